From an optimization exercise on the open Yosys and OpenROAD flow, aimed at small area, a short achievable clock period and few clock cycles per item; shortcuts taken in it are not production practice.
Where RTL was checked, it was by simulation tests only, not by an equivalence proof against the original.
Runs are listed by start time; runs that overlapped did not see each other's results, and the first one shown may already differ from the original design.
Not every run is shown, and edits may drop behaviour that the tests do not exercise.
Function not checked in runs 1, 9, 10, 12 and 13: the RTL went through the layout flow alone.
Power is estimated from default activity; no workload was simulated.

[flow/config.mk]
export PLATFORM = sky130hd
export DESIGN_NAME = md5
export DESIGN_NICKNAME = md5
export VERILOG_FILES = /design/flow/design.v
export SDC_FILE = /design/flow/constraint.sdc
export NUM_CORES = 4
export LEC_CHECK = 0
export CAP_MARGIN = 20
export CORE_MARGIN = 2
export CORE_UTILIZATION = 40
export PLACE_DENSITY = 0.6
export SLEW_MARGIN = 20
[flow/constraint.sdc]
create_clock -name core_clock -period 10.0 [get_ports {clk}]
set_input_delay 2.0000 -clock core_clock [delete_from_list [all_inputs] [get_ports {clk}]]
set_output_delay 2.0000 -clock core_clock [all_outputs]
set_load 0.01 [all_outputs]
[flow/design.v]
`timescale 1ns / 1ps
module md5(
    input clk,
    input reset,
    input [0:8*8-1] input_num,
    input input_valid,
    output  [0:128-1] output_hash,
    output  output_valid
);
localparam [2:0] S_WAIT = 3'b000, S_CAL_F = 3'b001, S_ROTATE = 3'b010,S_ADD = 3'b011, S_DONE = 3'b100;   
localparam [0:32*64 -1] r ={
    32'd7, 32'd12, 32'd17, 32'd22, 32'd7, 32'd12, 32'd17, 32'd22, 32'd7, 32'd12, 32'd17, 32'd22, 32'd7, 32'd12, 32'd17, 32'd22,
    32'd5, 32'd9  , 32'd14, 32'd20, 32'd5,  32'd9 , 32'd14, 32'd20, 32'd5, 32'd9  , 32'd14, 32'd20, 32'd5,  32'd9 , 32'd14, 32'd20,
    32'd4, 32'd11, 32'd16, 32'd23, 32'd4, 32'd11, 32'd16, 32'd23, 32'd4, 32'd11, 32'd16, 32'd23, 32'd4, 32'd11, 32'd16, 32'd23,
    32'd6, 32'd10, 32'd15, 32'd21, 32'd6, 32'd10, 32'd15, 32'd21, 32'd6, 32'd10, 32'd15, 32'd21, 32'd6, 32'd10, 32'd15, 32'd21
};
localparam [0:32*64-1]k = {
    32'hd76aa478, 32'he8c7b756, 32'h242070db, 32'hc1bdceee,
    32'hf57c0faf, 32'h4787c62a, 32'ha8304613, 32'hfd469501,
    32'h698098d8, 32'h8b44f7af, 32'hffff5bb1, 32'h895cd7be,
    32'h6b901122, 32'hfd987193, 32'ha679438e, 32'h49b40821,
    32'hf61e2562, 32'hc040b340, 32'h265e5a51, 32'he9b6c7aa,
    32'hd62f105d, 32'h02441453, 32'hd8a1e681, 32'he7d3fbc8,
    32'h21e1cde6, 32'hc33707d6, 32'hf4d50d87, 32'h455a14ed,
    32'ha9e3e905, 32'hfcefa3f8, 32'h676f02d9, 32'h8d2a4c8a,
    32'hfffa3942, 32'h8771f681, 32'h6d9d6122, 32'hfde5380c,
    32'ha4beea44, 32'h4bdecfa9, 32'hf6bb4b60, 32'hbebfbc70,
    32'h289b7ec6, 32'heaa127fa, 32'hd4ef3085, 32'h04881d05,
    32'hd9d4d039, 32'he6db99e5, 32'h1fa27cf8, 32'hc4ac5665,
    32'hf4292244, 32'h432aff97, 32'hab9423a7, 32'hfc93a039,
    32'h655b59c3, 32'h8f0ccc92, 32'hffeff47d, 32'h85845dd1,
    32'h6fa87e4f, 32'hfe2ce6e0, 32'ha3014314, 32'h4e0811a1,
    32'hf7537e82, 32'hbd3af235, 32'h2ad7d2bb, 32'heb86d391
};
localparam [31:0] h0 = 32'h67452301;
localparam [31:0] h1 = 32'hefcdab89;
localparam [31:0] h2 = 32'h98badcfe;
localparam [31:0] h3 = 32'h10325476;
reg [31:0] a, b, c, d, f, g, temp, temp2,temp3;
reg cal_done, cal_start;
reg [0:512-1] msg;
integer shift_amt, idx;
reg [2:0] P, P_next;
wire finished;
reg [0:128-1]  output_temp;
assign output_valid = cal_done;
assign output_hash = {output_temp[24+:8], output_temp[16+:8], output_temp[8+:8], output_temp[0+:8],
                                      output_temp[56+:8], output_temp[48+:8], output_temp[40+:8], output_temp[32+:8],
                                      output_temp[88+:8], output_temp[80+:8], output_temp[72+:8], output_temp[64+:8],
                                      output_temp[120+:8], output_temp[112+:8], output_temp[104+:8], output_temp[96+:8]};
assign finished = (idx >= 64);
always @(posedge clk) begin
  if (reset) output_temp <=0;  
  else output_temp <= {h0+a, h1+b, h2+c, h3+d};
end
always @(posedge clk) begin
    if (reset)begin
        cal_start <= 0;
        msg <= 0;
    end 
    else if (input_valid == 1)begin
        msg[0:(8*8)-1] <= {input_num[8*3+:8],input_num[8*2+:8],input_num[8*1+:8],input_num[8*0+:8], 
                                        input_num[8*7+:8],input_num[8*6+:8],input_num[8*5+:8],input_num[8*4+:8]};
        msg[(32*2)+:32] <= 32'd128;
        msg[(32*14)+:32] <= 32'd64;  
        cal_start <=1;
    end
    else if (P == S_DONE)begin
        cal_start <=0;
    end
end
always @(posedge clk) begin
    if (reset)begin
        f <=0;
        g<=0;
    end
    else if(P == S_CAL_F && !finished) begin
        shift_amt <= r[(idx*32)+:32];
        if(idx<16)begin
            f  <= (b & c) | ((~b) & d);  
            g <= idx;
        end
        else if (idx<32)begin
            f <= (d & b) | ((~d) & c);
            g <= (5*idx + 1) % 16;
        end
        else if (idx<48)begin
            f <= b ^ c ^ d;
            g <= (3*idx + 5) % 16;  
        end
        else if (idx<64)begin
            f <= c ^ (b | (~d));
            g <= (7*idx) % 16;
        end
    end
end
reg [63:0] sum;
always @(posedge clk) begin
    if (reset)begin
        temp <= 0;
    end
    else if(P == S_ROTATE && !finished)begin
        temp <=  a+ f+  k[(idx*32)+:32]+ msg[(g*32)+:32];
    end
end
reg [31:0] d_temp;
always @(posedge clk) begin
    if (reset)begin
        idx <= 0;
        a <= h0;
        b <= h1;
        c <= h2;
        d <= h3;
    end
    else if(P == S_ADD&& !finished) begin
        d<=c;
        c<=b;
        b<= b + (   (temp<<shift_amt) | (temp>>(32-shift_amt) )  );  
        a<= d;
        idx <=idx +1;
    end
end
always @(posedge clk) begin
    if (reset) cal_done <= 0;
    else if(idx >= 64) cal_done <= 1;
end
always @(posedge clk) begin
  if (reset) P <= S_WAIT;  
  else P <= P_next;
end
always @(*) begin  
    case (P)
        S_WAIT:  
            if(cal_start) P_next = S_CAL_F;
            else P_next = S_WAIT;
        S_CAL_F:
            P_next = S_ROTATE;
        S_ROTATE:
            P_next = S_ADD;
        S_ADD:
            if (idx <= 64) P_next = S_CAL_F;
            else P_next = S_DONE;
        S_DONE:
            P_next = S_WAIT;
        default:
            P_next = S_WAIT;
    endcase
end
endmodule
[flow/run.sh]
#!/bin/bash
# synth_recipe.tcl (not shown) runs the flow's synth.tcl, then flattens the netlist and writes it again
# the make line also repeats each setting of config.mk as NAME=value (left out here)
make -C /OpenROAD-flow-scripts/flow DESIGN_CONFIG=/design/flow/config.mk WORK_HOME=/design/flow/orfs CLKGATE_MAP_FILE= SYNTH_SCRIPT=/design/flow/synth_recipe.tcl finish
==> qor.txt, run 1 <==
Placed cell count: 5,424
Top cell type's share of synthesized area: 25.0%
RSZ-0062 raised after global routing: false
Final period utilization: 70.5%
Clock Tree Buf Depth: 3
Drt wl/cell: 21.9 um
Startpoint Class: register
Clock power frac: 32.9%
Core area: 85,000 sq um
Mean area per synthesized cell: 7.87 sq um
DRC marker count from the first detailed-route iteration: 3,191
Type of the worst setup path: register to register
Die H: 297 um
Maximum VDD drop: 140 uV
Worst Path Arrival: 7.55 ns
Final Hold Viols: 0
Via count: 32.1k
Fillers: 8,528
Achievable clock frequency: 142 MHz
Synth area leaders: dfxtp_1 (25%), ha_1 (10%), a21oi_1 (6.7%), nand2_1 (6.2%), fa_1 (5.3%)
Cells after synthesis: 4,359
Critical path fanouts, max: 30
Cell Rows: 107
Initial antenna violation count: 2
Root Buffer: clkbuf_16
CTS tree: built
Setup bufs post-CTS: 0
Avg Vias per Cell: 5.81
TritonCTS sink count: 433
H-tree depth: 2
Top-count cell post-synth: nand2_1
Worst-skew pair later-pin latency: 0.64 ns
PortBufs: 195
Final WL: 121,000 um
Detailed Routing Iterations Pass 1: 6
Post-synth EDFFs: 5
Detail Route Antenna Nets: 0
Final setup viols: 0
P_int: 4000 uW
Total track usage: 26.4%
Hold path cells: 2
Synth Flop Type: dfxtp_1
Total chip power: 6320 uW
Ports: 196
Final Slew Violations: 0
Non-Filler Instances: 5,524
Layout area overhead: 13.0%
LEAKAGE: 0.0162 uW
Sw frac: 36.7%
Clk pin slew, worst setup/hold paths: 0.06 ns
WP data required: 10.49 ns
Comb pwr share: 33.8%
Post-route DRC: 0
Die area: 88,100 sq um
PwrDens: 163 nW/um^2
Synthesized area: 34,300 sq um
Yosys top cell by area: dfxtp_1
P_sw: 2320 uW
Fin nets: 4,770
Skew final: 0.0220 ns
Status: no timing/DRC/antenna violations
Worst reg-to-reg path cell count: 21
Top post-synthesis cells by count: nand2_1 (562), a21oi_1 (461), nor2_1 (456)
Post_cts resized: 0
Die Wd: 297 um
Worst Hold Class: register to register
Relative slew margins: 29.2%
YS warnings: 1
Setup TNS: 0 ns
Final GP Congestion: 0.995
Hold-fix buffers, CTS: 0
First-pass GRT wire length: 183,000 um
Total congestion overflow: 0
Final HPWL DP: 88,600 um
Post-synthesis sequential area ratio: 25.4%
Initial Utilization: 40.3%
Share of post-route cells with drive strength above 1: 7.04%
Num CTS Buffers: 52
Fin crit period: 7.05 ns
Max cap viols: 0
Flop pwr share: 33.3%
Async SR Flop Fraction: 0%
Worst slew pin tran: 1.06 ns
Synthesis-stage register bit count: 433
Post-synthesis net count: 4,795
Largest net degree at the start of global routing: 185
Synth unique cells: 93
Crit path capture type: register
Vias in the first global route: 30.3k
[flip-flops by register name (all words and copies together), names as in the netlist]
signal       flops
cal_done         1
g                6
a               32
idx             32
temp            32
c               32
P                3
msg             65
b               32
d               32
shift_amt        5
f               32
cal_start        1
output_temp    128
[cell families (layout without fill, tap and decap cells)]
kind of cell	count (synthesis)	count (layout)	share of synthesized area (%)
AND/OR/NAND/NOR	1360	1360	17.2
AO/OA/AOI/OAI	1170	1170	21.1
other	0	2	0
multiplexers	228	228	8.49
buffers and inverters	570	589	6.44
flip-flops	433	433	25.4
adder cells (fa/ha/maj)	387	387	16.0
XOR/XNOR	211	211	5.43
[final cells by class]
cell class	instances	area [sq um]	share of cell area, %
clock buffer	63	1420	3.67
tap	1144	1430	3.70
sequential	433	8730	22.5
clock inverter	35	444	1.15
antenna	2	5.00	0.0129
multi-input combinational	3356	23400	60.5
inverter	246	923	2.38
timing repair buffer	245	2350	6.06
[metrics by stage]
step           setup slack [ns]  utilization, %  instance area, sq um  hold slack (ns)
2_1_floorplan              4.20               -                 34300            0.436
3_3_place_gp               3.09            43.3                 36800            0.444
3_5_place_dp               3.08            43.3                 36900            0.457
4_1_cts                    3.07            45.5                 38700            0.465
5_1_grt                    2.39            45.6                 38700            0.479
6_report                   2.95            45.6                 38700            0.460
[path summary, 6_finish.rpt]
| path | startpoint | endpoint | slack (ns) |
|---|---|---|---|
| hold reg to reg | a[11] | a[11] | 0.46 |
| hold / removal | a[11] | a[11] | 0.46 |
| setup / recovery | shift_amt[0] | b[30] | 2.95 |
| setup reg to reg | shift_amt[0] | b[30] | 2.95 |
[power groups by stage]
stage	combinational (uW)	sequential, uW	clock, uW
floorplan	1570	2020	0
global placement	2110	2130	0
detailed placement	2110	2130	0
CTS	2120	2100	2120
global route	2350	2120	2180
finish	2140	2100	2080
[cells in the final DEF, fill, tap and decap left out, types with 21 or more instances in the layout]
cell type / Yosys / final
a211oi_1: 56 / 56
a21o_1: 38 / 38
a21oi_1: 461 / 461
a31oi_1: 26 / 26
buf_4: 5 / 49
clkbuf_16: 0 / 52
clkdlybuf4s50_1: 0 / 193
dfxtp_1: 428 / 422
fa_1: 91 / 91
ha_1: 278 / 278
inv_1: 239 / 238
mux2_2: 49 / 49
mux2i_1: 133 / 133
mux4_2: 45 / 45
nand2_1: 562 / 561
nand2b_1: 31 / 30
nand3_1: 95 / 95
nand4_1: 31 / 31
nor2_1: 456 / 456
nor2b_1: 26 / 26
nor3_1: 62 / 61
o211ai_1: 69 / 69
o21a_1: 21 / 21
o21ai_0: 225 / 225
o221ai_1: 34 / 34
o22ai_1: 44 / 44
o31ai_1: 32 / 32
or3_1: 21 / 21
xnor2_1: 163 / 159
xor2_1: 46 / 45
[worst max-delay path, stage by stage, from the launching register on]
cell	delay (ns)
edfxtp_1	0.33
buf_4	0.41
clkinv_1	0.62
ha_1	1.03
buf_4	0.38
mux4_2	0.36
a21oi_1	0.36
a21oi_1	0.14
a21oi_1	0.16
o22ai_1	0.14
ha_1	0.30
fa_1	0.43
a211oi_1	0.30
o21ai_0	0.23
a41o_1	0.33
a32o_1	0.30
o32ai_2	0.37
o21bai_1	0.10
a21oi_1	0.24
a22oi_1	0.14
xnor2_1	0.16
o21ai_1	0.07
[layer usage]
metal	global-route usage [%]	wire [um]	vias up
met5	0	12	-
met3	3.66	8130	240
met2	42.8	55200	1247
met4	13.3	6520	2
li1	-	-	15200
met1	34.3	50900	15400
==> run 2, diff against run 1 <==
==> flow/design.v (replaced) <==
module md5(
    input clk,
    input reset,
    input [0:8*8-1] input_num,
    input input_valid,
    output [0:128-1] output_hash,
    output output_valid
);
localparam [31:0] H0 = 32'h67452301;
localparam [31:0] H1 = 32'hefcdab89;
localparam [31:0] H2 = 32'h98badcfe;
localparam [31:0] H3 = 32'h10325476;
reg idle;        
reg run;         
reg done;        
reg [5:0] i;     
reg [31:0] b, c, d, x;
reg [31:0] w0, w1;   
wire [31:0] in_w0 = {input_num[24:31], input_num[16:23], input_num[8:15], input_num[0:7]};
wire [31:0] in_w1 = {input_num[56:63], input_num[48:55], input_num[40:47], input_num[32:39]};
wire last = (i == 6'd63);
always @(posedge clk) begin
    if (reset) begin
        idle <= 1'b1;
        run <= 1'b0;
        done <= 1'b0;
    end else begin
        if (idle && input_valid) begin
            idle <= 1'b0;
            run <= 1'b1;
        end
        if (run && last) begin
            run <= 1'b0;
            done <= 1'b1;
        end
    end
end
reg [31:0] knext;
always @(*) begin
    case (i)
      6'd0: knext = 32'he8c7b756;
      6'd1: knext = 32'h2420715b;
      6'd2: knext = 32'hc1bdceee;
      6'd3: knext = 32'hf57c0faf;
      6'd4: knext = 32'h4787c62a;
      6'd5: knext = 32'ha8304613;
      6'd6: knext = 32'hfd469501;
      6'd7: knext = 32'h698098d8;
      6'd8: knext = 32'h8b44f7af;
      6'd9: knext = 32'hffff5bb1;
      6'd10: knext = 32'h895cd7be;
      6'd11: knext = 32'h6b901122;
      6'd12: knext = 32'hfd987193;
      6'd13: knext = 32'ha67943ce;
      6'd14: knext = 32'h49b40821;
      6'd15: knext = 32'hf61e2562;
      6'd16: knext = 32'hc040b340;
      6'd17: knext = 32'h265e5a51;
      6'd18: knext = 32'he9b6c7aa;
      6'd19: knext = 32'hd62f105d;
      6'd20: knext = 32'h02441453;
      6'd21: knext = 32'hd8a1e681;
      6'd22: knext = 32'he7d3fbc8;
      6'd23: knext = 32'h21e1cde6;
      6'd24: knext = 32'hc3370816;
      6'd25: knext = 32'hf4d50d87;
      6'd26: knext = 32'h455a14ed;
      6'd27: knext = 32'ha9e3e905;
      6'd28: knext = 32'hfcefa478;
      6'd29: knext = 32'h676f02d9;
      6'd30: knext = 32'h8d2a4c8a;
      6'd31: knext = 32'hfffa3942;
      6'd32: knext = 32'h8771f681;
      6'd33: knext = 32'h6d9d6122;
      6'd34: knext = 32'hfde5384c;
      6'd35: knext = 32'ha4beea44;
      6'd36: knext = 32'h4bdecfa9;
      6'd37: knext = 32'hf6bb4b60;
      6'd38: knext = 32'hbebfbc70;
      6'd39: knext = 32'h289b7ec6;
      6'd40: knext = 32'heaa127fa;
      6'd41: knext = 32'hd4ef3085;
      6'd42: knext = 32'h04881d05;
      6'd43: knext = 32'hd9d4d039;
      6'd44: knext = 32'he6db99e5;
      6'd45: knext = 32'h1fa27cf8;
      6'd46: knext = 32'hc4ac56e5;
      6'd47: knext = 32'hf4292244;
      6'd48: knext = 32'h432aff97;
      6'd49: knext = 32'hab9423e7;
      6'd50: knext = 32'hfc93a039;
      6'd51: knext = 32'h655b59c3;
      6'd52: knext = 32'h8f0ccc92;
      6'd53: knext = 32'hffeff47d;
      6'd54: knext = 32'h85845dd1;
      6'd55: knext = 32'h6fa87e4f;
      6'd56: knext = 32'hfe2ce6e0;
      6'd57: knext = 32'ha3014314;
      6'd58: knext = 32'h4e0811a1;
      6'd59: knext = 32'hf7537e82;
      6'd60: knext = 32'hbd3af235;
      6'd61: knext = 32'h2ad7d33b;
      6'd62: knext = 32'heb86d391;
      6'd63: knext = 32'h67452301;
      default: knext = 32'h0;
    endcase
end
wire sel_w0 = i == 6'd18 || i == 6'd40 || i == 6'd47;
wire sel_w1 = i == 6'd0 || i == 6'd15 || i == 6'd35 || i == 6'd54;
wire [31:0] wnext = ({32{sel_w0}} & w0) | ({32{sel_w1}} & w1);
wire [31:0] x_a = idle ? H0 : d;
wire [31:0] x_k = idle ? 32'hd76aa478 : knext;
wire [31:0] x_m = idle ? in_w0 : wnext;
wire [31:0] x_next = x_a + x_k + x_m;
wire [1:0] grp = i[5:4];
reg [31:0] f;
always @(*) begin
    case (grp)
        2'd0: f = (b & c) | (~b & d);
        2'd1: f = (d & b) | (~d & c);
        2'd2: f = b ^ c ^ d;
        default: f = c ^ (b | ~d);
    endcase
end
wire [31:0] t = f + x;
reg [31:0] t1;
always @(*) begin
    case (i[1:0])
        2'd0: t1 = {t[27:0], t[31:28]};    
        2'd1: t1 = {t[22:0], t[31:23]};    
        2'd2: t1 = {t[17:0], t[31:18]};    
        default: t1 = {t[11:0], t[31:12]};  
    endcase
end
reg [1:0] fine;
always @(*) begin
    case ({grp, i[1:0]})
        4'd0, 4'd1, 4'd2: fine = 2'd3;
        4'd3: fine = 2'd2;
        4'd4: fine = 2'd1;
        4'd5, 4'd6, 4'd7: fine = 2'd0;
        4'd8: fine = 2'd0;
        4'd9, 4'd10: fine = 2'd2;
        4'd11: fine = 2'd3;
        4'd12: fine = 2'd2;
        default: fine = 2'd1;
    endcase
end
reg [31:0] t2;
always @(*) begin
    case (fine)
        2'd0: t2 = t1;
        2'd1: t2 = {t1[30:0], t1[31]};
        2'd2: t2 = {t1[29:0], t1[31:30]};
        default: t2 = {t1[28:0], t1[31:29]};
    endcase
end
wire [31:0] b_next = b + t2;
always @(posedge clk) begin
    if (idle) begin
        b <= H1;
        c <= H2;
        d <= H3;
        x <= x_next;
        w0 <= in_w0;
        w1 <= in_w1;
        i <= 6'd0;
    end else if (run) begin
        b <= b_next;
        c <= b;
        d <= c;
        x <= x_next;
        i <= i + 6'd1;
    end
end
wire [31:0] o0 = x;
wire [31:0] o1 = H1 + b;
wire [31:0] o2 = H2 + c;
wire [31:0] o3 = H3 + d;
assign output_valid = done;
assign output_hash = {o0[7:0], o0[15:8], o0[23:16], o0[31:24],
                      o1[7:0], o1[15:8], o1[23:16], o1[31:24],
                      o2[7:0], o2[15:8], o2[23:16], o2[31:24],
                      o3[7:0], o3[15:8], o3[23:16], o3[31:24]};
endmodule
==> run 2 against run 1 <==
  * Still clean
  * Power up 24%
  * First-iteration DRC count down 20%
  * Sequential cell count down 198
  * Clock-buffer cell count down 20
  * Register-to-register slack worse by 1.5 ns
  * Clock skew up 0.0097 ns
  * Routed wire length down 23%
  * Via count down 28%
  * Cell area down 33%
  * Highest routed layer is now met4
==> qor.txt, run 2 <==
Fin nets: 3,171
Layout area overhead: 13.9%
Avg Vias per Cell: 6.21
Initial Utilization: 40.3%
Post-synthesis compound-gate area fraction: 28.3%
Final Slew Violations: 0
Xor/xnor share of the synthesized area: 7.58%
Synth Area in Adders: 9.86%
Synth unique cells: 92
Post-route DRC: 0
Critical Path Start: i[4]
H-tree depth: 1
Initial antenna violation count: 0
Maximum VDD drop: 189 uV
Share of post-route cells with drive strength above 1: 5.25%
Post-synth EDFFs: 96
Detail Route Antenna Nets: 0
Worst Path Arrival: 9.13 ns
Synth area leaders: edfxtp_1 (13%), dfxtp_1 (12%), ha_1 (6.9%), a21oi_1 (6.0%), nand2_1 (5.7%)
Async SR Flop Fraction: 0%
YS warnings: 1
Critical path fanouts, max: 87
Top-count cell post-synth: nand2_1
Total track usage: 30.6%
Hold-fix buffers, CTS: 0
Total chip power: 7840 uW
Final period utilization: 86.0%
Relative slew margins: 27.7%
Cell Rows: 87
Final GP Congestion: 0.952
Setup bufs post-CTS: 0
Non-Filler Instances: 3,726
Final HPWL DP: 70,100 um
Crit path capture type: register
Worst-skew pair later-pin latency: 0.59 ns
Ports: 196
Post-synthesis net count: 3,174
PwrDens: 304 nW/um^2
Post-synthesis sequential area ratio: 25.0%
Max cap viols: 0
Yosys top cell by area: edfxtp_1
CP max stage delay: 1.01 ns
Placed cell count: 3,671
Largest family of logic cells by synthesized area: compound AO/OA/AOI/OAI gates
Leading cell type in the layout, fill and taps excluded: nand2_1
LEAKAGE: 0.00961 uW
Final setup viols: 0
Fillers: 5,657
Num CTS Buffers: 29
Via count: 23.1k
Synthesis-stage register bit count: 235
Skew final: 0.0317 ns
Achievable clock frequency: 116 MHz
Worst slew pin tran: 1.08 ns
Die area: 58,500 sq um
Die Wd: 242 um
Setup TNS: 0 ns
First-pass GRT wire length: 138,000 um
Hold Path Origin: done
Worst Hold Class: register to register
Top post-synthesis cells by count: nand2_1 (346), nor2_1 (272), a21oi_1 (271)
Synth Flop Type: dfxtp_1
PortBufs: 195
Post-Synth Simple-Gate Area: 18.4%
RSZ-0062 raised after global routing: false
Fin crit period: 8.60 ns
Top cell type's share of synthesized area: 12.7%
CTS tree: built
Clock Tree Buf Depth: 3
Total congestion overflow: 0
Die H: 242 um
Clk pin slew, worst setup/hold paths: 0.08 ns
Final WL: 92,800 um
Most frequent cells in the layout: nand2_1 (346), nor2_1 (272), a21oi_1 (271), o21ai_0 (200), clkdlybuf4s50_1 (195)
Largest net degree at the start of global routing: 88
WP data required: 10.53 ns
DRC marker count from the first detailed-route iteration: 2,562
Mean area per synthesized cell: 7.67 sq um
Synthesized area: 22,600 sq um
Final Hold Viols: 0
Worst r2r src: i[4]
Startpoint Class: register
Core area: 56,200 sq um
TritonCTS sink count: 235
Status: no timing/DRC/antenna violations
Vias in the first global route: 21.6k
Drt wl/cell: 24.9 um
Post_cts resized: 0
Cells after synthesis: 2,949
CP max-delay cell: dfxtp_4
Type of the worst setup path: register to register
Detailed Routing Iterations Pass 1: 6
Root Buffer: clkbuf_16
Post-synthesis mux area share: 4.86%
[run 2: critical path: cells and delay by family, from the launching register on]
family | cells | cell delay, ns
AOI/OAI and AO/OA | 15 | 4.01
buffers and inverters | 1 | 0.52
adders and majority gates | 2 | 0.83
and+or+nand+nor | 7 | 1.62
DFF | 1 | 1.01
muxes | 3 | 0.53
[run 2: report_power, final]
group	internal (uW)	leakage, uW	switching [uW]	total [uW]
logic	2170	0.00705	3100	5270
registers	1180	0.00211	320	1500
clock network	625	0.000455	444	1070
total	3970	0.00961	3870	7840
[run 2: cell type report]
class / instances / area, sq um / area share (%)
Inverter: 77 / 289 / 1.12
Sequential cell: 235 / 5680 / 22.0
Antenna cell: 1 / 2.50 / 0.00970
Tap cell: 756 / 946 / 3.67
Multi-Input combinational cell: 2365 / 15600 / 60.7
Timing Repair Buffer: 238 / 2270 / 8.82
Clock inverter: 11 / 124 / 0.480
Clock buffer: 43 / 828 / 3.21
[run 2: final timing paths]
path / end / slack (ns) / cells past startpoint
worst min-delay path: done / 0.48 / 2
worst max-delay path: b[31] / 1.40 / 28
worst min register to register: done / 0.48 / 2
worst max register to register: b[31] / 1.40 / 28
[run 2: kinds of logic after synthesis]
group / count (synthesis)
AO/OA/AOI/OAI: 983
buffers and inverters: 349
XOR/XNOR: 196
adder cells (fa/ha/maj): 158
AND/OR/NAND/NOR: 923
multiplexers: 105
flip-flops: 235
[run 2: through the flow]
| step | instance area, sq um | hold slack, ns | util [%] | setup slack [ns] |
|---|---|---|---|---|
| finish | 25800 | 0.476 | 45.9 | 1.40 |
| global route | 25800 | 0.516 | 45.9 | 0.893 |
| CTS | 25800 | 0.479 | 45.9 | 1.57 |
| detailed placement | 24800 | 0.465 | 44.2 | 1.56 |
| global placement | 24800 | 0.459 | 44.2 | 1.75 |
| floorplan | 22600 | 0.503 | - | 2.96 |
[run 2: routing by layer]
| layer | track usage (%) | vias up | part of all wire, % |
|---|---|---|---|
| met1 | 40.4 | 11200 | 41 |
| met3 | 3.74 | 218 | 7.1 |
| li1 | - | 10700 | - |
| met4 | 17.4 | 0 | 6.7 |
| met2 | 48.2 | 1085 | 45 |
| met5 | 0 | - | 0 |
Testbench counts for the RTL of run 2, summed over its fixed seeds: cycles 25,720, hashes 384.
==> run 3, diff against run 2 <==
==> flow/design.v (replaced) <==
module md5(
    input clk,
    input reset,
    input [0:8*8-1] input_num,
    input input_valid,
    output [0:128-1] output_hash,
    output output_valid
);
localparam [31:0] H0 = 32'h67452301;
localparam [31:0] H1 = 32'hefcdab89;
localparam [31:0] H2 = 32'h98badcfe;
localparam [31:0] H3 = 32'h10325476;
reg idle;        
reg rnd;         
reg fin;         
reg done;        
reg [6:0] i;     
reg [31:0] b, c, d, x;
reg [31:0] w0, w1;   
wire [31:0] in_w0 = {input_num[24:31], input_num[16:23], input_num[8:15], input_num[0:7]};
wire [31:0] in_w1 = {input_num[56:63], input_num[48:55], input_num[40:47], input_num[32:39]};
always @(posedge clk) begin
    if (reset) begin
        idle <= 1'b1;
        rnd <= 1'b0;
        fin <= 1'b0;
        done <= 1'b0;
    end else begin
        if (idle && input_valid) begin
            idle <= 1'b0;
            rnd <= 1'b1;
        end
        if (rnd && i[5:0] == 6'd63) begin
            rnd <= 1'b0;
            fin <= 1'b1;
        end
        if (fin && i[1:0] == 2'd2) begin
            fin <= 1'b0;
            done <= 1'b1;
        end
    end
end
wire step = rnd || fin;
wire [6:0] i_next = idle ? 7'd0 : i + 7'd1;
always @(posedge clk) begin
    if (idle || step)
        i <= i_next;
end
reg [3:0] fs, rc, rf;
reg [3:0] fs_n, rc_n, rf_n;
always @(*) begin
    fs_n = 4'd0;
    fs_n[i_next[5:4]] = 1'b1;
    rc_n = 4'd0;
    rc_n[i_next[1:0]] = 1'b1;
    rf_n = 4'd0;
    case ({i_next[5:4], i_next[1:0]})
        4'd0, 4'd1, 4'd2: rf_n[3] = 1'b1;
        4'd3: rf_n[2] = 1'b1;
        4'd4: rf_n[1] = 1'b1;
        4'd5, 4'd6, 4'd7: rf_n[0] = 1'b1;
        4'd8: rf_n[0] = 1'b1;
        4'd9, 4'd10: rf_n[2] = 1'b1;
        4'd11: rf_n[3] = 1'b1;
        4'd12: rf_n[2] = 1'b1;
        default: rf_n[1] = 1'b1;
    endcase
end
always @(posedge clk) begin
    if (idle || step) begin
        fs <= fs_n;
        rc <= rc_n;
        rf <= rf_n;
    end
end
reg [31:0] knext;
always @(*) begin
    case (i)
        7'd0: knext = 32'he8c7b756;
        7'd1: knext = 32'h2420715b;
        7'd2: knext = 32'hc1bdceee;
        7'd3: knext = 32'hf57c0faf;
        7'd4: knext = 32'h4787c62a;
        7'd5: knext = 32'ha8304613;
        7'd6: knext = 32'hfd469501;
        7'd7: knext = 32'h698098d8;
        7'd8: knext = 32'h8b44f7af;
        7'd9: knext = 32'hffff5bb1;
        7'd10: knext = 32'h895cd7be;
        7'd11: knext = 32'h6b901122;
        7'd12: knext = 32'hfd987193;
        7'd13: knext = 32'ha67943ce;
        7'd14: knext = 32'h49b40821;
        7'd15: knext = 32'hf61e2562;
        7'd16: knext = 32'hc040b340;
        7'd17: knext = 32'h265e5a51;
        7'd18: knext = 32'he9b6c7aa;
        7'd19: knext = 32'hd62f105d;
        7'd20: knext = 32'h02441453;
        7'd21: knext = 32'hd8a1e681;
        7'd22: knext = 32'he7d3fbc8;
        7'd23: knext = 32'h21e1cde6;
        7'd24: knext = 32'hc3370816;
        7'd25: knext = 32'hf4d50d87;
        7'd26: knext = 32'h455a14ed;
        7'd27: knext = 32'ha9e3e905;
        7'd28: knext = 32'hfcefa478;
        7'd29: knext = 32'h676f02d9;
        7'd30: knext = 32'h8d2a4c8a;
        7'd31: knext = 32'hfffa3942;
        7'd32: knext = 32'h8771f681;
        7'd33: knext = 32'h6d9d6122;
        7'd34: knext = 32'hfde5384c;
        7'd35: knext = 32'ha4beea44;
        7'd36: knext = 32'h4bdecfa9;
        7'd37: knext = 32'hf6bb4b60;
        7'd38: knext = 32'hbebfbc70;
        7'd39: knext = 32'h289b7ec6;
        7'd40: knext = 32'heaa127fa;
        7'd41: knext = 32'hd4ef3085;
        7'd42: knext = 32'h04881d05;
        7'd43: knext = 32'hd9d4d039;
        7'd44: knext = 32'he6db99e5;
        7'd45: knext = 32'h1fa27cf8;
        7'd46: knext = 32'hc4ac56e5;
        7'd47: knext = 32'hf4292244;
        7'd48: knext = 32'h432aff97;
        7'd49: knext = 32'hab9423e7;
        7'd50: knext = 32'hfc93a039;
        7'd51: knext = 32'h655b59c3;
        7'd52: knext = 32'h8f0ccc92;
        7'd53: knext = 32'hffeff47d;
        7'd54: knext = 32'h85845dd1;
        7'd55: knext = 32'h6fa87e4f;
        7'd56: knext = 32'hfe2ce6e0;
        7'd57: knext = 32'ha3014314;
        7'd58: knext = 32'h4e0811a1;
        7'd59: knext = 32'hf7537e82;
        7'd60: knext = 32'hbd3af235;
        7'd61: knext = 32'h2ad7d33b;
        7'd62: knext = 32'heb86d391;
        7'd63: knext = 32'h67452301;
        7'd64: knext = 32'h10325476;
        7'd65: knext = 32'h98badcfe;
        7'd66: knext = 32'hefcdab89;
        default: knext = 32'h0;
    endcase
end
wire sel_w0 = i == 7'd18 || i == 7'd40 || i == 7'd47;
wire sel_w1 = i == 7'd0 || i == 7'd15 || i == 7'd35 || i == 7'd54;
wire [31:0] wnext = ({32{sel_w0}} & w0) | ({32{sel_w1}} & w1);
wire [31:0] x_a = idle ? H0 : d;
wire [31:0] x_k = idle ? 32'hd76aa478 : knext;
wire [31:0] x_m = idle ? in_w0 : wnext;
wire [31:0] x_next = x_a + x_k + x_m;
wire [31:0] f = ({32{fs[0]}} & ((b & c) | (~b & d)))
              | ({32{fs[1]}} & ((d & b) | (~d & c)))
              | ({32{fs[2]}} & (b ^ c ^ d))
              | ({32{fs[3]}} & (c ^ (b | ~d)));
wire [31:0] t = f + x;
wire [31:0] t1 = ({32{rc[0]}} & {t[27:0], t[31:28]})
               | ({32{rc[1]}} & {t[22:0], t[31:23]})
               | ({32{rc[2]}} & {t[17:0], t[31:18]})
               | ({32{rc[3]}} & {t[11:0], t[31:12]});
wire [31:0] t2 = ({32{rf[0]}} & t1)
               | ({32{rf[1]}} & {t1[30:0], t1[31]})
               | ({32{rf[2]}} & {t1[29:0], t1[31:30]})
               | ({32{rf[3]}} & {t1[28:0], t1[31:29]});
wire [31:0] b_next = b + t2;
always @(posedge clk) begin
    if (rnd)
        b <= b_next;
    else if (fin)
        b <= x;
    else if (idle)
        b <= H1;
end
always @(posedge clk) begin
    if (idle) begin
        c <= H2;
        d <= H3;
        w0 <= in_w0;
        w1 <= in_w1;
    end else if (step) begin
        c <= b;
        d <= c;
    end
end
always @(posedge clk) begin
    if (idle || step)
        x <= x_next;
end
assign output_valid = done;
assign output_hash = {d[7:0], d[15:8], d[23:16], d[31:24],
                      x[7:0], x[15:8], x[23:16], x[31:24],
                      b[7:0], b[15:8], b[23:16], b[31:24],
                      c[7:0], c[15:8], c[23:16], c[31:24]};
endmodule
==> run 3 against run 2 <==
  * Critical endpoint is now b[26]
  * Sequential share of layout area up 2.1 points
  * Largest cell class unchanged
  * Die area decreased by 9.1%
  * Combinational power up 9.3%
==> qor.txt, run 3 <==
Synthesis-stage register bit count: 215
Initial antenna violation count: 0
Post-Place Worst Slack: 1.43 ns
DRC marker count from the first detailed-route iteration: 2,708
Leading cell type in the layout, fill and taps excluded: nand2_1
Post-route DRC: 0
Final HPWL DP: 67,000 um
Final WL: 89,500 um
Critical path fanouts, max: 33
Final Slew Violations: 0
Post-synthesis net count: 2,818
Total congestion overflow: 0
CTS tree: built
Cells after synthesis: 2,587
Type of the worst setup path: register to register
Detail Route Antenna Nets: 0
PwrDens: 345 nW/um^2
Synth area leaders: edfxtp_1 (22%), ha_1 (7.9%), a21oi_1 (7.2%), nand2_1 (7.0%), dfxtp_1 (6.6%)
Clock Tree Buf Depth: 3
Final Hold Viols: 0
Most frequent cells in the layout: nand2_1 (384), a21oi_1 (296), clkdlybuf4s50_1 (195), o21ai_0 (180), nor2_1 (162)
Vias in the first global route: 20.1k
Hold WS: 0.493 ns
H-tree depth: 1
CP max-delay cell: nor2_2
Root Buffer: clkbuf_16
Critical Path Start: fs[0]
Layout area overhead: 16.5%
Hold-fix buffers, CTS: 0
Mean area per synthesized cell: 7.94 sq um
Ports: 196
Num CTS Buffers: 25
YS warnings: 1
LEAKAGE: 0.00917 uW
Worst Path Arrival: 8.99 ns
Startpoint Class: register
Total chip power: 8240 uW
Clk pin slew, worst setup/hold paths: 0.06 ns
TritonCTS sink count: 215
Worst-skew pair later-pin latency: 0.57 ns
Post-DP Area: 23,100 sq um
Final GP Congestion: 1.00
Initial Utilization: 40.3%
Post-synthesis sequential area ratio: 28.1%
Reg2reg setup slack: 1.30 ns
Async SR Flop Fraction: 0%
Skew final: 0.0227 ns
Top-count cell post-synth: nand2_1
M1 GR Usage: 41.1%
Top post-synthesis cells by count: nand2_1 (384), a21oi_1 (296), o21ai_0 (180)
Core area: 51,000 sq um
Post_cts resized: 0
Met2 usage: 56.2%
Setup TNS: 0 ns
WP data required: 10.29 ns
Grt peak-use layer: met2
Share of post-route cells with drive strength above 1: 4.66%
Top cell type's share of synthesized area: 21.5%
Status: no timing/DRC/antenna violations
Worst r2r src: fs[0]
Critical R2R Capture: b[26]
Cell area after layout: 23,900 sq um
CP most frequent cell: o21ai_0
Synthesized area: 20,500 sq um
Final setup viols: 0
PnR worst setup slack: 1.30 ns
Die H: 231 um
Largest net degree at the start of global routing: 154
PortBufs: 195
Cell Rows: 83
Worst slew pin tran: 1.08 ns
Die Wd: 231 um
First-pass GRT wire length: 131,000 um
Crit path capture type: register
Avg Vias per Cell: 6.25
Synth unique cells: 81
Fin nets: 2,916
Maximum VDD drop: 128 uV
Relative slew margins: 27.4%
Fin crit period: 8.70 ns
RSZ-0062 raised after global routing: false
Final period utilization: 87.0%
Yosys top cell by area: edfxtp_1
Achievable clock frequency: 115 MHz
Post-synth EDFFs: 147
Setup bufs post-CTS: 0
Synth Flop Type: edfxtp_1
Detailed Routing Iterations Pass 1: 7
Worst setup path endpoint: b[26]
Die area: 53,100 sq um
Worst reg-to-reg path cell count: 30
CP max stage delay: 0.82 ns
Via count: 21.2k
Total track usage: 32.6%
Max cap viols: 0
Worst Hold Class: register to register
Drt wl/cell: 26.4 um
Met3 Track Usage GR: 3.38%
==> run 3: cell families after synthesis <==
logic type | Yosys count | synth area share [%]
buffers and inverters | 272 | 4.98
muxes | 13 | 0.774
AOI/OAI and AO/OA | 914 | 29.0
DFF | 215 | 28.1
and+or+nand+nor | 860 | 19.5
adders and majority gates | 164 | 11.2
xor gates and xnor gates | 149 | 6.36
==> run 3: through the flow <==
stage	utilization [%]	cells
2_1_floorplan	-	2587
3_3_place_gp	45.3	3338
3_5_place_dp	45.3	3338
4_1_cts	46.9	3384
5_1_grt	46.9	3384
6_report	46.9	3385
==> run 3: how the worst min path moves through the flow <==
| stage | to | slack [ns] | startpoint | cells past startpoint |
|---|---|---|---|---|
| floorplan | done | 0.50 | done | 2 |
| global placement | done | 0.46 | done | 2 |
| detailed placement | done | 0.48 | done | 2 |
| CTS | done | 0.50 | done | 2 |
| global route | done | 0.53 | done | 2 |
| finish | done | 0.49 | done | 2 |
==> run 3: power by group <==
group | internal [uW] | switching, uW | leakage (uW)
logic | 2280 | 3480 | 0.00675
registers | 1180 | 359 | 0.00202
clock network | 537 | 402 | 0.000397
==> run 3: cell type report <==
cell class	count	area (sq um)
sequential	215	5780
multi-input combinational	2100	13800
timing repair buffer	241	2320
tap	680	851
clock inverter	9	95.1
antenna	1	2.50
fill	5053	27100
inverter	102	383
clock buffer	37	732
==> run 3: critical path, delay by kind of cell, from the launching register on <==
kind                       cells  cell delay [ns]
AOI/OAI and AO/OA             19             4.80
xor gates and xnor gates       1             0.18
muxes                          1             0.19
adders and majority gates      2             0.73
buffers and inverters          2             0.65
and+or+nand+nor                5             1.49
DFF                            1             0.35
==> run 3: layer usage <==
metal,up-vias,share of wire (%)
met2,942,48
met3,210,6.3
met4,0,5.0
met1,10300,41
met5,-,0
li1,9701,-
Testbench counts for the RTL of run 3, summed over its fixed seeds: cycles 26,872, hashes 384.
==> run 4, diff against run 3 <==
--- a/flow/config.mk
+++ b/flow/config.mk
@@ -9,4 +9,5 @@
 export CORE_MARGIN = 2
 export CORE_UTILIZATION = 40
 export PLACE_DENSITY = 0.6
+export SETUP_SLACK_MARGIN = 4
 export SLEW_MARGIN = 20
==> run 4 against run 3 <==
  * Critical path type unchanged
  * Still clean
  * Synthesized cell count stayed put
  * Worst hold slack worse by 0.0056 ns
  * Fmax is 26% higher
  * Worst setup slack better by 1.8 ns
==> qor.txt, run 4 <==
Status: no timing/DRC/antenna violations
Leading cell type in the layout, fill and taps excluded: nand2_1
PwrDens: 369 nW/um^2
Final HPWL DP: 66,800 um
RSZ-0062 raised after global routing: true
Total congestion overflow: 0
CTS tree: built
TritonCTS sink count: 215
Detail Route Antenna Nets: 0
Total track usage: 33.6%
Type of the worst setup path: register to register
Final WL: 92,800 um
Avg Vias per Cell: 6.24
Synth Flop Type: edfxtp_1
Top post-synthesis cells by count: nand2_1 (384), a21oi_1 (296), o21ai_0 (180)
Total chip power: 9750 uW
Cells after synthesis: 2,587
Top-count cell post-synth: nand2_1
Die area: 53,100 sq um
Final GP Congestion: 1.04
Most frequent cells in the layout: nand2_1 (378), a21oi_1 (268), clkdlybuf4s50_1 (195), nor2_1 (158), edfxtp_1 (147)
Initial antenna violation count: 1
Cell area after layout: 26,400 sq um
Comb pwr share: 73.7%
Num CTS Buffers: 27
Yosys top cell by area: edfxtp_1
Async SR Flop Fraction: 0%
Final Hold Viols: 0
Post-synthesis sequential area ratio: 28.1%
Ports: 196
Clk pin slew, worst setup/hold paths: 0.07 ns
Fin crit period: 6.92 ns
P_sw: 4790 uW
Post-synth EDFFs: 147
Mean area per synthesized cell: 7.94 sq um
Post-DP Area: 23,400 sq um
H-tree depth: 1
CP max-delay cell: edfxtp_1
Achievable clock frequency: 144 MHz
Startpoint Class: register
Fillers: 4,842
Worst Hold Class: register to register
Via count: 21.9k
Setup TNS: 0 ns
LEAKAGE: 0.0100 uW
Die Wd: 231 um
Post-route DRC: 0
Max cap viols: 0
CP most frequent cell: a21o_1
Skew final: 0.0133 ns
Synth area leaders: edfxtp_1 (22%), ha_1 (7.9%), a21oi_1 (7.2%), nand2_1 (7.0%), dfxtp_1 (6.6%)
Post-synthesis net count: 2,818
Layout area overhead: 28.5%
Share of post-route cells with drive strength above 1: 15.3%
Initial Utilization: 40.3%
Critical path fanouts, max: 13
Detailed Routing Iterations Pass 1: 11
P_int: 4960 uW
WP data required: 10.32 ns
Vias in the first global route: 20.7k
Maximum VDD drop: 187 uV
First-pass GRT wire length: 135,000 um
Final period utilization: 69.2%
Cell Rows: 83
Clock power frac: 10.1%
Worst-skew pair later-pin latency: 0.59 ns
Sw frac: 49.1%
Fin nets: 3,039
Root Buffer: clkbuf_16
Core area: 51,000 sq um
Relative slew margins: 14.4%
CP max stage delay: 0.43 ns
Drt wl/cell: 26.5 um
Top cell type's share of synthesized area: 21.5%
Worst Path Arrival: 7.24 ns
Flop pwr share: 16.2%
Synthesized area: 20,500 sq um
Final setup viols: 0
Worst slew pin tran: 1.27 ns
Clock Tree Buf Depth: 3
YS warnings: 1
Largest net degree at the start of global routing: 203
Synth unique cells: 81
Inserted Diodes: 0
PortBufs: 195
DRC marker count from the first detailed-route iteration: 2,579
Util after Layout: 51.7%
Synthesis-stage register bit count: 215
Die H: 231 um
Crit path capture type: register
Final Slew Violations: 0
run 4: routing by layer:
metal	up-vias	wire length (um)	share of wire, %	global-route usage (%)
met5	-	11	0.012	0
met3	249	6040	6.5	4.08
li1	9950	-	-	-
met1	10700	37600	40	42.7
met4	2	6050	6.5	19.5
met2	1033	43100	46	55.2
run 4: path summary, 6_finish.rpt:
| kind | cells past startpoint | slack [ns] | endpoint | startpoint |
|---|---|---|---|---|
| min reg2reg | 2 | 0.49 | done | done |
| max | 32 | 3.08 | b[30] | fs[1] |
| min | 2 | 0.49 | done | done |
| max reg2reg | 32 | 3.08 | b[30] | fs[1] |
run 4: final cells by class:
class,count,area [sq um],share of cell area [%]
Multi-Input combinational cell,2100,15000,56.9
Sequential cell,215,5780,21.9
Timing Repair Buffer,362,3460,13.1
Tap cell,680,851,3.22
Clock buffer,30,708,2.68
Inverter,102,402,1.52
Clock inverter,18,159,0.602
run 4: what timing repair did:
| item | 4_1_cts | 5_1_grt |
|---|---|---|
| hold endpoints to repair | 0 | 0 |
| buffers inserted | 73 | 43 |
| endpoints found under the setup margin | 44 | 38 |
| gates resized for setup | 160 | 92 |
| gates cloned | 5 | 0 |
| pin swaps | 124 | 74 |
| hold buffers | 0 | 0 |
run 4: power groups by stage:
stage | registers (uW) | clock network [uW] | logic, uW
2_1_floorplan | 1420 | 0 | 4110
3_3_place_gp | 1560 | 0 | 5730
4_1_cts | 1560 | 999 | 6620
6_report | 1580 | 985 | 7180
5_1_grt | 1590 | 1040 | 7680
3_5_place_dp | 1570 | 0 | 5770
run 4: per-stage QoR:
step                      hold slack [ns]  setup WS [ns]  cells
final                               0.487           3.08   3507
after global routing                0.545           2.81   3507
after CTS                           0.505           3.22   3463
after detailed placement            0.477           2.45   3337
after global placement              0.468           2.57   3337
after floorplan                     0.505           3.79   2587
run 4: kinds of logic (layout without fill, tap and decap cells):
| logic type | Yosys count | count (layout) | synth area share (%) |
|---|---|---|---|
| xor+xnor | 149 | 149 | 6.36 |
| flops | 215 | 215 | 28.1 |
| compound gates | 914 | 914 | 29.0 |
| mux | 13 | 13 | 0.774 |
| buf+inv | 272 | 512 | 4.98 |
| simple gates | 860 | 860 | 19.5 |
| fa+ha+maj | 164 | 164 | 11.2 |
run 4: worst max-delay path, delay by kind of cell (launching register included):
family / cells / cell delay [ns]
xor+xnor: 2 / 0.27
fa+ha+maj: 2 / 0.63
flops: 1 / 0.43
buf+inv: 4 / 0.57
simple gates: 4 / 0.63
compound gates: 20 / 4.10
==> run 5, diff against run 4 <==
--- a/flow/config.mk
+++ b/flow/config.mk
@@ -5,9 +5,11 @@
 export SDC_FILE = /design/flow/constraint.sdc
 export NUM_CORES = 4
 export LEC_CHECK = 0
+export ABC_AREA = 1
 export CAP_MARGIN = 20
+export CELL_PAD_IN_SITES_DETAIL_PLACEMENT = 1
 export CORE_MARGIN = 2
 export CORE_UTILIZATION = 40
 export PLACE_DENSITY = 0.6
-export SETUP_SLACK_MARGIN = 4
+export SETUP_SLACK_MARGIN = 4.5
 export SLEW_MARGIN = 20
==> run 5 against run 4 <==
  * Sequential cell count is the same
  * First-iteration DRC count fell by 0.97%
  * Critical path depth is 2 higher
  * Die area rose by 2.7%
  * Power grew 17%
  * Still clean
  * Cell count is 17% higher
  * Worst hold slack better by 0.018 ns
  * Clock-buffer cell count grew 5
  * Fmax grew 5.1%
  * Combinational power up 22%
  * Via count up 20%
==> qor.txt, run 5 <==
Top-count cell post-synth: nand2_1
Yosys top cell by area: edfxtp_1
Final WL: 122,000 um
Critical path fanouts, max: 5
Worst path bufs/invs: 3
Die Wd: 234 um
Worst path top cell family by delay: simple AND/OR/NAND/NOR gates
Total chip power: 11,400 uW
Post-synthesis sequential area ratio: 27.4%
DRC marker count from the first detailed-route iteration: 2,554
Status: no timing/DRC/antenna violations
Critical R2R Capture: b[21]
Most frequent cells in the layout: nand2_1 (730), inv_1 (369), o21ai_0 (219), nor2_1 (211), a21oi_1 (202)
Vias in the first global route: 25.8k
Post-DP Area: 23,800 sq um
Skew final: 0.0630 ns
Drt wl/cell: 29.6 um
Via count: 26.2k
First-pass GRT wire length: 163,000 um
Leading cell type in the layout, fill and taps excluded: nand2_1
Non-Filler Instances: 4,119
Fin crit period: 6.58 ns
Synthesized area: 21,100 sq um
RSZ-0062 raised after global routing: true
Setup TNS: 0 ns
Num CTS Buffers: 28
Avg Vias per Cell: 6.37
Detail Route Antenna Nets: 0
Relative slew margins: 9.67%
TritonCTS sink count: 215
Worst slew pin tran: 1.35 ns
Top cell type's share of synthesized area: 20.9%
Hold Path Origin: done
Hold-fix buffers, CTS: 0
Worst Path Arrival: 6.93 ns
Reg2reg setup slack: 3.42 ns
Clock Tree Buf Depth: 3
Worst reg-to-reg path cell count: 34
Final Slew Violations: 0
Crit path capture type: register
Root Buffer: clkbuf_16
CP most frequent cell: nand2_1
Clk pin slew, worst setup/hold paths: 0.08 ns
Post-synthesis net count: 3,350
CP max stage delay: 0.70 ns
YS warnings: 1
Largest net degree at the start of global routing: 71
Ports: 196
Core area: 52,300 sq um
Worst r2r src: b[5]
Cells after synthesis: 3,119
Initial Utilization: 40.3%
Final GP Congestion: 1.05
Synthesis-stage register bit count: 215
Synth area leaders: edfxtp_1 (21%), nand2_1 (14%), ha_1 (7.7%), inv_1 (6.9%), o21ai_0 (6.5%)
Final setup viols: 0
Cell area after layout: 28,000 sq um
Layout area overhead: 32.9%
WP data required: 10.34 ns
Type of the worst setup path: register to register
Mean area per synthesized cell: 6.76 sq um
WHS Endpoint: done
Max cap viols: 0
LEAKAGE: 0.0120 uW
CTS tree: built
Final Hold Viols: 0
Worst Hold Class: register to register
Top post-synthesis cells by count: nand2_1 (801), inv_1 (386), o21ai_0 (274)
Fin nets: 3,637
Post-synth EDFFs: 147
Die H: 234 um
Cell Rows: 84
Achievable clock frequency: 152 MHz
Hold path cells: 2
H-tree depth: 1
CP max-delay cell: o21ai_0
Final period utilization: 65.8%
Die area: 54,600 sq um
Share of post-route cells with drive strength above 1: 19.1%
PwrDens: 407 nW/um^2
Final HPWL DP: 85,500 um
Maximum VDD drop: 195 uV
Async SR Flop Fraction: 0%
Total track usage: 40.1%
Initial antenna violation count: 4
Synth unique cells: 64
Worst-skew pair later-pin latency: 0.61 ns
Startpoint Class: register
Synth Flop Type: edfxtp_1
Total congestion overflow: 0
Post-route DRC: 0
Placed cell count: 3,920
Detailed Routing Iterations Pass 1: 5
PortBufs: 195
-- run 5: layout make-up --
cell class,instances,area [sq um]
Fill cell,6427,24300
Multi-Input combinational cell,2375,15400
Sequential cell,215,5820
Timing Repair Buffer,372,3410
Inverter,413,1570
Tap cell,688,861
Clock buffer,35,779
Clock inverter,17,204
Antenna cell,3,7.51
Timing Repair inverter,1,5.00
-- run 5: kinds of logic after synthesis --
kind of cell    count (synthesis)  synth area share, %
flops                         215                 27.4
buf+inv                       529                 9.46
simple gates                 1359                 26.9
compound gates                782                 22.4
fa+ha+maj                     164                 10.9
xor+xnor                       70                 2.98
-- run 5: stage by stage --
stage	hold slack [ns]	utilization [%]	setup WS, ns
floorplan	0.503	-	4.61
global placement	0.456	45.3	3.74
detailed placement	0.486	45.4	3.55
CTS	0.503	48.8	4.41
global route	0.522	53.5	3.32
finish	0.505	53.5	3.42
-- run 5: worst max path at each step --
stage	end	cells past startpoint	from	slack [ns]
2_1_floorplan	x[29]	18	idle	4.61
3_3_place_gp	b[22]	30	fs[3]	3.74
3_5_place_dp	b[22]	33	d[1]	3.55
4_1_cts	b[22]	33	b[1]	4.41
5_1_grt	b[21]	34	b[5]	3.32
6_report	b[21]	34	b[5]	3.42
-- run 5: what timing repair did --
item,in CTS,in global routing
buffers inserted,48,94
cloned,0,1
gates resized for setup,124,425
pin swaps,20,160
endpoints found under the setup margin,38,35
-- run 5: per-layer routing --
metal	global-route usage [%]	wire [um]	up-vias
met5	0	27	-
met3	8.51	12300	546
met1	49.1	45700	12900
met4	24.7	9120	4
li1	-	-	11200
met2	64.4	54800	1673
-- run 5: where the power goes --
group,total (uW),leakage [uW],switching [uW],internal (uW)
clock network,1110,0.000480,452,658
registers,1560,0.00204,380,1180
logic,8750,0.00952,5560,3190
total,11400,0.0120,6390,5020
-- run 5: worst reg2reg max path: cells and delay by family, from the launching register on --
family | cells | cell delay, ns
simple gates | 20 | 2.50
flops | 1 | 0.58
compound gates | 9 | 2.06
buf+inv | 3 | 0.40
fa+ha+maj | 2 | 0.77
==> run 6, diff against run 5 <==
--- a/flow/config.mk
+++ b/flow/config.mk
@@ -7,7 +7,6 @@
 export LEC_CHECK = 0
 export ABC_AREA = 1
 export CAP_MARGIN = 20
-export CELL_PAD_IN_SITES_DETAIL_PLACEMENT = 1
 export CORE_MARGIN = 2
 export CORE_UTILIZATION = 40
 export PLACE_DENSITY = 0.6
==> run 6 against run 5 <==
  * Still clean
  * Power decreased by 11%
  * Clock-buffer cell count decreased by 6
  * Cell area decreased by 3.9%
  * First-iteration DRC count increased by 0.67%
  * Fmax increased by 22%
  * Routed wire length decreased by 15%
  * Combinational power decreased by 15%
  * Sequential share of layout area increased by 0.84 points
  * Cell count decreased by 0.97%
  * Clock power about the same
  * Worst setup slack improved by 1.2 ns
  * Register-to-register slack improved by 1.2 ns
  * Critical endpoint is now x[30]
  * Largest cell class unchanged
==> qor.txt, run 6 <==
Status: no timing/DRC/antenna violations
Yosys top cell by area: edfxtp_1
CP most frequent cell: inv_1
Share of post-route cells with drive strength above 1: 14.9%
Comb pwr share: 73.9%
Detailed Routing Iterations Pass 1: 7
Detail Route Antenna Nets: 0
Cell area after layout: 26,900 sq um
Final Slew Violations: 0
P_sw: 5500 uW
Die H: 234 um
Root Buffer: clkbuf_16
Top cell type's share of synthesized area: 20.9%
Achievable clock frequency: 186 MHz
Mean area per synthesized cell: 6.76 sq um
Ports: 196
Final HPWL DP: 79,200 um
Post-synth EDFFs: 147
Post-Place Worst Slack: 3.64 ns
Worst slew pin tran: 1.08 ns
Async SR Flop Fraction: 0%
CP max stage delay: 0.59 ns
First-pass GRT wire length: 147,000 um
Final WL: 104,000 um
Synth area leaders: edfxtp_1 (21%), nand2_1 (14%), ha_1 (7.7%), inv_1 (6.9%), o21ai_0 (6.5%)
Synth unique cells: 64
Final setup viols: 0
CTS tree: built
Worst-skew pair later-pin latency: 0.60 ns
Clock Tree Buf Depth: 3
Largest net degree at the start of global routing: 71
Cell chain of the critical path: inv_1 > ha_2 > inv_1 > ha_1 > nor2_1 > a21oi_1 > o211ai_1 > nand2_1 > nand2_1 > fa_1 > inv_1 > ha_1 > inv_1 > nor3_1 > nor3b_1 > nand3_1 > o21ai_0 > xor2_1
Crit path capture type: register
Avg Vias per Cell: 5.95
Type of the worst setup path: register to register
Final GP Congestion: 1.05
Die Wd: 234 um
Worst Hold Class: register to register
Initial Utilization: 40.3%
Inserted Diodes: 0
Synth Flop Type: edfxtp_1
LEAKAGE: 0.0116 uW
Num CTS Buffers: 28
Fillers: 5,117
Synthesized area: 21,100 sq um
PnR worst setup slack: 4.62 ns
Die area: 54,600 sq um
CP max-delay cell: nor2_1
Post-DP Area: 23,800 sq um
Vias in the first global route: 23.1k
Post-synthesis net count: 3,350
Top-count cell post-synth: nand2_1
Maximum VDD drop: 164 uV
Register area: 5820 sq um
Max cap viols: 0
Final Hold Viols: 0
Total track usage: 36.6%
PortBufs: 195
Setup TNS: 0 ns
YS warnings: 1
Multi-input gate area: 14,600 sq um
PwrDens: 375 nW/um^2
Synthesis-stage register bit count: 215
Relative slew margins: 27.6%
Drt wl/cell: 25.5 um
Leading cell type in the layout, fill and taps excluded: nand2_1
WP data required: 10.34 ns
Post-synthesis sequential area ratio: 27.4%
Layout area overhead: 27.7%
Clk pin slew, worst setup/hold paths: 0.06 ns
Flop pwr share: 15.2%
Reg2reg setup slack: 4.62 ns
Fin crit period: 5.38 ns
DRC marker count from the first detailed-route iteration: 2,571
Top post-synthesis cells by count: nand2_1 (801), inv_1 (386), o21ai_0 (274)
Final period utilization: 53.8%
H-tree depth: 1
Fin nets: 3,600
Total congestion overflow: 0
Worst Path Arrival: 5.71 ns
Cells after synthesis: 3,119
Critical path fanouts, max: 9
Initial antenna violation count: 2
Hold WS: 0.507 ns
Via count: 24.3k
Startpoint Class: register
P_int: 4610 uW
Sw frac: 54.4%
Skew final: 0.0186 ns
Cell Rows: 84
Most frequent cells in the layout: nand2_1 (762), inv_1 (380), o21ai_0 (242), nor2_1 (233), a21oi_1 (204)
Core area: 52,300 sq um
TritonCTS sink count: 215
Total chip power: 10,100 uW
Clock power frac: 10.9%
Post-route DRC: 0
RSZ-0062 raised after global routing: true
Hold-fix buffers, CTS: 0
==> run 6: cell counts after synthesis <==
No cell type changed its count.
==> run 6: area by class of cell <==
cell class / count / share of cell area [%]
timing repair buffer: 335 / 11.4
clock inverter: 23 / 1.05
timing repair inverter: 1 / 0.0186
multi-input combinational: 2375 / 54.3
tap: 688 / 3.20
sequential: 215 / 21.6
clock buffer: 29 / 2.61
inverter: 413 / 5.84
==> run 6: kinds of logic after synthesis <==
group,Yosys count,share of synthesized area (%)
xor+xnor,70,2.98
flops,215,27.4
compound gates,782,22.4
buf+inv,529,9.46
fa+ha+maj,164,10.9
simple gates,1359,26.9
==> run 6: timing repair <==
item	4_1_cts	5_1_grt
buffers inserted	31	74
pin swaps	11	95
endpoints found under the setup margin	34	36
gates resized for setup	84	265
gates cloned	0	1
==> run 6: path summary, 6_finish.rpt <==
path | start | end | cells after the start
setup / recovery | i[1] | x[30] | 18
hold / removal | done | done | 2
setup reg to reg | i[1] | x[30] | 18
hold reg to reg | done | done | 2
==> run 6: power by group through the flow <==
| stage | clock (uW) | sequential (uW) | combinational (uW) |
|---|---|---|---|
| 2_1_floorplan | 0 | 1390 | 3880 |
| 3_3_place_gp | 0 | 1540 | 5860 |
| 3_5_place_dp | 0 | 1540 | 5900 |
| 4_1_cts | 1110 | 1510 | 6260 |
| 5_1_grt | 1140 | 1530 | 8050 |
| 6_report | 1100 | 1530 | 7470 |
==> run 6: per-stage QoR <==
| step | std cells | utilization (%) |
|---|---|---|
| final | 4079 | 51.5 |
| after global routing | 4079 | 51.5 |
| after CTS | 4003 | 48.4 |
| after detailed placement | 3920 | 45.4 |
| after global placement | 3919 | 45.3 |
| after floorplan | 3119 | - |
==> run 6: per-layer routing <==
layer	GRT usage (%)	vias up	routed length, um
li1	-	11100	-
met1	45.8	11600	41500
met2	58.2	1245	46800
met3	7.92	323	9240
met4	20.7	0	6570
met5	0	-	0
==> run 6: critical path, delay by kind of cell (launching register included) <==
family	cells	cell delay, ns
AND/OR/NAND/NOR	6	1.69
adder cells (fa/ha/maj)	4	1.25
AO/OA/AOI/OAI	3	0.99
buffers and inverters	4	0.61
flip-flops	1	0.48
XOR/XNOR	1	0.10
==> run 7, diff against run 6 <==
==> flow/flow/run.sh (new file) <==
#!/bin/bash
set -euo pipefail
export BUFFER_PORTS_ARGS="-buffer_cell sky130_fd_sc_hd__buf_1"
bash standard.sh > standard.log 2>&1
==> flow/standard.sh (new file) <==
#!/bin/bash
# synth_recipe.tcl (not shown) runs the flow's synth.tcl, then flattens the netlist and writes it again
# the make line also repeats each setting of config.mk as NAME=value (left out here)
make -C /OpenROAD-flow-scripts/flow DESIGN_CONFIG=/design/flow/config.mk WORK_HOME=/design/flow/orfs CLKGATE_MAP_FILE= SYNTH_SCRIPT=/design/flow/synth_recipe.tcl "${@:-finish}"
--- a/flow/config.mk
+++ b/flow/config.mk
@@ -10,5 +10,5 @@
 export CORE_MARGIN = 2
 export CORE_UTILIZATION = 40
 export PLACE_DENSITY = 0.6
-export SETUP_SLACK_MARGIN = 4.5
+export SETUP_SLACK_MARGIN = 5
 export SLEW_MARGIN = 20
removed: flow/run.sh
==> run 7 against run 6 <==
  * Worst hold slack got worse by 0.027 ns
  * Core utilization increased by 1.8 points
  * Worst setup slack improved by 0.044 ns
  * Via count increased by 1.8%
  * Combinational power increased by 15%
  * Clock skew increased by 0.030 ns
  * Global-route usage about the same
  * Die area unchanged
  * Area after synthesis unchanged
  * Cell count increased by 2.5%
==> qor.txt, run 7 <==
Worst Path Arrival: 5.69 ns
Achievable clock frequency: 188 MHz
First-pass GRT wire length: 147,000 um
Final setup viols: 0
Worst r2r src: b[7]
PortBufs: 195
TritonCTS sink count: 215
YS warnings: 1
Clock power frac: 9.2%
Mean area per synthesized cell: 6.76 sq um
CTS tree: built
Initial Utilization: 40.3%
Hold path cells: 2
Die area: 54,600 sq um
Yosys top cell by area: edfxtp_1
Leading cell type in the layout, fill and taps excluded: nand2_1
Initial antenna violation count: 2
Largest net degree at the start of global routing: 76
Cell area after layout: 27,900 sq um
Max cap viols: 0
Final Hold Viols: 0
Final WL: 106,000 um
Crit path capture type: register
Num CTS Buffers: 28
Final GP Congestion: 1.07
Root Buffer: clkbuf_16
Final HPWL DP: 77,800 um
Reg2reg setup slack: 4.67 ns
Avg Vias per Cell: 5.91
WHS Endpoint: done
CP max-delay cell: edfxtp_1
Detailed Routing Iterations Pass 1: 6
Total congestion overflow: 0
Post-synthesis net count: 3,350
Multi-input gate area: 15,900 sq um
Maximum VDD drop: 196 uV
Critical path fanouts, max: 4
Cell Rows: 84
Total chip power: 11,200 uW
Top-count cell post-synth: nand2_1
Hold WS: 0.480 ns
Hold Path Origin: done
DRC marker count from the first detailed-route iteration: 2,506
Via count: 24.7k
WP data required: 10.36 ns
Flop pwr share: 13.9%
Core area: 52,300 sq um
Async SR Flop Fraction: 0%
Worst slew pin tran: 1.11 ns
Final period utilization: 53.3%
Synthesis-stage register bit count: 215
Post-synth EDFFs: 147
Drt wl/cell: 25.2 um
Clk pin slew, worst setup/hold paths: 0.07 ns
Worst Hold Class: register to register
Worst reg-to-reg path cell count: 34
Total track usage: 36.6%
Final Slew Violations: 0
Clock Tree Buf Depth: 3
Ports: 196
Critical R2R Capture: b[18]
Fin crit period: 5.33 ns
Sw frac: 54.0%
P_sw: 6050 uW
Comb pwr share: 76.9%
Worst-skew pair later-pin latency: 0.61 ns
Inserted Diodes: 0
P_int: 5140 uW
Vias in the first global route: 23.1k
Synth area leaders: edfxtp_1 (21%), nand2_1 (14%), ha_1 (7.7%), inv_1 (6.9%), o21ai_0 (6.5%)
Fillers: 5,066
Setup TNS: 0 ns
Post-route DRC: 0
Startpoint Class: register
Synth Flop Type: edfxtp_1
CP max stage delay: 0.52 ns
Post-DP Area: 22,500 sq um
Skew final: 0.0489 ns
Synth unique cells: 64
LEAKAGE: 0.0118 uW
Top cell type's share of synthesized area: 20.9%
Detail Route Antenna Nets: 0
Fin nets: 3,704
Util after Layout: 53.2%
Relative slew margins: 25.7%
PwrDens: 402 nW/um^2
H-tree depth: 1
Most frequent cells in the layout: nand2_1 (713), inv_1 (352), o21ai_0 (220), buf_4 (211), nor2_1 (205)
Post-synthesis sequential area ratio: 27.4%
RSZ-0062 raised after global routing: true
Die Wd: 234 um
Synthesized area: 21,100 sq um
Register area: 5830 sq um
Worst path bufs/invs: 5
Hold-fix buffers, CTS: 0
Share of post-route cells with drive strength above 1: 23.7%
Layout area overhead: 32.1%
Status: no timing/DRC/antenna violations
Die H: 234 um
Type of the worst setup path: register to register
Worst path top cell family by delay: simple AND/OR/NAND/NOR gates
Top post-synthesis cells by count: nand2_1 (801), inv_1 (386), o21ai_0 (274)
Cells after synthesis: 3,119
[run 7: what timing repair did]
action | in CTS | in global routing
setup endpoints to repair | 47 | 46
gates cloned | 1 | 2
gates resized for setup | 335 | 363
buffers inserted | 119 | 89
pin swaps | 107 | 163
[run 7: power groups by stage]
stage	logic [uW]	registers (uW)	clock network, uW
after detailed placement	5700	1560	0
after floorplan	3880	1390	0
after global placement	5680	1550	0
final	8610	1560	1020
after CTS	7090	1520	1030
after global routing	9200	1550	1060
[run 7: cell type report]
| type | count | share of cell area (%) |
|---|---|---|
| multi-input cells | 2375 | 57.2 |
| flip-flops and latches | 215 | 20.9 |
| repair buffers | 437 | 9.78 |
| inverters | 413 | 5.77 |
| well taps | 688 | 3.09 |
| clock buffers | 32 | 2.64 |
| clock inverters | 19 | 0.521 |
| repair inverters | 3 | 0.0629 |
[run 7: worst min-delay path, stage by stage (launching register included)]
cell and delay [ns]:
dfxtp_1 0.33, nor2_1 0.05, nor2_1 0.07
[run 7: metrics by stage]
| step | setup WS (ns) | instances |
|---|---|---|
| 3_3_place_gp | 3.77 | 3920 |
| 5_1_grt | 4.43 | 4182 |
| 3_5_place_dp | 3.64 | 3920 |
| 6_report | 4.67 | 4182 |
| 2_1_floorplan | 5.06 | 3119 |
| 4_1_cts | 4.78 | 4091 |
[run 7: how the worst max path moves through the flow]
stage                     startpoint  endpoint  slack [ns]  cells past startpoint
after floorplan                 b[1]     b[22]        5.06                     32
after global placement         fs[3]     b[22]        3.77                     28
after detailed placement       fs[3]     b[22]        3.64                     28
after CTS                       b[5]     b[18]        4.78                     33
after global routing           b[15]     b[22]        4.43                     36
final                           b[7]     b[18]        4.67                     34
[run 7: cell families after synthesis]
family	synth area share, %
and+or+nand+nor	26.9
AOI/OAI and AO/OA	22.4
buffers and inverters	9.46
DFF	27.4
adders and majority gates	10.9
xor gates and xnor gates	2.98
[run 7: per-layer routing]
layer	vias to the layer above	share of wire, %	global-route usage, %
li1	11300	-	-
met1	11800	41	47.2
met2	1281	45	58.4
met3	315	8.5	7.01
met4	2	6.0	18.2
met5	-	0.017	0
==> run 8, diff against run 7 <==
--- a/flow/config.mk
+++ b/flow/config.mk
@@ -10,5 +10,5 @@
 export CORE_MARGIN = 2
 export CORE_UTILIZATION = 40
 export PLACE_DENSITY = 0.6
-export SETUP_SLACK_MARGIN = 5
+export SETUP_SLACK_MARGIN = 4.5
 export SLEW_MARGIN = 20
==> run 8 against run 7 <==
  * Core utilization down 4.2 points
  * Combinational power down 17%
  * Largest power group unchanged
  * Clock skew down 0.024 ns
  * Area after synthesis unchanged
  * First-iteration DRC count up 1.6%
==> qor.txt, run 8 <==
Status: no timing/DRC/antenna violations
Drt wl/cell: 25.1 um
Final period utilization: 53.9%
Relative slew margins: 26.9%
Hold path cells: 2
Final WL: 102,000 um
Final Hold Viols: 0
Synth Flop Type: edfxtp_1
Synthesis-stage register bit count: 215
DRC marker count from the first detailed-route iteration: 2,545
Die Wd: 234 um
Root Buffer: clkbuf_16
Final HPWL DP: 78,600 um
Cell Rows: 84
Maximum VDD drop: 201 uV
Share of post-route cells with drive strength above 1: 15.1%
Yosys top cell by area: edfxtp_1
Hold-fix buffers, CTS: 0
Largest net degree at the start of global routing: 81
PwrDens: 381 nW/um^2
Detail Route Antenna Nets: 0
Skew final: 0.0245 ns
Crit path capture type: register
Startpoint Class: register
Achievable clock frequency: 185 MHz
Total congestion overflow: 0
Clock Tree Buf Depth: 3
Multi-input gate area: 14,600 sq um
Worst-skew pair later-pin latency: 0.59 ns
Sw frac: 55.2%
Post-synthesis net count: 3,350
Final GP Congestion: 1.03
Reg2reg setup slack: 4.61 ns
Placed cell count: 3,921
PortBufs: 195
P_int: 4390 uW
Most frequent cells in the layout: nand2_1 (759), inv_1 (379), o21ai_0 (236), nor2_1 (228), a21oi_1 (203)
TritonCTS sink count: 215
Ports: 196
Hold Path Origin: done
Top cell type's share of synthesized area: 20.9%
Async SR Flop Fraction: 0%
Synthesized area: 21,100 sq um
P_sw: 5400 uW
Max cap viols: 0
First-pass GRT wire length: 144,000 um
Vias in the first global route: 22.6k
Core area: 52,300 sq um
CTS tree: built
Synth unique cells: 64
Post-synthesis sequential area ratio: 27.4%
Leading cell type in the layout, fill and taps excluded: nand2_1
LEAKAGE: 0.0111 uW
Initial antenna violation count: 3
Total track usage: 35.9%
YS warnings: 1
Clock power frac: 10.9%
Post-route DRC: 0
WP data required: 10.32 ns
Detailed Routing Iterations Pass 1: 6
Initial Utilization: 40.3%
Mean area per synthesized cell: 6.76 sq um
Via count: 24.0k
Post-synth EDFFs: 147
Die H: 234 um
Fillers: 5,297
H-tree depth: 1
Type of the worst setup path: register to register
Final setup viols: 0
Die area: 54,600 sq um
Register area: 5820 sq um
Worst r2r src: i[1]
RSZ-0062 raised after global routing: true
Worst slew pin tran: 1.10 ns
Avg Vias per Cell: 5.89
Critical path fanouts, max: 10
Synth area leaders: edfxtp_1 (21%), nand2_1 (14%), ha_1 (7.7%), inv_1 (6.9%), o21ai_0 (6.5%)
Fin crit period: 5.39 ns
Critical R2R Capture: x[29]
Flop pwr share: 15.7%
Final Slew Violations: 0
Top-count cell post-synth: nand2_1
Clk pin slew, worst setup/hold paths: 0.07 ns
WHS Endpoint: done
Setup TNS: 0 ns
Worst reg-to-reg path cell count: 24
Worst Hold Class: register to register
Top post-synthesis cells by count: nand2_1 (801), inv_1 (386), o21ai_0 (274)
Comb pwr share: 73.4%
Fin nets: 3,602
Worst Path Arrival: 5.71 ns
Non-Filler Instances: 4,082
Layout area overhead: 21.7%
Num CTS Buffers: 28
Cells after synthesis: 3,119
## run 8: worst max-delay path by stage
stage | depth (start not counted) | endpoint | slack [ns] | start
3_3_place_gp | 28 | b[22] | 3.86 | fs[3]
2_1_floorplan | 18 | x[29] | 4.61 | idle
5_1_grt | 29 | b[22] | 4.39 | b[7]
4_1_cts | 31 | b[22] | 4.37 | d[12]
3_5_place_dp | 28 | b[22] | 3.76 | fs[3]
6_report | 24 | x[29] | 4.61 | i[1]
## run 8: layer usage
layer  share of wire [%]  track usage [%]  up-vias
li1                    -                -    11100
met1                  40             45.7    11500
met2                  45             57.3     1235
met3                 8.4             7.47      258
met4                 5.6             18.4        2
met5               0.011                0        -
## run 8: worst max-delay path: stages (launching register included)
cell and delay, ns:
edfxtp_1 0.32, buf_4 0.20, clkinvlp_4 0.22, buf_4 0.19, ha_1 0.25, nor2_1 0.43, nor2_1 0.19, inv_1 0.18
o21ai_0 0.09, nand2_1 0.12, o2111ai_2 0.21, nand2_1 0.17, nand2_1 0.09, fa_1 0.52, inv_1 0.05, ha_1 0.37
nand2_1 0.09, nor4_1 0.35, a21oi_2 0.13, o21bai_1 0.28, a21oi_2 0.13, o21bai_2 0.18, a21boi_2 0.10, o211ai_1 0.17
nand2_1 0.08
## run 8: cell families (layout without fill, tap and decap cells)
kind of cell    count (synthesis)  count (layout)  synth area share, %
simple gates                 1359            1359                 26.9
compound gates                782             782                 22.4
buf+inv                       529             803                 9.46
flops                         215             215                 27.4
fa+ha+maj                     164             164                 10.9
xor+xnor                       70              70                 2.98
other cells                     0               1                    0
## run 8: layout make-up
type / instances / share of cell area [%]
Tap cell: 688 / 3.35
Multi-Input combinational cell: 2375 / 56.9
Antenna cell: 1 / 0.00975
Clock buffer: 37 / 2.98
Sequential cell: 215 / 22.7
Timing Repair Buffer: 338 / 7.26
Clock inverter: 15 / 0.707
Inverter: 413 / 6.11
## run 8: power groups by stage
stage / logic, uW / registers [uW] / clock network, uW
final: 7180 / 1540 / 1070
after global routing: 7760 / 1540 / 1110
after CTS: 6000 / 1520 / 1080
after detailed placement: 5720 / 1550 / 0
after global placement: 5720 / 1540 / 0
after floorplan: 3880 / 1390 / 0
## run 8: stage by stage
stage	area (sq um)	worst slack, ns	hold slack, ns	utilization (%)	total power [uW]
after floorplan	21100	4.61	0.503	-	5270
after global placement	22500	3.86	0.460	43.0	7260
after detailed placement	22500	3.76	0.488	43.0	7270
after CTS	23900	4.37	0.501	45.6	8600
after global routing	25700	4.39	0.516	49.0	10400
final	25700	4.61	0.500	49.0	9790
## run 8: repair_timing
action,in CTS,in global routing
gates resized for setup,60,303
buffers inserted,27,81
pin swaps,11,86
endpoints found under the setup margin,31,35
==> run 9, diff against run 8 <==
==> flow/design.v (replaced) <==
module md5(
    input clk,
    input reset,
    input [0:8*8-1] input_num,
    input input_valid,
    output [0:128-1] output_hash,
    output output_valid
);
localparam [31:0] H0 = 32'h67452301;
localparam [31:0] H1 = 32'hefcdab89;
localparam [31:0] H2 = 32'h98badcfe;
localparam [31:0] H3 = 32'h10325476;
reg idle;        
reg rnd;         
reg fin;         
reg done;        
reg [6:0] i;     
reg [31:0] b, c, d, x;
reg [31:0] w0, w1;   
wire [31:0] in_w0 = {input_num[24:31], input_num[16:23], input_num[8:15], input_num[0:7]};
wire [31:0] in_w1 = {input_num[56:63], input_num[48:55], input_num[40:47], input_num[32:39]};
always @(posedge clk) begin
    if (reset) begin
        idle <= 1'b1;
        rnd <= 1'b0;
        fin <= 1'b0;
        done <= 1'b0;
    end else begin
        if (idle && input_valid) begin
            idle <= 1'b0;
            rnd <= 1'b1;
        end
        if (rnd && i[5:0] == 6'd63) begin
            rnd <= 1'b0;
            fin <= 1'b1;
        end
        if (fin && i[1:0] == 2'd2) begin
            fin <= 1'b0;
            done <= 1'b1;
        end
    end
end
wire step = rnd || fin;
wire [6:0] i_next = idle ? 7'd0 : i + 7'd1;
always @(posedge clk)
    i <= i_next;
reg [3:0] fs, rc, rf;
reg [3:0] fs_n, rc_n, rf_n;
always @(*) begin
    fs_n = 4'd0;
    fs_n[i_next[5:4]] = 1'b1;
    rc_n = 4'd0;
    rc_n[i_next[1:0]] = 1'b1;
    rf_n = 4'd0;
    case ({i_next[5:4], i_next[1:0]})
        4'd0, 4'd1, 4'd2: rf_n[3] = 1'b1;
        4'd3: rf_n[2] = 1'b1;
        4'd4: rf_n[1] = 1'b1;
        4'd5, 4'd6, 4'd7: rf_n[0] = 1'b1;
        4'd8: rf_n[0] = 1'b1;
        4'd9, 4'd10: rf_n[2] = 1'b1;
        4'd11: rf_n[3] = 1'b1;
        4'd12: rf_n[2] = 1'b1;
        default: rf_n[1] = 1'b1;
    endcase
end
always @(posedge clk) begin
    fs <= fs_n;
    rc <= rc_n;
    rf <= rf_n;
end
reg [31:0] knext;
reg sel_w0, sel_w1;
always @(posedge clk) begin
    case (i_next)
        7'd0: knext <= 32'he8c7b756;
        7'd1: knext <= 32'h2420715b;
        7'd2: knext <= 32'hc1bdceee;
        7'd3: knext <= 32'hf57c0faf;
        7'd4: knext <= 32'h4787c62a;
        7'd5: knext <= 32'ha8304613;
        7'd6: knext <= 32'hfd469501;
        7'd7: knext <= 32'h698098d8;
        7'd8: knext <= 32'h8b44f7af;
        7'd9: knext <= 32'hffff5bb1;
        7'd10: knext <= 32'h895cd7be;
        7'd11: knext <= 32'h6b901122;
        7'd12: knext <= 32'hfd987193;
        7'd13: knext <= 32'ha67943ce;
        7'd14: knext <= 32'h49b40821;
        7'd15: knext <= 32'hf61e2562;
        7'd16: knext <= 32'hc040b340;
        7'd17: knext <= 32'h265e5a51;
        7'd18: knext <= 32'he9b6c7aa;
        7'd19: knext <= 32'hd62f105d;
        7'd20: knext <= 32'h02441453;
        7'd21: knext <= 32'hd8a1e681;
        7'd22: knext <= 32'he7d3fbc8;
        7'd23: knext <= 32'h21e1cde6;
        7'd24: knext <= 32'hc3370816;
        7'd25: knext <= 32'hf4d50d87;
        7'd26: knext <= 32'h455a14ed;
        7'd27: knext <= 32'ha9e3e905;
        7'd28: knext <= 32'hfcefa478;
        7'd29: knext <= 32'h676f02d9;
        7'd30: knext <= 32'h8d2a4c8a;
        7'd31: knext <= 32'hfffa3942;
        7'd32: knext <= 32'h8771f681;
        7'd33: knext <= 32'h6d9d6122;
        7'd34: knext <= 32'hfde5384c;
        7'd35: knext <= 32'ha4beea44;
        7'd36: knext <= 32'h4bdecfa9;
        7'd37: knext <= 32'hf6bb4b60;
        7'd38: knext <= 32'hbebfbc70;
        7'd39: knext <= 32'h289b7ec6;
        7'd40: knext <= 32'heaa127fa;
        7'd41: knext <= 32'hd4ef3085;
        7'd42: knext <= 32'h04881d05;
        7'd43: knext <= 32'hd9d4d039;
        7'd44: knext <= 32'he6db99e5;
        7'd45: knext <= 32'h1fa27cf8;
        7'd46: knext <= 32'hc4ac56e5;
        7'd47: knext <= 32'hf4292244;
        7'd48: knext <= 32'h432aff97;
        7'd49: knext <= 32'hab9423e7;
        7'd50: knext <= 32'hfc93a039;
        7'd51: knext <= 32'h655b59c3;
        7'd52: knext <= 32'h8f0ccc92;
        7'd53: knext <= 32'hffeff47d;
        7'd54: knext <= 32'h85845dd1;
        7'd55: knext <= 32'h6fa87e4f;
        7'd56: knext <= 32'hfe2ce6e0;
        7'd57: knext <= 32'ha3014314;
        7'd58: knext <= 32'h4e0811a1;
        7'd59: knext <= 32'hf7537e82;
        7'd60: knext <= 32'hbd3af235;
        7'd61: knext <= 32'h2ad7d33b;
        7'd62: knext <= 32'heb86d391;
        7'd63: knext <= 32'h67452301;
        7'd64: knext <= 32'h10325476;
        7'd65: knext <= 32'h98badcfe;
        7'd66: knext <= 32'hefcdab89;
        default: knext <= 32'h0;
    endcase
    sel_w0 <= i_next == 7'd18 || i_next == 7'd40 || i_next == 7'd47;
    sel_w1 <= i_next == 7'd0 || i_next == 7'd15 || i_next == 7'd35 || i_next == 7'd54;
end
wire [31:0] wnext = ({32{sel_w0}} & w0) | ({32{sel_w1}} & w1);
wire [31:0] x_a = idle ? H0 : d;
wire [31:0] x_k = idle ? 32'hd76aa478 : knext;
wire [31:0] x_m = idle ? in_w0 : wnext;
wire [31:0] x_next = x_a + x_k + x_m;
wire [31:0] f = ({32{fs[0]}} & ((b & c) | (~b & d)))
              | ({32{fs[1]}} & ((d & b) | (~d & c)))
              | ({32{fs[2]}} & (b ^ c ^ d))
              | ({32{fs[3]}} & (c ^ (b | ~d)));
wire [31:0] t = f + x;
wire [31:0] t1 = ({32{rc[0]}} & {t[27:0], t[31:28]})
               | ({32{rc[1]}} & {t[22:0], t[31:23]})
               | ({32{rc[2]}} & {t[17:0], t[31:18]})
               | ({32{rc[3]}} & {t[11:0], t[31:12]});
wire [31:0] t2 = ({32{rf[0]}} & t1)
               | ({32{rf[1]}} & {t1[30:0], t1[31]})
               | ({32{rf[2]}} & {t1[29:0], t1[31:30]})
               | ({32{rf[3]}} & {t1[28:0], t1[31:29]});
wire [31:0] b_next = b + t2;
always @(posedge clk) begin
    if (rnd)
        b <= b_next;
    else if (fin)
        b <= x;
    else if (idle)
        b <= H1;
end
always @(posedge clk) begin
    if (idle) begin
        c <= H2;
        d <= H3;
        w0 <= in_w0;
        w1 <= in_w1;
    end else if (step) begin
        c <= b;
        d <= c;
    end
end
always @(posedge clk) begin
    if (idle || step)
        x <= x_next;
end
assign output_valid = done;
assign output_hash = {d[7:0], d[15:8], d[23:16], d[31:24],
                      x[7:0], x[15:8], x[23:16], x[31:24],
                      b[7:0], b[15:8], b[23:16], b[31:24],
                      c[7:0], c[15:8], c[23:16], c[31:24]};
endmodule
==> run 9 against run 8 <==
  * Still clean on timing, DRC and antenna
  * Register-to-register slack better by 0.04 ns
  * Routed wire length down 6.2%
  * Global-route usage down 3.2 points
  * Clock power up 4%
  * Clock-buffer cell count down 2
  * Sequential power up 9.7%
  * Via count about the same
  * Non-clock buffer count down 15
  * Critical path depth up 4
  * Critical endpoint is now b[25]
  * Largest cell class unchanged
  * Highest routed layer unchanged
==> qor.txt, run 9 <==
Status: no timing/DRC/antenna violations
Vias in the first global route: 21.3k
DRC marker count from the first detailed-route iteration: 2,540
Share of post-route cells with drive strength above 1: 11.8%
CP max-delay cell: edfxtp_1
Final HPWL DP: 72,600 um
Fin crit period: 5.36 ns
Post-synthesis mux area share: 0%
Hold WS: 0.503 ns
Layout area overhead: 19.2%
Detail Route Antenna Nets: 0
Worst Path Arrival: 5.71 ns
Xor/xnor share of the synthesized area: 2.54%
Total chip power: 8390 uW
Worst path bufs/invs: 5
Root Buffer: clkbuf_16
Synthesis-stage register bit count: 249
H-tree depth: 1
Core area: 52,800 sq um
Synth unique cells: 54
Final WL: 95,900 um
Max cap viols: 0
Drt wl/cell: 23.4 um
Type of the worst setup path: register to register
Top post-synthesis cells by count: nand2_1 (756), inv_1 (401), o21ai_0 (332)
Cell area after layout: 25,500 sq um
Post-synthesis compound-gate area fraction: 22.1%
Cells after synthesis: 3,152
Post-Synth Simple-Gate Area: 26.7%
Mean area per synthesized cell: 6.79 sq um
Crit path capture type: register
Placed cell count: 3,954
Synthesized area: 21,400 sq um
PortBufs: 195
Final GP Congestion: 1.05
Final setup viols: 0
Die area: 55,300 sq um
Final Slew Violations: 0
Clock Tree Buf Depth: 3
LEAKAGE: 0.0110 uW
Num CTS Buffers: 30
Yosys top cell by area: edfxtp_1
Largest family of logic cells by synthesized area: simple AND/OR/NAND/NOR gates
WP data required: 10.35 ns
Avg Vias per Cell: 5.85
CP max stage delay: 0.52 ns
Total congestion overflow: 0
CTS tree: built
TritonCTS sink count: 249
Clk pin slew, worst setup/hold paths: 0.06 ns
Non-Filler Instances: 4,106
Worst path top cell family by delay: compound AO/OA/AOI/OAI gates
Ports: 196
Post-DP Area: 22,800 sq um
Total track usage: 32.7%
Worst-skew pair later-pin latency: 0.62 ns
First-pass GRT wire length: 137,000 um
Synth Flop Type: edfxtp_1
Setup TNS: 0 ns
YS warnings: 1
Startpoint Class: register
Worst Hold Class: register to register
Post-synth EDFFs: 128
CP most frequent cell: nand2_1
Post-synthesis net count: 3,369
Final Hold Viols: 0
Largest net degree at the start of global routing: 81
Top-count cell post-synth: nand2_1
Most frequent cells in the layout: nand2_1 (733), inv_1 (381), o21ai_0 (311), nor2_1 (292), buf_1 (195)
Top cell type's share of synthesized area: 18.0%
Post-route DRC: 0
Achievable clock frequency: 187 MHz
Worst slew pin tran: 1.13 ns
Die H: 235 um
Die Wd: 235 um
Initial antenna violation count: 5
RSZ-0062 raised after global routing: true
Final period utilization: 53.6%
Critical path fanouts, max: 6
Async SR Flop Fraction: 0%
Fin nets: 3,609
Synth area leaders: edfxtp_1 (18%), nand2_1 (13%), dfxtp_1 (11%), o21ai_0 (7.8%), inv_1 (7.0%)
Maximum VDD drop: 166 uV
Cell Rows: 84
Relative slew margins: 24.8%
Synth Area in Adders: 9.97%
Detailed Routing Iterations Pass 1: 6
PwrDens: 329 nW/um^2
Post-synthesis sequential area ratio: 29.3%
Via count: 24.0k
Fillers: 5,496
Initial Utilization: 40.5%
Skew final: 0.0155 ns
Leading cell type in the layout, fill and taps excluded: nand2_1
-- run 9: cell types whose count changed in the layout (fill, tap and decap cells not counted), moves of 24 or more --
cell / before / now
a21oi_1: 203 / 157
nor2_1: 228 / 292
nand2_1: 759 / 733
o21ai_0: 236 / 311
o2bb2ai_1: 24 / 0
nand2_2: 45 / 19
a221o_1: 1 / 34
dfxtp_1: 46 / 110
-- run 9: logic make-up (layout without fill, tap and decap cells) --
logic type                 Yosys count  count (layout)
and+or+nand+nor                   1380            1380
AOI/OAI and AO/OA                  786             786
buffers and inverters              525             789
DFF                                249             249
adders and majority gates          150             150
xor gates and xnor gates            62              62
other                                0               2
-- run 9: final timing paths --
path	from	end	slack, ns	cells past startpoint
worst max-delay path	b[18]	b[25]	4.64	28
worst min-delay path	done	done	0.50	2
worst max register to register	b[18]	b[25]	4.64	28
worst min register to register	done	done	0.50	2
-- run 9: timing repair --
item,in CTS,in global routing
pin swaps,13,73
setup buffers,31,63
setup endpoints to repair,23,25
resized for setup,41,214
hold buffers,0,0
-- run 9: report_power, final --
part           internal (uW)  total, uW  switching (uW)  leakage, uW
sequential              1300       1690             394      0.00228
clock                    628       1110             477     0.000469
combinational           1970       5600            3620      0.00827
-- run 9: through the flow --
| step | worst slack, ns | utilization [%] |
|---|---|---|
| after floorplan | 4.92 | - |
| after global placement | 3.62 | 43.2 |
| after detailed placement | 3.56 | 43.2 |
| after CTS | 4.50 | 45.8 |
| after global routing | 4.34 | 48.3 |
| final | 4.64 | 48.3 |
-- run 9: cell type report --
cell class                      count  area, sq um  area share, %
Multi-Input combinational cell   2378        14100           55.3
Sequential cell                   249         6290           24.7
Timing Repair Buffer              323         1710           6.69
Inverter                          410         1550           6.07
Tap cell                          688          861           3.38
Clock buffer                       35          769           3.02
Clock inverter                     21          206          0.810
Antenna cell                        2         5.00         0.0196
-- run 9: tightest hold or removal path, cell delays in order (launching register included) --
cell and delay [ns]:
dfxtp_1 0.34, nor2_1 0.05, nor2_1 0.08
-- run 9: metal layers --
metal	part of all wire, %	wire, um	vias to the layer above	global-route usage, %
met2	43	41600	1265	50.6
li1	-	-	11200	-
met5	0.016	15	-	0
met4	6.5	6230	2	17.2
met1	41	39600	11300	44.3
met3	8.9	8510	289	4.89
==> run 10, diff against run 9 <==
--- a/flow/design.v
+++ b/flow/design.v
@@ -11,6 +11,7 @@
 localparam [31:0] H2 = 32'h98badcfe;
 localparam [31:0] H3 = 32'h10325476;
 reg idle;        
+reg prep;        
 reg rnd;         
 reg fin;         
 reg done;        
@@ -22,12 +23,17 @@
 always @(posedge clk) begin
     if (reset) begin
         idle <= 1'b1;
+        prep <= 1'b0;
         rnd <= 1'b0;
         fin <= 1'b0;
         done <= 1'b0;
     end else begin
         if (idle && input_valid) begin
             idle <= 1'b0;
+            prep <= 1'b1;
+        end
+        if (prep) begin
+            prep <= 1'b0;
             rnd <= 1'b1;
         end
         if (rnd && i[5:0] == 6'd63) begin
@@ -41,7 +47,7 @@
     end
 end
 wire step = rnd || fin;
-wire [6:0] i_next = idle ? 7'd0 : i + 7'd1;
+wire [6:0] i_next = idle ? 7'd127 : i + 7'd1;
 always @(posedge clk)
     i <= i_next;
 reg [3:0] fs, rc, rf;
@@ -140,16 +146,74 @@
         7'd64: knext <= 32'h10325476;
         7'd65: knext <= 32'h98badcfe;
         7'd66: knext <= 32'hefcdab89;
+        7'd67: knext <= 32'h00000000;
+        7'd68: knext <= 32'h00000000;
+        7'd69: knext <= 32'h00000000;
+        7'd70: knext <= 32'h00000000;
+        7'd71: knext <= 32'h00000000;
+        7'd72: knext <= 32'h00000000;
+        7'd73: knext <= 32'h00000000;
+        7'd74: knext <= 32'h00000000;
+        7'd75: knext <= 32'h00000000;
+        7'd76: knext <= 32'h00000000;
+        7'd77: knext <= 32'h00000000;
+        7'd78: knext <= 32'h00000000;
+        7'd79: knext <= 32'h00000000;
+        7'd80: knext <= 32'h00000000;
+        7'd81: knext <= 32'h00000000;
+        7'd82: knext <= 32'h00000000;
+        7'd83: knext <= 32'h00000000;
+        7'd84: knext <= 32'h00000000;
+        7'd85: knext <= 32'h00000000;
+        7'd86: knext <= 32'h00000000;
+        7'd87: knext <= 32'h00000000;
+        7'd88: knext <= 32'h00000000;
+        7'd89: knext <= 32'h00000000;
+        7'd90: knext <= 32'h00000000;
+        7'd91: knext <= 32'h00000000;
+        7'd92: knext <= 32'h00000000;
+        7'd93: knext <= 32'h00000000;
+        7'd94: knext <= 32'h00000000;
+        7'd95: knext <= 32'h00000000;
+        7'd96: knext <= 32'h00000000;
+        7'd97: knext <= 32'h00000000;
+        7'd98: knext <= 32'h00000000;
+        7'd99: knext <= 32'h00000000;
+        7'd100: knext <= 32'h00000000;
+        7'd101: knext <= 32'h00000000;
+        7'd102: knext <= 32'h00000000;
+        7'd103: knext <= 32'h00000000;
+        7'd104: knext <= 32'h00000000;
+        7'd105: knext <= 32'h00000000;
+        7'd106: knext <= 32'h00000000;
+        7'd107: knext <= 32'h00000000;
+        7'd108: knext <= 32'h00000000;
+        7'd109: knext <= 32'h00000000;
+        7'd110: knext <= 32'h00000000;
+        7'd111: knext <= 32'h00000000;
+        7'd112: knext <= 32'h00000000;
+        7'd113: knext <= 32'h00000000;
+        7'd114: knext <= 32'h00000000;
+        7'd115: knext <= 32'h00000000;
+        7'd116: knext <= 32'h00000000;
+        7'd117: knext <= 32'h00000000;
+        7'd118: knext <= 32'h00000000;
+        7'd119: knext <= 32'h00000000;
+        7'd120: knext <= 32'h00000000;
+        7'd121: knext <= 32'h00000000;
+        7'd122: knext <= 32'h00000000;
+        7'd123: knext <= 32'h00000000;
+        7'd124: knext <= 32'h00000000;
+        7'd125: knext <= 32'h00000000;
+        7'd126: knext <= 32'h00000000;
+        7'd127: knext <= 32'hd76aa478;
         default: knext <= 32'h0;
     endcase
-    sel_w0 <= i_next == 7'd18 || i_next == 7'd40 || i_next == 7'd47;
+    sel_w0 <= i_next == 7'd127 || i_next == 7'd18 || i_next == 7'd40 || i_next == 7'd47;
     sel_w1 <= i_next == 7'd0 || i_next == 7'd15 || i_next == 7'd35 || i_next == 7'd54;
 end
 wire [31:0] wnext = ({32{sel_w0}} & w0) | ({32{sel_w1}} & w1);
-wire [31:0] x_a = idle ? H0 : d;
-wire [31:0] x_k = idle ? 32'hd76aa478 : knext;
-wire [31:0] x_m = idle ? in_w0 : wnext;
-wire [31:0] x_next = x_a + x_k + x_m;
+wire [31:0] x_next = d + knext + wnext;
 wire [31:0] f = ({32{fs[0]}} & ((b & c) | (~b & d)))
               | ({32{fs[1]}} & ((d & b) | (~d & c)))
               | ({32{fs[2]}} & (b ^ c ^ d))
@@ -169,22 +233,24 @@
         b <= b_next;
     else if (fin)
         b <= x;
+    else if (prep)
+        b <= H1;
     else if (idle)
-        b <= H1;
+        b <= H2;
 end
 always @(posedge clk) begin
     if (idle) begin
-        c <= H2;
-        d <= H3;
+        c <= H3;
+        d <= H0;
         w0 <= in_w0;
         w1 <= in_w1;
-    end else if (step) begin
+    end else if (prep || step) begin
         c <= b;
         d <= c;
     end
 end
 always @(posedge clk) begin
-    if (idle || step)
+    if (prep || step)
         x <= x_next;
 end
 assign output_valid = done;
==> run 10 against run 9 <==
  * Cell area down 0.19%
  * First-iteration DRC count is 3.1% lower
  * Combinational power up 12%
  * Non-clock buffer count up 8
  * Area after synthesis is 1.7% lower
  * Global-route usage is 3.1 points higher
  * Clock skew rose by 0.030 ns
  * Clock-buffer cell count grew 2
  * Synthesized cell count shrank 3.6%
  * Critical path depth grew 6
  * Sequential cell count is 1 higher
  * Largest cell class unchanged
  * Highest routed layer is now met4
==> qor.txt, run 10 <==
Status: no timing/DRC/antenna violations
Max cap viols: 0
WP data required: 10.38 ns
Root Buffer: clkbuf_16
Post-synth EDFFs: 128
Worst Hold Class: register to register
Achievable clock frequency: 182 MHz
Num CTS Buffers: 31
Core area: 52,200 sq um
PnR worst setup slack: 4.52 ns
Relative slew margins: 23.3%
Total track usage: 35.8%
Mean area per synthesized cell: 6.92 sq um
Synth Flop Type: edfxtp_1
DRC marker count from the first detailed-route iteration: 2,462
Initial antenna violation count: 2
Die H: 233 um
Fin nets: 3,516
Final GP Congestion: 1.01
Sw frac: 52.8%
Synth unique cells: 61
Top post-synthesis cells by count: nand2_1 (740), inv_1 (434), o21ai_0 (306)
Clock Tree Buf Depth: 3
Largest net degree at the start of global routing: 76
Final Slew Violations: 0
Share of post-route cells with drive strength above 1: 13.3%
Final Hold Viols: 0
PwrDens: 358 nW/um^2
Clk pin slew, worst setup/hold paths: 0.06 ns
Die Wd: 233 um
YS warnings: 1
Worst r2r src: b[23]
Type of the worst setup path: register to register
Via count: 23.6k
Die area: 54,400 sq um
Drt wl/cell: 25.1 um
Worst Path Arrival: 5.86 ns
Post-synthesis net count: 3,256
RSZ-0062 raised after global routing: true
Post-Place Worst Slack: 3.51 ns
Layout area overhead: 21.1%
Cell Rows: 84
Async SR Flop Fraction: 0%
Worst slew pin tran: 1.15 ns
Synth area leaders: edfxtp_1 (18%), nand2_1 (13%), dfxtp_1 (12%), inv_1 (7.8%), o21ai_0 (7.3%)
CP most frequent cell: nand2_1
Most frequent cells in the layout: nand2_1 (703), inv_1 (411), o21ai_0 (280), nor2_1 (240), buf_1 (195)
Critical Path Start: b[23]
TritonCTS sink count: 250
Startpoint Class: register
Final period utilization: 54.8%
Synthesized area: 21,000 sq um
Initial Utilization: 40.2%
First-pass GRT wire length: 144,000 um
Synthesis-stage register bit count: 250
Fin crit period: 5.48 ns
Register area: 6300 sq um
Vias in the first global route: 22.5k
CP max stage delay: 0.50 ns
Hold-fix buffers, CTS: 0
Skew final: 0.0452 ns
Maximum VDD drop: 203 uV
Top cell type's share of synthesized area: 18.3%
Total congestion overflow: 0
Post-route DRC: 0
Worst-skew pair later-pin latency: 0.63 ns
Crit path capture type: register
Avg Vias per Cell: 5.87
Clock power frac: 13.7%
Final WL: 101,000 um
Flop pwr share: 17.6%
Cells after synthesis: 3,039
CTS tree: built
Multi-input gate area: 13,700 sq um
CP max-delay cell: edfxtp_1
Yosys top cell by area: edfxtp_1
PortBufs: 195
Leading cell type in the layout, fill and taps excluded: nand2_1
Hold Path Origin: prep
Fillers: 5,286
Final HPWL DP: 75,900 um
Comb pwr share: 68.7%
Detail Route Antenna Nets: 0
LEAKAGE: 0.0112 uW
Post-synthesis sequential area ratio: 29.9%
Ports: 196
P_sw: 4810 uW
Final setup viols: 0
Critical path fanouts, max: 4
Detailed Routing Iterations Pass 1: 6
Setup TNS: 0 ns
P_int: 4300 uW
Top-count cell post-synth: nand2_1
H-tree depth: 1
## run 10: cell types whose count changed in the layout (fill, tap and decap cells not counted), moves of 11 or more
cell	delta
a21oi_1	-13
nand2_2	+12
a221o_1	-34
nand4_1	-17
o21ai_1	-20
nand2_1	-30
o21ai_0	-31
nor2_1	-52
and2_1	-11
a22o_1	+28
inv_1	+30
## run 10: metal layers
metal / share of wire, % / global-route usage, %
met5: 0 / 0
met4: 7.0 / 21.7
met3: 7.8 / 5.83
met2: 46 / 58.5
met1: 39 / 44.2
## run 10: metrics by stage
stage / utilization [%] / total power (uW) / hold WS (ns) / cells / instance area, sq um
floorplan: - / 4860 / 0.397 / 3039 / 21000
global placement: 42.9 / 6560 / 0.408 / 3850 / 22400
detailed placement: 42.9 / 6570 / 0.417 / 3850 / 22400
CTS: 46.3 / 8170 / 0.425 / 3955 / 24200
global route: 48.7 / 9630 / 0.464 / 4012 / 25400
finish: 48.7 / 9110 / 0.418 / 4017 / 25400
## run 10: power groups by stage
stage                     clock, uW  sequential (uW)  combinational, uW
after floorplan                   0             1500               3360
after global placement            0             1600               4960
after detailed placement          0             1600               4970
after CTS                      1260             1580               5330
after global routing           1300             1610               6720
final                          1250             1600               6260
## run 10: cells by family (layout without fill, tap and decap cells)
group | Yosys count | count (layout) | synth area share [%]
AOI/OAI and AO/OA | 749 | 749 | 21.7
other | 0 | 5 | 0
buffers and inverters | 547 | 832 | 10.1
DFF | 250 | 250 | 29.9
xor gates and xnor gates | 74 | 74 | 3.12
and+or+nand+nor | 1269 | 1269 | 25.1
adders and majority gates | 150 | 150 | 10.1
## run 10: critical path, delay by kind of cell, from the launching register on
family                     cells  cell delay [ns]
AOI/OAI and AO/OA             10             1.72
adders and majority gates      2             0.60
buffers and inverters          4             0.52
DFF                            1             0.50
and+or+nand+nor               18             1.88
## run 10: layout make-up
| cell class | count | area share [%] |
|---|---|---|
| Antenna cell | 5 | 0.0492 |
| Clock buffer | 37 | 3.18 |
| Clock inverter | 21 | 1.18 |
| Inverter | 443 | 6.55 |
| Multi-Input combinational cell | 2242 | 53.9 |
| Sequential cell | 250 | 24.8 |
| Tap cell | 688 | 3.38 |
| Timing Repair Buffer | 331 | 7.01 |
## run 10: final timing paths
| kind | endpoint | cells past startpoint | slack (ns) |
|---|---|---|---|
| worst max-delay path | b[26] | 34 | 4.52 |
| worst min-delay path | prep | 1 | 0.42 |
| worst max register to register | b[26] | 34 | 4.52 |
| worst min register to register | prep | 1 | 0.42 |
## run 10: repair_timing
item / CTS / global route
pin swaps: 27 / 70
setup buffers: 47 / 57
resized for setup: 82 / 211
gates cloned: 0 / 0
setup endpoints to repair: 23 / 24
==> run 11, diff against run 10 <==
==> flow/design.v (replaced) <==
module md5(
    input clk,
    input reset,
    input [0:8*8-1] input_num,
    input input_valid,
    output [0:128-1] output_hash,
    output output_valid
);
localparam [31:0] H0 = 32'h67452301;
localparam [31:0] H1 = 32'hefcdab89;
localparam [31:0] H2 = 32'h98badcfe;
localparam [31:0] H3 = 32'h10325476;
reg idle;        
reg rnd;         
reg fin;         
reg done;        
reg [6:0] i;     
reg [31:0] b, c, d, x;
reg [31:0] w0, w1;   
wire [31:0] in_w0 = {input_num[24:31], input_num[16:23], input_num[8:15], input_num[0:7]};
wire [31:0] in_w1 = {input_num[56:63], input_num[48:55], input_num[40:47], input_num[32:39]};
wire last_rnd = i[5:0] == 6'd63;
wire last_fin = i[1:0] == 2'd2;
wire idle_n = reset || (idle && !input_valid);
wire rnd_n = !reset && ((idle && input_valid) || (rnd && !last_rnd));
wire fin_n = !reset && ((rnd && last_rnd) || (fin && !last_fin));
wire done_n = !reset && (done || (fin && last_fin));
always @(posedge clk) begin
    idle <= idle_n;
    rnd <= rnd_n;
    fin <= fin_n;
    done <= done_n;
end
wire step = rnd || fin;
wire [6:0] i_next = idle ? 7'd0 : i + 7'd1;
always @(posedge clk)
    i <= i_next;
reg [3:0] fs, rc, rf;
reg [3:0] fs_n, rc_n, rf_n;
always @(*) begin
    fs_n = 4'd0;
    rc_n = 4'd0;
    rf_n = 4'd0;
    if (rnd_n) begin
        fs_n[i_next[5:4]] = 1'b1;
        rc_n[i_next[1:0]] = 1'b1;
        case ({i_next[5:4], i_next[1:0]})
            4'd0, 4'd1, 4'd2: rf_n[3] = 1'b1;
            4'd3: rf_n[2] = 1'b1;
            4'd4: rf_n[1] = 1'b1;
            4'd5, 4'd6, 4'd7: rf_n[0] = 1'b1;
            4'd8: rf_n[0] = 1'b1;
            4'd9, 4'd10: rf_n[2] = 1'b1;
            4'd11: rf_n[3] = 1'b1;
            4'd12: rf_n[2] = 1'b1;
            default: rf_n[1] = 1'b1;
        endcase
    end else if (fin_n) begin
        rc_n[0] = 1'b1;
        rf_n[0] = 1'b1;
    end
end
always @(posedge clk) begin
    fs <= fs_n;
    rc <= rc_n;
    rf <= rf_n;
end
reg [31:0] knext;
reg sel_w0, sel_w1;
always @(posedge clk) begin
    case (i_next)
        7'd0: knext <= 32'he8c7b756;
        7'd1: knext <= 32'h2420715b;
        7'd2: knext <= 32'hc1bdceee;
        7'd3: knext <= 32'hf57c0faf;
        7'd4: knext <= 32'h4787c62a;
        7'd5: knext <= 32'ha8304613;
        7'd6: knext <= 32'hfd469501;
        7'd7: knext <= 32'h698098d8;
        7'd8: knext <= 32'h8b44f7af;
        7'd9: knext <= 32'hffff5bb1;
        7'd10: knext <= 32'h895cd7be;
        7'd11: knext <= 32'h6b901122;
        7'd12: knext <= 32'hfd987193;
        7'd13: knext <= 32'ha67943ce;
        7'd14: knext <= 32'h49b40821;
        7'd15: knext <= 32'hf61e2562;
        7'd16: knext <= 32'hc040b340;
        7'd17: knext <= 32'h265e5a51;
        7'd18: knext <= 32'he9b6c7aa;
        7'd19: knext <= 32'hd62f105d;
        7'd20: knext <= 32'h02441453;
        7'd21: knext <= 32'hd8a1e681;
        7'd22: knext <= 32'he7d3fbc8;
        7'd23: knext <= 32'h21e1cde6;
        7'd24: knext <= 32'hc3370816;
        7'd25: knext <= 32'hf4d50d87;
        7'd26: knext <= 32'h455a14ed;
        7'd27: knext <= 32'ha9e3e905;
        7'd28: knext <= 32'hfcefa478;
        7'd29: knext <= 32'h676f02d9;
        7'd30: knext <= 32'h8d2a4c8a;
        7'd31: knext <= 32'hfffa3942;
        7'd32: knext <= 32'h8771f681;
        7'd33: knext <= 32'h6d9d6122;
        7'd34: knext <= 32'hfde5384c;
        7'd35: knext <= 32'ha4beea44;
        7'd36: knext <= 32'h4bdecfa9;
        7'd37: knext <= 32'hf6bb4b60;
        7'd38: knext <= 32'hbebfbc70;
        7'd39: knext <= 32'h289b7ec6;
        7'd40: knext <= 32'heaa127fa;
        7'd41: knext <= 32'hd4ef3085;
        7'd42: knext <= 32'h04881d05;
        7'd43: knext <= 32'hd9d4d039;
        7'd44: knext <= 32'he6db99e5;
        7'd45: knext <= 32'h1fa27cf8;
        7'd46: knext <= 32'hc4ac56e5;
        7'd47: knext <= 32'hf4292244;
        7'd48: knext <= 32'h432aff97;
        7'd49: knext <= 32'hab9423e7;
        7'd50: knext <= 32'hfc93a039;
        7'd51: knext <= 32'h655b59c3;
        7'd52: knext <= 32'h8f0ccc92;
        7'd53: knext <= 32'hffeff47d;
        7'd54: knext <= 32'h85845dd1;
        7'd55: knext <= 32'h6fa87e4f;
        7'd56: knext <= 32'hfe2ce6e0;
        7'd57: knext <= 32'ha3014314;
        7'd58: knext <= 32'h4e0811a1;
        7'd59: knext <= 32'hf7537e82;
        7'd60: knext <= 32'hbd3af235;
        7'd61: knext <= 32'h2ad7d33b;
        7'd62: knext <= 32'heb86d391;
        7'd63: knext <= 32'h67452301;
        7'd64: knext <= 32'h10325476;
        7'd65: knext <= 32'h98badcfe;
        7'd66: knext <= 32'hefcdab89;
        default: knext <= 32'h0;
    endcase
    sel_w0 <= i_next == 7'd18 || i_next == 7'd40 || i_next == 7'd47;
    sel_w1 <= i_next == 7'd0 || i_next == 7'd15 || i_next == 7'd35 || i_next == 7'd54;
end
wire [31:0] wnext = ({32{sel_w0}} & w0) | ({32{sel_w1}} & w1);
wire [31:0] x_a = idle ? H0 : d;
wire [31:0] x_k = idle ? 32'hd76aa478 : knext;
wire [31:0] x_m = idle ? in_w0 : wnext;
wire [31:0] x_next = x_a + x_k + x_m;
wire [31:0] f = ({32{fs[0]}} & ((b & c) | (~b & d)))
              | ({32{fs[1]}} & ((d & b) | (~d & c)))
              | ({32{fs[2]}} & (b ^ c ^ d))
              | ({32{fs[3]}} & (c ^ (b | ~d)));
wire [31:0] t = f + x;
wire [31:0] t1 = ({32{rc[0]}} & {t[27:0], t[31:28]})
               | ({32{rc[1]}} & {t[22:0], t[31:23]})
               | ({32{rc[2]}} & {t[17:0], t[31:18]})
               | ({32{rc[3]}} & {t[11:0], t[31:12]});
wire [31:0] t2 = ({32{rf[0]}} & t1)
               | ({32{rf[1]}} & {t1[30:0], t1[31]})
               | ({32{rf[2]}} & {t1[29:0], t1[31:30]})
               | ({32{rf[3]}} & {t1[28:0], t1[31:29]});
wire [31:0] bop = idle ? H1 : fin ? 32'd0 : b;
always @(posedge clk)
    b <= bop + t2;
always @(posedge clk) begin
    if (idle) begin
        c <= H2;
        d <= H3;
        w0 <= in_w0;
        w1 <= in_w1;
    end else if (step) begin
        c <= b;
        d <= c;
    end
end
always @(posedge clk) begin
    if (idle || step)
        x <= x_next;
end
wire [31:0] o0 = {d[3:0], d[31:4]};
wire [31:0] o2 = {b[3:0], b[31:4]};
wire [31:0] o3 = {c[3:0], c[31:4]};
assign output_valid = done;
assign output_hash = {o0[7:0], o0[15:8], o0[23:16], o0[31:24],
                      x[7:0], x[15:8], x[23:16], x[31:24],
                      o2[7:0], o2[15:8], o2[23:16], o2[31:24],
                      o3[7:0], o3[15:8], o3[23:16], o3[31:24]};
endmodule
==> run 11 against run 10 <==
  * Global-route usage shrank 4.1 points
  * Fmax rose by 5.2%
  * Critical endpoint is now b[30]
  * Still clean on timing, DRC and antenna
  * Clock skew fell by 0.0061 ns
  * Sequential cell count down 1
  * Area after synthesis rose by 0.46%
  * Worst hold slack improved by 0.068 ns
  * Cell area shrank 5.9%
  * First-iteration DRC count grew 21%
==> qor.txt, run 11 <==
Fin crit period: 5.21 ns
Synth Area in Adders: 10.2%
Share of post-route cells with drive strength above 1: 7.01%
Worst Path Arrival: 5.74 ns
Synth unique cells: 56
Top cell type's share of synthesized area: 14.5%
Worst Hold Class: register to register
Ports: 196
Total chip power: 4780 uW
Met3 Wirelength: 8880 um
CP max stage delay: 0.46 ns
Final HPWL DP: 69,700 um
Type of the worst setup path: register to register
Reg2reg setup slack: 4.79 ns
Die H: 234 um
WP data required: 10.53 ns
Die Wd: 234 um
Worst slew pin tran: 0.871 ns
Core area: 52,300 sq um
Synthesized area: 21,100 sq um
Total congestion overflow: 0
Critical Path Start: b[4]
Achievable clock frequency: 192 MHz
Relative slew margins: 41.5%
WL met1: 38,100 um
Async SR Flop Fraction: 0%
Mean area per synthesized cell: 6.75 sq um
Avg Vias per Cell: 5.70
Synth area leaders: dfxtp_1 (15%), edfxtp_1 (14%), nand2_1 (13%), o21ai_0 (7.2%), ha_1 (6.9%)
LEAKAGE: 0.0108 uW
Status: no timing/DRC/antenna violations
Yosys top cell by area: dfxtp_1
Hold Path Origin: done
CP max-delay cell: ha_1
Xor/xnor share of the synthesized area: 3.61%
Post-Place Worst Slack: 3.65 ns
Largest net degree at the start of global routing: 78
RSZ-0062 raised after global routing: true
Total track usage: 31.7%
Post-route DRC: 0
Most frequent cells in the layout: nand2_1 (745), inv_1 (387), o21ai_0 (298), nor2_1 (283), buf_1 (195)
Final WL: 89,200 um
Initial antenna violation count: 2
First-pass GRT wire length: 132,000 um
Die area: 54,600 sq um
Post-synthesis net count: 3,346
Worst reg-to-reg path cell count: 29
TritonCTS sink count: 249
Maximum VDD drop: 130 uV
Clk pin slew, worst setup/hold paths: 0.06 ns
Largest family of logic cells by synthesized area: simple AND/OR/NAND/NOR gates
Post-synthesis sequential area ratio: 28.2%
CP most frequent cell: nand2_1
Root Buffer: clkbuf_16
Final Hold Viols: 0
Setup TNS: 0 ns
Worst r2r src: b[4]
Synth Flop Type: dfxtp_1
Cell Rows: 84
Num CTS Buffers: 30
Clock Tree Buf Depth: 3
Worst setup path endpoint: b[30]
Layout area overhead: 13.4%
Final period utilization: 52.1%
CTS tree: built
Worst-skew pair later-pin latency: 0.60 ns
Vias in the first global route: 20.8k
Placed cell count: 3,925
Post-Synth Simple-Gate Area: 27.5%
Synthesis-stage register bit count: 249
DRC marker count from the first detailed-route iteration: 2,972
Leading cell type in the layout, fill and taps excluded: nand2_1
Met2 routed WL: 38,700 um
Top-count cell post-synth: nand2_1
Initial Utilization: 40.3%
Cells after synthesis: 3,128
YS warnings: 1
Non-Filler Instances: 4,001
Post-synth EDFFs: 96
Final GP Congestion: 1.03
H-tree depth: 1
Crit path capture type: register
Via count: 22.8k
PortBufs: 195
Drt wl/cell: 22.3 um
Startpoint Class: register
Final Slew Violations: 0
Detail Route Antenna Nets: 0
Max cap viols: 0
Detailed Routing Iterations Pass 1: 7
Post-synthesis mux area share: 0%
PwrDens: 200 nW/um^2
Top post-synthesis cells by count: nand2_1 (752), inv_1 (387), o21ai_0 (302)
PnR worst setup slack: 4.79 ns
Highest routed layer: met4
Fin nets: 3,504
Final setup viols: 0
Post-synthesis compound-gate area fraction: 21.1%
Critical R2R Capture: b[30]
Critical path fanouts, max: 6
Skew final: 0.0392 ns
[run 11: cell count changes after synthesis, sizes merged, moves of 19 or more]
cell and change:
a21oi +19, a221o +34, a22o -29, inv -39
nor2 +21, nand2 +20, o21ai +24, dfxtp +31
nand3 +31, edfxtp -32
[run 11: logic make-up (layout without fill, tap and decap cells)]
| logic type | after synthesis | count (layout) |
|---|---|---|
| AND/OR/NAND/NOR | 1377 | 1377 |
| AO/OA/AOI/OAI | 744 | 744 |
| buffers and inverters | 520 | 702 |
| flip-flops | 249 | 249 |
| adder cells (fa/ha/maj) | 151 | 151 |
| XOR/XNOR | 87 | 87 |
| other | 0 | 3 |
[run 11: how the worst min path moves through the flow]
stage | slack, ns | cells after the start | end
after detailed placement | 0.46 | 2 | done
after CTS | 0.49 | 2 | done
after global placement | 0.47 | 2 | done
after global routing | 0.50 | 2 | done
final | 0.49 | 2 | done
after floorplan | 0.46 | 2 | fin
[run 11: stage by stage]
step,utilization [%],cell area [sq um],hold WS (ns)
2_1_floorplan,-,21100,0.459
3_3_place_gp,42.9,22500,0.467
3_5_place_dp,42.9,22500,0.460
5_1_grt,45.7,23900,0.497
4_1_cts,44.9,23500,0.487
6_report,45.8,23900,0.486
[run 11: layer usage]
layer,global-route usage (%),vias to the layer above
met4,10.7,0
met1,43.7,10600
li1,-,10900
met2,49.3,1141
met3,6.49,192
met5,0,-
[run 11: report_power, final]
part           total, uW  leakage, uW  switching [uW]  internal (uW)
clock               1100     0.000482             464            639
combinational       2150      0.00808            1470            687
sequential          1520      0.00223             273           1250
total               4780       0.0108            2200           2570
[run 11: repair_timing]
item | 4_1_cts | 5_1_grt
pin swaps | 2 | 18
gates resized for setup | 10 | 75
setup endpoints to repair | 25 | 20
setup buffers | 1 | 16
hold buffers | 0 | 0
[run 11: layout make-up]
class                   instances  area, sq um
fillers                      5563        28400
multi-input cells            2359        13500
flip-flops and latches        249         5960
inverters                     402         1520
repair buffers                244         1100
well taps                     688          861
clock buffers                  36          825
clock inverters                20          169
diodes                          3         7.51
[run 11: critical path: cells and delay by family (launching register included)]
family	cells	cell delay (ns)
AOI/OAI and AO/OA	7	1.05
and+or+nand+nor	15	1.83
DFF	1	0.44
adders and majority gates	3	1.05
buffers and inverters	2	0.17
xor gates and xnor gates	2	0.60
Testbench counts for the RTL of run 11, summed over its fixed seeds: cycles 26,872, hashes 384.
==> run 12, diff against run 11 <==
--- a/flow/design.v
+++ b/flow/design.v
@@ -35,14 +35,19 @@
 wire [6:0] i_next = idle ? 7'd0 : i + 7'd1;
 always @(posedge clk)
     i <= i_next;
-reg [3:0] fs, rc, rf;
-reg [3:0] fs_n, rc_n, rf_n;
+reg [4:0] fs;
+reg [3:0] rc, rf;
+reg [4:0] fs_n;
+reg [3:0] rc_n, rf_n;
 always @(*) begin
-    fs_n = 4'd0;
+    fs_n = 5'd0;
     rc_n = 4'd0;
     rf_n = 4'd0;
     if (rnd_n) begin
-        fs_n[i_next[5:4]] = 1'b1;
+        if (i_next[5:0] == 6'd0)
+            fs_n[4] = 1'b1;
+        else
+            fs_n[i_next[5:4]] = 1'b1;
         rc_n[i_next[1:0]] = 1'b1;
         case ({i_next[5:4], i_next[1:0]})
             4'd0, 4'd1, 4'd2: rf_n[3] = 1'b1;
@@ -142,14 +147,15 @@
     sel_w1 <= i_next == 7'd0 || i_next == 7'd15 || i_next == 7'd35 || i_next == 7'd54;
 end
 wire [31:0] wnext = ({32{sel_w0}} & w0) | ({32{sel_w1}} & w1);
-wire [31:0] x_a = idle ? H0 : d;
-wire [31:0] x_k = idle ? 32'hd76aa478 : knext;
-wire [31:0] x_m = idle ? in_w0 : wnext;
+wire [31:0] x_a = idle ? 32'd0 : d;
+wire [31:0] x_k = idle ? 32'hd76aa477 : knext;
+wire [31:0] x_m = idle ? 32'd0 : wnext;
 wire [31:0] x_next = x_a + x_k + x_m;
 wire [31:0] f = ({32{fs[0]}} & ((b & c) | (~b & d)))
               | ({32{fs[1]}} & ((d & b) | (~d & c)))
               | ({32{fs[2]}} & (b ^ c ^ d))
-              | ({32{fs[3]}} & (c ^ (b | ~d)));
+              | ({32{fs[3]}} & (c ^ (b | ~d)))
+              | ({32{fs[4]}} & w0);
 wire [31:0] t = f + x;
 wire [31:0] t1 = ({32{rc[0]}} & {t[27:0], t[31:28]})
                | ({32{rc[1]}} & {t[22:0], t[31:23]})
--- a/flow/config.mk
+++ b/flow/config.mk
@@ -10,5 +10,5 @@
 export CORE_MARGIN = 2
 export CORE_UTILIZATION = 40
 export PLACE_DENSITY = 0.6
-export SETUP_SLACK_MARGIN = 4.5
+export SETUP_SLACK_MARGIN = 5
 export SLEW_MARGIN = 20
==> run 12 against run 11 <==
  * Still clean
  * Global-route usage increased by 0.85 points
  * Sequential power down 3%
  * Via count is 4.7% higher
  * Clock-buffer cell count is the same
  * Critical path type unchanged
  * Highest routed layer unchanged
==> qor.txt, run 12 <==
Worst Hold Class: register to register
Type of the worst setup path: register to register
Core area: 52,700 sq um
Die Wd: 235 um
Ports: 196
TritonCTS sink count: 250
CP max stage delay: 0.38 ns
Critical Path Start: fs[0]
Leading cell type in the layout, fill and taps excluded: nand2_1
Inserted Diodes: 0
Num CTS Buffers: 30
Skew final: 0.0438 ns
Initial antenna violation count: 0
Worst-skew pair later-pin latency: 0.61 ns
Detailed Routing Iterations Pass 1: 6
Crit path capture type: register
Final GP Congestion: 1.05
Most frequent cells in the layout: nand2_1 (836), inv_1 (366), o21ai_0 (237), nor2_1 (236), buf_1 (195)
Initial Utilization: 40.6%
Clock Tree Buf Depth: 3
Critical path fanouts, max: 32
Clk pin slew, worst setup/hold paths: 0.06 ns
Worst Path Arrival: 5.43 ns
Relative slew margins: 33.1%
Final period utilization: 49.6%
Startpoint Class: register
CP max-delay cell: ha_1
Worst slew pin tran: 1.00 ns
Cell Rows: 84
Largest family of logic cells by synthesized area: simple AND/OR/NAND/NOR gates
Worst setup path endpoint: b[31]
Cells after synthesis: 3,220
Xor/xnor share of the synthesized area: 4.13%
M1 GR Usage: 46.0%
Post-synthesis sequential area ratio: 27.9%
Post-route DRC: 0
Async SR Flop Fraction: 0%
Synthesis-stage register bit count: 250
Reg2reg setup slack: 5.04 ns
Met2 usage: 49.5%
Post-synthesis mux area share: 0%
Total congestion overflow: 0
Worst r2r src: fs[0]
Die area: 55,300 sq um
Hold-fix buffers, CTS: 0
Final setup viols: 0
Synth area leaders: nand2_1 (16%), dfxtp_1 (14%), edfxtp_1 (13%), ha_1 (7.3%), inv_1 (6.8%)
Post-synthesis net count: 3,445
Fin crit period: 4.96 ns
Final Slew Violations: 0
WP data required: 10.47 ns
PwrDens: 181 nW/um^2
Post-synthesis compound-gate area fraction: 19.7%
Root Buffer: clkbuf_16
Synthesized area: 21,400 sq um
Detail Route Antenna Nets: 0
Final HPWL DP: 73,000 um
Final WL: 94,700 um
CTS tree: built
Post-Synth Simple-Gate Area: 28.5%
Achievable clock frequency: 202 MHz
Register area: 6140 sq um
Worst reg-to-reg path cell count: 29
Util after Layout: 48.8%
Hold WS: 0.508 ns
Via count: 23.9k
LEAKAGE: 0.0116 uW
YS warnings: 1
Top-count cell post-synth: nand2_1
Synth unique cells: 61
Share of post-route cells with drive strength above 1: 15.1%
PortBufs: 195
Post-synth EDFFs: 96
First-pass GRT wire length: 138,000 um
Synth Area in Adders: 10.4%
CP most frequent cell: nand2_1
Multi-input gate area: 14,500 sq um
Fin nets: 3,664
Top post-synthesis cells by count: nand2_1 (897), inv_1 (387), nor2_1 (282)
Layout area overhead: 20.2%
RSZ-0062 raised after global routing: true
Final Hold Viols: 0
Status: no timing/DRC/antenna violations
Maximum VDD drop: 169 uV
Avg Vias per Cell: 5.75
Total track usage: 32.6%
Synth Flop Type: dfxtp_1
Mean area per synthesized cell: 6.64 sq um
Largest net degree at the start of global routing: 78
Yosys top cell by area: nand2_1
Setup TNS: 0 ns
Fillers: 5,487
Max cap viols: 0
Grt peak-use layer: met2
Top cell type's share of synthesized area: 15.8%
Met3 Track Usage GR: 4.27%
Die H: 235 um
Vias in the first global route: 21.7k
DRC marker count from the first detailed-route iteration: 2,499
Drt wl/cell: 22.8 um
Critical R2R Capture: b[31]
H-tree depth: 1
-- run 12: changes by cell type after synthesis, sizes merged, moves of 16 or more --
cell	delta
nand2	+145
a31oi	+38
o2111ai	-38
a221o	-34
a22o	+22
o21ai	-21
nand3	-17
xor2	+16
-- run 12: worst min-delay path by stage --
stage,depth (start not counted),to,start
2_1_floorplan,2,done,done
3_3_place_gp,2,done,done
3_5_place_dp,2,done,done
4_1_cts,2,c[0],b[0]
5_1_grt,2,d[13],d[13]
6_report,2,d[19],d[19]
-- run 12: cell families after synthesis --
| logic type | Yosys count |
|---|---|
| simple gates | 1473 |
| compound gates | 722 |
| buf+inv | 517 |
| flops | 250 |
| fa+ha+maj | 158 |
| xor+xnor | 100 |
-- run 12: stage by stage --
| stage | cells | setup slack (ns) | cell area (sq um) | power, uW |
|---|---|---|---|---|
| 6_report | 4151 | 5.04 | 25700 | 4660 |
| 4_1_cts | 4098 | 4.96 | 24200 | 4340 |
| 3_5_place_dp | 4015 | 4.37 | 22700 | 3070 |
| 3_3_place_gp | 4015 | 4.39 | 22700 | 3090 |
| 5_1_grt | 4151 | 4.86 | 25700 | 4880 |
| 2_1_floorplan | 3220 | 5.36 | 21400 | 2420 |
-- run 12: final cells by class --
cell class	count	area share, %
repair buffers	306	6.42
flip-flops and latches	250	23.9
well taps	688	3.35
multi-input cells	2453	56.5
inverters	398	5.84
clock buffers	36	3.13
clock inverters	20	0.892
-- run 12: critical path, delay by kind of cell (launching register included) --
kind                     cells  cell delay [ns]
XOR/XNOR                     1             0.19
adder cells (fa/ha/maj)      2             0.74
buffers and inverters        3             0.43
AND/OR/NAND/NOR             18             2.31
AO/OA/AOI/OAI                5             0.83
flip-flops                   1             0.31
-- run 12: power by group --
group	internal (uW)	switching [uW]
combinational	709	1300
clock	698	470
sequential	1230	255
total	2640	2020
-- run 12: timing repair --
item,4_1_cts,5_1_grt
gates cloned,0,0
gates resized for setup,116,337
setup buffers,27,52
pin swaps,34,156
endpoints found under the setup margin,20,37
-- run 12: routing by layer --
metal,up-vias,part of all wire [%],wire length (um)
li1,11200,-,-
met1,11200,43,40700
met2,1259,43,40600
met3,216,8.9,8450
met4,0,5.2,4950
met5,-,0,0
==> run 13, diff against run 12 <==
--- a/flow/config.mk
+++ b/flow/config.mk
@@ -10,5 +10,5 @@
 export CORE_MARGIN = 2
 export CORE_UTILIZATION = 40
 export PLACE_DENSITY = 0.6
-export SETUP_SLACK_MARGIN = 5
+export SETUP_SLACK_MARGIN = 4.75
 export SLEW_MARGIN = 20
==> run 13 against run 12 <==
  * Sequential power barely moved
  * Cell count fell by 0.82%
  * Clock power barely moved
  * Largest cell class unchanged
  * Die area did not move
  * Via count fell by 1.3%
  * Synthesized cell count did not move
  * Still clean
  * Sequential share of layout area rose by 0.59 points
  * Non-clock buffer count fell by 34
  * Fmax fell by 3.0%
  * Worst hold slack improved by 0.014 ns
==> qor.txt, run 13 <==
Total congestion overflow: 0
Final GP Congestion: 1.05
Final period utilization: 51.1%
Critical path fanouts, max: 6
Synth Flop Type: dfxtp_1
Total track usage: 32.5%
Synthesized area: 21,400 sq um
CP max stage delay: 0.40 ns
RSZ-0062 raised after global routing: true
Relative slew margins: 33.5%
Vias in the first global route: 21.6k
First-pass GRT wire length: 138,000 um
CP most frequent cell: nand2_1
Final WL: 93,900 um
Yosys top cell by area: nand2_1
Clock Tree Buf Depth: 3
Worst-skew pair later-pin latency: 0.61 ns
Hold-fix buffers, CTS: 0
Synthesis-stage register bit count: 250
Mean area per synthesized cell: 6.64 sq um
Flop pwr share: 33.0%
Status: no timing/DRC/antenna violations
P_sw: 1940 uW
Async SR Flop Fraction: 0%
Die H: 235 um
Fin crit period: 5.11 ns
Fin nets: 3,630
Post-synthesis sequential area ratio: 27.9%
PwrDens: 180 nW/um^2
Initial Utilization: 40.6%
Worst Hold Class: register to register
Final HPWL DP: 73,000 um
Root Buffer: clkbuf_16
Register area: 6090 sq um
Placed cell count: 4,015
Num CTS Buffers: 30
PortBufs: 195
Crit path capture type: register
Detailed Routing Iterations Pass 1: 6
P_int: 2540 uW
Layout area overhead: 16.2%
Post-route DRC: 0
TritonCTS sink count: 250
Max cap viols: 0
Leading cell type in the layout, fill and taps excluded: nand2_1
CTS tree: built
Top post-synthesis cells by count: nand2_1 (897), inv_1 (387), nor2_1 (282)
H-tree depth: 1
Synth area leaders: nand2_1 (16%), dfxtp_1 (14%), edfxtp_1 (13%), ha_1 (7.3%), inv_1 (6.8%)
Final setup viols: 0
Comb pwr share: 41.1%
Achievable clock frequency: 196 MHz
DRC marker count from the first detailed-route iteration: 2,584
Worst Path Arrival: 5.59 ns
Initial antenna violation count: 1
YS warnings: 1
Post-synth EDFFs: 96
Inserted Diodes: 0
Skew final: 0.0458 ns
Multi-input gate area: 14,000 sq um
Worst path top cell family by delay: simple AND/OR/NAND/NOR gates
Sw frac: 43.3%
Startpoint Class: register
Cells after synthesis: 3,220
Die area: 55,300 sq um
Ports: 196
Core area: 52,700 sq um
Worst slew pin tran: 0.996 ns
Final Hold Viols: 0
Most frequent cells in the layout: nand2_1 (877), inv_1 (384), o21ai_0 (268), nor2_1 (257), buf_1 (195)
Critical Path Start: b[18]
Via count: 23.6k
Type of the worst setup path: register to register
Non-Filler Instances: 4,117
WP data required: 10.47 ns
Avg Vias per Cell: 5.72
Clock power frac: 26.0%
Top cell type's share of synthesized area: 15.8%
Synth unique cells: 61
CP max-delay cell: ha_1
Setup TNS: 0 ns
Worst r2r src: b[18]
Clk pin slew, worst setup/hold paths: 0.06 ns
Top-count cell post-synth: nand2_1
Drt wl/cell: 22.8 um
Cell Rows: 84
Maximum VDD drop: 168 uV
Share of post-route cells with drive strength above 1: 10.4%
Hold Path Origin: done
Final Slew Violations: 0
Largest net degree at the start of global routing: 78
Worst path bufs/invs: 5
Die Wd: 235 um
Fillers: 5,543
Detail Route Antenna Nets: 0
Post-synthesis net count: 3,445
LEAKAGE: 0.0113 uW
[run 13: final cells by class]
cell class / instances / area share [%]
clock buffers: 36 / 3.24
clock inverters: 20 / 0.922
inverters: 398 / 6.03
multi-input cells: 2453 / 56.4
flip-flops and latches: 250 / 24.5
well taps: 688 / 3.46
repair buffers: 272 / 5.45
[run 13: through the flow]
stage / setup slack, ns / hold WS (ns) / util (%) / total power [uW] / instance area, sq um
2_1_floorplan: 5.36 / 0.503 / - / 2420 / 21400
3_3_place_gp: 4.39 / 0.510 / 43.1 / 3090 / 22700
3_5_place_dp: 4.37 / 0.517 / 43.1 / 3070 / 22700
4_1_cts: 4.79 / 0.508 / 45.7 / 4310 / 24100
5_1_grt: 4.65 / 0.553 / 47.2 / 4700 / 24800
6_report: 4.89 / 0.523 / 47.2 / 4480 / 24800
[run 13: timing repair]
item | in CTS | in global routing
pin swaps | 26 | 56
buffers inserted | 21 | 24
setup endpoints to repair | 14 | 19
resized for setup | 87 | 151
[run 13: cells by family after synthesis]
group / count (synthesis) / synth area share (%)
AND/OR/NAND/NOR: 1473 / 28.5
flip-flops: 250 / 27.9
adder cells (fa/ha/maj): 158 / 10.4
buffers and inverters: 517 / 9.31
XOR/XNOR: 100 / 4.13
AO/OA/AOI/OAI: 722 / 19.7
[run 13: metal layers]
metal	vias to the layer above	share of wire (%)	track usage (%)
met1	11100	43	45.9
li1	11100	-	-
met4	2	5.1	13.9
met5	-	0.014	0
met3	208	8.8	4.35
met2	1162	43	49.6
[run 13: worst paths after layout]
kind / end / slack (ns) / cells past startpoint
worst min register to register: done / 0.52 / 2
worst min-delay path: done / 0.52 / 2
worst max register to register: b[31] / 4.89 / 31
worst max-delay path: b[31] / 4.89 / 31
[run 13: power by group through the flow]
| stage | registers, uW | logic [uW] | clock network, uW |
|---|---|---|---|
| global placement | 1480 | 1610 | 0 |
| finish | 1480 | 1840 | 1160 |
| detailed placement | 1470 | 1600 | 0 |
| CTS | 1460 | 1670 | 1180 |
| global route | 1480 | 2000 | 1220 |
| floorplan | 1380 | 1040 | 0 |
[run 13: worst min-delay path, cell delays in order, from the launching register on]
cell and delay (ns):
dfxtp_1 0.36, a21oi_1 0.05, nor2_1 0.07
==> run 14, diff against run 13 <==
--- a/flow/design.v
+++ b/flow/design.v
@@ -35,19 +35,14 @@
 wire [6:0] i_next = idle ? 7'd0 : i + 7'd1;
 always @(posedge clk)
     i <= i_next;
-reg [4:0] fs;
-reg [3:0] rc, rf;
-reg [4:0] fs_n;
-reg [3:0] rc_n, rf_n;
+reg [3:0] fs, rc, rf;
+reg [3:0] fs_n, rc_n, rf_n;
 always @(*) begin
-    fs_n = 5'd0;
+    fs_n = 4'd0;
     rc_n = 4'd0;
     rf_n = 4'd0;
     if (rnd_n) begin
-        if (i_next[5:0] == 6'd0)
-            fs_n[4] = 1'b1;
-        else
-            fs_n[i_next[5:4]] = 1'b1;
+        fs_n[i_next[5:4]] = 1'b1;
         rc_n[i_next[1:0]] = 1'b1;
         case ({i_next[5:4], i_next[1:0]})
             4'd0, 4'd1, 4'd2: rf_n[3] = 1'b1;
@@ -147,15 +142,14 @@
     sel_w1 <= i_next == 7'd0 || i_next == 7'd15 || i_next == 7'd35 || i_next == 7'd54;
 end
 wire [31:0] wnext = ({32{sel_w0}} & w0) | ({32{sel_w1}} & w1);
-wire [31:0] x_a = idle ? 32'd0 : d;
-wire [31:0] x_k = idle ? 32'hd76aa477 : knext;
-wire [31:0] x_m = idle ? 32'd0 : wnext;
+wire [31:0] x_a = idle ? H0 : d;
+wire [31:0] x_k = idle ? 32'hd76aa478 : knext;
+wire [31:0] x_m = idle ? in_w0 : wnext;
 wire [31:0] x_next = x_a + x_k + x_m;
 wire [31:0] f = ({32{fs[0]}} & ((b & c) | (~b & d)))
               | ({32{fs[1]}} & ((d & b) | (~d & c)))
               | ({32{fs[2]}} & (b ^ c ^ d))
-              | ({32{fs[3]}} & (c ^ (b | ~d)))
-              | ({32{fs[4]}} & w0);
+              | ({32{fs[3]}} & (c ^ (b | ~d)));
 wire [31:0] t = f + x;
 wire [31:0] t1 = ({32{rc[0]}} & {t[27:0], t[31:28]})
                | ({32{rc[1]}} & {t[22:0], t[31:23]})
--- a/flow/config.mk
+++ b/flow/config.mk
@@ -9,6 +9,8 @@
 export CAP_MARGIN = 20
 export CORE_MARGIN = 2
 export CORE_UTILIZATION = 40
+export CTS_CLUSTER_DIAMETER = 80
+export CTS_CLUSTER_SIZE = 25
 export PLACE_DENSITY = 0.6
-export SETUP_SLACK_MARGIN = 4.75
+export SETUP_SLACK_MARGIN = 5
 export SLEW_MARGIN = 20
==> run 14 against run 13 <==
  * Sequential cell count fell by 1
  * Clock skew fell by 0.018 ns
  * Largest power group unchanged
  * Critical endpoint is now b[28]
  * Via count fell by 1.7%
  * Synthesized cell count fell by 2.9%
  * Area after synthesis fell by 1.2%
  * Largest cell class unchanged
==> qor.txt, run 14 <==
Core area: 52,300 sq um
P_sw: 2380 uW
CP most frequent cell: nand2_1
RSZ-0062 raised after global routing: true
PwrDens: 196 nW/um^2
Via count: 23.2k
Worst Path Arrival: 5.39 ns
Post-synthesis sequential area ratio: 28.2%
Flop pwr share: 31.3%
Hold-fix buffers, CTS: 0
Clock power frac: 19.3%
M1 GR Usage: 43.3%
Clock Tree Buf Depth: 3
Setup TNS: 0 ns
Share of post-route cells with drive strength above 1: 14.2%
Avg Vias per Cell: 5.76
Met3 Track Usage GR: 6.98%
Cells after synthesis: 3,128
Initial Utilization: 40.3%
Synthesized area: 21,100 sq um
YS warnings: 1
Comb pwr share: 49.4%
WP data required: 10.49 ns
Relative slew margins: 42.9%
Crit path capture type: register
LEAKAGE: 0.0110 uW
Worst-skew pair later-pin latency: 0.57 ns
Type of the worst setup path: register to register
Die area: 54,600 sq um
Inserted Diodes: 0
Total track usage: 31.9%
Util after Layout: 48.0%
Die Wd: 234 um
Root Buffer: clkbuf_16
TritonCTS sink count: 249
Async SR Flop Fraction: 0%
Startpoint Class: register
Synthesis-stage register bit count: 249
Final HPWL DP: 69,200 um
Post-route DRC: 0
Yosys top cell by area: dfxtp_1
Sw frac: 48.5%
Mean area per synthesized cell: 6.75 sq um
Fillers: 5,412
Grt peak-use layer: met2
H-tree depth: 1
Num CTS Buffers: 21
Final setup viols: 0
Worst Hold Class: register to register
Status: no timing/DRC/antenna violations
Total chip power: 4910 uW
Final Hold Viols: 0
Met2 usage: 50.1%
Initial antenna violation count: 1
Final WL: 90,500 um
Max cap viols: 0
Total congestion overflow: 0
Leading cell type in the layout, fill and taps excluded: nand2_1
CTS tree: built
Vias in the first global route: 20.9k
P_int: 2530 uW
Top-count cell post-synth: nand2_1
Top post-synthesis cells by count: nand2_1 (752), inv_1 (387), o21ai_0 (302)
Worst slew pin tran: 0.854 ns
Synth unique cells: 56
Drt wl/cell: 22.5 um
Post-synth EDFFs: 96
Detail Route Antenna Nets: 0
Detailed Routing Iterations Pass 1: 6
Largest net degree at the start of global routing: 79
DRC marker count from the first detailed-route iteration: 3,032
Die H: 234 um
Most frequent cells in the layout: nand2_1 (716), inv_1 (377), o21ai_0 (286), nor2_1 (245), buf_1 (195)
Clk pin slew, worst setup/hold paths: 0.09 ns
CP max-delay cell: dfxtp_1
Final Slew Violations: 0
Synth Flop Type: dfxtp_1
Critical path fanouts, max: 5
Skew final: 0.0277 ns
Synth area leaders: dfxtp_1 (15%), edfxtp_1 (14%), nand2_1 (13%), o21ai_0 (7.2%), ha_1 (6.9%)
First-pass GRT wire length: 132,000 um
Final GP Congestion: 1.06
Final period utilization: 48.9%
Layout area overhead: 18.9%
Maximum VDD drop: 105 uV
Fin crit period: 4.89 ns
CP max stage delay: 0.52 ns
PortBufs: 195
Post-synthesis net count: 3,346
Achievable clock frequency: 204 MHz
Ports: 196
Cell Rows: 84
Fin nets: 3,537
Top cell type's share of synthesized area: 14.5%
run 14: power by group through the flow:
stage	Combinational, uW	Clock (uW)	Sequential (uW)
floorplan	1320	0	1430
global placement	2020	0	1540
detailed placement	2010	0	1540
CTS	2100	959	1510
global route	2640	993	1540
finish	2430	947	1540
run 14: cell type report:
| class | instances | area [sq um] | share of cell area, % |
|---|---|---|---|
| clock buffers | 23 | 533 | 2.12 |
| clock inverters | 15 | 245 | 0.977 |
| inverters | 402 | 1520 | 6.04 |
| multi-input cells | 2359 | 14500 | 57.6 |
| flip-flops and latches | 249 | 6050 | 24.1 |
| well taps | 688 | 861 | 3.43 |
| repair buffers | 286 | 1440 | 5.74 |
run 14: stage by stage:
| step | hold WS [ns] | instances | setup WS (ns) | cell area [sq um] |
|---|---|---|---|---|
| 2_1_floorplan | 0.459 | 3128 | 5.46 | 21100 |
| 3_3_place_gp | 0.458 | 3924 | 3.67 | 22500 |
| 5_1_grt | 0.545 | 4022 | 4.83 | 25100 |
| 4_1_cts | 0.486 | 3980 | 5.00 | 23700 |
| 6_report | 0.483 | 4022 | 5.11 | 25100 |
| 3_5_place_dp | 0.466 | 3924 | 3.58 | 22500 |
run 14: layer usage:
metal,vias up,share of wire [%]
li1,10900,-
met1,10900,43
met3,203,9.4
met2,1150,44
met5,-,0
met4,0,4.1
run 14: worst paths after layout:
path / start / cells after the start / slack, ns / to
worst max-delay path: b[15] / 31 / 5.11 / b[28]
worst min-delay path: done / 2 / 0.48 / done
worst max register to register: b[15] / 31 / 5.11 / b[28]
worst min register to register: done / 2 / 0.48 / done
run 14: what timing repair did:
item                       in CTS  in global routing
resized for setup              82                281
pin swaps                      18                 79
buffers inserted               18                 42
setup endpoints to repair      31                 34
run 14: worst max-delay path: cells and delay by family (launching register included):
kind | cells | cell delay, ns
flip-flops | 1 | 0.52
AND/OR/NAND/NOR | 17 | 1.54
XOR/XNOR | 2 | 0.44
AO/OA/AOI/OAI | 6 | 1.17
buffers and inverters | 3 | 0.30
adder cells (fa/ha/maj) | 3 | 0.84
run 14: cell families (layout without fill, tap and decap cells):
| family | after synthesis | count (layout) | synth area share [%] |
|---|---|---|---|
| AND/OR/NAND/NOR | 1377 | 1377 | 27.5 |
| AO/OA/AOI/OAI | 744 | 744 | 21.1 |
| buffers and inverters | 520 | 726 | 9.51 |
| flip-flops | 249 | 249 | 28.2 |
| adder cells (fa/ha/maj) | 151 | 151 | 10.2 |
| XOR/XNOR | 87 | 87 | 3.61 |
Testbench counts for the RTL of run 14, summed over its fixed seeds: cycles 26,872, hashes 384.
==> run 15, diff against run 14 <==
--- a/flow/config.mk
+++ b/flow/config.mk
@@ -12,5 +12,5 @@
 export CTS_CLUSTER_DIAMETER = 80
 export CTS_CLUSTER_SIZE = 25
 export PLACE_DENSITY = 0.6
-export SETUP_SLACK_MARGIN = 5
+export SETUP_SLACK_MARGIN = 4.75
 export SLEW_MARGIN = 20
==> run 15 against run 14 <==
  * Global-route usage shrank 0.11 points
  * Area after synthesis is the same
  * Worst hold slack gained 0.016 ns
  * Highest routed layer unchanged
==> qor.txt, run 15 <==
Synth area leaders: dfxtp_1 (15%), edfxtp_1 (14%), nand2_1 (13%), o21ai_0 (7.2%), ha_1 (6.9%)
Cell Rows: 84
Placed cell count: 3,925
Worst r2r src: fs[0]
Largest family of logic cells by synthesized area: simple AND/OR/NAND/NOR gates
Fin crit period: 5.01 ns
Final HPWL DP: 69,700 um
Synth unique cells: 56
Relative slew margins: 41.7%
Hold path cells: 2
Hold-fix buffers, CTS: 0
PortBufs: 195
Skew final: 0.0270 ns
Avg Vias per Cell: 5.72
Share of post-route cells with drive strength above 1: 10.7%
Worst reg-to-reg path cell count: 32
Clock Tree Buf Depth: 3
PnR worst setup slack: 4.99 ns
Ports: 196
Leading cell type in the layout, fill and taps excluded: nand2_1
LEAKAGE: 0.0108 uW
Synth Flop Type: dfxtp_1
CP max stage delay: 0.43 ns
CP most frequent cell: nand2_1
Crit path capture type: register
CTS tree: built
Cells after synthesis: 3,128
Via count: 22.9k
Total track usage: 31.8%
Xor/xnor share of the synthesized area: 3.61%
Maximum VDD drop: 152 uV
Top post-synthesis cells by count: nand2_1 (752), inv_1 (387), o21ai_0 (302)
Final Hold Viols: 0
Post-Synth Simple-Gate Area: 27.5%
Post-synthesis compound-gate area fraction: 21.1%
H-tree depth: 1
Final WL: 89,600 um
Final setup viols: 0
WHS Endpoint: done
Yosys top cell by area: dfxtp_1
Root Buffer: clkbuf_16
Layout area overhead: 15.6%
Initial antenna violation count: 2
Hold Path Origin: done
Most frequent cells in the layout: nand2_1 (730), inv_1 (382), o21ai_0 (290), nor2_1 (261), buf_1 (195)
Reg2reg setup slack: 4.99 ns
Type of the worst setup path: register to register
Post-synthesis net count: 3,346
Post-route DRC: 0
Post-synth EDFFs: 96
Synthesized area: 21,100 sq um
Clk pin slew, worst setup/hold paths: 0.10 ns
First-pass GRT wire length: 132,000 um
Die H: 234 um
Vias in the first global route: 20.8k
Non-Filler Instances: 4,000
Achievable clock frequency: 200 MHz
Die Wd: 234 um
Critical R2R Capture: b[30]
Post-synthesis sequential area ratio: 28.2%
DRC marker count from the first detailed-route iteration: 3,056
Die area: 54,600 sq um
Largest net degree at the start of global routing: 78
Setup TNS: 0 ns
Detail Route Antenna Nets: 0
Synthesis-stage register bit count: 249
Total chip power: 4740 uW
Worst Path Arrival: 5.50 ns
RSZ-0062 raised after global routing: false
Mean area per synthesized cell: 6.75 sq um
Worst-skew pair later-pin latency: 0.56 ns
Startpoint Class: register
Top-count cell post-synth: nand2_1
Max cap viols: 0
PwrDens: 194 nW/um^2
WP data required: 10.49 ns
YS warnings: 1
Synth Area in Adders: 10.2%
CP max-delay cell: fa_2
Post-Place Worst Slack: 3.65 ns
Detailed Routing Iterations Pass 1: 6
Final period utilization: 50.1%
Initial Utilization: 40.3%
Post-synthesis mux area share: 0%
Async SR Flop Fraction: 0%
Critical Path Start: fs[0]
Status: no timing/DRC/antenna violations
Critical path fanouts, max: 32
Num CTS Buffers: 21
Top cell type's share of synthesized area: 14.5%
Worst Hold Class: register to register
Final GP Congestion: 1.03
Final Slew Violations: 0
Core area: 52,300 sq um
Total congestion overflow: 0
Fin nets: 3,515
Worst slew pin tran: 0.869 ns
TritonCTS sink count: 249
Drt wl/cell: 22.4 um
[run 15: worst max path at each step]
stage | depth (start not counted) | end
finish | 32 | b[30]
global route | 36 | b[30]
CTS | 29 | b[31]
detailed placement | 28 | b[28]
global placement | 28 | b[28]
floorplan | 14 | x[13]
[run 15: metal layers]
layer	part of all wire (%)	track usage (%)	routed length (um)	up-vias
met2	43	49.3	38700	1185
met5	0	0	0	-
met3	9.8	6.30	8810	200
li1	-	-	-	10900
met1	42	43.8	38000	10600
met4	4.5	11.4	4060	0
[run 15: cells by family (layout without fill, tap and decap cells)]
family / count (synthesis) / count (layout)
buffers and inverters: 520 / 703
AOI/OAI and AO/OA: 744 / 744
xor gates and xnor gates: 87 / 87
and+or+nand+nor: 1377 / 1377
adders and majority gates: 151 / 151
other: 0 / 1
DFF: 249 / 249
[run 15: through the flow]
stage / utilization [%] / area (sq um) / hold WS, ns
4_1_cts: 44.7 / 23400 / 0.493
3_5_place_dp: 42.9 / 22500 / 0.460
2_1_floorplan: - / 21100 / 0.459
3_3_place_gp: 42.9 / 22500 / 0.467
5_1_grt: 46.6 / 24400 / 0.504
6_report: 46.7 / 24400 / 0.499
[run 15: power by group]
| part | total (uW) | leakage (uW) | switching, uW | internal, uW |
|---|---|---|---|---|
| Clock | 920 | 0.000367 | 486 | 434 |
| Sequential | 1530 | 0.00223 | 283 | 1250 |
| Combinational | 2290 | 0.00825 | 1520 | 771 |
| Total | 4740 | 0.0108 | 2280 | 2460 |
[run 15: what timing repair did]
action | 4_1_cts | 5_1_grt
setup buffers | 7 | 30
setup endpoints to repair | 28 | 21
endpoints found under the hold margin | 0 | 0
pin swaps | 8 | 38
gates resized for setup | 21 | 208
[run 15: area by class of cell]
class,instances,area (sq um)
Tap cell,688,861
Multi-Input combinational cell,2359,14000
Antenna cell,1,2.50
Clock inverter,14,221
Timing Repair Buffer,264,1260
Inverter,402,1520
Clock buffer,23,543
Sequential cell,249,6010
Fill cell,5517,27900
[run 15: worst max-delay path, delay by kind of cell (launching register included)]
kind            cells  cell delay, ns
compound gates      7            1.10
xor+xnor            1            0.15
fa+ha+maj           4            1.09
buf+inv             2            0.45
flops               1            0.32
simple gates       18            1.80
==> run 16, diff against run 15 <==
--- a/flow/config.mk
+++ b/flow/config.mk
@@ -9,8 +9,6 @@
 export CAP_MARGIN = 20
 export CORE_MARGIN = 2
 export CORE_UTILIZATION = 40
-export CTS_CLUSTER_DIAMETER = 80
-export CTS_CLUSTER_SIZE = 25
 export PLACE_DENSITY = 0.6
 export SETUP_SLACK_MARGIN = 4.75
 export SLEW_MARGIN = 20
==> run 16 against run 15 <==
  * Critical path type unchanged
  * Core utilization increased by 0.46 points
  * Still clean
  * Routed wire length increased by 0.35%
  * Largest cell class unchanged
  * Worst setup slack better by 0.0037 ns
  * Clock-buffer cell count increased by 13
==> qor.txt, run 16 <==
Worst slew pin tran: 0.906 ns
Clock power frac: 22.3%
Initial Utilization: 40.3%
Share of post-route cells with drive strength above 1: 11.1%
Placed cell count: 3,925
RSZ-0062 raised after global routing: false
Total track usage: 31.8%
Fin nets: 3,518
Crit path capture type: register
Detailed Routing Iterations Pass 1: 6
Type of the worst setup path: register to register
Skew final: 0.0333 ns
Vias in the first global route: 20.9k
Most frequent cells in the layout: nand2_1 (730), inv_1 (379), o21ai_0 (288), nor2_1 (262), buf_1 (195)
Final GP Congestion: 1.03
Synth area leaders: dfxtp_1 (15%), edfxtp_1 (14%), nand2_1 (13%), o21ai_0 (7.2%), ha_1 (6.9%)
Worst-skew pair later-pin latency: 0.59 ns
CP max-delay cell: dfxtp_1
Core area: 52,300 sq um
Status: no timing/DRC/antenna violations
Initial antenna violation count: 2
H-tree depth: 1
Num CTS Buffers: 30
Final Hold Viols: 0
Drt wl/cell: 22.4 um
Largest net degree at the start of global routing: 78
Achievable clock frequency: 200 MHz
PwrDens: 200 nW/um^2
Flop pwr share: 31.2%
Via count: 23.1k
Post-route DRC: 0
CP most frequent cell: nand2_1
Total congestion overflow: 0
Cell area after layout: 24,700 sq um
Cell Rows: 84
Cells after synthesis: 3,128
Worst Path Arrival: 5.50 ns
Fillers: 5,507
Die area: 54,600 sq um
Clock Tree Buf Depth: 3
Max cap viols: 0
Hold-fix buffers, CTS: 0
Sw frac: 46.0%
Maximum VDD drop: 130 uV
Top cell type's share of synthesized area: 14.5%
DRC marker count from the first detailed-route iteration: 3,116
Final HPWL DP: 69,700 um
Top-count cell post-synth: nand2_1
Top post-synthesis cells by count: nand2_1 (752), inv_1 (387), o21ai_0 (302)
CTS tree: built
Setup TNS: 0 ns
Die Wd: 234 um
Post-DP Area: 22,500 sq um
Synth Flop Type: dfxtp_1
Startpoint Class: register
Async SR Flop Fraction: 0%
First-pass GRT wire length: 132,000 um
Comb pwr share: 46.5%
Synthesis-stage register bit count: 249
LEAKAGE: 0.0109 uW
Die H: 234 um
P_sw: 2270 uW
Synthesized area: 21,100 sq um
PortBufs: 195
P_int: 2660 uW
Mean area per synthesized cell: 6.75 sq um
Fin crit period: 5.00 ns
Relative slew margins: 39.2%
Final setup viols: 0
WP data required: 10.49 ns
Final period utilization: 50.0%
Final WL: 89,900 um
Avg Vias per Cell: 5.75
Hold WS: 0.486 ns
Layout area overhead: 16.8%
Post-synthesis sequential area ratio: 28.2%
Clk pin slew, worst setup/hold paths: 0.06 ns
Post-synth EDFFs: 96
Post-synthesis net count: 3,346
TritonCTS sink count: 249
Synth unique cells: 56
Non-Filler Instances: 4,014
Final Slew Violations: 0
CP max stage delay: 0.32 ns
Leading cell type in the layout, fill and taps excluded: nand2_1
Yosys top cell by area: dfxtp_1
Ports: 196
YS warnings: 1
Detail Route Antenna Nets: 0
Critical path fanouts, max: 32
Root Buffer: clkbuf_16
Worst Hold Class: register to register
-- run 16: what timing repair did --
item                                   4_1_cts  5_1_grt
setup endpoints to repair                   28       21
pin swaps                                    7       43
endpoints found under the hold margin        0        0
gates resized for setup                     20      224
buffers inserted                             6       25
-- run 16: path summary, 6_finish.rpt --
path,from,endpoint,slack (ns),depth (start not counted)
setup / recovery,fs[2],b[31],5.00,30
hold / removal,done,done,0.49,2
setup reg to reg,fs[2],b[31],5.00,30
hold reg to reg,done,done,0.49,2
-- run 16: kinds of logic after synthesis --
family	share of synthesized area [%]
AOI/OAI and AO/OA	21.1
xor gates and xnor gates	3.61
adders and majority gates	10.2
buffers and inverters	9.51
DFF	28.2
and+or+nand+nor	27.5
-- run 16: critical path, delay by kind of cell, from the launching register on --
kind,cells,cell delay [ns]
fa+ha+maj,3,0.74
buf+inv,2,0.34
compound gates,7,1.31
flops,1,0.32
simple gates,18,2.18
-- run 16: final cells by class --
class / count / area (sq um) / area share [%]
antenna: 2 / 5.00 / 0.0203
clock inverter: 20 / 169 / 0.685
tap: 688 / 861 / 3.49
clock buffer: 36 / 825 / 3.34
multi-input combinational: 2359 / 14100 / 57.0
timing repair buffer: 258 / 1210 / 4.92
inverter: 402 / 1520 / 6.16
sequential: 249 / 6010 / 24.4
-- run 16: per-stage QoR --
step	worst slack, ns	total power [uW]	utilization [%]
3_5_place_dp	3.65	3550	42.9
4_1_cts	4.76	4680	45.1
3_3_place_gp	3.70	3570	42.9
6_report	5.00	4920	47.1
2_1_floorplan	4.89	2750	-
5_1_grt	4.67	5210	47.1
-- run 16: routing by layer --
metal  part of all wire, %  wire length [um]  global-route usage, %
met5                     0                 0                      0
met4                   4.0              3560                   10.9
met3                    10              9120                   6.54
met2                    44             39200                   49.4
met1                    42             38100                   43.8
-- run 16: power by group through the flow --
| stage | logic, uW | clock network (uW) | registers, uW |
|---|---|---|---|
| 5_1_grt | 2510 | 1160 | 1540 |
| 6_report | 2290 | 1100 | 1530 |
| 4_1_cts | 2040 | 1120 | 1520 |
| 3_5_place_dp | 2010 | 0 | 1540 |
| 2_1_floorplan | 1320 | 0 | 1430 |
| 3_3_place_gp | 2020 | 0 | 1540 |
==> run 17, diff against run 16 <==
--- a/flow/config.mk
+++ b/flow/config.mk
@@ -10,5 +10,5 @@
 export CORE_MARGIN = 2
 export CORE_UTILIZATION = 40
 export PLACE_DENSITY = 0.6
-export SETUP_SLACK_MARGIN = 4.75
+export SETUP_SLACK_MARGIN = 4.9
 export SLEW_MARGIN = 20
==> run 17 against run 16 <==
  * Still clean
  * Worst hold slack worse by 0.010 ns
  * Sequential power about the same
  * Die area unchanged
  * Critical path depth stayed put
  * Sequential cell count unchanged
  * Clock-buffer cell count shrank 2
  * Routed wire length increased by 0.71%
  * Critical path type unchanged
==> qor.txt, run 17 <==
Layout area overhead: 18.9%
Most frequent cells in the layout: nand2_1 (718), inv_1 (380), o21ai_0 (286), nor2_1 (252), buf_1 (195)
Critical path fanouts, max: 6
CTS tree: built
Setup TNS: 0 ns
P_int: 2760 uW
Post-synthesis compound-gate area fraction: 21.1%
Crit path capture type: register
Worst Path Arrival: 5.48 ns
P_sw: 2340 uW
Core area: 52,300 sq um
CP most frequent cell: nand2_1
Worst r2r src: b[17]
PwrDens: 203 nW/um^2
Num CTS Buffers: 30
Drt wl/cell: 22.5 um
Die H: 234 um
Post-synthesis net count: 3,346
Avg Vias per Cell: 5.73
Top-count cell post-synth: nand2_1
Reg2reg setup slack: 5.04 ns
Clock power frac: 23.2%
Top post-synthesis cells by count: nand2_1 (752), inv_1 (387), o21ai_0 (302)
Worst slew pin tran: 0.904 ns
DRC marker count from the first detailed-route iteration: 2,837
Critical R2R Capture: b[28]
Status: no timing/DRC/antenna violations
Skew final: 0.0216 ns
Top cell type's share of synthesized area: 14.5%
LEAKAGE: 0.0111 uW
Max cap viols: 0
Synth Flop Type: dfxtp_1
Vias in the first global route: 20.9k
Synthesized area: 21,100 sq um
Clock Tree Buf Depth: 3
Synth Area in Adders: 10.2%
Post-synth EDFFs: 96
Relative slew margins: 39.5%
CP max-delay cell: dfxtp_1
Cells after synthesis: 3,128
RSZ-0062 raised after global routing: true
Sw frac: 45.9%
Final WL: 90,600 um
Root Buffer: clkbuf_16
CP max stage delay: 0.52 ns
Largest family of logic cells by synthesized area: simple AND/OR/NAND/NOR gates
Fin nets: 3,535
Final period utilization: 49.6%
Fin crit period: 4.96 ns
Post-Synth Simple-Gate Area: 27.5%
Worst-skew pair later-pin latency: 0.61 ns
WP data required: 10.53 ns
Share of post-route cells with drive strength above 1: 13.0%
Detail Route Antenna Nets: 0
Final Hold Viols: 0
Post-route DRC: 0
Cell Rows: 84
Final HPWL DP: 69,200 um
Largest net degree at the start of global routing: 79
Hold-fix buffers, CTS: 0
Initial Utilization: 40.3%
Post-synthesis sequential area ratio: 28.2%
Ports: 196
Xor/xnor share of the synthesized area: 3.61%
YS warnings: 1
Die Wd: 234 um
Via count: 23.1k
Critical Path Start: b[17]
Total congestion overflow: 0
Die area: 54,600 sq um
Final setup viols: 0
Flop pwr share: 30.0%
Leading cell type in the layout, fill and taps excluded: nand2_1
Total track usage: 32.0%
Inserted Diodes: 0
Achievable clock frequency: 202 MHz
Post-synthesis mux area share: 0%
Worst reg-to-reg path cell count: 30
Yosys top cell by area: dfxtp_1
PortBufs: 195
Detailed Routing Iterations Pass 1: 6
TritonCTS sink count: 249
Clk pin slew, worst setup/hold paths: 0.07 ns
Mean area per synthesized cell: 6.75 sq um
Hold path cells: 2
Startpoint Class: register
Synthesis-stage register bit count: 249
Maximum VDD drop: 121 uV
Hold WS: 0.476 ns
Synth unique cells: 56
Comb pwr share: 46.8%
Worst Hold Class: register to register
Final GP Congestion: 1.06
Synth area leaders: dfxtp_1 (15%), edfxtp_1 (14%), nand2_1 (13%), o21ai_0 (7.2%), ha_1 (6.9%)
Worst setup path endpoint: b[28]
Initial antenna violation count: 1
Final Slew Violations: 0
Type of the worst setup path: register to register
H-tree depth: 1
Async SR Flop Fraction: 0%
First-pass GRT wire length: 132,000 um
-- run 17: cell counts after synthesis --
No cell type changed its count.
-- run 17: logic make-up (layout without fill, tap and decap cells) --
| family | count (synthesis) | count (layout) |
|---|---|---|
| DFF | 249 | 249 |
| adders and majority gates | 151 | 151 |
| buffers and inverters | 520 | 733 |
| xor gates and xnor gates | 87 | 87 |
| and+or+nand+nor | 1377 | 1377 |
| AOI/OAI and AO/OA | 744 | 744 |
-- run 17: critical path: cells and delay by family (launching register included) --
| family | cells | cell delay, ns |
|---|---|---|
| and+or+nand+nor | 16 | 1.61 |
| adders and majority gates | 3 | 0.84 |
| AOI/OAI and AO/OA | 6 | 1.22 |
| buffers and inverters | 3 | 0.21 |
| xor gates and xnor gates | 2 | 0.46 |
| DFF | 1 | 0.52 |
-- run 17: through the flow --
step	instance area [sq um]	total power (uW)	std cells	setup slack [ns]	util [%]
global route	25100	5380	4029	4.75	48.0
global placement	22500	3560	3924	3.67	42.9
finish	25100	5100	4029	5.04	48.0
CTS	23800	4780	3991	4.90	45.4
floorplan	21100	2750	3128	5.46	-
detailed placement	22500	3550	3924	3.58	42.9
-- run 17: worst min path at each step --
stage          start   end  slack, ns
4_1_cts         done  done       0.48
2_1_floorplan    rnd   fin       0.46
6_report        done  done       0.48
5_1_grt         done  done       0.54
3_5_place_dp    done  done       0.47
3_3_place_gp    done  done       0.46
-- run 17: area by class of cell --
type / instances / area (sq um)
Tap cell: 688 / 861
Multi-Input combinational cell: 2359 / 14300
Sequential cell: 249 / 6020
Inverter: 402 / 1520
Clock inverter: 22 / 277
Timing Repair Buffer: 275 / 1360
Clock buffer: 34 / 776
Fill cell: 5436 / 27200
-- run 17: per-layer routing --
layer | global-route usage (%) | vias to the layer above | share of wire (%) | wire length [um]
li1 | - | 10900 | - | -
met1 | 42.8 | 10800 | 42 | 38000
met2 | 50.1 | 1160 | 44 | 40000
met3 | 7.55 | 210 | 9.5 | 8600
met4 | 11.7 | 0 | 4.4 | 4010
met5 | 0 | - | 0 | 0
-- run 17: power groups by stage --
stage	logic, uW	clock network, uW	registers (uW)
floorplan	1320	0	1430
finish	2390	1180	1530
CTS	2070	1200	1520
global placement	2020	0	1540
detailed placement	2010	0	1540
global route	2610	1240	1540
-- run 17: timing repair --
action,in CTS,in global routing
buffers inserted,11,38
hold endpoints to repair,0,0
gates resized for setup,46,261
pin swaps,10,72
endpoints found under the setup margin,31,32
==> run 18, diff against run 17 <==
--- a/flow/design.v
+++ b/flow/design.v
@@ -11,6 +11,7 @@
 localparam [31:0] H2 = 32'h98badcfe;
 localparam [31:0] H3 = 32'h10325476;
 reg idle;        
+reg prep;        
 reg rnd;         
 reg fin;         
 reg done;        
@@ -22,17 +23,19 @@
 wire last_rnd = i[5:0] == 6'd63;
 wire last_fin = i[1:0] == 2'd2;
 wire idle_n = reset || (idle && !input_valid);
-wire rnd_n = !reset && ((idle && input_valid) || (rnd && !last_rnd));
+wire prep_n = !reset && idle && input_valid;
+wire rnd_n = !reset && (prep || (rnd && !last_rnd));
 wire fin_n = !reset && ((rnd && last_rnd) || (fin && !last_fin));
 wire done_n = !reset && (done || (fin && last_fin));
 always @(posedge clk) begin
     idle <= idle_n;
+    prep <= prep_n;
     rnd <= rnd_n;
     fin <= fin_n;
     done <= done_n;
 end
 wire step = rnd || fin;
-wire [6:0] i_next = idle ? 7'd0 : i + 7'd1;
+wire [6:0] i_next = idle ? 7'd127 : i + 7'd1;
 always @(posedge clk)
     i <= i_next;
 reg [3:0] fs, rc, rf;
@@ -136,16 +139,74 @@
         7'd64: knext <= 32'h10325476;
         7'd65: knext <= 32'h98badcfe;
         7'd66: knext <= 32'hefcdab89;
+        7'd67: knext <= 32'h00000000;
+        7'd68: knext <= 32'h00000000;
+        7'd69: knext <= 32'h00000000;
+        7'd70: knext <= 32'h00000000;
+        7'd71: knext <= 32'h00000000;
+        7'd72: knext <= 32'h00000000;
+        7'd73: knext <= 32'h00000000;
+        7'd74: knext <= 32'h00000000;
+        7'd75: knext <= 32'h00000000;
+        7'd76: knext <= 32'h00000000;
+        7'd77: knext <= 32'h00000000;
+        7'd78: knext <= 32'h00000000;
+        7'd79: knext <= 32'h00000000;
+        7'd80: knext <= 32'h00000000;
+        7'd81: knext <= 32'h00000000;
+        7'd82: knext <= 32'h00000000;
+        7'd83: knext <= 32'h00000000;
+        7'd84: knext <= 32'h00000000;
+        7'd85: knext <= 32'h00000000;
+        7'd86: knext <= 32'h00000000;
+        7'd87: knext <= 32'h00000000;
+        7'd88: knext <= 32'h00000000;
+        7'd89: knext <= 32'h00000000;
+        7'd90: knext <= 32'h00000000;
+        7'd91: knext <= 32'h00000000;
+        7'd92: knext <= 32'h00000000;
+        7'd93: knext <= 32'h00000000;
+        7'd94: knext <= 32'h00000000;
+        7'd95: knext <= 32'h00000000;
+        7'd96: knext <= 32'h00000000;
+        7'd97: knext <= 32'h00000000;
+        7'd98: knext <= 32'h00000000;
+        7'd99: knext <= 32'h00000000;
+        7'd100: knext <= 32'h00000000;
+        7'd101: knext <= 32'h00000000;
+        7'd102: knext <= 32'h00000000;
+        7'd103: knext <= 32'h00000000;
+        7'd104: knext <= 32'h00000000;
+        7'd105: knext <= 32'h00000000;
+        7'd106: knext <= 32'h00000000;
+        7'd107: knext <= 32'h00000000;
+        7'd108: knext <= 32'h00000000;
+        7'd109: knext <= 32'h00000000;
+        7'd110: knext <= 32'h00000000;
+        7'd111: knext <= 32'h00000000;
+        7'd112: knext <= 32'h00000000;
+        7'd113: knext <= 32'h00000000;
+        7'd114: knext <= 32'h00000000;
+        7'd115: knext <= 32'h00000000;
+        7'd116: knext <= 32'h00000000;
+        7'd117: knext <= 32'h00000000;
+        7'd118: knext <= 32'h00000000;
+        7'd119: knext <= 32'h00000000;
+        7'd120: knext <= 32'h00000000;
+        7'd121: knext <= 32'h00000000;
+        7'd122: knext <= 32'h00000000;
+        7'd123: knext <= 32'h00000000;
+        7'd124: knext <= 32'h00000000;
+        7'd125: knext <= 32'h00000000;
+        7'd126: knext <= 32'h00000000;
+        7'd127: knext <= 32'hd76aa478;
         default: knext <= 32'h0;
     endcase
-    sel_w0 <= i_next == 7'd18 || i_next == 7'd40 || i_next == 7'd47;
+    sel_w0 <= i_next == 7'd127 || i_next == 7'd18 || i_next == 7'd40 || i_next == 7'd47;
     sel_w1 <= i_next == 7'd0 || i_next == 7'd15 || i_next == 7'd35 || i_next == 7'd54;
 end
 wire [31:0] wnext = ({32{sel_w0}} & w0) | ({32{sel_w1}} & w1);
-wire [31:0] x_a = idle ? H0 : d;
-wire [31:0] x_k = idle ? 32'hd76aa478 : knext;
-wire [31:0] x_m = idle ? in_w0 : wnext;
-wire [31:0] x_next = x_a + x_k + x_m;
+wire [31:0] x_next = d + knext + wnext;
 wire [31:0] f = ({32{fs[0]}} & ((b & c) | (~b & d)))
               | ({32{fs[1]}} & ((d & b) | (~d & c)))
               | ({32{fs[2]}} & (b ^ c ^ d))
@@ -159,22 +220,22 @@
                | ({32{rf[1]}} & {t1[30:0], t1[31]})
                | ({32{rf[2]}} & {t1[29:0], t1[31:30]})
                | ({32{rf[3]}} & {t1[28:0], t1[31:29]});
-wire [31:0] bop = idle ? H1 : fin ? 32'd0 : b;
+wire [31:0] bop = idle ? H2 : prep ? H1 : fin ? 32'd0 : b;
 always @(posedge clk)
     b <= bop + t2;
 always @(posedge clk) begin
     if (idle) begin
-        c <= H2;
-        d <= H3;
+        c <= H3;
+        d <= H0;
         w0 <= in_w0;
         w1 <= in_w1;
-    end else if (step) begin
+    end else if (prep || step) begin
         c <= b;
         d <= c;
     end
 end
 always @(posedge clk) begin
-    if (idle || step)
+    if (prep || step)
         x <= x_next;
 end
 wire [31:0] o0 = {d[3:0], d[31:4]};
--- a/flow/config.mk
+++ b/flow/config.mk
@@ -10,5 +10,5 @@
 export CORE_MARGIN = 2
 export CORE_UTILIZATION = 40
 export PLACE_DENSITY = 0.6
-export SETUP_SLACK_MARGIN = 4.9
+export SETUP_SLACK_MARGIN = 5
 export SLEW_MARGIN = 20
==> run 18 against run 17 <==
  * Area after synthesis fell by 0.39%
  * Combinational power is 9.6% lower
  * Routed wire length grew 1.8%
  * Clock power shrank 3%
  * Cell count increased by 1.3%
  * Non-clock buffer count is 13 higher
  * Still clean on timing, DRC and antenna
  * Clock skew down 0.0039 ns
  * Worst setup slack better by 0.19 ns
  * Highest routed layer unchanged
  * Fmax grew 4.0%
  * Core utilization rose by 0.74 points
  * Clock-buffer cell count is 2 lower
==> qor.txt, run 18 <==
Register area: 6050 sq um
Detailed Routing Iterations Pass 1: 6
Maximum VDD drop: 139 uV
Startpoint Class: register
Post-synthesis net count: 3,375
Clk pin slew, worst setup/hold paths: 0.06 ns
Relative slew margins: 29.4%
WP data required: 10.46 ns
Comb pwr share: 45.5%
Synthesized area: 21,000 sq um
Post-synth EDFFs: 96
Top cell type's share of synthesized area: 14.7%
Worst slew pin tran: 1.06 ns
Num CTS Buffers: 29
Synthesis-stage register bit count: 250
Die H: 233 um
TritonCTS sink count: 250
Fin crit period: 4.77 ns
Skew final: 0.0177 ns
Clock power frac: 24.0%
P_sw: 2140 uW
YS warnings: 1
Inserted Diodes: 0
First-pass GRT wire length: 133,000 um
Root Buffer: clkbuf_16
Detail Route Antenna Nets: 0
Post-Place Worst Slack: 4.39 ns
Core area: 52,200 sq um
PortBufs: 195
Share of post-route cells with drive strength above 1: 14.1%
Die area: 54,400 sq um
Fillers: 5,315
Yosys top cell by area: dfxtp_1
Cells after synthesis: 3,157
CP max stage delay: 0.51 ns
H-tree depth: 1
Max cap viols: 0
Final setup viols: 0
Final Hold Viols: 0
Flop pwr share: 30.4%
Worst Hold Class: register to register
DRC marker count from the first detailed-route iteration: 2,597
Avg Vias per Cell: 5.72
Total congestion overflow: 0
Mean area per synthesized cell: 6.66 sq um
Total chip power: 4740 uW
LEAKAGE: 0.0115 uW
Hold-fix buffers, CTS: 0
Critical path fanouts, max: 6
PnR worst setup slack: 5.23 ns
Final GP Congestion: 1.07
P_int: 2610 uW
RSZ-0062 raised after global routing: false
Initial antenna violation count: 0
Final HPWL DP: 70,100 um
Status: no timing/DRC/antenna violations
Layout area overhead: 21.0%
Sw frac: 45.0%
Synth area leaders: dfxtp_1 (15%), nand2_1 (15%), edfxtp_1 (14%), inv_1 (8.4%), o21ai_0 (7.1%)
Via count: 23.4k
Total track usage: 32.5%
Worst-skew pair later-pin latency: 0.58 ns
Multi-input gate area: 14,200 sq um
Cell Rows: 84
Post-synthesis sequential area ratio: 28.4%
Final Slew Violations: 0
Type of the worst setup path: register to register
PwrDens: 186 nW/um^2
Die Wd: 233 um
Post-route DRC: 0
Leading cell type in the layout, fill and taps excluded: nand2_1
Worst Path Arrival: 5.23 ns
Synth Flop Type: dfxtp_1
CP most frequent cell: nand2_1
Ports: 196
CP max-delay cell: dfxtp_2
Drt wl/cell: 22.6 um
Achievable clock frequency: 210 MHz
Final period utilization: 47.7%
Top post-synthesis cells by count: nand2_1 (816), inv_1 (472), o21ai_0 (300)
Largest net degree at the start of global routing: 85
CTS tree: built
Most frequent cells in the layout: nand2_1 (771), inv_1 (443), o21ai_0 (273), nor2_1 (195), buf_1 (195)
Final WL: 92,200 um
Synth unique cells: 52
Initial Utilization: 40.3%
Async SR Flop Fraction: 0%
Clock Tree Buf Depth: 3
Vias in the first global route: 21.3k
Top-count cell post-synth: nand2_1
Fin nets: 3,589
Setup TNS: 0 ns
Crit path capture type: register
==> run 18: cell count changes in the layout (fill, tap and decap cells not counted), sizes merged, moves of 10 or more <==
cell	delta
nand4	-10
nor2	-61
o21ai	-27
nand2	+58
nor3	+16
inv	+79
xor2	-13
or2	-12
a22o	+25
nand3	+11
a21o	+21
buf	+12
a221o	-34
==> run 18: per-layer routing <==
layer / wire [um] / vias to the layer above / global-route usage [%]
met2: 43000 / 1136 / 54.9
li1: - / 11000 / -
met5: 0 / - / 0
met1: 36200 / 11000 / 40.2
met4: 5370 / 0 / 16.0
met3: 7590 / 277 / 5.19
==> run 18: power by group through the flow <==
stage	registers (uW)	clock network [uW]	logic (uW)
detailed placement	1430	0	1840
CTS	1420	1150	1930
floorplan	1390	0	1180
global route	1450	1190	2340
global placement	1430	0	1860
finish	1440	1140	2160
==> run 18: path summary, 6_finish.rpt <==
path	start	end	slack (ns)	depth (start not counted)
setup reg to reg	b[10]	b[30]	5.23	30
hold reg to reg	done	done	0.53	2
setup / recovery	b[10]	b[30]	5.23	30
hold / removal	done	done	0.53	2
==> run 18: cells by family after synthesis <==
kind of cell / share of synthesized area, %
buffers and inverters: 10.8
xor gates and xnor gates: 2.75
and+or+nand+nor: 27.3
AOI/OAI and AO/OA: 20.6
adders and majority gates: 10.2
DFF: 28.4
==> run 18: worst max-delay path: cells and delay by family, from the launching register on <==
family / cells / cell delay, ns
AOI/OAI and AO/OA: 6 / 1.07
adders and majority gates: 2 / 0.55
xor gates and xnor gates: 1 / 0.15
DFF: 1 / 0.51
buffers and inverters: 2 / 0.30
and+or+nand+nor: 19 / 2.07
==> run 18: repair_timing <==
action	in CTS	in global routing
buffers inserted	22	40
pin swaps	19	95
gates cloned	0	0
gates resized for setup	84	305
hold endpoints to repair	0	0
setup endpoints to repair	22	24
==> run 18: through the flow <==
stage                     util [%]  instances  instance area, sq um  hold slack [ns]
after floorplan                  -       3157                 21000            0.503
after global placement        42.9       3966                 22400            0.530
after detailed placement      42.9       3966                 22400            0.525
after CTS                     45.8       4041                 23900            0.541
after global routing          48.7       4081                 25400            0.565
final                         48.7       4081                 25400            0.531
==> run 18: layout make-up <==
type | instances | share of cell area, %
clock buffers | 32 | 2.98
repair buffers | 288 | 5.69
flip-flops and latches | 250 | 23.8
clock inverters | 21 | 0.974
multi-input cells | 2318 | 56.0
well taps | 688 | 3.38
inverters | 484 | 7.20
Testbench counts for the RTL of run 18, summed over its fixed seeds: cycles 27,256, hashes 384.
==> run 19, diff against run 18 <==
--- a/flow/config.mk
+++ b/flow/config.mk
@@ -10,5 +10,5 @@
 export CORE_MARGIN = 2
 export CORE_UTILIZATION = 40
 export PLACE_DENSITY = 0.6
-export SETUP_SLACK_MARGIN = 5
+export SETUP_SLACK_MARGIN = 4.75
 export SLEW_MARGIN = 20
==> run 19 against run 18 <==
  * Still clean on timing, DRC and antenna
  * Combinational power down 6%
  * First-iteration DRC count down 2.4%
  * Area after synthesis unchanged
  * Clock power about the same
  * Sequential cell count unchanged
  * Core utilization down 1.9 points
  * Synthesized cell count unchanged
  * Critical endpoint is now b[31]
  * Largest power group unchanged
  * Highest routed layer is now met5
==> qor.txt, run 19 <==
Status: no timing/DRC/antenna violations
WP data required: 10.47 ns
Top-count cell post-synth: nand2_1
Vias in the first global route: 21.2k
Met3 Track Usage GR: 4.70%
Final WL: 91,500 um
Total congestion overflow: 0
Ports: 196
Die H: 233 um
CP most frequent cell: nand2_1
Most frequent cells in the layout: nand2_1 (791), inv_1 (456), o21ai_0 (294), nor2_1 (209), buf_1 (195)
Worst Hold Class: register to register
Type of the worst setup path: register to register
Initial antenna violation count: 1
Synthesis-stage register bit count: 250
Async SR Flop Fraction: 0%
DRC marker count from the first detailed-route iteration: 2,534
RSZ-0062 raised after global routing: true
Met2 usage: 54.7%
Top post-synthesis cells by count: nand2_1 (816), inv_1 (472), o21ai_0 (300)
M1 GR Usage: 40.6%
Total track usage: 32.5%
Clk pin slew, worst setup/hold paths: 0.07 ns
Achievable clock frequency: 201 MHz
Synth Flop Type: dfxtp_1
Cell Rows: 84
Setup TNS: 0 ns
Skew final: 0.0137 ns
Post-synth EDFFs: 96
Final Hold Viols: 0
PortBufs: 195
Final setup viols: 0
Mean area per synthesized cell: 6.66 sq um
Root Buffer: clkbuf_16
CTS tree: built
Detail Route Antenna Nets: 0
Yosys top cell by area: dfxtp_1
Maximum VDD drop: 139 uV
TritonCTS sink count: 250
Initial Utilization: 40.3%
Detailed Routing Iterations Pass 1: 8
Top cell type's share of synthesized area: 14.7%
Post-synthesis sequential area ratio: 28.4%
Placed cell count: 3,966
Num CTS Buffers: 29
LEAKAGE: 0.0112 uW
CP max-delay cell: buf_4
Grt peak-use layer: met2
Worst Path Arrival: 5.46 ns
Critical path fanouts, max: 32
Synthesized area: 21,000 sq um
Final Slew Violations: 0
CP max stage delay: 0.47 ns
Final GP Congestion: 1.07
Clock Tree Buf Depth: 3
Post-synthesis net count: 3,375
Fin nets: 3,555
Crit path capture type: register
Fin crit period: 4.99 ns
Share of post-route cells with drive strength above 1: 8.69%
H-tree depth: 1
Hold WS: 0.521 ns
Synth unique cells: 52
Non-Filler Instances: 4,047
Relative slew margins: 29.3%
Final HPWL DP: 70,100 um
Via count: 23.0k
YS warnings: 1
Inserted Diodes: 0
Worst-skew pair later-pin latency: 0.58 ns
Post-route DRC: 0
Core area: 52,200 sq um
Layout area overhead: 16.2%
Largest net degree at the start of global routing: 85
Final period utilization: 49.9%
Worst slew pin tran: 1.06 ns
Die area: 54,400 sq um
Fillers: 5,421
Synth area leaders: dfxtp_1 (15%), nand2_1 (15%), edfxtp_1 (14%), inv_1 (8.4%), o21ai_0 (7.1%)
Leading cell type in the layout, fill and taps excluded: nand2_1
PwrDens: 188 nW/um^2
Avg Vias per Cell: 5.69
Drt wl/cell: 22.6 um
Cells after synthesis: 3,157
First-pass GRT wire length: 133,000 um
Die Wd: 233 um
Startpoint Class: register
Max cap viols: 0
run 19: cell counts after synthesis:
Identical to the previous run, type by type.
run 19: cell type report:
| class | count | area [sq um] | share of cell area, % |
|---|---|---|---|
| inverter | 484 | 1830 | 7.50 |
| clock inverter | 21 | 248 | 1.01 |
| tap | 688 | 861 | 3.52 |
| sequential | 250 | 5990 | 24.5 |
| clock buffer | 32 | 757 | 3.10 |
| timing repair buffer | 254 | 1190 | 4.85 |
| multi-input combinational | 2318 | 13600 | 55.5 |
run 19: path summary, 6_finish.rpt:
path	startpoint	end	slack, ns	cells after the start
max	fs[1]	b[31]	5.01	28
min reg2reg	done	done	0.52	2
max reg2reg	fs[1]	b[31]	5.01	28
min	done	done	0.52	2
run 19: cells by family after synthesis:
kind of cell	synth area share (%)
flops	28.4
compound gates	20.6
xor+xnor	2.75
simple gates	27.3
buf+inv	10.8
fa+ha+maj	10.2
run 19: worst max-delay path: cells and delay by family (launching register included):
kind / cells / cell delay, ns
simple gates: 17 / 2.10
compound gates: 4 / 0.91
flops: 1 / 0.31
buf+inv: 5 / 0.89
fa+ha+maj: 2 / 0.65
run 19: per-layer routing:
layer / wire length [um] / vias to the layer above
met1: 35800 / 10700
met3: 7720 / 254
met2: 42900 / 1120
li1: - / 10900
met4: 5060 / 2
met5: 12 / -
run 19: timing repair:
| item | CTS | global route |
|---|---|---|
| pin swaps | 3 | 28 |
| setup buffers | 5 | 23 |
| resized for setup | 22 | 169 |
| hold buffers | 0 | 0 |
| setup endpoints to repair | 15 | 23 |
run 19: metrics by stage:
step                      total power, uW  worst slack, ns  util, %  instance area [sq um]
after CTS                            4430             4.76     45.1                  23500
after floorplan                      2570             5.32        -                  21000
after detailed placement             3280             4.39     42.9                  22400
final                                4600             5.01     46.8                  24400
after global routing                 4830             4.69     46.8                  24400
after global placement               3290             4.41     42.9                  22400
run 19: power by group:
| part | total (uW) | internal, uW | switching (uW) | leakage (uW) |
|---|---|---|---|---|
| sequential | 1430 | 1240 | 189 | 0.00221 |
| clock | 1140 | 658 | 480 | 0.000493 |
| combinational | 2030 | 628 | 1400 | 0.00851 |
| total | 4600 | 2530 | 2070 | 0.0112 |
==> run 20, diff against run 19 <==
--- a/flow/config.mk
+++ b/flow/config.mk
@@ -9,6 +9,8 @@
 export CAP_MARGIN = 20
 export CORE_MARGIN = 2
 export CORE_UTILIZATION = 40
+export CTS_CLUSTER_DIAMETER = 80
+export CTS_CLUSTER_SIZE = 25
 export PLACE_DENSITY = 0.6
-export SETUP_SLACK_MARGIN = 4.75
+export SETUP_SLACK_MARGIN = 5
 export SLEW_MARGIN = 20
==> run 20 against run 19 <==
  * Clock skew rose by 0.025 ns
  * Via count up 0.59%
  * Global-route usage about the same
  * Largest cell class unchanged
  * Non-clock buffer count increased by 35
  * Die area did not move
  * Sequential power is essentially flat
  * Cell count rose by 0.44%
  * Fmax is 4.5% higher
  * Critical path type unchanged
==> qor.txt, run 20 <==
Skew final: 0.0386 ns
Total track usage: 32.4%
Post-DP Area: 22,400 sq um
Synthesized area: 21,000 sq um
Synth unique cells: 52
Total chip power: 4490 uW
Vias in the first global route: 21.2k
Final Slew Violations: 0
Share of post-route cells with drive strength above 1: 13.3%
Top-count cell post-synth: nand2_1
Maximum VDD drop: 101 uV
Ports: 196
Achievable clock frequency: 210 MHz
Non-Filler Instances: 4,065
Worst Path Arrival: 5.21 ns
Critical path fanouts, max: 6
Worst slew pin tran: 1.06 ns
Fin nets: 3,581
CTS tree: built
Worst-skew pair later-pin latency: 0.57 ns
First-pass GRT wire length: 133,000 um
Die Wd: 233 um
Initial Utilization: 40.3%
Inserted Diodes: 0
Core area: 52,200 sq um
YS warnings: 1
LEAKAGE: 0.0114 uW
Detailed Routing Iterations Pass 1: 6
Synthesis-stage register bit count: 250
Status: no timing/DRC/antenna violations
Type of the worst setup path: register to register
Largest net degree at the start of global routing: 85
Worst Hold Class: register to register
Die H: 233 um
Leading cell type in the layout, fill and taps excluded: nand2_1
Die area: 54,400 sq um
PortBufs: 195
Total congestion overflow: 0
PwrDens: 179 nW/um^2
Avg Vias per Cell: 5.69
Post-synth EDFFs: 96
Post-synthesis net count: 3,375
RSZ-0062 raised after global routing: true
Layout area overhead: 19.5%
Async SR Flop Fraction: 0%
Setup TNS: 0 ns
Final Hold Viols: 0
Worst path bufs/invs: 4
PnR worst setup slack: 5.23 ns
Initial antenna violation count: 1
Relative slew margins: 29.6%
Most frequent cells in the layout: nand2_1 (775), inv_1 (442), o21ai_0 (279), nor2_1 (196), buf_1 (195)
Drt wl/cell: 22.6 um
Final HPWL DP: 70,100 um
Via count: 23.1k
Post-synthesis sequential area ratio: 28.4%
CP max stage delay: 0.40 ns
Mean area per synthesized cell: 6.66 sq um
DRC marker count from the first detailed-route iteration: 2,503
Num CTS Buffers: 20
Cells after synthesis: 3,157
Clock Tree Buf Depth: 3
Detail Route Antenna Nets: 0
Clk pin slew, worst setup/hold paths: 0.11 ns
Placed cell count: 3,966
Worst path top cell family by delay: simple AND/OR/NAND/NOR gates
TritonCTS sink count: 250
CP max-delay cell: dfxtp_4
Top post-synthesis cells by count: nand2_1 (816), inv_1 (472), o21ai_0 (300)
Cell area after layout: 25,100 sq um
Top cell type's share of synthesized area: 14.7%
Crit path capture type: register
Synth Flop Type: dfxtp_1
Final period utilization: 47.7%
Root Buffer: clkbuf_16
Cell Rows: 84
WP data required: 10.44 ns
Post-Place Worst Slack: 4.39 ns
Final WL: 91,800 um
H-tree depth: 1
Yosys top cell by area: dfxtp_1
Fin crit period: 4.77 ns
Final setup viols: 0
Final GP Congestion: 1.07
Max cap viols: 0
Startpoint Class: register
Synth area leaders: dfxtp_1 (15%), nand2_1 (15%), edfxtp_1 (14%), inv_1 (8.4%), o21ai_0 (7.1%)
CP most frequent cell: nand2_1
Post-route DRC: 0
## run 20: cell count changes in the layout (fill, tap and decap cells not counted), moves of 16 or more
cell | previous run | this run
dfxtp_1 | 140 | 100
dfxtp_2 | 12 | 47
buf_4 | 56 | 89
ha_4 | 18 | 34
nand2_1 | 791 | 775
## run 20: worst register-to-register path: cells and delay by family, from the launching register on
kind | cells | cell delay [ns]
buffers and inverters | 4 | 0.43
adder cells (fa/ha/maj) | 2 | 0.57
XOR/XNOR | 1 | 0.14
flip-flops | 1 | 0.40
AO/OA/AOI/OAI | 6 | 1.20
AND/OR/NAND/NOR | 16 | 1.92
## run 20: what timing repair did
| action | in CTS | in global routing |
|---|---|---|
| pin swaps | 15 | 90 |
| endpoints found under the hold margin | 0 | 0 |
| setup endpoints to repair | 23 | 25 |
| hold buffers | 0 | 0 |
| setup buffers | 17 | 46 |
| resized for setup | 91 | 278 |
## run 20: kinds of logic (layout without fill, tap and decap cells)
logic type	Yosys count	after routing	synth area share [%]
AO/OA/AOI/OAI	727	727	20.6
XOR/XNOR	66	66	2.75
adder cells (fa/ha/maj)	151	151	10.2
buffers and inverters	589	809	10.8
flip-flops	250	250	28.4
AND/OR/NAND/NOR	1374	1374	27.3
## run 20: per-layer routing
metal | global-route usage (%) | part of all wire [%] | vias up
met5 | 0 | 0 | -
met4 | 15.2 | 5.6 | 0
met3 | 5.53 | 8.5 | 275
met2 | 54.7 | 47 | 1150
met1 | 40.2 | 39 | 10800
li1 | - | - | 11000
## run 20: through the flow
stage,util [%],hold WS (ns)
4_1_cts,45.3,0.551
3_3_place_gp,42.9,0.530
5_1_grt,48.1,0.572
2_1_floorplan,-,0.503
3_5_place_dp,42.9,0.525
6_report,48.1,0.540
## run 20: worst paths after layout
path	start	slack, ns	cells after the start	to
max	b[19]	5.23	29	b[28]
min	done	0.54	2	done
max reg2reg	b[19]	5.23	29	b[28]
min reg2reg	done	0.54	2	done
## run 20: report_power, final
part           leakage, uW  total, uW  switching (uW)  internal, uW
Combinational      0.00880       2150            1450           694
Sequential         0.00221       1440             194          1240
Clock             0.000357        910             483           427
Total               0.0114       4490            2130          2360
## run 20: layout make-up
class	count	area, sq um
fillers	5350	27100
repair buffers	289	1470
multi-input cells	2318	14200
well taps	688	861
flip-flops and latches	250	6050
clock inverters	13	210
clock buffers	23	533
inverters	484	1830

[port drivers added, routing unchanged]
In the flow no input, the clock included, has a driving cell. The finished layouts below were timed again as built, in two steps.
Step 1 (the two cells are an assumption about what drives the block):
set clk [get_ports {clk}]
set_driving_cell -lib_cell sky130_fd_sc_hd__clkbuf_16 $clk
set_driving_cell -lib_cell sky130_fd_sc_hd__buf_2 [delete_from_list [all_inputs] $clk]
Step 2, shift: input delay + t, output delay - t, t = (earliest + latest rising clock arrival at the registers) / 2. This alone moves slack from input paths to output paths.
a / b / c = ideal / step 1 / step 2; a / b = the first two.
run | t (ns) | slack for setup (ns) | worst slew at a driven data input, ns
run 1 | 0.692 | 2.945 / 2.945 / 2.945 | 0.07
run 2 | 0.637 | 1.401 / 1.401 / 1.401 | 0.05
run 3 | 0.622 | 1.297 / 1.297 / 1.297 | 0.07
run 4 | 0.637 | 3.079 / 3.079 / 3.079 | 0.06
run 5 | 0.639 | 3.416 / 3.416 / 3.416 | 0.07
run 6 | 0.657 | 4.625 / 4.625 / 4.504 | 0.07
run 7 | 0.651 | 4.668 / 4.668 / 4.668 | 0.07
run 8 | 0.639 | 4.609 / 4.609 / 4.609 | 0.08
run 9 | 0.667 | 4.644 / 4.644 / 4.347 | 0.05
run 10 | 0.661 | 4.517 / 4.517 / 4.517 | 0.06
run 11 | 0.636 | 4.786 / 4.786 / 4.763 | 0.05
run 12 | 0.654 | 5.039 / 5.039 / 5.039 | 0.04
run 13 | 0.655 | 4.888 / 4.888 / 4.888 | 0.04
run 14 | 0.614 | 5.105 / 5.105 / 4.814 | 0.05
run 15 | 0.611 | 4.992 / 4.992 / 4.805 | 0.05
run 16 | 0.635 | 4.996 / 4.996 / 4.733 | 0.05
run 17 | 0.655 | 5.043 / 5.043 / 4.831 | 0.05
run 18 | 0.629 | 5.234 / 5.234 / 5.234 | 0.05
run 19 | 0.625 | 5.013 / 5.013 / 5.013 | 0.05
run 20 | 0.608 | 5.229 / 5.229 / 5.229 | 0.05
After both steps setup and hold are still met in every run listed. The setup slack of run 9, which loses most, moves by 0.000 ns with the drivers and by -0.297 ns with both steps.
